What follows belongs to an exercise in optimizing a design on an open flow for small area, a short achievable clock period and few clock cycles per item; a production flow would make more cautious choices.
Function was checked by simulation only, so behaviour that the tests miss may differ from the original.
Runs are listed by start time; runs that overlapped did not see each other's results, and the first one shown may already differ from the original design.
Some runs may be left out. An edit can pass the tests and still lose a function that they never use.

--- flow/constraint.sdc ---
create_clock -name core_clock -period 12.0 [get_ports {clk}]
set_input_delay 2.4000 -clock core_clock [delete_from_list [all_inputs] [get_ports {clk}]]
set_output_delay 2.4000 -clock core_clock [all_outputs]
set_load 0.01 [all_outputs]
--- flow/run.sh ---
#!/bin/bash
# synth_recipe.tcl (not shown) runs the flow's synth.tcl, then flattens the netlist and writes it again
# the make line also repeats each setting of config.mk as NAME=value (left out here)
make -C /OpenROAD-flow-scripts/flow DESIGN_CONFIG=/design/flow/config.mk WORK_HOME=/design/flow/orfs CLKGATE_MAP_FILE= SYNTH_SCRIPT=/design/flow/synth_recipe.tcl finish
--- flow/config.mk ---
export PLATFORM = sky130hd
export DESIGN_NAME = l3_gan
export DESIGN_NICKNAME = l3_gan
export VERILOG_FILES = /design/flow/design.v
export SDC_FILE = /design/flow/constraint.sdc
export NUM_CORES = 4
export LEC_CHECK = 0
export CAP_MARGIN = 50
export CORE_MARGIN = 2
export CORE_UTILIZATION = 35
export SLEW_MARGIN = 50
--- flow/design.v ---
module l3_neuron #(
    parameter N     = 4,
    parameter WIDTH = 16
) (
    input  signed [N*WIDTH-1:0] x,  
    input  signed [N*WIDTH-1:0] w,  
    input  signed [WIDTH-1:0]   b,  
    output signed [WIDTH-1:0]   y   
);
    localparam ACC_WIDTH   = 2*WIDTH + 1;                
    localparam MAX_16BIT_S = {1'b0, {(WIDTH-1){1'b1}}};  
    integer i;
    reg signed [ACC_WIDTH:0] sum;
    reg signed [WIDTH-1:0]   y_out;
    always @* begin
        sum = b;
        for (i = 0; i < N; i = i + 1) begin
            sum = sum + $signed(x[i*WIDTH +: WIDTH]) * $signed(w[i*WIDTH +: WIDTH]);
        end
        if (sum <= 0) begin
            y_out = 0;  
        end else if (sum > MAX_16BIT_S) begin
            y_out = MAX_16BIT_S;  
        end else begin
            y_out = sum[WIDTH-1:0];  
        end
    end
    assign y = y_out;
endmodule
module l3_gan (
    input               clk,
    input               rst,
    input               start,            
    input  signed [15:0] x1,
    input  signed [15:0] x2,
    input  signed [15:0] x3,
    input  signed [15:0] x4,
    input  signed [16*4*4-1:0] L1_w,      
    input  signed [16*4-1:0]   L1_b,
    input  signed [16*2*4-1:0] L2_w,      
    input  signed [16*2-1:0]   L2_b,
    input  signed [16*1*2-1:0] L3_w,      
    input  signed [16*1-1:0]   L3_b,
    input  signed [16*1*1-1:0] L4_w,      
    input  signed [16*1-1:0]   L4_b,
    input  signed [16*1*1-1:0] L5_w,      
    input  signed [16*1-1:0]   L5_b,
    input  signed [16*2*1-1:0] L6_w,      
    input  signed [16*2-1:0]   L6_b,
    input  signed [16*4*2-1:0] L7_w,      
    input  signed [16*4-1:0]   L7_b,
    input  signed [16*4*4-1:0] L8_w,      
    input  signed [16*4-1:0]   L8_b,
    output reg signed [15:0] out1,
    output reg signed [15:0] out2,
    output reg signed [15:0] out3,
    output reg signed [15:0] out4,
    output reg               done         
);
    reg signed [15:0] L1_1_out, L1_2_out, L1_3_out, L1_4_out;
    reg signed [15:0] L2_1_out, L2_2_out;
    reg signed [15:0] L3_1_out;
    reg signed [15:0] L4_1_out;
    reg signed [15:0] L5_1_out;
    reg signed [15:0] L6_1_out, L6_2_out;
    reg signed [15:0] L7_1_out, L7_2_out, L7_3_out, L7_4_out;
    reg signed [15:0] L8_1_out, L8_2_out, L8_3_out, L8_4_out;
    reg [5:0] state;
    localparam S_IDLE=0,
               S_L1_1=1, S_W1_1=2, S_L1_2=3, S_W1_2=4, S_L1_3=5, S_W1_3=6, S_L1_4=7, S_W1_4=8,
               S_L2_1=9, S_W2_1=10, S_L2_2=11, S_W2_2=12,
               S_L3_1=13, S_W3_1=14,
               S_L4_1=15, S_W4_1=16,
               S_L5_1=17, S_W5_1=18,
               S_L6_1=19, S_W6_1=20, S_L6_2=21, S_W6_2=22,
               S_L7_1=23, S_W7_1=24, S_L7_2=25, S_W7_2=26, S_L7_3=27, S_W7_3=28, S_L7_4=29, S_W7_4=30,
               S_L8_1=31, S_W8_1=32, S_L8_2=33, S_W8_2=34, S_L8_3=35, S_W8_3=36, S_L8_4=37, S_W8_4=38,
               S_OUT=39, S_DONE=40;
    reg  signed [63:0] neuron_x;  
    reg  signed [63:0] neuron_w;
    reg  signed [15:0] neuron_b;
    wire signed [15:0] neuron_y;
    l3_neuron #(.N(4), .WIDTH(16)) neuron_inst (
        .x(neuron_x),
        .w(neuron_w),
        .b(neuron_b),
        .y(neuron_y)
    );
    always @(posedge clk or posedge rst) begin
        if (rst) begin
            state    <= S_IDLE;
            done     <= 0;
            out1     <= 0;
            out2     <= 0;
            out3     <= 0;
            out4     <= 0;
            L1_1_out <= 0; L1_2_out <= 0; L1_3_out <= 0; L1_4_out <= 0;
            L2_1_out <= 0; L2_2_out <= 0;
            L3_1_out <= 0;
            L4_1_out <= 0;
            L5_1_out <= 0;
            L6_1_out <= 0; L6_2_out <= 0;
            L7_1_out <= 0; L7_2_out <= 0; L7_3_out <= 0; L7_4_out <= 0;
            L8_1_out <= 0; L8_2_out <= 0; L8_3_out <= 0; L8_4_out <= 0;
        end else begin
            case (state)
                S_IDLE: begin
                    done <= 0;
                    if (start) state <= S_L1_1;
                end
                S_L1_1: begin
                    neuron_x <= {x4, x3, x2, x1};
                    neuron_w <= L1_w[0*64 +: 64];
                    neuron_b <= L1_b[0*16 +: 16];
                    state    <= S_W1_1;
                end
                S_W1_1: begin
                    L1_1_out <= neuron_y;
                    state    <= S_L1_2;
                end
                S_L1_2: begin
                    neuron_x <= {x4, x3, x2, x1};
                    neuron_w <= L1_w[1*64 +: 64];
                    neuron_b <= L1_b[1*16 +: 16];
                    state    <= S_W1_2;
                end
                S_W1_2: begin
                    L1_2_out <= neuron_y;
                    state    <= S_L1_3;
                end
                S_L1_3: begin
                    neuron_x <= {x4, x3, x2, x1};
                    neuron_w <= L1_w[2*64 +: 64];
                    neuron_b <= L1_b[2*16 +: 16];
                    state    <= S_W1_3;
                end
                S_W1_3: begin
                    L1_3_out <= neuron_y;
                    state    <= S_L1_4;
                end
                S_L1_4: begin
                    neuron_x <= {x4, x3, x2, x1};
                    neuron_w <= L1_w[3*64 +: 64];
                    neuron_b <= L1_b[3*16 +: 16];
                    state    <= S_W1_4;
                end
                S_W1_4: begin
                    L1_4_out <= neuron_y;
                    state    <= S_L2_1;
                end
                S_L2_1: begin
                    neuron_x <= {L1_4_out, L1_3_out, L1_2_out, L1_1_out};
                    neuron_w <= L2_w[0*64 +: 64];
                    neuron_b <= L2_b[0*16 +: 16];
                    state    <= S_W2_1;
                end
                S_W2_1: begin
                    L2_1_out <= neuron_y;
                    state    <= S_L2_2;
                end
                S_L2_2: begin
                    neuron_x <= {L1_4_out, L1_3_out, L1_2_out, L1_1_out};
                    neuron_w <= L2_w[1*64 +: 64];
                    neuron_b <= L2_b[1*16 +: 16];
                    state    <= S_W2_2;
                end
                S_W2_2: begin
                    L2_2_out <= neuron_y;
                    state    <= S_L3_1;
                end
                S_L3_1: begin
                    neuron_x <= {32'b0, L2_2_out, L2_1_out};  
                    neuron_w <= L3_w;
                    neuron_b <= L3_b;
                    state    <= S_W3_1;
                end
                S_W3_1: begin
                    L3_1_out <= neuron_y;
                    state    <= S_L4_1;
                end
                S_L4_1: begin
                    neuron_x <= {48'b0, L3_1_out};  
                    neuron_w <= L4_w;
                    neuron_b <= L4_b;
                    state    <= S_W4_1;
                end
                S_W4_1: begin
                    L4_1_out <= neuron_y;
                    state    <= S_L5_1;
                end
                S_L5_1: begin
                    neuron_x <= {48'b0, L4_1_out};  
                    neuron_w <= L5_w;
                    neuron_b <= L5_b;
                    state    <= S_W5_1;
                end
                S_W5_1: begin
                    L5_1_out <= neuron_y;
                    state    <= S_L6_1;
                end
                S_L6_1: begin
                    neuron_x <= {48'b0, L5_1_out};  
                    neuron_w <= L6_w[0*16 +: 16];
                    neuron_b <= L6_b[0*16 +: 16];
                    state    <= S_W6_1;
                end
                S_W6_1: begin
                    L6_1_out <= neuron_y;
                    state    <= S_L6_2;
                end
                S_L6_2: begin
                    neuron_x <= {48'b0, L5_1_out};  
                    neuron_w <= L6_w[1*16 +: 16];
                    neuron_b <= L6_b[1*16 +: 16];
                    state    <= S_W6_2;
                end
                S_W6_2: begin
                    L6_2_out <= neuron_y;
                    state    <= S_L7_1;
                end
                S_L7_1: begin
                    neuron_x <= {32'b0, L6_2_out, L6_1_out};  
                    neuron_w <= L7_w[0*32 +: 32];
                    neuron_b <= L7_b[0*16 +: 16];
                    state    <= S_W7_1;
                end
                S_W7_1: begin
                    L7_1_out <= neuron_y;
                    state    <= S_L7_2;
                end
                S_L7_2: begin
                    neuron_x <= {32'b0, L6_2_out, L6_1_out};  
                    neuron_w <= L7_w[1*32 +: 32];
                    neuron_b <= L7_b[1*16 +: 16];
                    state    <= S_W7_2;
                end
                S_W7_2: begin
                    L7_2_out <= neuron_y;
                    state    <= S_L7_3;
                end
                S_L7_3: begin
                    neuron_x <= {32'b0, L6_2_out, L6_1_out};  
                    neuron_w <= L7_w[2*32 +: 32];
                    neuron_b <= L7_b[2*16 +: 16];
                    state    <= S_W7_3;
                end
                S_W7_3: begin
                    L7_3_out <= neuron_y;
                    state    <= S_L7_4;
                end
                S_L7_4: begin
                    neuron_x <= {32'b0, L6_2_out, L6_1_out};  
                    neuron_w <= L7_w[3*32 +: 32];
                    neuron_b <= L7_b[3*16 +: 16];
                    state    <= S_W7_4;
                end
                S_W7_4: begin
                    L7_4_out <= neuron_y;
                    state    <= S_L8_1;
                end
                S_L8_1: begin
                    neuron_x <= {L7_4_out, L7_3_out, L7_2_out, L7_1_out};
                    neuron_w <= L8_w[0*64 +: 64];
                    neuron_b <= L8_b[0*16 +: 16];
                    state    <= S_W8_1;
                end
                S_W8_1: begin
                    L8_1_out <= neuron_y;
                    state    <= S_L8_2;
                end
                S_L8_2: begin
                    neuron_x <= {L7_4_out, L7_3_out, L7_2_out, L7_1_out};
                    neuron_w <= L8_w[1*64 +: 64];
                    neuron_b <= L8_b[1*16 +: 16];
                    state    <= S_W8_2;
                end
                S_W8_2: begin
                    L8_2_out <= neuron_y;
                    state    <= S_L8_3;
                end
                S_L8_3: begin
                    neuron_x <= {L7_4_out, L7_3_out, L7_2_out, L7_1_out};
                    neuron_w <= L8_w[2*64 +: 64];
                    neuron_b <= L8_b[2*16 +: 16];
                    state    <= S_W8_3;
                end
                S_W8_3: begin
                    L8_3_out <= neuron_y;
                    state    <= S_L8_4;
                end
                S_L8_4: begin
                    neuron_x <= {L7_4_out, L7_3_out, L7_2_out, L7_1_out};
                    neuron_w <= L8_w[3*64 +: 64];
                    neuron_b <= L8_b[3*16 +: 16];
                    state    <= S_W8_4;
                end
                S_W8_4: begin
                    L8_4_out <= neuron_y;
                    state    <= S_OUT;
                end
                S_OUT: begin
                    out1 <= L8_1_out;
                    out2 <= L8_2_out;
                    out3 <= L8_3_out;
                    out4 <= L8_4_out;
                    done <= 1;
                    state <= S_DONE;
                end
                S_DONE: begin
                    done  <= 1;
                    if (!start)
                        state <= S_IDLE;
                end
            endcase
        end
    end
endmodule
==> results of run 1 <==
==> metrics by stage <==
step / utilization [%] / cells / area (µm²) / setup WS, ns
6_report: 44.9 / 11965 / 92700 / 0.769
5_1_grt: 44.8 / 11907 / 92500 / 0.279
4_1_cts: 44.6 / 11819 / 92000 / 0.725
3_5_place_dp: 43.5 / 11697 / 89700 / 0.793
3_3_place_gp: 42.9 / 11619 / 88600 / 0.637
2_1_floorplan: - / 7950 / 72500 / 2.64
==> critical path, delay by kind of cell, from the launching register on <==
family,cells,cell delay (ns)
adders and majority gates,10,4.99
xor gates and xnor gates,1,0.20
AOI/OAI and AO/OA,12,2.25
and+or+nand+nor,6,1.63
DFF,1,0.69
buffers and inverters,9,1.19
==> cell families (layout without fill, tap and decap cells) <==
kind of cell    after synthesis  after routing  share of synthesized area, %
simple gates               2518           2518                          16.6
buf+inv                    1771           2978                          9.39
fa+ha+maj                  1501           1501                          37.7
compound gates             1413           1413                          14.5
flops                       519            519                          18.9
xor+xnor                    164            164                          1.98
mux                          64             64                         0.984
other cells                   0            104                             0
==> worst max-delay path by stage <==
stage	from	endpoint	slack, ns	cells after the start
after CTS	neuron_x[9]$_DFFE_PP_	L6_2_out[8]$_DFFE_PP0P_	0.73	37
after floorplan	neuron_x[31]$_DFFE_PP_	L6_1_out[10]$_DFFE_PP0P_	2.64	40
after detailed placement	neuron_x[12]$_DFFE_PP_	L2_2_out[8]$_DFFE_PP0P_	0.79	36
after global placement	neuron_w[33]$_DFFE_PP_	L8_1_out[4]$_DFFE_PP0P_	0.64	32
final	neuron_x[31]$_DFFE_PP_	L7_4_out[4]$_DFFE_PP0P_	0.77	38
after global routing	neuron_x[31]$_DFFE_PP_	L1_4_out[5]$_DFFE_PP0P_	0.28	35
==> cell usage in the layout, fill, tap and decap left out, drive strengths merged, types with 100 or more instances in the layout <==
master and count:
nand3 116, nor2 539, a22oi 395, nand2 831, nor3 265, buf 266, xnor2 118, clkbuf 100
clkdlybuf4s50 1295, and2 493, ha 364, a21oi 183, diode 104, inv 1293, a211oi 298, dfrtp 375
edfxtp 144, a222oi 114, fa 1137
==> final cells by class <==
type / instances / area, µm²
diodes: 104 / 260
clock buffers: 93 / 1940
clock inverters: 29 / 319
fillers: 20183 / 114000
inverters: 1284 / 4820
multi-input cells: 5660 / 52700
flip-flops and latches: 519 / 13700
well taps: 2704 / 3380
repair buffers: 1572 / 15500
==> routing by layer <==
layer,up-vias,routed length (µm),GRT usage [%]
met5,-,477,0
met4,74,30400,24.0
met3,809,53100,14.6
met2,4230,183000,58.8
met1,36512,179000,55.0
li1,28816,-,-
==> impl_metrics.py, run 1 <==
metrics = {
    "run_status": {
        "status": "complete, no violations",
    },
    "critical_path": {
        "slowest_delay_ns": 0.71,
        "arrival_ns": 11.77,
        "crit_required_ns": 12.54,
        "cp-start-kind": "register",
        "crit_top_cell": "fa_1",
        "reg2reg_to": "L7_4_out[4]$_DFFE_PP0P_",
        "critPathSlowestCell": "fa_1",
        "crit_type": "register to register",
        "timing.rr.start": "neuron_x[31]$_DFFE_PP_",
        "critical_path.max_fanout": 42,
        "r2r_setup_slack_ns": 0.77,
        "reg2reg_depth": 38,
        "crit_path_end_kind": "register",
    },
    "yosys": {
        "synth_ff_type": "dfrtp_1",
        "synth_cell_types": 78,
        "synth_edf_count": 144,
        "synth_top_area_share_pct": 31.4,
        "synth_common_cells": "inv_1 (1,283), fa_1 (1,137), nand2_1 (831), nor2_1 (539), and2_1 (493)",
        "ys_async_sr_fraction_pct": 72.3,
        "yosysWarningCount": 2,
        "ys_ff_latch": 519,
        "syn_area_per_cell_um2": 9.12,
        "synth_area_leader_cell": "fa_1",
        "syn_inst": 7950,
        "netlist_area_um2": 72500,
        "synth.area.top_cells": "fa_1 (31%), dfrtp_1 (13%), inv_1 (6.6%), ha_1 (6.3%), edfxtp_1 (6.0%)",
        "post-synth-top-count-cell": "inv_1",
        "yosysSeqAreaShare_pct": 18.9,
    },
    "sta": {
        "fin_crit_ns": 11.23,
        "relSlewSlack_pct": 44.1,
        "timing.final.max_slew_violations": 0,
        "setup_tns_ns": 0,
        "rsz0062_at_grt": "no",
        "post-route-period-util_pct": 93.6,
        "tightestPinTransition_ns": 0.839,
        "holdWs_ns": 0.489,
        "setup_viol": 0,
        "final_hold_viol_count": 0,
        "fmax_mhz": 89.0,
        "finClkSkew_ns": 0.0569,
    },
    "global_routing": {
        "first_global_vias": 70124,
        "grt_max_degree": 161,
        "grt_first_pass_wirelength_mm": 598,
        "track_usage_pct": 41.7,
        "grt_remaining_overflow": 0,
        "antenna_found_initial": 174,
    },
    "drt": {
        "drcViolationCount": 0,
        "avgRoutedWirePerCell_um": 37.2,
        "vias_per_cell": 5.89,
        "vias": 70441,
        "route.antenna.remaining_nets": 0,
        "drt-initial-drc-count": 9405,
        "wirelength_mm": 445,
        "firstDrtPassIters": 7,
    },
    "clock_network": {
        "post_cts_buffers": 0,
        "cts_resized": 0,
        "ctsLongestPathBuffers": 3,
        "clk_latency_ns": 0.74,
        "numCtsBuffers": 68,
        "cts.sinks": 519,
        "cts_tree": "built",
        "clkTransAtPathRegs_ns": 0.06,
        "cts-hold-fix-buffers": 0,
        "clock-root-buffer": "clkbuf_16",
        "cts_max_level": 3,
    },
    "die": {
        "die_w_um": 459,
        "core_area_um2": 206000,
        "die_area_um2": 211000,
        "rows": 167,
        "die_h_um": 459,
        "ios": 1300,
        "initial_core_util_pct": 35.1,
    },
    "min_path": {
        "hold_class": "register to register",
        "hold_path_startpoint": "L1_3_out[15]$_DFFE_PP0P_",
        "min_path_cells": 1,
        "hold_end": "L1_3_out[15]$_DFFE_PP0P_",
    },
    "layout": {
        "drive_above_1_share_pct": 6.25,
        "nets": 11841,
        "area_delta_synth_final_pct": 27.8,
    },
    "place": {
        "port_buffers": 1299,
        "dp_hpwl_mm": 370,
        "gp_congestion": 1.05,
    },
    "job": {
        "maxCapViolations": 0,
    },
}
Testbench counts, summed over its fixed seeds: cycles 67,200, items 1,600.
Power of run 1 is not shown: default switching activity piles up to over one toggle a cycle in this logic, so the estimate is an artifact.
==> run 2, diff against run 1 <==
==> flow/design.v (replaced) <==
module l3_neuron (
    input  signed [63:0] x,   
    input  signed [63:0] w,   
    input  signed [15:0] b,   
    output        [14:0] y    
);
    wire signed [34:0] sum = b
        + $signed(x[15:0])  * $signed(w[15:0])
        + $signed(x[31:16]) * $signed(w[31:16])
        + $signed(x[47:32]) * $signed(w[47:32])
        + $signed(x[63:48]) * $signed(w[63:48]);
    assign y = sum[34] ? 15'd0 : (|sum[33:15]) ? 15'h7fff : sum[14:0];
endmodule
module l3_gan (
    input               clk,
    input               rst,
    input               start,
    input  signed [15:0] x1,
    input  signed [15:0] x2,
    input  signed [15:0] x3,
    input  signed [15:0] x4,
    input  signed [16*4*4-1:0] L1_w,
    input  signed [16*4-1:0]   L1_b,
    input  signed [16*2*4-1:0] L2_w,
    input  signed [16*2-1:0]   L2_b,
    input  signed [16*1*2-1:0] L3_w,
    input  signed [16*1-1:0]   L3_b,
    input  signed [16*1*1-1:0] L4_w,
    input  signed [16*1-1:0]   L4_b,
    input  signed [16*1*1-1:0] L5_w,
    input  signed [16*1-1:0]   L5_b,
    input  signed [16*2*1-1:0] L6_w,
    input  signed [16*2-1:0]   L6_b,
    input  signed [16*4*2-1:0] L7_w,
    input  signed [16*4-1:0]   L7_b,
    input  signed [16*4*4-1:0] L8_w,
    input  signed [16*4-1:0]   L8_b,
    output signed [15:0] out1,
    output signed [15:0] out2,
    output signed [15:0] out3,
    output signed [15:0] out4,
    output reg           done
);
    reg        busy;
    reg  [4:0] step;           
    reg  [63:0] wr;
    reg  [15:0] br;
    reg  [63:0] xr;
    reg  [14:0] o0, o1, o2, o3;
    wire [14:0] y;
    l3_neuron neuron_inst (.x(xr), .w(wr), .b(br), .y(y));
    function [79:0] wsel;
        input [4:0] s;
        begin
            case (s)
                5'd0:  wsel = {L1_b[0*16 +: 16], L1_w[0*64 +: 64]};
                5'd1:  wsel = {L1_b[1*16 +: 16], L1_w[1*64 +: 64]};
                5'd2:  wsel = {L1_b[2*16 +: 16], L1_w[2*64 +: 64]};
                5'd3:  wsel = {L1_b[3*16 +: 16], L1_w[3*64 +: 64]};
                5'd4:  wsel = {L2_b[0*16 +: 16], L2_w[0*64 +: 64]};
                5'd5:  wsel = {L2_b[1*16 +: 16], L2_w[1*64 +: 64]};
                5'd6:  wsel = {L3_b, L3_w, 32'd0};
                5'd7:  wsel = {L4_b, L4_w, 48'd0};
                5'd8:  wsel = {L5_b, L5_w, 48'd0};
                5'd9:  wsel = {L6_b[0*16 +: 16], L6_w[0*16 +: 16], 48'd0};
                5'd10: wsel = {L6_b[1*16 +: 16], L6_w[1*16 +: 16], 48'd0};
                5'd11: wsel = {L7_b[0*16 +: 16], L7_w[0*32 +: 32], 32'd0};
                5'd12: wsel = {L7_b[1*16 +: 16], L7_w[1*32 +: 32], 32'd0};
                5'd13: wsel = {L7_b[2*16 +: 16], L7_w[2*32 +: 32], 32'd0};
                5'd14: wsel = {L7_b[3*16 +: 16], L7_w[3*32 +: 32], 32'd0};
                5'd15: wsel = {L8_b[0*16 +: 16], L8_w[0*64 +: 64]};
                5'd16: wsel = {L8_b[1*16 +: 16], L8_w[1*64 +: 64]};
                5'd17: wsel = {L8_b[2*16 +: 16], L8_w[2*64 +: 64]};
                default: wsel = {L8_b[3*16 +: 16], L8_w[3*64 +: 64]};
            endcase
        end
    endfunction
    wire layer_end = (step == 5'd3) | (step == 5'd5) | (step == 5'd6) |
                     (step == 5'd7) | (step == 5'd8) | (step == 5'd10) |
                     (step == 5'd14);
    wire [4:0] step_nx = busy ? step + 5'd1 : 5'd0;
    always @(posedge clk or posedge rst) begin
        if (rst) begin
            busy <= 1'b0;
            done <= 1'b0;
            step <= 5'd0;
        end else if (busy) begin
            step <= step_nx;
            if (step == 5'd18) begin
                busy <= 1'b0;
                done <= 1'b1;
            end
        end else if (done) begin
            if (!start) done <= 1'b0;
        end else if (start) begin
            busy <= 1'b1;
            step <= 5'd0;
        end
    end
    always @(posedge clk) begin
        if (!busy) begin
            {br, wr} <= wsel(5'd0);
            xr <= {x4, x3, x2, x1};
        end else begin
            {br, wr} <= wsel(step_nx);
            {o3, o2, o1, o0} <= {y, o3, o2, o1};
            if (layer_end) xr <= {1'b0, y, 1'b0, o3, 1'b0, o2, 1'b0, o1};
        end
    end
    assign out1 = {1'b0, o0};
    assign out2 = {1'b0, o1};
    assign out3 = {1'b0, o2};
    assign out4 = {1'b0, o3};
endmodule
==> impl_metrics.py, run 2 <==
metrics = {
    "sta": {
        "final_hold_viol_count": 0,
        "finClkSkew_ns": 0.0351,
        "post-route-period-util_pct": 96.5,
        "timing.final.max_slew_violations": 0,
        "relSlewSlack_pct": 36.9,
        "fmax_mhz": 86.3,
        "setup_tns_ns": 0,
        "rsz0062_at_grt": "no",
        "worst_slack_ns": 0.416,
        "tightestPinTransition_ns": 0.946,
        "setup_viol": 0,
        "fin_crit_ns": 11.58,
    },
    "drt": {
        "route.antenna.remaining_nets": 0,
        "vias": 56044,
        "wirelength_mm": 412,
        "firstDrtPassIters": 13,
        "drcViolationCount": 0,
        "avgRoutedWirePerCell_um": 42.4,
        "vias_per_cell": 5.76,
        "drt-initial-drc-count": 6896,
    },
    "place": {
        "placed_area_um2": 73700,
        "port_buffers": 1295,
        "gp_congestion": 1.15,
        "pre_cts_ws_ns": 0.439,
        "dp_hpwl_mm": 361,
    },
    "run_status": {
        "status": "complete, no violations",
    },
    "critical_path": {
        "path_buf_inv": 9,
        "crit_type": "register to register",
        "crit_top_cell": "fa_1",
        "slowest_delay_ns": 0.67,
        "crit_path_end_kind": "register",
        "cp-start-kind": "register",
        "arrival_ns": 11.96,
        "critPathSlowestCell": "edfxtp_1",
        "r2r_setup_slack_ns": 0.42,
        "crit_required_ns": 12.37,
        "crit_family": "adder cells",
        "critical_path.max_fanout": 15,
    },
    "die": {
        "initial_core_util_pct": 35.3,
        "rows": 147,
        "die_area_um2": 166000,
        "core_area_um2": 161000,
        "die_h_um": 407,
        "die_w_um": 407,
        "ios": 1300,
    },
    "layout": {
        "drive_above_1_share_pct": 6.41,
        "fill_cells": 15695,
        "final_common_cell": "inv_1",
        "fin_area_um2": 75300,
        "multi_input_area_um2": 45700,
        "area_delta_synth_final_pct": 32.5,
        "nets": 10136,
        "seq_area_um2": 5530,
        "mostFrequentLayoutCells": "inv_1 (1,343), clkdlybuf4s50_1 (1,285), fa_1 (1,146)",
    },
    "yosys": {
        "synth_area_leader_cell": "fa_1",
        "yosysWarningCount": 1,
        "synth_top_area_share_pct": 40.4,
        "ys_async_sr_fraction_pct": 3.32,
        "synth.area.top_cells": "fa_1 (40%), inv_1 (8.9%), ha_1 (8.1%), and2_1 (6.9%), edfxtp_1 (6.6%)",
        "synth_edf_count": 124,
        "yosysSeqAreaShare_pct": 9.68,
        "netlist_area_um2": 56800,
        "synth_common_cells": "inv_1 (1,343), fa_1 (1,146), and2_1 (629), nand2_1 (491), ha_1 (367)",
        "syn_inst": 6101,
        "post-synth-top-count-cell": "inv_1",
        "synth_cell_types": 71,
        "syn_area_per_cell_um2": 9.32,
        "ys_ff_latch": 211,
        "synth_ff_type": "edfxtp_1",
    },
    "min_path": {
        "hold_class": "register to register",
    },
    "clock_network": {
        "cts-hold-fix-buffers": 0,
        "cts_max_level": 2,
        "ctsLongestPathBuffers": 3,
        "clkTransAtPathRegs_ns": 0.07,
        "cts.sinks": 211,
        "clock-root-buffer": "clkbuf_16",
        "cts_tree": "built",
        "numCtsBuffers": 35,
        "clk_latency_ns": 0.63,
    },
    "global_routing": {
        "grt_first_pass_wirelength_mm": 535,
        "antenna_found_initial": 223,
        "grt_max_degree": 70,
        "track_usage_pct": 49.9,
        "grt_remaining_overflow": 0,
        "first_global_vias": 56364,
    },
    "job": {
        "maxCapViolations": 0,
    },
}
==> run 2: cell type report <==
class                      count  share of cell area [%]
multi-input combinational   4264                    60.6
antenna                      157                   0.521
sequential                   211                    7.35
tap                         2160                    3.59
timing repair buffer        1532                    19.7
clock inverter                23                   0.357
clock buffer                  40                    1.19
inverter                    1344                    6.70
==> run 2: final timing paths <==
check	to	startpoint	cells past startpoint
max in group asynchronous	busy$_DFF_PP0_	rst	2
min in group asynchronous	done$_DFFE_PP0P_	rst	2
worst min-delay path	o1[1]$_DFFE_PP_	o2[1]$_DFFE_PP_	0
worst max register to register	xr[61]$_DFFE_PP_	xr[53]$_DFFE_PP_	41
worst max-delay path	xr[61]$_DFFE_PP_	xr[53]$_DFFE_PP_	41
worst min register to register	o1[1]$_DFFE_PP_	o2[1]$_DFFE_PP_	0
==> run 2: cells by family (layout without fill, tap and decap cells) <==
| kind of cell | count (synthesis) | after routing | share of synthesized area (%) |
|---|---|---|---|
| flip-flops | 211 | 211 | 9.68 |
| buffers and inverters | 1629 | 2939 | 10.8 |
| multiplexers | 97 | 97 | 1.91 |
| AO/OA/AOI/OAI | 926 | 926 | 12.4 |
| XOR/XNOR | 177 | 177 | 2.73 |
| adder cells (fa/ha/maj) | 1513 | 1513 | 48.4 |
| AND/OR/NAND/NOR | 1547 | 1547 | 14.1 |
| other | 1 | 161 | 0.00660 |
==> run 2: timing repair <==
action,4_1_cts,5_1_grt
gates resized for setup,0,1
setup endpoints to repair,0,1
buffers inserted,0,2
==> run 2: per-stage QoR <==
step | hold slack, ns | instances | utilization [%]
2_1_floorplan | 0.515 | 6104 | -
3_5_place_dp | 0.468 | 9504 | 45.8
5_1_grt | 0.496 | 9663 | 46.7
4_1_cts | 0.480 | 9567 | 46.5
3_3_place_gp | 0.451 | 9466 | 45.4
6_report | 0.482 | 9731 | 46.8
==> run 2: per-layer routing <==
layer / share of wire (%) / track usage (%) / vias to the layer above
met1: 33 / 51.7 / 28591
li1: - / - / 22266
met2: 42 / 71.3 / 3877
met4: 13 / 55.6 / 58
met5: 0.090 / 0.446 / -
met3: 11 / 21.9 / 1252
Testbench counts for the RTL of run 2, summed over its fixed seeds: cycles 33,600, items 1,600.
Power of run 2 is left out for the same reason.
==> run 3: too many edits to list; what changed since run 2 <==
flow/design.v: 114 -> 5412 lines; modules unchanged: 0
  l3_neuron: edited, 13 -> 5290 lines, shown in part
  l3_fa: new, 4 lines
  l3_ha: new, 4 lines
  l3_hn: new, 4 lines
  l3_gan: edited, 101 -> 110 lines
==> module l3_neuron, changes in run 3, first 92 of 5301 lines <==
@@ -1,13 +1,5290 @@
 module l3_neuron (
-    input  signed [63:0] x,   
-    input  signed [63:0] w,   
-    input  signed [15:0] b,   
-    output        [14:0] y    
+    input  [63:0] x,     
+    input  [63:0] w,     
+    input  [15:0] ba,    
+    input  [15:0] bb,    
+    input         dual,
+    output [14:0] y1,    
+    output [14:0] y2
 );
-    wire signed [34:0] sum = b
-        + $signed(x[15:0])  * $signed(w[15:0])
-        + $signed(x[31:16]) * $signed(w[31:16])
-        + $signed(x[47:32]) * $signed(w[47:32])
-        + $signed(x[63:48]) * $signed(w[63:48]);
-    assign y = sum[34] ? 15'd0 : (|sum[33:15]) ? 15'h7fff : sum[14:0];
+    wire pp1;
+    wire pp2;
+    wire pp3;
+    wire pp4;
+    wire pp5;
+    wire pp6;
+    wire pp7;
+    wire pp8;
+    wire pp9;
+    wire pp10;
+    wire pp11;
+    wire pp12;
+    wire pp13;
+    wire pp14;
+    wire pp15;
+    wire pp16;
+    wire pp17;
+    wire pp18;
+    wire pp19;
+    wire pp20;
+    wire pp21;
+    wire pp22;
+    wire pp23;
+    wire pp24;
+    wire pp25;
+    wire pp26;
+    wire pp27;
+    wire pp28;
+    wire pp29;
+    wire pp30;
+    wire pp31;
+    wire pp32;
+    wire pp33;
+    wire pp34;
+    wire pp35;
+    wire pp36;
+    wire pp37;
+    wire pp38;
+    wire pp39;
+    wire pp40;
+    wire pp41;
+    wire pp42;
+    wire pp43;
+    wire pp44;
+    wire pp45;
+    wire pp46;
+    wire pp47;
+    wire pp48;
+    wire pp49;
+    wire pp50;
+    wire pp51;
+    wire pp52;
+    wire pp53;
+    wire pp54;
+    wire pp55;
+    wire pp56;
+    wire pp57;
+    wire pp58;
+    wire pp59;
+    wire pp60;
+    wire pp61;
+    wire pp62;
+    wire pp63;
+    wire pp64;
+    wire pp65;
+    wire pp66;
+    wire pp67;
+    wire pp68;
+    wire pp69;
+    wire pp70;
+    wire pp71;
+    wire pp72;
==> module l3_fa as of run 3 <==
module l3_fa (input a, input b, input c, output s, output co);
    assign s  = a ^ b ^ c;
    assign co = (a & b) | (a & c) | (b & c);
endmodule
==> module l3_ha as of run 3 <==
module l3_ha (input a, input b, output s, output co);
    assign s  = a ^ b;
    assign co = a & b;
endmodule
==> module l3_hn as of run 3 <==
module l3_hn (input a, input b, output s, output co);
    assign s  = ~(a ^ b);
    assign co = a | b;
endmodule
==> module l3_gan as of run 3 <==
module l3_gan (
    input               clk,
    input               rst,
    input               start,
    input  signed [15:0] x1,
    input  signed [15:0] x2,
    input  signed [15:0] x3,
    input  signed [15:0] x4,
    input  signed [16*4*4-1:0] L1_w,
    input  signed [16*4-1:0]   L1_b,
    input  signed [16*2*4-1:0] L2_w,
    input  signed [16*2-1:0]   L2_b,
    input  signed [16*1*2-1:0] L3_w,
    input  signed [16*1-1:0]   L3_b,
    input  signed [16*1*1-1:0] L4_w,
    input  signed [16*1-1:0]   L4_b,
    input  signed [16*1*1-1:0] L5_w,
    input  signed [16*1-1:0]   L5_b,
    input  signed [16*2*1-1:0] L6_w,
    input  signed [16*2-1:0]   L6_b,
    input  signed [16*4*2-1:0] L7_w,
    input  signed [16*4-1:0]   L7_b,
    input  signed [16*4*4-1:0] L8_w,
    input  signed [16*4-1:0]   L8_b,
    output signed [15:0] out1,
    output signed [15:0] out2,
    output signed [15:0] out3,
    output signed [15:0] out4,
    output reg           done
);
    reg        busy;
    reg  [3:0] step;           
    reg        dual;           
    reg  [63:0] wr;
    reg  [15:0] bar, bbr;      
    reg  [63:0] xr;
    reg  [14:0] o0, o1, o2, o3;
    wire [14:0] y1, y2;
    l3_neuron neuron_inst (.x(xr), .w(wr), .ba(bar), .bb(bbr), .dual(dual),
                           .y1(y1), .y2(y2));
    function [95:0] wsel;
        input [3:0] s;
        begin
            case (s)
                4'd0:  wsel = {16'd0, L1_b[0*16 +: 16], L1_w[0*64 +: 64]};
                4'd1:  wsel = {16'd0, L1_b[1*16 +: 16], L1_w[1*64 +: 64]};
                4'd2:  wsel = {16'd0, L1_b[2*16 +: 16], L1_w[2*64 +: 64]};
                4'd3:  wsel = {16'd0, L1_b[3*16 +: 16], L1_w[3*64 +: 64]};
                4'd4:  wsel = {16'd0, L2_b[0*16 +: 16], L2_w[0*64 +: 64]};
                4'd5:  wsel = {16'd0, L2_b[1*16 +: 16], L2_w[1*64 +: 64]};
                4'd6:  wsel = {16'd0, L3_b, L3_w, 32'd0};
                4'd7:  wsel = {16'd0, L4_b, L4_w, 48'd0};
                4'd8:  wsel = {16'd0, L5_b, L5_w, 48'd0};
                4'd9:  wsel = {L6_b[1*16 +: 16], L6_b[0*16 +: 16],
                               L6_w[1*16 +: 16], 16'd0, L6_w[0*16 +: 16], 16'd0};
                4'd10: wsel = {L7_b[1*16 +: 16], L7_b[0*16 +: 16], L7_w[0*64 +: 64]};
                4'd11: wsel = {L7_b[3*16 +: 16], L7_b[2*16 +: 16], L7_w[1*64 +: 64]};
                4'd12: wsel = {16'd0, L8_b[0*16 +: 16], L8_w[0*64 +: 64]};
                4'd13: wsel = {16'd0, L8_b[1*16 +: 16], L8_w[1*64 +: 64]};
                4'd14: wsel = {16'd0, L8_b[2*16 +: 16], L8_w[2*64 +: 64]};
                default: wsel = {16'd0, L8_b[3*16 +: 16], L8_w[3*64 +: 64]};
            endcase
        end
    endfunction
    wire layer_end = (step == 4'd3) | (step == 4'd5) | (step == 4'd6) |
                     (step == 4'd7) | (step == 4'd8) | (step == 4'd9) |
                     (step == 4'd11);
    wire dup = (step == 4'd8) | (step == 4'd9);
    wire [3:0] step_nx = busy ? step + 4'd1 : 4'd0;
    wire [59:0] o_nx = dual ? {y2, y1, o3, o2} : {y1, o3, o2, o1};
    always @(posedge clk or posedge rst) begin
        if (rst) begin
            busy <= 1'b0;
            done <= 1'b0;
            step <= 4'd0;
            dual <= 1'b0;
        end else if (busy) begin
            step <= step_nx;
            dual <= (step_nx == 4'd9) | (step_nx == 4'd10) | (step_nx == 4'd11);
            if (step == 4'd15) begin
                busy <= 1'b0;
                done <= 1'b1;
            end
        end else if (done) begin
            if (!start) done <= 1'b0;
        end else if (start) begin
            busy <= 1'b1;
            step <= 4'd0;
            dual <= 1'b0;
        end
    end
    always @(posedge clk) begin
        if (!busy) begin
            {bbr, bar, wr} <= wsel(4'd0) ^ {16'h7fff, 16'h7fff, 64'd0};
            xr <= {x4, x3, x2, x1};
        end else begin
            {bbr, bar, wr} <= wsel(step_nx) ^ {16'h7fff, 16'h7fff, 64'd0};
            {o3, o2, o1, o0} <= o_nx;
            if (layer_end) begin
                xr[63:32] <= {1'b0, o_nx[59:45], 1'b0, o_nx[44:30]};
                xr[31:0]  <= dup ? {1'b0, o_nx[59:45], 1'b0, o_nx[44:30]}
                                 : {1'b0, o_nx[29:15], 1'b0, o_nx[14:0]};
            end
        end
    end
    assign out1 = {1'b0, o0};
    assign out2 = {1'b0, o1};
    assign out3 = {1'b0, o2};
    assign out4 = {1'b0, o3};
endmodule
--- a/flow/config.mk
+++ b/flow/config.mk
@@ -9,3 +9,5 @@
 export CORE_MARGIN = 2
 export CORE_UTILIZATION = 35
 export SLEW_MARGIN = 50
+export SYNTH_HIERARCHICAL = 1
+export SYNTH_MINIMUM_KEEP_SIZE = 0
==> impl_metrics.py, run 3 <==
metrics = {
    "run_status": {
        "status": "complete, no violations",
    },
    "critical_path": {
        "reg2reg_to": "xr[23]$_DFFE_PP_",
        "crit_top_cell": "fa_1",
        "cp-start-kind": "register",
        "reg2reg_depth": 27,
        "slowest_delay_ns": 0.84,
        "critPathSlowestCell": "edfxtp_1",
        "arrival_ns": 11.47,
        "crit_type": "register to register",
        "timing.rr.start": "xr[40]$_DFFE_PP_",
        "critical_path.max_fanout": 15,
        "r2r_setup_slack_ns": 0.91,
        "crit_required_ns": 12.38,
        "crit_path_end_kind": "register",
    },
    "clock_network": {
        "clk_latency_ns": 0.67,
        "cts-hold-fix-buffers": 0,
        "cts_max_level": 2,
        "cts_tree": "built",
        "clock-root-buffer": "clkbuf_16",
        "post_cts_buffers": 0,
        "clkTransAtPathRegs_ns": 0.06,
        "numCtsBuffers": 35,
        "ctsLongestPathBuffers": 3,
        "cts_resized": 0,
        "cts.sinks": 227,
    },
    "yosys": {
        "syn_area_per_cell_um2": 9.25,
        "netlist_area_um2": 48800,
        "yosysWarningCount": 7,
        "syn_inst": 5280,
    },
    "global_routing": {
        "grt_remaining_overflow": 0,
        "first_global_vias": 54628,
        "grt_util_met3_pct": 50.4,
        "grt_max_degree": 65,
        "grt.busiest_layer": "met2",
        "grt_use_met2_pct": 72.9,
        "grt_first_pass_wirelength_mm": 550,
        "track_usage_pct": 59.8,
        "antenna_found_initial": 289,
        "use_met1_pct": 66.3,
    },
    "sta": {
        "relSlewSlack_pct": 40.4,
        "finClkSkew_ns": 0.0631,
        "rsz0062_at_grt": "no",
        "post-route-period-util_pct": 92.4,
        "setup_viol": 0,
        "fmax_mhz": 90.2,
        "tightestPinTransition_ns": 0.894,
        "final_hold_viol_count": 0,
        "timing.final.max_slew_violations": 0,
        "setup_tns_ns": 0,
        "fin_crit_ns": 11.09,
    },
    "drt": {
        "drcViolationCount": 0,
        "vias": 58696,
        "vias_per_cell": 6.80,
        "avgRoutedWirePerCell_um": 50.6,
        "wirelength_mm": 437,
        "firstDrtPassIters": 10,
        "drt-initial-drc-count": 10880,
        "route.antenna.remaining_nets": 0,
    },
    "layout": {
        "final_common_cell": "clkdlybuf4s50_1",
        "fill_cells": 13287,
        "area_delta_synth_final_pct": 37.6,
        "nets": 8877,
        "mostFrequentLayoutCells": "clkdlybuf4s50_1 (1,291), nand2_1 (1,142), fa_1 (992)",
        "drive_above_1_share_pct": 10.3,
    },
    "place": {
        "gp_congestion": 1.18,
        "dp_hpwl_mm": 369,
        "port_buffers": 1295,
    },
    "die": {
        "die_w_um": 378,
        "rows": 137,
        "die_area_um2": 143000,
        "die_h_um": 378,
        "ios": 1300,
        "core_area_um2": 139000,
        "initial_core_util_pct": 35.1,
    },
    "min_path": {
        "hold_path_startpoint": "done$_DFFE_PP0P_",
        "min_path_cells": 2,
        "hold_end": "done$_DFFE_PP0P_",
        "hold_class": "register to register",
    },
    "job": {
        "maxCapViolations": 0,
    },
}
[run 3: worst max-delay path by stage]
stage,start,endpoint,slack [ns],cells past startpoint
finish,xr[40]$_DFFE_PP_,xr[23]$_DFFE_PP_,0.91,27
detailed placement,xr[34]$_DFFE_PP_,xr[23]$_DFFE_PP_,1.12,27
floorplan,xr[41]$_DFFE_PP_,xr[3]$_DFFE_PP_,2.43,29
global placement,xr[35]$_DFFE_PP_,xr[7]$_DFFE_PP_,1.04,27
CTS,xr[34]$_DFFE_PP_,xr[23]$_DFFE_PP_,1.04,27
global route,wr[46]$_DFF_P_,xr[10]$_DFFE_PP_,0.64,27
[run 3: per-stage QoR]
stage | hold slack (ns) | area [µm²] | util, % | instances | setup slack (ns)
after global placement | 0.552 | 64500 | 46.4 | 8313 | 1.04
after global routing | 0.641 | 67000 | 48.2 | 8546 | 0.635
after floorplan | 0.579 | 48900 | - | 5283 | 2.43
final | 0.592 | 67200 | 48.3 | 8628 | 0.910
after detailed placement | 0.584 | 65300 | 47.0 | 8364 | 1.12
after CTS | 0.598 | 66500 | 47.9 | 8428 | 1.04
[run 3: final cells by class]
cell class	instances	area (µm²)	share of cell area, %
Inverter	340	1280	1.90
Tap cell	1876	2350	3.49
Clock inverter	22	279	0.415
Sequential cell	227	5870	8.73
Antenna cell	186	465	0.693
Timing Repair Buffer	1584	15200	22.7
Multi-Input combinational cell	4351	40800	60.6
Clock buffer	42	975	1.45
[run 3: worst max-delay path, delay by kind of cell, from the launching register on]
family | cells | cell delay (ns)
adder cells (fa/ha/maj) | 11 | 5.72
multiplexers | 2 | 0.60
flip-flops | 1 | 0.84
buffers and inverters | 2 | 0.35
AO/OA/AOI/OAI | 7 | 1.97
AND/OR/NAND/NOR | 5 | 1.29
[run 3: metal layers]
layer	share of wire, %	up-vias
met5	0.45	-
met4	8.7	166
met3	21	1784
met2	36	6441
met1	34	29417
li1	-	20888
Testbench counts for the RTL of run 3, summed over its fixed seeds: cycles 28,800, items 1,600.
Power of run 3 is left out for the same reason.
## Run 4: large edit since run 3, in outline
flow/design.v: 5412 -> 6379 lines; modules unchanged: 3
  l3_neuron: edited, 5290 -> 5283 lines, shown in part
  l3_wmux: new, 981 lines, not shown
  l3_aoi222: new, 3 lines
  l3_gan: edited, 110 -> 100 lines
==> module l3_neuron, changes in run 4, first 96 of 3328 lines <==
@@ -1481,10 +1481,10 @@
     wire c1472;
     wire s1473;
     wire c1474;
-    wire s1475;
-    wire c1476;
-    wire s1477;
-    wire c1478;
+    wire pp1475;
+    wire pp1476;
+    wire pp1477;
+    wire pp1478;
     wire pp1479;
     wire pp1480;
     wire pp1481;
@@ -1993,10 +1993,10 @@
     wire pp1984;
     wire pp1985;
     wire pp1986;
-    wire pp1987;
-    wire pp1988;
-    wire pp1989;
-    wire pp1990;
+    wire s1987;
+    wire c1988;
+    wire s1989;
+    wire c1990;
     wire s1991;
     wire c1992;
     wire s1993;
@@ -2955,14 +2955,14 @@
     wire c2946;
     wire s2947;
     wire c2948;
-    wire s2949;
-    wire c2950;
-    wire s2951;
-    wire c2952;
-    wire s2953;
-    wire c2954;
-    wire s2955;
-    wire c2956;
+    wire g2949;
+    wire g2950;
+    wire g2951;
+    wire g2952;
+    wire g2953;
+    wire g2954;
+    wire g2955;
+    wire g2956;
     wire g2957;
     wire g2958;
     wire g2959;
@@ -3021,14 +3021,14 @@
     wire g3012;
     wire g3013;
     wire g3014;
-    wire g3015;
-    wire g3016;
-    wire g3017;
-    wire g3018;
-    wire g3019;
-    wire g3020;
-    wire g3021;
-    wire g3022;
+    wire s3015;
+    wire c3016;
+    wire s3017;
+    wire c3018;
+    wire s3019;
+    wire c3020;
+    wire s3021;
+    wire c3022;
     wire s3023;
     wire c3024;
     wire s3025;
@@ -3151,16 +3151,6 @@
     wire c3142;
     wire s3143;
     wire c3144;
-    wire s3145;
-    wire c3146;
-    wire s3147;
-    wire c3148;
-    wire s3149;
-    wire c3150;
-    wire s3151;
-    wire c3152;
-    wire s3153;
-    wire c3154;
     assign pp1 = ~(x[0] & w[0]);
     assign pp2 = ~(x[0] & w[1]);
     assign pp3 = ~(x[0] & w[2]);
@@ -3673,1618 +3663,1621 @@
     assign pp510 = x[31] & w[29];
     assign pp511 = x[31] & w[30];
==> module l3_aoi222 as of run 4 <==
module l3_aoi222 (input a1, input a2, input b1, input b2, input c1, input c2, output y);
    assign y = ~((a1 & a2) | (b1 & b2) | (c1 & c2));
endmodule
==> module l3_gan as of run 4 <==
module l3_gan (
    input               clk,
    input               rst,
    input               start,
    input  signed [15:0] x1,
    input  signed [15:0] x2,
    input  signed [15:0] x3,
    input  signed [15:0] x4,
    input  signed [16*4*4-1:0] L1_w,
    input  signed [16*4-1:0]   L1_b,
    input  signed [16*2*4-1:0] L2_w,
    input  signed [16*2-1:0]   L2_b,
    input  signed [16*1*2-1:0] L3_w,
    input  signed [16*1-1:0]   L3_b,
    input  signed [16*1*1-1:0] L4_w,
    input  signed [16*1-1:0]   L4_b,
    input  signed [16*1*1-1:0] L5_w,
    input  signed [16*1-1:0]   L5_b,
    input  signed [16*2*1-1:0] L6_w,
    input  signed [16*2-1:0]   L6_b,
    input  signed [16*4*2-1:0] L7_w,
    input  signed [16*4-1:0]   L7_b,
    input  signed [16*4*4-1:0] L8_w,
    input  signed [16*4-1:0]   L8_b,
    output signed [15:0] out1,
    output signed [15:0] out2,
    output signed [15:0] out3,
    output signed [15:0] out4,
    output reg           done
);
    reg        busy;
    reg  [3:0] step;           
    reg        dual;           
    reg  [63:0] wr;
    reg  [15:0] bar, bbr;      
    reg  [63:0] xr;
    reg  [14:0] o0, o1, o2, o3;
    wire [14:0] y1, y2;
    l3_neuron neuron_inst (.x(xr), .w(wr), .ba(bar), .bb(bbr), .dual(dual),
                           .y1(y1), .y2(y2));
    wire [15:0] sel;
    wire [95:0] wsel;
    l3_wmux wmux_inst (
        .L1_w(L1_w), .L1_b(L1_b), .L2_w(L2_w), .L2_b(L2_b),
        .L3_w(L3_w), .L3_b(L3_b), .L4_w(L4_w), .L4_b(L4_b),
        .L5_w(L5_w), .L5_b(L5_b), .L6_w(L6_w), .L6_b(L6_b),
        .L7_w(L7_w), .L7_b(L7_b), .L8_w(L8_w), .L8_b(L8_b),
        .e(sel), .y(wsel));
    wire layer_end = (step == 4'd3) | (step == 4'd5) | (step == 4'd6) |
                     (step == 4'd7) | (step == 4'd8) | (step == 4'd9) |
                     (step == 4'd11);
    wire dup = (step == 4'd8) | (step == 4'd9);
    wire [3:0] step_nx = busy ? step + 4'd1 : 4'd0;
    genvar k;
    generate
        for (k = 0; k < 16; k = k + 1) begin : g_sel
            assign sel[k] = (step_nx == k);
        end
    endgenerate
    wire [59:0] o_nx = dual ? {y1, y2, o3, o2} : {y1, o3, o2, o1};
    always @(posedge clk or posedge rst) begin
        if (rst) begin
            busy <= 1'b0;
            done <= 1'b0;
            step <= 4'd0;
            dual <= 1'b0;
        end else if (busy) begin
            step <= step_nx;
            dual <= (step_nx == 4'd9) | (step_nx == 4'd10) | (step_nx == 4'd11);
            if (step == 4'd15) begin
                busy <= 1'b0;
                done <= 1'b1;
            end
        end else if (done) begin
            if (!start) done <= 1'b0;
        end else if (start) begin
            busy <= 1'b1;
            step <= 4'd0;
            dual <= 1'b0;
        end
    end
    always @(posedge clk) begin
        if (!busy) begin
            {bbr, bar, wr} <= wsel;
            xr <= {x4, x3, x2, x1};
        end else begin
            {bbr, bar, wr} <= wsel;
            {o3, o2, o1, o0} <= o_nx;
            if (layer_end) begin
                xr[63:32] <= {1'b0, o_nx[59:45], 1'b0, o_nx[44:30]};
                xr[31:0]  <= dup ? {1'b0, o_nx[59:45], 1'b0, o_nx[44:30]}
                                 : {1'b0, o_nx[29:15], 1'b0, o_nx[14:0]};
            end
        end
    end
    assign out1 = {1'b0, o0};
    assign out2 = {1'b0, o1};
    assign out3 = {1'b0, o2};
    assign out4 = {1'b0, o3};
endmodule
removed: flow/run.sh
==> flow/flow/run.sh (new file) <==
#!/bin/bash
set -e
cp standard.sh standard.sh.txt
cp config.mk config.mk.txt
export BUFFER_PORTS_ARGS="-buffer_cell sky130_fd_sc_hd__buf_1"
bash standard.sh > standard.log 2>&1
==> flow/standard.sh (new file) <==
#!/bin/bash
# synth_recipe.tcl (not shown) runs the flow's synth.tcl, then flattens the netlist and writes it again
# the make line also repeats each setting of config.mk as NAME=value (left out here)
make -C /OpenROAD-flow-scripts/flow DESIGN_CONFIG=/design/flow/config.mk WORK_HOME=/design/flow/orfs CLKGATE_MAP_FILE= SYNTH_SCRIPT=/design/flow/synth_recipe.tcl "${@:-finish}"
--- a/flow/config.mk
+++ b/flow/config.mk
@@ -8,6 +8,7 @@
 export CAP_MARGIN = 50
 export CORE_MARGIN = 2
 export CORE_UTILIZATION = 35
+export SETUP_SLACK_MARGIN = 4.5
 export SLEW_MARGIN = 50
 export SYNTH_HIERARCHICAL = 1
 export SYNTH_MINIMUM_KEEP_SIZE = 0
==> impl_metrics.py, run 4 <==
metrics = {
    "yosys": {
        "yosysWarningCount": 7,
        "netlist_area_um2": 43100,
        "synth_cell_types": 72,
        "synth_common_cells": "nand2_1 (996), fa_1 (992), a222oi_1 (368), inv_1 (263), clkbuf_1 (143)",
        "post-synth-top-count-cell": "nand2_1",
        "synth_top_area_share_pct": 46.1,
        "synth_compound_area_share_pct": 13.4,
        "synth_xor_area_share_pct": 1.20,
        "ys_async_sr_fraction_pct": 3.08,
        "synth_top_family_by_area": "adder cells",
        "synth_edf_count": 124,
        "synth_area_leader_cell": "fa_1",
        "synth_ff_type": "edfxtp_1",
        "ys_ff_latch": 227,
        "synth.mux.area_fraction_pct": 1.98,
        "synth.area.top_cells": "fa_1 (46%), nand2_1 (8.7%), edfxtp_1 (8.6%), a222oi_1 (8.6%), dfxtp_1 (4.5%)",
        "syn_inst": 4046,
        "yosysSeqAreaShare_pct": 13.5,
        "syn_area_per_cell_um2": 10.6,
        "yosys.area_share.adder_pct": 50.2,
        "yosys.area_share.simple_pct": 15.0,
    },
    "run_status": {
        "status": "stopped before the end",
        "stop_error": "[ERROR PPL-0024] Number of IO pins (1300) exceeds maximum number of available positions (1282). Increase the die perimeter from 1419.04um to 1768.00um.",
        "stop_stage": "I/O pin placement (3_2_place_iop)",
    },
    "die": {
        "initial_core_util_pct": 35.3,
        "die_w_um": 355,
        "rows": 128,
        "die_h_um": 355,
    },
}
==> run 4: cell families after synthesis <==
logic type,Yosys count
AO/OA/AOI/OAI,633
other,1
flip-flops,227
XOR/XNOR,59
adder cells (fa/ha/maj),1133
buffers and inverters,467
multiplexers,62
AND/OR/NAND/NOR,1464
==> run 4: modules after synthesis, one instance, submodules excluded <==
module	cell area, µm²	flops+latches	copies in the design	cells inside
l3_aoi222	10.0	0	368	1
l3_neuron	8830	0	1	1760
l3_hn	27.5	0	31	5
l3_gan	8480	227	1	568
l3_ha	12.5	0	6	1
l3_fa	20.0	0	990	1
l3_wmux	1320	0	1	199
Testbench counts for the RTL of run 4, summed over its fixed seeds: cycles 28,800, items 1,600.
==> run 5, diff against run 4 <==
--- a/flow/design.v
+++ b/flow/design.v
@@ -6313,7 +6313,7 @@
     reg  [63:0] wr;
     reg  [15:0] bar, bbr;      
     reg  [63:0] xr;
-    reg  [14:0] o0, o1, o2, o3;
+    reg  [14:0] o1, o2, o3;
     wire [14:0] y1, y2;
     l3_neuron neuron_inst (.x(xr), .w(wr), .ba(bar), .bb(bbr), .dual(dual),
                            .y1(y1), .y2(y2));
@@ -6327,7 +6327,7 @@
         .e(sel), .y(wsel));
     wire layer_end = (step == 4'd3) | (step == 4'd5) | (step == 4'd6) |
                      (step == 4'd7) | (step == 4'd8) | (step == 4'd9) |
-                     (step == 4'd11);
+                     (step == 4'd11) | (step == 4'd15);
     wire dup = (step == 4'd8) | (step == 4'd9);
     wire [3:0] step_nx = busy ? step + 4'd1 : 4'd0;
     genvar k;
@@ -6359,12 +6359,11 @@
         end
     end
     always @(posedge clk) begin
+        {bbr, bar, wr} <= wsel;
         if (!busy) begin
-            {bbr, bar, wr} <= wsel;
-            xr <= {x4, x3, x2, x1};
+            if (!done) xr <= {x4, x3, x2, x1};
         end else begin
-            {bbr, bar, wr} <= wsel;
-            {o3, o2, o1, o0} <= o_nx;
+            {o3, o2, o1} <= o_nx[59:15];
             if (layer_end) begin
                 xr[63:32] <= {1'b0, o_nx[59:45], 1'b0, o_nx[44:30]};
                 xr[31:0]  <= dup ? {1'b0, o_nx[59:45], 1'b0, o_nx[44:30]}
@@ -6372,8 +6371,8 @@
             end
         end
     end
-    assign out1 = {1'b0, o0};
-    assign out2 = {1'b0, o1};
-    assign out3 = {1'b0, o2};
-    assign out4 = {1'b0, o3};
+    assign out1 = xr[15:0];
+    assign out2 = xr[31:16];
+    assign out3 = xr[47:32];
+    assign out4 = xr[63:48];
 endmodule
==> impl_metrics.py, run 5 <==
metrics = {
    "run_status": {
        "status": "stopped before the end",
        "stop_stage": "I/O pin placement (3_2_place_iop)",
        "stop_error": "[ERROR PPL-0024] Number of IO pins (1300) exceeds maximum number of available positions (1266). Increase the die perimeter from 1403.26um to 1768.00um.",
    },
    "yosys": {
        "synth_top_area_share_pct": 47.2,
        "synth_common_cells": "nand2_1 (994), fa_1 (992), a222oi_1 (368), inv_1 (264), clkbuf_1 (150)",
        "yosys.area_share.adder_pct": 51.4,
        "syn_inst": 4028,
        "synth_area_leader_cell": "fa_1",
        "netlist_area_um2": 42100,
        "yosys.area_share.simple_pct": 15.5,
        "ys_ff_latch": 212,
        "synth_xor_area_share_pct": 1.23,
        "yosysSeqAreaShare_pct": 12.8,
        "ys_async_sr_fraction_pct": 3.30,
        "synth.area.top_cells": "fa_1 (47%), nand2_1 (8.9%), a222oi_1 (8.7%), edfxtp_1 (7.8%), dfxtp_1 (4.6%)",
        "synth_edf_count": 109,
        "syn_area_per_cell_um2": 10.5,
        "synth_ff_type": "edfxtp_1",
        "yosysWarningCount": 7,
        "synth.mux.area_fraction_pct": 1.31,
        "synth_top_family_by_area": "adder cells",
        "synth_cell_types": 68,
        "post-synth-top-count-cell": "nand2_1",
        "synth_compound_area_share_pct": 13.3,
    },
    "die": {
        "initial_core_util_pct": 35.2,
        "rows": 127,
        "die_h_um": 351,
        "die_w_um": 351,
    },
}
run 5: cell types whose count changed after synthesis, sizes merged, moves of 7 or more:
cell / before / now
a21oi: 66 / 47
clkbuf: 143 / 150
a221oi: 1 / 17
buf: 60 / 53
edfxtp: 124 / 109
nor2b: 13 / 28
mux2: 61 / 47
run 5: logic make-up after synthesis:
group,after synthesis
flip-flops,212
AND/OR/NAND/NOR,1479
multiplexers,49
adder cells (fa/ha/maj),1133
AO/OA/AOI/OAI,629
buffers and inverters,467
XOR/XNOR,59
run 5: modules after synthesis (local to each module, per instance), excerpt:
module | area [µm²] | copies in the design | flops+latches | cells inside
l3_gan | 7520 | 1 | 212 | 550
l3_neuron | 8830 | 1 | 0 | 1760
l3_hn | 27.5 | 31 | 0 | 5
l3_ha | 12.5 | 6 | 0 | 1
l3_fa | 20.0 | 990 | 0 | 1
l3_aoi222 | 10.0 | 368 | 0 | 1
Testbench counts for the RTL of run 5, summed over its fixed seeds: cycles 28,800, items 1,600.
==> run 6, diff against run 5 <==
==> flow/run.sh (new file) <==
#!/bin/bash
# synth_recipe.tcl (not shown) runs the flow's synth.tcl, then flattens the netlist and writes it again
# the make line also repeats each setting of config.mk as NAME=value (left out here)
make -C /OpenROAD-flow-scripts/flow DESIGN_CONFIG=/design/flow/config.mk WORK_HOME=/design/flow/orfs CLKGATE_MAP_FILE= SYNTH_SCRIPT=/design/flow/synth_recipe.tcl finish
--- a/flow/config.mk
+++ b/flow/config.mk
@@ -8,7 +8,7 @@
 export CAP_MARGIN = 50
 export CORE_MARGIN = 2
 export CORE_UTILIZATION = 35
-export SETUP_SLACK_MARGIN = 4.5
+export SETUP_SLACK_MARGIN = 3.5
 export SLEW_MARGIN = 50
 export SYNTH_HIERARCHICAL = 1
 export SYNTH_MINIMUM_KEEP_SIZE = 0
removed: flow/flow/run.sh
removed: flow/standard.sh
==> impl_metrics.py, run 6 <==
metrics = {
    "run_status": {
        "status": "stopped before the end",
        "stop_stage": "I/O pin placement (3_2_place_iop)",
        "stop_error": "[ERROR PPL-0024] Number of IO pins (1300) exceeds maximum number of available positions (1266). Increase the die perimeter from 1403.26um to 1768.00um.",
    },
    "yosys": {
        "ys_async_sr_fraction_pct": 3.30,
        "synth_top_area_share_pct": 47.2,
        "synth_area_leader_cell": "fa_1",
        "synth_edf_count": 109,
        "syn_inst": 4028,
        "ys_ff_latch": 212,
        "syn_area_per_cell_um2": 10.5,
        "synth_ff_type": "edfxtp_1",
        "synth_common_cells": "nand2_1 (994), fa_1 (992), a222oi_1 (368), inv_1 (264), clkbuf_1 (150)",
        "synth.area.top_cells": "fa_1 (47%), nand2_1 (8.9%), a222oi_1 (8.7%), edfxtp_1 (7.8%), dfxtp_1 (4.6%)",
        "netlist_area_um2": 42100,
        "yosysSeqAreaShare_pct": 12.8,
        "post-synth-top-count-cell": "nand2_1",
        "synth_cell_types": 68,
        "yosysWarningCount": 7,
    },
    "die": {
        "die_h_um": 351,
        "die_w_um": 351,
        "rows": 127,
        "initial_core_util_pct": 35.2,
    },
}
run 6: cell counts after synthesis:
No cell type changed its count.
run 6: logic make-up after synthesis:
family | synth area share [%]
DFF | 12.8
and+or+nand+nor | 15.5
AOI/OAI and AO/OA | 13.3
adders and majority gates | 51.4
muxes | 1.31
xor gates and xnor gates | 1.23
buffers and inverters | 4.56
run 6: Yosys stat by module (local to each module, per instance):
| module | cells inside | copies in the design | flops+latches | area [µm²] |
|---|---|---|---|---|
| l3_wmux | 199 | 1 | 0 | 1320 |
| l3_aoi222 | 1 | 368 | 0 | 10.0 |
| l3_ha | 1 | 6 | 0 | 12.5 |
| l3_gan | 550 | 1 | 212 | 7520 |
| l3_neuron | 1760 | 1 | 0 | 8830 |
| l3_fa | 1 | 990 | 0 | 20.0 |
| l3_hn | 5 | 31 | 0 | 27.5 |
==> run 7, diff against run 6 <==
==> flow/flow/run.sh (new file) <==
#!/bin/bash
set -e
cp standard.sh standard.sh.txt
cp config.mk config.mk.txt
export BUFFER_PORTS_ARGS="-buffer_cell sky130_fd_sc_hd__buf_1"
bash standard.sh > standard.log 2>&1
==> flow/standard.sh (new file) <==
#!/bin/bash
# synth_recipe.tcl (not shown) runs the flow's synth.tcl, then flattens the netlist and writes it again
# the make line also repeats each setting of config.mk as NAME=value (left out here)
make -C /OpenROAD-flow-scripts/flow DESIGN_CONFIG=/design/flow/config.mk WORK_HOME=/design/flow/orfs CLKGATE_MAP_FILE= SYNTH_SCRIPT=/design/flow/synth_recipe.tcl "${@:-finish}"
--- a/flow/config.mk
+++ b/flow/config.mk
@@ -6,9 +6,9 @@
 export NUM_CORES = 4
 export LEC_CHECK = 0
 export CAP_MARGIN = 50
-export CORE_MARGIN = 2
-export CORE_UTILIZATION = 35
-export SETUP_SLACK_MARGIN = 3.5
+export CORE_AREA = 5 5 465 465
+export DIE_AREA = 0 0 470 470
+export SETUP_SLACK_MARGIN = 4.5
 export SLEW_MARGIN = 50
 export SYNTH_HIERARCHICAL = 1
 export SYNTH_MINIMUM_KEEP_SIZE = 0
removed: flow/run.sh
==> impl_metrics.py, run 7 <==
metrics = {
    "clock_network": {
        "clk_latency_ns": 0.62,
        "ctsLongestPathBuffers": 3,
        "cts_max_level": 1,
        "numCtsBuffers": 27,
        "cts.sinks": 212,
        "cts_tree": "built",
        "clock-root-buffer": "clkbuf_16",
        "clkTransAtPathRegs_ns": 0.07,
    },
    "layout": {
        "final_common_cell": "buf_1",
        "fin_area_um2": 55600,
        "fin_cells": 8406,
        "mostFrequentLayoutCells": "buf_1 (1,308), nand2_1 (988), fa_1 (847)",
        "drive_above_1_share_pct": 15.8,
        "nets": 7916,
        "fill_cells": 22457,
        "area_delta_synth_final_pct": 32.1,
    },
    "yosys": {
        "yosysSeqAreaShare_pct": 12.8,
        "synth_cell_types": 68,
        "ys_ff_latch": 212,
        "synth_edf_count": 109,
        "ys_async_sr_fraction_pct": 3.30,
        "synth.area.top_cells": "fa_1 (47%), nand2_1 (8.9%), a222oi_1 (8.7%), edfxtp_1 (7.8%), dfxtp_1 (4.6%)",
        "synth_common_cells": "nand2_1 (994), fa_1 (992), a222oi_1 (368), inv_1 (264), clkbuf_1 (150)",
        "synth_ff_type": "edfxtp_1",
        "yosysWarningCount": 7,
        "synth_area_leader_cell": "fa_1",
        "syn_area_per_cell_um2": 10.5,
        "netlist_area_um2": 42100,
        "post-synth-top-count-cell": "nand2_1",
        "syn_inst": 4028,
        "synth_top_area_share_pct": 47.2,
    },
    "critical_path": {
        "cp-start-kind": "register",
        "reg2reg_to": "xr[25]$_DFFE_PP_",
        "crit_top_cell": "fa_1",
        "crit_type": "register to register",
        "arrival_ns": 8.53,
        "timing.rr.start": "xr[5]$_DFFE_PP_",
        "crit_end": "xr[25]$_DFFE_PP_",
        "critPathSlowestCell": "fa_1",
        "r2r_setup_slack_ns": 3.78,
        "startpoint": "xr[5]$_DFFE_PP_",
        "reg2reg_depth": 29,
        "crit_required_ns": 12.31,
        "crit_path_end_kind": "register",
        "critical_path.max_fanout": 8,
        "slowest_delay_ns": 0.56,
    },
    "run_status": {
        "status": "complete, no violations",
    },
    "place": {
        "pre_cts_ws_ns": 3.04,
        "gp_congestion": 1.05,
        "dp_hpwl_mm": 240,
        "placed_area_um2": 52000,
        "port_buffers": 1299,
        "place_inst": 8197,
    },
    "die": {
        "initial_core_util_pct": 20.0,
        "die_h_um": 470,
        "rows": 168,
        "ios": 1300,
        "die_w_um": 470,
        "core_area_um2": 210000,
        "die_area_um2": 221000,
    },
    "sta": {
        "tightestPinTransition_ns": 0.867,
        "fmax_mhz": 122,
        "fin_crit_ns": 8.22,
        "post-route-period-util_pct": 68.5,
        "setup_tns_ns": 0,
        "finClkSkew_ns": 0.0403,
        "rsz0062_at_grt": "yes",
        "setup_viol": 0,
        "relSlewSlack_pct": 42.2,
        "timing.final.max_slew_violations": 0,
        "final_hold_viol_count": 0,
        "worst_slack_ns": 3.78,
    },
    "global_routing": {
        "track_usage_pct": 25.2,
        "antenna_found_initial": 70,
        "grt_max_degree": 80,
        "grt_first_pass_wirelength_mm": 390,
        "first_global_vias": 45544,
        "grt_remaining_overflow": 0,
    },
    "min_path": {
        "hold_class": "register to register",
    },
    "drt": {
        "vias": 44169,
        "drt-initial-drc-count": 6916,
        "avgRoutedWirePerCell_um": 34.9,
        "wirelength_mm": 293,
        "drcViolationCount": 0,
        "firstDrtPassIters": 11,
        "vias_per_cell": 5.25,
        "route.antenna.remaining_nets": 0,
    },
    "job": {
        "maxCapViolations": 0,
    },
}
run 7: area by class of cell:
class | count | area [µm²] | area share, %
multi-input cells | 3350 | 36200 | 65.2
inverters | 264 | 991 | 1.78
well taps | 2805 | 3510 | 6.31
repair buffers | 1693 | 8380 | 15.1
diodes | 35 | 87.6 | 0.157
clock inverters | 13 | 91.3 | 0.164
flip-flops and latches | 212 | 5560 | 10.0
clock buffers | 34 | 743 | 1.34
run 7: critical path, delay by kind of cell, from the launching register on:
family | cells | cell delay [ns]
AO/OA/AOI/OAI | 5 | 0.90
adder cells (fa/ha/maj) | 11 | 4.90
buffers and inverters | 9 | 1.18
flip-flops | 1 | 0.44
AND/OR/NAND/NOR | 4 | 0.49
run 7: cells by family after synthesis:
kind of cell,Yosys count,synth area share (%)
simple gates,1479,15.5
fa+ha+maj,1133,51.4
compound gates,629,13.3
buf+inv,467,4.56
flops,212,12.8
xor+xnor,59,1.23
mux,49,1.31
run 7: timing repair:
| item | in CTS | in global routing |
|---|---|---|
| hold buffers | 0 | 0 |
| pin swaps | 82 | 20 |
| setup buffers | 80 | 32 |
| gates cloned | 3 | 2 |
| endpoints found under the setup margin | 90 | 69 |
| gates resized for setup | 306 | 98 |
run 7: per-layer routing:
metal / vias to the layer above / track usage, % / share of wire [%]
met5: - / 0 / 0.083
met4: 38 / 6.64 / 3.5
met3: 566 / 10.3 / 13
met2: 3470 / 38.7 / 44
met1: 22931 / 32.9 / 40
li1: 17164 / - / -
run 7: worst min path at each step:
stage / startpoint / to / slack, ns / cells after the start
finish: o2[14]$_DFFE_PP_ / o1[14]$_DFFE_PP_ / 0.61 / 1
global route: o2[14]$_DFFE_PP_ / o1[14]$_DFFE_PP_ / 0.62 / 1
CTS: o2[14]$_DFFE_PP_ / o1[14]$_DFFE_PP_ / 0.60 / 1
global placement: o2[0]$_DFFE_PP_ / o1[0]$_DFFE_PP_ / 0.59 / 1
floorplan: o3[0]$_DFFE_PP_ / o1[0]$_DFFE_PP_ / 0.56 / 1
detailed placement: o2[10]$_DFFE_PP_ / o1[10]$_DFFE_PP_ / 0.59 / 1
run 7: modules after synthesis (local to each module, per instance):
module	cells inside	times used
l3_aoi222	1	368
l3_fa	1	990
l3_gan	550	1
l3_ha	1	6
l3_hn	5	31
l3_neuron	1760	1
l3_wmux	199	1
run 7: through the flow:
step,utilization [%],hold slack [ns]
floorplan,-,0.564
global route,26.5,0.622
finish,26.5,0.605
detailed placement,24.8,0.590
CTS,26.0,0.598
global placement,24.2,0.591
Power of run 7 is left out for the same reason.
==> run 8, diff against run 7 <==
==> flow/run.sh (new file) <==
#!/bin/bash
# synth_recipe.tcl (not shown) runs the flow's synth.tcl, then flattens the netlist and writes it again
# the make line also repeats each setting of config.mk as NAME=value (left out here)
make -C /OpenROAD-flow-scripts/flow DESIGN_CONFIG=/design/flow/config.mk WORK_HOME=/design/flow/orfs CLKGATE_MAP_FILE= SYNTH_SCRIPT=/design/flow/synth_recipe.tcl finish
--- a/flow/config.mk
+++ b/flow/config.mk
@@ -8,7 +8,7 @@
 export CAP_MARGIN = 50
 export CORE_AREA = 5 5 465 465
 export DIE_AREA = 0 0 470 470
-export SETUP_SLACK_MARGIN = 4.5
+export SETUP_SLACK_MARGIN = 3.5
 export SLEW_MARGIN = 50
 export SYNTH_HIERARCHICAL = 1
 export SYNTH_MINIMUM_KEEP_SIZE = 0
removed: flow/flow/run.sh
removed: flow/standard.sh
==> impl_metrics.py, run 8 <==
metrics = {
    "drt": {
        "wirelength_mm": 295,
        "drcViolationCount": 0,
        "vias_per_cell": 5.22,
        "route.antenna.remaining_nets": 0,
        "drt-initial-drc-count": 6602,
        "avgRoutedWirePerCell_um": 35.3,
        "vias": 43696,
        "firstDrtPassIters": 13,
    },
    "yosys": {
        "post-synth-top-count-cell": "nand2_1",
        "synth_common_cells": "nand2_1 (994), fa_1 (992), a222oi_1 (368), inv_1 (264), clkbuf_1 (150)",
        "ys_ff_latch": 212,
        "yosysWarningCount": 7,
        "yosysSeqAreaShare_pct": 12.8,
        "synth_cell_types": 68,
        "syn_inst": 4028,
        "synth_ff_type": "edfxtp_1",
        "syn_area_per_cell_um2": 10.5,
        "synth_edf_count": 109,
        "netlist_area_um2": 42100,
        "synth_top_area_share_pct": 47.2,
        "synth.area.top_cells": "fa_1 (47%), nand2_1 (8.9%), a222oi_1 (8.7%), edfxtp_1 (7.8%), dfxtp_1 (4.6%)",
        "ys_async_sr_fraction_pct": 3.30,
        "synth_area_leader_cell": "fa_1",
    },
    "critical_path": {
        "critPathSlowestCell": "fa_1",
        "critical_path.max_fanout": 7,
        "r2r_setup_slack_ns": 3.54,
        "cp-start-kind": "register",
        "crit_required_ns": 12.38,
        "slowest_delay_ns": 0.62,
        "crit_path_end_kind": "register",
        "crit_top_cell": "fa_1",
        "path_buf_inv": 6,
        "crit_family": "adder cells",
        "timing.rr.start": "xr[1]$_DFFE_PP_",
        "crit_type": "register to register",
        "reg2reg_to": "xr[23]$_DFFE_PP_",
        "reg2reg_depth": 28,
        "arrival_ns": 8.84,
    },
    "sta": {
        "setup_tns_ns": 0,
        "relSlewSlack_pct": 43.5,
        "post-route-period-util_pct": 70.5,
        "fmax_mhz": 118,
        "finClkSkew_ns": 0.0506,
        "rsz0062_at_grt": "no",
        "timing.final.max_slew_violations": 0,
        "fin_crit_ns": 8.46,
        "setup_viol": 0,
        "tightestPinTransition_ns": 0.848,
        "final_hold_viol_count": 0,
    },
    "clock_network": {
        "clock-root-buffer": "clkbuf_16",
        "clkTransAtPathRegs_ns": 0.08,
        "clk_latency_ns": 0.62,
        "ctsLongestPathBuffers": 3,
        "cts.sinks": 212,
        "cts_tree": "built",
        "cts_max_level": 1,
        "numCtsBuffers": 26,
    },
    "layout": {
        "mostFrequentLayoutCells": "clkdlybuf4s50_1 (1,299), nand2_1 (992), fa_1 (925)",
        "nets": 7861,
        "final_common_cell": "clkdlybuf4s50_1",
        "fin_area_um2": 62400,
        "area_delta_synth_final_pct": 48.3,
        "fill_cells": 21811,
        "drive_above_1_share_pct": 12.7,
    },
    "die": {
        "die_h_um": 470,
        "rows": 168,
        "core_area_um2": 210000,
        "die_w_um": 470,
        "die_area_um2": 221000,
        "ios": 1300,
        "initial_core_util_pct": 20.0,
    },
    "global_routing": {
        "grt_max_degree": 81,
        "grt_remaining_overflow": 0,
        "grt_first_pass_wirelength_mm": 394,
        "antenna_found_initial": 87,
        "first_global_vias": 45927,
        "track_usage_pct": 25.5,
    },
    "job": {
        "maxCapViolations": 0,
    },
    "place": {
        "port_buffers": 1299,
        "gp_congestion": 1.01,
        "placed_area_um2": 59900,
        "dp_hpwl_mm": 246,
    },
    "min_path": {
        "min_path_cells": 1,
        "hold_end": "o1[5]$_DFFE_PP_",
        "hold_class": "register to register",
        "hold_path_startpoint": "o3[5]$_DFFE_PP_",
    },
    "run_status": {
        "status": "complete, no violations",
    },
}
==> run 8: cell counts after synthesis <==
No cell type changed its count.
==> run 8: per-layer routing <==
| layer | vias up | track usage [%] | wire length (µm) |
|---|---|---|---|
| met5 | - | 0 | 401 |
| met4 | 55 | 6.45 | 9250 |
| met3 | 580 | 8.64 | 37300 |
| met2 | 3459 | 39.8 | 131000 |
| met1 | 22530 | 34.0 | 117000 |
| li1 | 17072 | - | - |
==> run 8: worst max path at each step <==
stage,from,to,slack [ns],cells after the start
global route,xr[15]$_SDFFCE_PP0P_,xr[20]$_DFFE_PP_,3.44,26
global placement,xr[54]$_DFFE_PP_,xr[23]$_DFFE_PP_,2.56,24
finish,xr[1]$_DFFE_PP_,xr[23]$_DFFE_PP_,3.54,28
floorplan,xr[43]$_DFFE_PP_,xr[29]$_DFFE_PP_,4.03,26
CTS,xr[44]$_DFFE_PP_,xr[26]$_DFFE_PP_,3.50,25
detailed placement,xr[50]$_DFFE_PP_,xr[30]$_DFFE_PP_,2.76,25
==> run 8: kinds of logic (layout without fill, tap and decap cells) <==
logic type               count (synthesis)  after routing  synth area share, %
other                                    0             55                    0
AND/OR/NAND/NOR                       1479           1479                 15.5
multiplexers                            49             49                 1.31
flip-flops                             212            212                 12.8
adder cells (fa/ha/maj)               1133           1133                 51.4
XOR/XNOR                                59             59                 1.23
AO/OA/AOI/OAI                          629            630                 13.3
buffers and inverters                  467           1951                 4.56
==> run 8: per-module statistics from Yosys (local to each module, per instance) <==
| module | cell area [µm²] | flops+latches | cells inside | copies in the design |
|---|---|---|---|---|
| l3_fa | 20.0 | 0 | 1 | 990 |
| l3_ha | 12.5 | 0 | 1 | 6 |
| l3_hn | 27.5 | 0 | 5 | 31 |
| l3_aoi222 | 10.0 | 0 | 1 | 368 |
| l3_wmux | 1320 | 0 | 199 | 1 |
| l3_gan | 7520 | 212 | 550 | 1 |
| l3_neuron | 8830 | 0 | 1760 | 1 |
==> run 8: area by class of cell <==
class	instances	area [µm²]	area share (%)
Antenna cell	55	138	0.220
Clock buffer	37	756	1.21
Multi-Input combinational cell	3350	35400	56.8
Timing Repair Buffer	1639	15900	25.5
Sequential cell	212	5570	8.92
Tap cell	2805	3510	5.62
Inverter	264	991	1.59
Clock inverter	11	100	0.160
==> run 8: timing repair <==
item | 4_1_cts | 5_1_grt
hold buffers | 0 | 0
buffers inserted | 40 | 42
gates cloned | 1 | 0
pin swaps | 6 | 43
gates resized for setup | 40 | 180
setup endpoints to repair | 48 | 50
==> run 8: through the flow <==
stage / setup slack (ns) / cells / hold slack, ns / util (%)
finish: 3.54 / 8373 / 0.602 / 29.7
global route: 3.44 / 8329 / 0.628 / 29.7
CTS: 3.50 / 8272 / 0.598 / 29.2
detailed placement: 2.76 / 8183 / 0.591 / 28.5
global placement: 2.56 / 8044 / 0.581 / 28.0
floorplan: 4.03 / 4028 / 0.564 / -
Power of run 8 is left out for the same reason.
==> run 9, diff against run 8 <==
==> flow/flow/run.sh (new file) <==
#!/bin/bash
set -e
cp standard.sh standard.sh.txt
cp config.mk config.mk.txt
export BUFFER_PORTS_ARGS="-buffer_cell sky130_fd_sc_hd__buf_1"
bash standard.sh > standard.log 2>&1
==> flow/standard.sh (new file) <==
#!/bin/bash
# synth_recipe.tcl (not shown) runs the flow's synth.tcl, then flattens the netlist and writes it again
# the make line also repeats each setting of config.mk as NAME=value (left out here)
make -C /OpenROAD-flow-scripts/flow DESIGN_CONFIG=/design/flow/config.mk WORK_HOME=/design/flow/orfs CLKGATE_MAP_FILE= SYNTH_SCRIPT=/design/flow/synth_recipe.tcl "${@:-finish}"
--- a/flow/config.mk
+++ b/flow/config.mk
@@ -8,7 +8,7 @@
 export CAP_MARGIN = 50
 export CORE_AREA = 5 5 465 465
 export DIE_AREA = 0 0 470 470
-export SETUP_SLACK_MARGIN = 3.5
+export SETUP_SLACK_MARGIN = 5
 export SLEW_MARGIN = 50
 export SYNTH_HIERARCHICAL = 1
 export SYNTH_MINIMUM_KEEP_SIZE = 0
removed: flow/run.sh
==> impl_metrics.py, run 9 <==
metrics = {
    "clock_network": {
        "cts.sinks": 212,
        "clock-root-buffer": "clkbuf_16",
        "clkTransAtPathRegs_ns": 0.07,
        "ctsLongestPathBuffers": 3,
        "cts-hold-fix-buffers": 0,
        "cts_max_level": 1,
        "clk_latency_ns": 0.63,
        "numCtsBuffers": 26,
        "cts_tree": "built",
    },
    "global_routing": {
        "track_usage_pct": 24.6,
        "first_global_vias": 46253,
        "grt_first_pass_wirelength_mm": 382,
        "grt_max_degree": 97,
        "grt_remaining_overflow": 0,
        "antenna_found_initial": 70,
    },
    "sta": {
        "tightestPinTransition_ns": 0.872,
        "fin_crit_ns": 8.16,
        "post-route-period-util_pct": 68.0,
        "setup_viol": 0,
        "holdWs_ns": 0.610,
        "final_hold_viol_count": 0,
        "setup_tns_ns": 0,
        "relSlewSlack_pct": 41.9,
        "rsz0062_at_grt": "yes",
        "finClkSkew_ns": 0.0382,
        "fmax_mhz": 123,
        "timing.final.max_slew_violations": 0,
    },
    "min_path": {
        "hold_class": "register to register",
    },
    "yosys": {
        "syn_area_per_cell_um2": 10.5,
        "netlist_area_um2": 42100,
        "synth_ff_type": "edfxtp_1",
        "synth_common_cells": "nand2_1 (994), fa_1 (992), a222oi_1 (368), inv_1 (264), clkbuf_1 (150)",
        "synth.area.top_cells": "fa_1 (47%), nand2_1 (8.9%), a222oi_1 (8.7%), edfxtp_1 (7.8%), dfxtp_1 (4.6%)",
        "syn_inst": 4028,
        "ys_async_sr_fraction_pct": 3.30,
        "synth_top_area_share_pct": 47.2,
        "synth_cell_types": 68,
        "yosysSeqAreaShare_pct": 12.8,
        "post-synth-top-count-cell": "nand2_1",
        "yosysWarningCount": 7,
        "ys_ff_latch": 212,
        "synth_area_leader_cell": "fa_1",
        "synth_edf_count": 109,
    },
    "critical_path": {
        "slowest_delay_ns": 0.58,
        "crit_family": "adder cells",
        "critPathSlowestCell": "fa_1",
        "crit_path_end_kind": "register",
        "crit_top_cell": "fa_1",
        "crit_type": "register to register",
        "cp-start-kind": "register",
        "path_buf_inv": 5,
        "crit_required_ns": 12.33,
        "arrival_ns": 8.48,
        "critical_path.max_fanout": 8,
    },
    "layout": {
        "nets": 7954,
        "drive_above_1_share_pct": 16.9,
        "final_common_cell": "buf_1",
        "mostFrequentLayoutCells": "buf_1 (1,301), nand2_1 (986), fa_1 (833)",
        "fin_cells": 8440,
        "area_delta_synth_final_pct": 33.8,
        "fin_area_um2": 56300,
    },
    "drt": {
        "vias": 43922,
        "avgRoutedWirePerCell_um": 33.8,
        "drt-initial-drc-count": 7011,
        "wirelength_mm": 285,
        "drcViolationCount": 0,
        "firstDrtPassIters": 14,
        "vias_per_cell": 5.20,
        "route.antenna.remaining_nets": 0,
    },
    "die": {
        "core_area_um2": 210000,
        "die_w_um": 470,
        "rows": 168,
        "die_h_um": 470,
        "ios": 1300,
        "die_area_um2": 221000,
        "initial_core_util_pct": 20.0,
    },
    "run_status": {
        "status": "complete, no violations",
    },
    "place": {
        "placed_area_um2": 52400,
        "port_buffers": 1299,
        "place_inst": 8204,
        "gp_congestion": 1.00,
        "dp_hpwl_mm": 235,
    },
    "job": {
        "maxCapViolations": 0,
    },
}
## run 9: changes by cell type in the layout (fill, tap and decap cells not counted), moves of 25 or more
cell / previous run / this run
mux2_2: 46 / 17
fa_2: 67 / 159
buf_4: 171 / 210
buf_1: 4 / 1301
clkdlybuf4s50_1: 1299 / 0
mux2_4: 1 / 30
diode_2: 55 / 30
buf_6: 46 / 79
fa_1: 925 / 833
## run 9: per-layer routing
metal	track usage, %	part of all wire [%]
met1	32.9	40
met2	38.1	44
met3	8.06	12
met4	6.70	3.6
met5	0	0.048
## run 9: timing repair
item	CTS	global route
pin swaps	64	37
gates resized for setup	292	85
cloned	5	1
setup buffers	118	30
setup endpoints to repair	90	90
## run 9: logic make-up (layout without fill, tap and decap cells)
kind of cell	Yosys count	count (layout)	synth area share, %
AOI/OAI and AO/OA	629	629	13.3
xor gates and xnor gates	59	59	1.23
adders and majority gates	1133	1133	51.4
buffers and inverters	467	2042	4.56
DFF	212	212	12.8
muxes	49	49	1.31
other	0	30	0
and+or+nand+nor	1479	1481	15.5
## run 9: area by class of cell
cell class	instances	area [µm²]
timing repair buffer	1731	8890
fill	22271	154000
inverter	264	991
clock inverter	14	146
sequential	212	5540
clock buffer	33	761
antenna	30	75.1
tap	2805	3510
multi-input combinational	3351	36400
## run 9: path summary, 6_finish.rpt
check	start	endpoint	slack [ns]	cells after the start
setup / recovery	xr[2]$_DFFE_PP_	xr[29]$_DFFE_PP_	3.84	27
hold / removal	o3[13]$_DFFE_PP_	o1[13]$_DFFE_PP_	0.61	1
setup reg to reg	xr[2]$_DFFE_PP_	xr[29]$_DFFE_PP_	3.84	27
hold reg to reg	o3[13]$_DFFE_PP_	o1[13]$_DFFE_PP_	0.61	1
max in group asynchronous	rst	busy$_DFF_PP0_	9.80	2
min in group asynchronous	rst	step[0]$_DFFE_PP0P_	1.96	2
## run 9: metrics by stage
step	worst slack (ns)	utilization (%)
after floorplan	4.61	-
after global placement	2.94	24.3
after detailed placement	3.14	25.0
after CTS	3.98	26.5
after global routing	3.64	26.8
final	3.84	26.8
## run 9: Yosys stat by module, one instance, submodules excluded
module / cell area (µm²) / cells
l3_ha: 12.5 / 1
l3_hn: 27.5 / 5
l3_aoi222: 10.0 / 1
l3_wmux: 1320 / 199
l3_fa: 20.0 / 1
l3_neuron: 8830 / 1760
l3_gan: 7520 / 550
Power of run 9 is left out for the same reason.
==> run 10, diff against run 9 <==
==> flow/config.mk (replaced) <==
export PLATFORM = sky130hd
export DESIGN_NAME = l3_gan
export DESIGN_NICKNAME = l3_gan
export VERILOG_FILES = /design/flow/design.v
export SDC_FILE = /design/flow/constraint.sdc
export NUM_CORES = 4
export LEC_CHECK = 0
export CAP_MARGIN = 20
export CORE_AREA = 5 5 465 465
export DIE_AREA = 0 0 470 470
export PLACE_DENSITY = 0.7
export SETUP_SLACK_MARGIN = 4.5
export SLEW_MARGIN = 20
export SYNTH_HIERARCHICAL = 1
export SYNTH_MINIMUM_KEEP_SIZE = 0
==> impl_metrics.py, run 10 <==
metrics = {
    "run_status": {
        "status": "complete, no violations",
    },
    "clock_network": {
        "clk_latency_ns": 0.61,
        "ctsLongestPathBuffers": 3,
        "cts_max_level": 1,
        "numCtsBuffers": 27,
        "cts.sinks": 212,
        "cts_tree": "built",
        "clock-root-buffer": "clkbuf_16",
        "clkTransAtPathRegs_ns": 0.07,
        "cts-hold-fix-buffers": 0,
    },
    "min_path": {
        "hold_class": "register to register",
        "hold_path_startpoint": "o3[2]$_DFFE_PP_",
    },
    "yosys": {
        "synth_top_area_share_pct": 47.2,
        "post-synth-top-count-cell": "nand2_1",
        "synth_ff_type": "edfxtp_1",
        "yosysWarningCount": 7,
        "synth_common_cells": "nand2_1 (994), fa_1 (992), a222oi_1 (368), inv_1 (264), clkbuf_1 (150)",
        "synth_cell_types": 68,
        "netlist_area_um2": 42100,
        "ys_async_sr_fraction_pct": 3.30,
        "synth_edf_count": 109,
        "synth_area_leader_cell": "fa_1",
        "syn_area_per_cell_um2": 10.5,
        "synth.area.top_cells": "fa_1 (47%), nand2_1 (8.9%), a222oi_1 (8.7%), edfxtp_1 (7.8%), dfxtp_1 (4.6%)",
        "ys_ff_latch": 212,
        "yosysSeqAreaShare_pct": 12.8,
        "syn_inst": 4028,
    },
    "critical_path": {
        "reg2reg_to": "xr[29]$_DFFE_PP_",
        "reg2reg_depth": 25,
        "crit_path_end_kind": "register",
        "cp.depth": 25,
        "crit_type": "register to register",
        "crit_required_ns": 12.31,
        "critPathSlowestCell": "dfxtp_2",
        "crit_family": "adder cells",
        "r2r_setup_slack_ns": 3.79,
        "arrival_ns": 8.52,
        "crit_end": "xr[29]$_DFFE_PP_",
        "path_buf_inv": 3,
        "cp-start-kind": "register",
        "slowest_delay_ns": 0.66,
        "crit_top_cell": "fa_1",
        "timing.rr.start": "wr[27]$_DFF_P_",
        "critical_path.max_fanout": 16,
        "startpoint": "wr[27]$_DFF_P_",
    },
    "job": {
        "maxCapViolations": 0,
    },
    "drt": {
        "firstDrtPassIters": 11,
        "drt-initial-drc-count": 7367,
        "wirelength_mm": 303,
        "route.antenna.remaining_nets": 0,
        "vias": 44180,
        "avgRoutedWirePerCell_um": 36.3,
        "vias_per_cell": 5.29,
        "drcViolationCount": 0,
    },
    "die": {
        "die_area_um2": 221000,
        "die_h_um": 470,
        "core_area_um2": 210000,
        "rows": 168,
        "die_w_um": 470,
        "ios": 1300,
        "initial_core_util_pct": 20.0,
    },
    "sta": {
        "finClkSkew_ns": 0.0214,
        "tightestPinTransition_ns": 1.24,
        "relSlewSlack_pct": 17.5,
        "fin_crit_ns": 8.21,
        "final_hold_viol_count": 0,
        "timing.final.max_slew_violations": 0,
        "setup_viol": 0,
        "post-route-period-util_pct": 68.4,
        "setup_tns_ns": 0,
        "fmax_mhz": 122,
        "rsz0062_at_grt": "yes",
    },
    "place": {
        "dp_hpwl_mm": 249,
        "gp_congestion": 1.06,
        "port_buffers": 1299,
    },
    "global_routing": {
        "grt_max_degree": 89,
        "grt_remaining_overflow": 0,
        "track_usage_pct": 26.2,
        "antenna_found_initial": 104,
        "grt_first_pass_wirelength_mm": 401,
        "first_global_vias": 45924,
    },
    "layout": {
        "final_common_cell": "buf_1",
        "nets": 7831,
        "drive_above_1_share_pct": 13.1,
        "mostFrequentLayoutCells": "buf_1 (1,299), nand2_1 (992), fa_1 (882)",
        "area_delta_synth_final_pct": 30.3,
    },
}
run 10: repair_timing:
item	in CTS	in global routing
setup buffers	139	21
resized for setup	256	78
setup endpoints to repair	90	73
gates cloned	0	2
pin swaps	43	26
hold endpoints to repair	0	0
run 10: kinds of logic after synthesis:
kind of cell | Yosys count | synth area share, %
compound gates | 629 | 13.3
buf+inv | 467 | 4.56
fa+ha+maj | 1133 | 51.4
xor+xnor | 59 | 1.23
mux | 49 | 1.31
flops | 212 | 12.8
simple gates | 1479 | 15.5
run 10: cell type report:
cell class	instances	area, µm²
fillers	22339	155000
flip-flops and latches	212	5560
inverters	264	991
well taps	2805	3510
clock buffers	33	719
multi-input cells	3349	35700
repair buffers	1609	8050
diodes	63	158
clock inverters	15	148
run 10: how the worst min path moves through the flow:
stage	cells past startpoint	slack [ns]	endpoint
after global routing	1	0.62	o1[7]$_DFFE_PP_
final	1	0.60	o1[2]$_DFFE_PP_
after global placement	1	0.58	o1[12]$_DFFE_PP_
after floorplan	1	0.56	o1[0]$_DFFE_PP_
after CTS	1	0.61	o1[7]$_DFFE_PP_
after detailed placement	1	0.59	o1[2]$_DFFE_PP_
run 10: Yosys stat by module, one instance, submodules excluded:
module     times used  flip-flops and latches
l3_hn              31                       0
l3_gan              1                     212
l3_ha               6                       0
l3_aoi222         368                       0
l3_fa             990                       0
l3_wmux             1                       0
l3_neuron           1                       0
run 10: stage by stage:
stage / cell area (µm²) / utilization [%] / cells / worst slack, ns / hold WS (ns)
floorplan: 42500 / - / 4028 / 4.51 / 0.564
global placement: 51000 / 24.3 / 8067 / 2.91 / 0.583
detailed placement: 51000 / 24.3 / 8074 / 2.90 / 0.587
CTS: 54200 / 25.8 / 8261 / 3.89 / 0.605
global route: 54700 / 26.1 / 8301 / 3.67 / 0.618
finish: 54900 / 26.1 / 8350 / 3.79 / 0.605
run 10: worst reg2reg max path, cell delays in order, from the launching register on:
cell,delay [ns]
dfxtp_2,0.66
nand2_1,0.16
fa_1,0.43
fa_1,0.47
fa_1,0.47
fa_1,0.52
fa_1,0.45
fa_1,0.43
fa_1,0.43
fa_2,0.63
fa_1,0.45
fa_1,0.54
inv_2,0.06
ha_4,0.23
xnor2_2,0.15
nor4_1,0.19
nand3_1,0.17
nor4_4,0.31
nand2_1,0.09
mux2_4,0.33
o21ai_4,0.08
buf_12,0.15
buf_12,0.15
o21ai_4,0.08
nor3_2,0.19
o31ai_1,0.11
run 10: metal layers:
| layer | GRT usage (%) | up-vias | routed length, µm | share of wire, % |
|---|---|---|---|---|
| met5 | 0.173 | - | 376 | 0.12 |
| met1 | 35.8 | 22771 | 124000 | 41 |
| li1 | - | 17031 | - | - |
| met4 | 7.36 | 55 | 11600 | 3.8 |
| met3 | 9.99 | 597 | 40200 | 13 |
| met2 | 38.6 | 3726 | 126000 | 42 |
Power of run 10 is left out for the same reason.
==> run 11, diff against run 10 <==
--- a/flow/design.v
+++ b/flow/design.v
@@ -3663,19 +3663,19 @@
     assign pp510 = x[31] & w[29];
     assign pp511 = x[31] & w[30];
     assign pp512 = ~(x[31] & w[31]);
-    l3_hn u_s513 (.a(ba[0]), .b(pp1), .s(s513), .co(c514));
+    l3_fa u_s513 (.a(ba[0]), .b(pp1), .c(1'b1), .s(s513), .co(c514));
     l3_fa u_s515 (.a(ba[1]), .b(pp2), .c(pp17), .s(s515), .co(c516));
     l3_fa u_s517 (.a(pp258), .b(pp273), .c(c514), .s(s517), .co(c518));
     l3_fa u_s519 (.a(ba[2]), .b(pp3), .c(pp18), .s(s519), .co(c520));
     l3_fa u_s521 (.a(pp33), .b(pp259), .c(pp274), .s(s521), .co(c522));
     l3_fa u_s523 (.a(pp289), .b(c516), .c(s519), .s(s523), .co(c524));
-    l3_hn u_s525 (.a(s521), .b(c518), .s(s525), .co(c526));
+    l3_fa u_s525 (.a(s521), .b(c518), .c(1'b1), .s(s525), .co(c526));
     l3_fa u_s527 (.a(ba[3]), .b(pp4), .c(pp19), .s(s527), .co(c528));
     l3_fa u_s529 (.a(pp34), .b(pp49), .c(pp260), .s(s529), .co(c530));
     l3_fa u_s531 (.a(pp275), .b(pp290), .c(pp305), .s(s531), .co(c532));
     l3_fa u_s533 (.a(c520), .b(c522), .c(s527), .s(s533), .co(c534));
     l3_fa u_s535 (.a(s529), .b(s531), .c(c524), .s(s535), .co(c536));
-    l3_hn u_s537 (.a(s533), .b(c526), .s(s537), .co(c538));
+    l3_fa u_s537 (.a(s533), .b(c526), .c(1'b1), .s(s537), .co(c538));
     l3_fa u_s539 (.a(ba[4]), .b(pp5), .c(pp20), .s(s539), .co(c540));
     l3_fa u_s541 (.a(pp35), .b(pp50), .c(pp65), .s(s541), .co(c542));
     l3_fa u_s543 (.a(pp261), .b(pp276), .c(pp291), .s(s543), .co(c544));
@@ -3683,7 +3683,7 @@
     l3_fa u_s547 (.a(c530), .b(c532), .c(s539), .s(s547), .co(c548));
     l3_fa u_s549 (.a(s541), .b(s543), .c(s545), .s(s549), .co(c550));
     l3_fa u_s551 (.a(c534), .b(s547), .c(c536), .s(s551), .co(c552));
-    l3_hn u_s553 (.a(s549), .b(c538), .s(s553), .co(c554));
+    l3_fa u_s553 (.a(s549), .b(c538), .c(1'b1), .s(s553), .co(c554));
     l3_fa u_s555 (.a(ba[5]), .b(pp6), .c(pp21), .s(s555), .co(c556));
     l3_fa u_s557 (.a(pp36), .b(pp51), .c(pp66), .s(s557), .co(c558));
     l3_fa u_s559 (.a(pp81), .b(pp262), .c(pp277), .s(s559), .co(c560));
@@ -3693,7 +3693,7 @@
     l3_fa u_s567 (.a(s559), .b(s561), .c(c546), .s(s567), .co(c568));
     l3_fa u_s569 (.a(c548), .b(s563), .c(s565), .s(s569), .co(c570));
     l3_fa u_s571 (.a(c550), .b(s567), .c(s569), .s(s571), .co(c572));
-    l3_hn u_s573 (.a(c552), .b(c554), .s(s573), .co(c574));
+    l3_fa u_s573 (.a(c552), .b(c554), .c(1'b1), .s(s573), .co(c574));
     l3_fa u_s575 (.a(ba[6]), .b(pp7), .c(pp22), .s(s575), .co(c576));
     l3_fa u_s577 (.a(pp37), .b(pp52), .c(pp67), .s(s577), .co(c578));
     l3_fa u_s579 (.a(pp82), .b(pp97), .c(pp263), .s(s579), .co(c580));
@@ -3705,7 +3705,7 @@
     l3_fa u_s591 (.a(c564), .b(c566), .c(s585), .s(s591), .co(c592));
     l3_fa u_s593 (.a(s587), .b(s589), .c(c568), .s(s593), .co(c594));
     l3_fa u_s595 (.a(c570), .b(s591), .c(s593), .s(s595), .co(c596));
-    l3_hn u_s597 (.a(c572), .b(s595), .s(s597), .co(c598));
+    l3_fa u_s597 (.a(c572), .b(s595), .c(1'b1), .s(s597), .co(c598));
     l3_fa u_s599 (.a(ba[7]), .b(pp8), .c(pp23), .s(s599), .co(c600));
     l3_fa u_s601 (.a(pp38), .b(pp53), .c(pp68), .s(s601), .co(c602));
     l3_fa u_s603 (.a(pp83), .b(pp98), .c(pp113), .s(s603), .co(c604));
@@ -3719,7 +3719,7 @@
     l3_fa u_s619 (.a(c590), .b(s611), .c(s613), .s(s619), .co(c620));
     l3_fa u_s621 (.a(s615), .b(c592), .c(s617), .s(s621), .co(c622));
     l3_fa u_s623 (.a(s619), .b(c594), .c(s621), .s(s623), .co(c624));
-    l3_hn u_s625 (.a(c596), .b(s623), .s(s625), .co(c626));
+    l3_fa u_s625 (.a(c596), .b(s623), .c(1'b1), .s(s625), .co(c626));
     l3_fa u_s627 (.a(ba[8]), .b(pp9), .c(pp24), .s(s627), .co(c628));
     l3_fa u_s629 (.a(pp39), .b(pp54), .c(pp69), .s(s629), .co(c630));
     l3_fa u_s631 (.a(pp84), .b(pp99), .c(pp114), .s(s631), .co(c632));
@@ -3735,7 +3735,7 @@
     l3_fa u_s651 (.a(s643), .b(s645), .c(c618), .s(s651), .co(c652));
     l3_fa u_s653 (.a(s647), .b(c620), .c(s649), .s(s653), .co(c654));
     l3_fa u_s655 (.a(s651), .b(c622), .c(s653), .s(s655), .co(c656));
-    l3_hn u_s657 (.a(c624), .b(s655), .s(s657), .co(c658));
+    l3_fa u_s657 (.a(c624), .b(s655), .c(1'b1), .s(s657), .co(c658));
     l3_fa u_s659 (.a(ba[9]), .b(pp10), .c(pp25), .s(s659), .co(c660));
     l3_fa u_s661 (.a(pp40), .b(pp55), .c(pp70), .s(s661), .co(c662));
     l3_fa u_s663 (.a(pp85), .b(pp100), .c(pp115), .s(s663), .co(c664));
@@ -3753,7 +3753,7 @@
     l3_fa u_s687 (.a(c648), .b(c650), .c(s681), .s(s687), .co(c688));
     l3_fa u_s689 (.a(s683), .b(s685), .c(c652), .s(s689), .co(c690));
     l3_fa u_s691 (.a(c654), .b(s687), .c(s689), .s(s691), .co(c692));
-    l3_hn u_s693 (.a(c656), .b(s691), .s(s693), .co(c694));
+    l3_fa u_s693 (.a(c656), .b(s691), .c(1'b1), .s(s693), .co(c694));
     l3_fa u_s695 (.a(ba[10]), .b(pp11), .c(pp26), .s(s695), .co(c696));
     l3_fa u_s697 (.a(pp41), .b(pp56), .c(pp71), .s(s697), .co(c698));
     l3_fa u_s699 (.a(pp86), .b(pp101), .c(pp116), .s(s699), .co(c700));
@@ -3773,7 +3773,7 @@
     l3_fa u_s727 (.a(c684), .b(c686), .c(s721), .s(s727), .co(c728));
     l3_fa u_s729 (.a(s723), .b(c688), .c(s725), .s(s729), .co(c730));
     l3_fa u_s731 (.a(s727), .b(c690), .c(s729), .s(s731), .co(c732));
-    l3_hn u_s733 (.a(c692), .b(s731), .s(s733), .co(c734));
+    l3_fa u_s733 (.a(c692), .b(s731), .c(1'b1), .s(s733), .co(c734));
     l3_fa u_s735 (.a(ba[11]), .b(pp12), .c(pp27), .s(s735), .co(c736));
     l3_fa u_s737 (.a(pp42), .b(pp57), .c(pp72), .s(s737), .co(c738));
     l3_fa u_s739 (.a(pp87), .b(pp102), .c(pp117), .s(s739), .co(c740));
@@ -3795,7 +3795,7 @@
     l3_fa u_s771 (.a(s763), .b(s765), .c(s767), .s(s771), .co(c772));
     l3_fa u_s773 (.a(c726), .b(c728), .c(s769), .s(s773), .co(c774));
     l3_fa u_s775 (.a(s771), .b(c730), .c(s773), .s(s775), .co(c776));
-    l3_hn u_s777 (.a(c732), .b(s775), .s(s777), .co(c778));
+    l3_fa u_s777 (.a(c732), .b(s775), .c(1'b1), .s(s777), .co(c778));
     l3_fa u_s779 (.a(ba[12]), .b(pp13), .c(pp28), .s(s779), .co(c780));
     l3_fa u_s781 (.a(pp43), .b(pp58), .c(pp73), .s(s781), .co(c782));
     l3_fa u_s783 (.a(pp88), .b(pp103), .c(pp118), .s(s783), .co(c784));
@@ -3819,7 +3819,7 @@
     l3_fa u_s819 (.a(s813), .b(c768), .c(s815), .s(s819), .co(c820));
     l3_fa u_s821 (.a(c770), .b(s817), .c(c772), .s(s821), .co(c822));
     l3_fa u_s823 (.a(s819), .b(c774), .c(s821), .s(s823), .co(c824));
-    l3_hn u_s825 (.a(c776), .b(s823), .s(s825), .co(c826));
+    l3_fa u_s825 (.a(c776), .b(s823), .c(1'b1), .s(s825), .co(c826));
     l3_fa u_s827 (.a(ba[13]), .b(pp14), .c(pp29), .s(s827), .co(c828));
     l3_fa u_s829 (.a(pp44), .b(pp59), .c(pp74), .s(s829), .co(c830));
     l3_fa u_s831 (.a(pp89), .b(pp104), .c(pp119), .s(s831), .co(c832));
@@ -3845,7 +3845,7 @@
     l3_fa u_s871 (.a(c816), .b(s865), .c(c818), .s(s871), .co(c872));
     l3_fa u_s873 (.a(s867), .b(s869), .c(c820), .s(s873), .co(c874));
     l3_fa u_s875 (.a(s871), .b(c822), .c(s873), .s(s875), .co(c876));
-    l3_hn u_s877 (.a(c824), .b(s875), .s(s877), .co(c878));
+    l3_fa u_s877 (.a(c824), .b(s875), .c(1'b1), .s(s877), .co(c878));
     l3_fa u_s879 (.a(ba[14]), .b(pp15), .c(pp30), .s(s879), .co(c880));
     l3_fa u_s881 (.a(pp45), .b(pp60), .c(pp75), .s(s881), .co(c882));
     l3_fa u_s883 (.a(pp90), .b(pp105), .c(pp120), .s(s883), .co(c884));
@@ -3873,7 +3873,7 @@
     l3_fa u_s927 (.a(c868), .b(s921), .c(c870), .s(s927), .co(c928));
     l3_fa u_s929 (.a(s923), .b(s925), .c(c872), .s(s929), .co(c930));
     l3_fa u_s931 (.a(s927), .b(c874), .c(s929), .s(s931), .co(c932));
-    l3_hn u_s933 (.a(c876), .b(s931), .s(s933), .co(c934));
+    l3_fa u_s933 (.a(c876), .b(s931), .c(1'b1), .s(s933), .co(c934));
     l3_ha u_s935 (.a(ba[15]), .b(pp16), .s(s935), .co(c936));
     l3_fa u_s937 (.a(pp31), .b(pp46), .c(pp61), .s(s937), .co(c938));
     l3_fa u_s939 (.a(pp76), .b(pp91), .c(pp106), .s(s939), .co(c940));
@@ -3933,7 +3933,7 @@
     l3_fa u_s1047 (.a(c984), .b(s1041), .c(s1043), .s(s1047), .co(c1048));
     l3_fa u_s1049 (.a(c986), .b(c988), .c(s1045), .s(s1049), .co(c1050));
     l3_fa u_s1051 (.a(s1047), .b(c990), .c(s1049), .s(s1051), .co(c1052));
-    l3_hn u_s1053 (.a(c992), .b(s1051), .s(s1053), .co(c1054));
+    l3_fa u_s1053 (.a(c992), .b(s1051), .c(1'b1), .s(s1053), .co(c1054));
     l3_fa u_s1055 (.a(pp48), .b(pp63), .c(pp78), .s(s1055), .co(c1056));
     l3_fa u_s1057 (.a(pp93), .b(pp108), .c(pp123), .s(s1057), .co(c1058));
     l3_fa u_s1059 (.a(pp138), .b(pp153), .c(pp168), .s(s1059), .co(c1060));
@@ -4656,19 +4656,19 @@
     assign pp1984 = x[63] & w[61];
     assign pp1985 = x[63] & w[62];
     assign pp1986 = ~(x[63] & w[63]);
-    l3_hn u_s1987 (.a(bb[0]), .b(pp1475), .s(s1987), .co(c1988));
+    l3_fa u_s1987 (.a(bb[0]), .b(pp1475), .c(1'b1), .s(s1987), .co(c1988));
     l3_fa u_s1989 (.a(bb[1]), .b(pp1476), .c(pp1491), .s(s1989), .co(c1990));
     l3_fa u_s1991 (.a(pp1732), .b(pp1747), .c(c1988), .s(s1991), .co(c1992));
     l3_fa u_s1993 (.a(bb[2]), .b(pp1477), .c(pp1492), .s(s1993), .co(c1994));
     l3_fa u_s1995 (.a(pp1507), .b(pp1733), .c(pp1748), .s(s1995), .co(c1996));
     l3_fa u_s1997 (.a(pp1763), .b(c1990), .c(s1993), .s(s1997), .co(c1998));
-    l3_hn u_s1999 (.a(s1995), .b(c1992), .s(s1999), .co(c2000));
+    l3_fa u_s1999 (.a(s1995), .b(c1992), .c(1'b1), .s(s1999), .co(c2000));
     l3_fa u_s2001 (.a(bb[3]), .b(pp1478), .c(pp1493), .s(s2001), .co(c2002));
     l3_fa u_s2003 (.a(pp1508), .b(pp1523), .c(pp1734), .s(s2003), .co(c2004));
     l3_fa u_s2005 (.a(pp1749), .b(pp1764), .c(pp1779), .s(s2005), .co(c2006));
     l3_fa u_s2007 (.a(c1994), .b(c1996), .c(s2001), .s(s2007), .co(c2008));
     l3_fa u_s2009 (.a(s2003), .b(s2005), .c(c1998), .s(s2009), .co(c2010));
-    l3_hn u_s2011 (.a(s2007), .b(c2000), .s(s2011), .co(c2012));
+    l3_fa u_s2011 (.a(s2007), .b(c2000), .c(1'b1), .s(s2011), .co(c2012));
     l3_fa u_s2013 (.a(bb[4]), .b(pp1479), .c(pp1494), .s(s2013), .co(c2014));
     l3_fa u_s2015 (.a(pp1509), .b(pp1524), .c(pp1539), .s(s2015), .co(c2016));
     l3_fa u_s2017 (.a(pp1735), .b(pp1750), .c(pp1765), .s(s2017), .co(c2018));
@@ -4676,7 +4676,7 @@
     l3_fa u_s2021 (.a(c2004), .b(c2006), .c(s2013), .s(s2021), .co(c2022));
     l3_fa u_s2023 (.a(s2015), .b(s2017), .c(s2019), .s(s2023), .co(c2024));
     l3_fa u_s2025 (.a(c2008), .b(s2021), .c(c2010), .s(s2025), .co(c2026));
-    l3_hn u_s2027 (.a(s2023), .b(c2012), .s(s2027), .co(c2028));
+    l3_fa u_s2027 (.a(s2023), .b(c2012), .c(1'b1), .s(s2027), .co(c2028));
     l3_fa u_s2029 (.a(bb[5]), .b(pp1480), .c(pp1495), .s(s2029), .co(c2030));
     l3_fa u_s2031 (.a(pp1510), .b(pp1525), .c(pp1540), .s(s2031), .co(c2032));
     l3_fa u_s2033 (.a(pp1555), .b(pp1736), .c(pp1751), .s(s2033), .co(c2034));
@@ -4686,7 +4686,7 @@
     l3_fa u_s2041 (.a(s2033), .b(s2035), .c(c2020), .s(s2041), .co(c2042));
     l3_fa u_s2043 (.a(c2022), .b(s2037), .c(s2039), .s(s2043), .co(c2044));
     l3_fa u_s2045 (.a(c2024), .b(s2041), .c(s2043), .s(s2045), .co(c2046));
-    l3_hn u_s2047 (.a(c2026), .b(c2028), .s(s2047), .co(c2048));
+    l3_fa u_s2047 (.a(c2026), .b(c2028), .c(1'b1), .s(s2047), .co(c2048));
     l3_fa u_s2049 (.a(bb[6]), .b(pp1481), .c(pp1496), .s(s2049), .co(c2050));
     l3_fa u_s2051 (.a(pp1511), .b(pp1526), .c(pp1541), .s(s2051), .co(c2052));
     l3_fa u_s2053 (.a(pp1556), .b(pp1571), .c(pp1737), .s(s2053), .co(c2054));
@@ -4698,7 +4698,7 @@
     l3_fa u_s2065 (.a(c2038), .b(c2040), .c(s2059), .s(s2065), .co(c2066));
     l3_fa u_s2067 (.a(s2061), .b(s2063), .c(c2042), .s(s2067), .co(c2068));
     l3_fa u_s2069 (.a(c2044), .b(s2065), .c(s2067), .s(s2069), .co(c2070));
-    l3_hn u_s2071 (.a(c2046), .b(s2069), .s(s2071), .co(c2072));
+    l3_fa u_s2071 (.a(c2046), .b(s2069), .c(1'b1), .s(s2071), .co(c2072));
     l3_fa u_s2073 (.a(bb[7]), .b(pp1482), .c(pp1497), .s(s2073), .co(c2074));
     l3_fa u_s2075 (.a(pp1512), .b(pp1527), .c(pp1542), .s(s2075), .co(c2076));
     l3_fa u_s2077 (.a(pp1557), .b(pp1572), .c(pp1587), .s(s2077), .co(c2078));
@@ -4712,7 +4712,7 @@
     l3_fa u_s2093 (.a(c2064), .b(s2085), .c(s2087), .s(s2093), .co(c2094));
     l3_fa u_s2095 (.a(s2089), .b(c2066), .c(s2091), .s(s2095), .co(c2096));
     l3_fa u_s2097 (.a(s2093), .b(c2068), .c(s2095), .s(s2097), .co(c2098));
-    l3_hn u_s2099 (.a(c2070), .b(s2097), .s(s2099), .co(c2100));
+    l3_fa u_s2099 (.a(c2070), .b(s2097), .c(1'b1), .s(s2099), .co(c2100));
     l3_fa u_s2101 (.a(bb[8]), .b(pp1483), .c(pp1498), .s(s2101), .co(c2102));
     l3_fa u_s2103 (.a(pp1513), .b(pp1528), .c(pp1543), .s(s2103), .co(c2104));
     l3_fa u_s2105 (.a(pp1558), .b(pp1573), .c(pp1588), .s(s2105), .co(c2106));
@@ -4728,7 +4728,7 @@
     l3_fa u_s2125 (.a(s2117), .b(s2119), .c(c2092), .s(s2125), .co(c2126));
     l3_fa u_s2127 (.a(s2121), .b(c2094), .c(s2123), .s(s2127), .co(c2128));
     l3_fa u_s2129 (.a(s2125), .b(c2096), .c(s2127), .s(s2129), .co(c2130));
-    l3_hn u_s2131 (.a(c2098), .b(s2129), .s(s2131), .co(c2132));
+    l3_fa u_s2131 (.a(c2098), .b(s2129), .c(1'b1), .s(s2131), .co(c2132));
     l3_fa u_s2133 (.a(bb[9]), .b(pp1484), .c(pp1499), .s(s2133), .co(c2134));
     l3_fa u_s2135 (.a(pp1514), .b(pp1529), .c(pp1544), .s(s2135), .co(c2136));
     l3_fa u_s2137 (.a(pp1559), .b(pp1574), .c(pp1589), .s(s2137), .co(c2138));
@@ -4746,7 +4746,7 @@
     l3_fa u_s2161 (.a(c2122), .b(c2124), .c(s2155), .s(s2161), .co(c2162));
     l3_fa u_s2163 (.a(s2157), .b(s2159), .c(c2126), .s(s2163), .co(c2164));
     l3_fa u_s2165 (.a(c2128), .b(s2161), .c(s2163), .s(s2165), .co(c2166));
-    l3_hn u_s2167 (.a(c2130), .b(s2165), .s(s2167), .co(c2168));
+    l3_fa u_s2167 (.a(c2130), .b(s2165), .c(1'b1), .s(s2167), .co(c2168));
     l3_fa u_s2169 (.a(bb[10]), .b(pp1485), .c(pp1500), .s(s2169), .co(c2170));
     l3_fa u_s2171 (.a(pp1515), .b(pp1530), .c(pp1545), .s(s2171), .co(c2172));
     l3_fa u_s2173 (.a(pp1560), .b(pp1575), .c(pp1590), .s(s2173), .co(c2174));
@@ -4766,7 +4766,7 @@
     l3_fa u_s2201 (.a(c2158), .b(c2160), .c(s2195), .s(s2201), .co(c2202));
     l3_fa u_s2203 (.a(s2197), .b(c2162), .c(s2199), .s(s2203), .co(c2204));
     l3_fa u_s2205 (.a(s2201), .b(c2164), .c(s2203), .s(s2205), .co(c2206));
-    l3_hn u_s2207 (.a(c2166), .b(s2205), .s(s2207), .co(c2208));
+    l3_fa u_s2207 (.a(c2166), .b(s2205), .c(1'b1), .s(s2207), .co(c2208));
     l3_fa u_s2209 (.a(bb[11]), .b(pp1486), .c(pp1501), .s(s2209), .co(c2210));
     l3_fa u_s2211 (.a(pp1516), .b(pp1531), .c(pp1546), .s(s2211), .co(c2212));
     l3_fa u_s2213 (.a(pp1561), .b(pp1576), .c(pp1591), .s(s2213), .co(c2214));
@@ -4788,7 +4788,7 @@
     l3_fa u_s2245 (.a(s2237), .b(s2239), .c(s2241), .s(s2245), .co(c2246));
     l3_fa u_s2247 (.a(c2200), .b(c2202), .c(s2243), .s(s2247), .co(c2248));
     l3_fa u_s2249 (.a(s2245), .b(c2204), .c(s2247), .s(s2249), .co(c2250));
-    l3_hn u_s2251 (.a(c2206), .b(s2249), .s(s2251), .co(c2252));
+    l3_fa u_s2251 (.a(c2206), .b(s2249), .c(1'b1), .s(s2251), .co(c2252));
     l3_fa u_s2253 (.a(bb[12]), .b(pp1487), .c(pp1502), .s(s2253), .co(c2254));
     l3_fa u_s2255 (.a(pp1517), .b(pp1532), .c(pp1547), .s(s2255), .co(c2256));
     l3_fa u_s2257 (.a(pp1562), .b(pp1577), .c(pp1592), .s(s2257), .co(c2258));
@@ -4812,7 +4812,7 @@
     l3_fa u_s2293 (.a(s2287), .b(c2242), .c(s2289), .s(s2293), .co(c2294));
     l3_fa u_s2295 (.a(c2244), .b(s2291), .c(c2246), .s(s2295), .co(c2296));
     l3_fa u_s2297 (.a(s2293), .b(c2248), .c(s2295), .s(s2297), .co(c2298));
-    l3_hn u_s2299 (.a(c2250), .b(s2297), .s(s2299), .co(c2300));
+    l3_fa u_s2299 (.a(c2250), .b(s2297), .c(1'b1), .s(s2299), .co(c2300));
     l3_fa u_s2301 (.a(bb[13]), .b(pp1488), .c(pp1503), .s(s2301), .co(c2302));
     l3_fa u_s2303 (.a(pp1518), .b(pp1533), .c(pp1548), .s(s2303), .co(c2304));
     l3_fa u_s2305 (.a(pp1563), .b(pp1578), .c(pp1593), .s(s2305), .co(c2306));
@@ -4838,7 +4838,7 @@
     l3_fa u_s2345 (.a(c2290), .b(s2339), .c(c2292), .s(s2345), .co(c2346));
     l3_fa u_s2347 (.a(s2341), .b(s2343), .c(c2294), .s(s2347), .co(c2348));
     l3_fa u_s2349 (.a(s2345), .b(c2296), .c(s2347), .s(s2349), .co(c2350));
-    l3_hn u_s2351 (.a(c2298), .b(s2349), .s(s2351), .co(c2352));
+    l3_fa u_s2351 (.a(c2298), .b(s2349), .c(1'b1), .s(s2351), .co(c2352));
     l3_fa u_s2353 (.a(bb[14]), .b(pp1489), .c(pp1504), .s(s2353), .co(c2354));
     l3_fa u_s2355 (.a(pp1519), .b(pp1534), .c(pp1549), .s(s2355), .co(c2356));
     l3_fa u_s2357 (.a(pp1564), .b(pp1579), .c(pp1594), .s(s2357), .co(c2358));
@@ -4866,7 +4866,7 @@
     l3_fa u_s2401 (.a(c2342), .b(s2395), .c(c2344), .s(s2401), .co(c2402));
     l3_fa u_s2403 (.a(s2397), .b(s2399), .c(c2346), .s(s2403), .co(c2404));
     l3_fa u_s2405 (.a(s2401), .b(c2348), .c(s2403), .s(s2405), .co(c2406));
-    l3_hn u_s2407 (.a(c2350), .b(s2405), .s(s2407), .co(c2408));
+    l3_fa u_s2407 (.a(c2350), .b(s2405), .c(1'b1), .s(s2407), .co(c2408));
     l3_ha u_s2409 (.a(bb[15]), .b(pp1490), .s(s2409), .co(c2410));
     l3_fa u_s2411 (.a(pp1505), .b(pp1520), .c(pp1535), .s(s2411), .co(c2412));
     l3_fa u_s2413 (.a(pp1550), .b(pp1565), .c(pp1580), .s(s2413), .co(c2414));
@@ -4926,7 +4926,7 @@
     l3_fa u_s2521 (.a(c2458), .b(s2515), .c(s2517), .s(s2521), .co(c2522));
     l3_fa u_s2523 (.a(c2460), .b(c2462), .c(s2519), .s(s2523), .co(c2524));
     l3_fa u_s2525 (.a(s2521), .b(c2464), .c(s2523), .s(s2525), .co(c2526));
-    l3_hn u_s2527 (.a(c2466), .b(s2525), .s(s2527), .co(c2528));
+    l3_fa u_s2527 (.a(c2466), .b(s2525), .c(1'b1), .s(s2527), .co(c2528));
     l3_fa u_s2529 (.a(pp1522), .b(pp1537), .c(pp1552), .s(s2529), .co(c2530));
     l3_fa u_s2531 (.a(pp1567), .b(pp1582), .c(pp1597), .s(s2531), .co(c2532));
     l3_fa u_s2533 (.a(pp1612), .b(pp1627), .c(pp1642), .s(s2533), .co(c2534));
@@ -5211,7 +5211,7 @@
     assign g3014 = 1'b0 | dual;
     l3_fa u_s3015 (.a(pp257), .b(g2949), .c(s513), .s(s3015), .co(c3016));
     l3_fa u_s3017 (.a(s515), .b(g2951), .c(s517), .s(s3017), .co(c3018));
-    l3_hn u_s3019 (.a(c3016), .b(g2952), .s(s3019), .co(c3020));
+    l3_fa u_s3019 (.a(c3016), .b(g2952), .c(1'b1), .s(s3019), .co(c3020));
     l3_fa u_s3021 (.a(s523), .b(g2953), .c(c3018), .s(s3021), .co(c3022));
     l3_fa u_s3023 (.a(s525), .b(c3020), .c(g2954), .s(s3023), .co(c3024));
     l3_fa u_s3025 (.a(s535), .b(g2955), .c(s537), .s(s3025), .co(c3026));
@@ -5289,10 +5289,6 @@
     assign s  = a ^ b;
     assign co = a & b;
 endmodule
-module l3_hn (input a, input b, output s, output co);
-    assign s  = ~(a ^ b);
-    assign co = a | b;
-endmodule
 module l3_wmux (
     input  [255:0] L1_w,
     input  [63:0] L1_b,
==> impl_metrics.py, run 11 <==
metrics = {
    "run_status": {
        "status": "complete, no violations",
    },
    "sta": {
        "relSlewSlack_pct": 5.84,
        "final_hold_viol_count": 0,
        "fmax_mhz": 121,
        "tightestPinTransition_ns": 1.41,
        "holdWs_ns": 0.613,
        "finClkSkew_ns": 0.0195,
        "fin_crit_ns": 8.23,
        "setup_viol": 0,
        "setup_tns_ns": 0,
        "rsz0062_at_grt": "yes",
        "worst_slack_ns": 3.77,
        "timing.final.max_slew_violations": 0,
        "post-route-period-util_pct": 68.6,
    },
    "global_routing": {
        "antenna_found_initial": 89,
        "first_global_vias": 45880,
        "track_usage_pct": 25.8,
        "grt_remaining_overflow": 0,
        "grt_max_degree": 97,
        "grt_first_pass_wirelength_mm": 394,
    },
    "critical_path": {
        "arrival_ns": 8.55,
        "critical_path.max_fanout": 8,
        "crit_path_end_kind": "register",
        "critPathSlowestCell": "fa_1",
        "crit_required_ns": 12.32,
        "crit_type": "register to register",
        "slowest_delay_ns": 0.58,
        "cp-start-kind": "register",
        "crit_top_cell": "fa_2",
    },
    "layout": {
        "mostFrequentLayoutCells": "buf_1 (1,299), nand2_1 (988), fa_1 (908)",
        "final_common_cell": "buf_1",
        "fill_cells": 22310,
        "area_delta_synth_final_pct": 32.5,
        "nets": 7792,
        "drive_above_1_share_pct": 15.1,
    },
    "place": {
        "port_buffers": 1299,
        "gp_congestion": 1.02,
        "dp_hpwl_mm": 244,
        "pre_cts_ws_ns": 2.74,
    },
    "yosys": {
        "synth_common_cells": "fa_1 (1,023), nand2_1 (994), a222oi_1 (368), clkbuf_1 (150), inv_1 (140)",
        "ys_async_sr_fraction_pct": 3.30,
        "syn_inst": 3905,
        "synth_cell_types": 69,
        "yosysWarningCount": 7,
        "netlist_area_um2": 41900,
        "synth_ff_type": "edfxtp_1",
        "synth.area.top_cells": "fa_1 (49%), nand2_1 (8.9%), a222oi_1 (8.8%), edfxtp_1 (7.8%), dfxtp_1 (4.6%)",
        "ys_ff_latch": 212,
        "post-synth-top-count-cell": "fa_1",
        "yosysSeqAreaShare_pct": 12.8,
        "synth_edf_count": 109,
        "syn_area_per_cell_um2": 10.7,
        "synth_area_leader_cell": "fa_1",
        "synth_top_area_share_pct": 48.9,
    },
    "min_path": {
        "hold_class": "register to register",
    },
    "drt": {
        "firstDrtPassIters": 13,
        "drt-initial-drc-count": 7453,
        "avgRoutedWirePerCell_um": 36.0,
        "wirelength_mm": 299,
        "drcViolationCount": 0,
        "route.antenna.remaining_nets": 0,
        "vias_per_cell": 5.32,
        "vias": 44192,
    },
    "die": {
        "die_area_um2": 221000,
        "die_w_um": 470,
        "rows": 168,
        "core_area_um2": 210000,
        "initial_core_util_pct": 19.9,
        "ios": 1300,
        "die_h_um": 470,
    },
    "clock_network": {
        "cts_max_level": 1,
        "cts.sinks": 212,
        "ctsLongestPathBuffers": 3,
        "clk_latency_ns": 0.62,
        "cts_tree": "built",
        "clkTransAtPathRegs_ns": 0.07,
        "numCtsBuffers": 26,
        "clock-root-buffer": "clkbuf_16",
    },
    "job": {
        "maxCapViolations": 0,
    },
}
==> run 11: cell types whose count changed in the layout (fill, tap and decap cells not counted), sizes merged <==
cell and change:
clkinv +2, fa +31, clkbuf -3, diode -4, nand2 +2, bufinv -2
ha -31, clkinvlp +1, bufbuf +1, inv -121, conb +31, buf +51
==> run 11: cell families (layout without fill, tap and decap cells) <==
family	Yosys count	in the layout	share of synthesized area, %
fa+ha+maj	1133	1133	52.2
xor+xnor	59	59	1.23
buf+inv	343	1850	3.48
compound gates	629	629	13.3
flops	212	212	12.8
other cells	1	90	0.00896
simple gates	1479	1481	15.6
mux	49	49	1.32
==> run 11: what timing repair did <==
item                                    CTS  global route
pin swaps                                65            53
buffers inserted                        190            29
gates cloned                              3             1
hold buffers                              0             0
endpoints found under the setup margin   90            83
gates resized for setup                 217           126
==> run 11: critical path, delay by kind of cell (launching register included) <==
family | cells | cell delay, ns
simple gates | 6 | 0.98
buf+inv | 5 | 0.69
compound gates | 6 | 0.87
fa+ha+maj | 11 | 4.89
flops | 1 | 0.50
==> run 11: through the flow <==
step	utilization [%]	cells	area (µm²)
after floorplan	-	3935	42600
after global placement	24.2	7963	50900
after detailed placement	24.2	7972	50900
after CTS	25.9	8213	54500
after global routing	26.4	8263	55400
final	26.4	8308	55500
==> run 11: layout make-up <==
| cell class | instances | area [µm²] | share of cell area [%] |
|---|---|---|---|
| antenna | 59 | 148 | 0.266 |
| clock buffer | 29 | 662 | 1.19 |
| sequential | 212 | 5540 | 9.98 |
| tap | 2805 | 3510 | 6.32 |
| clock inverter | 19 | 150 | 0.271 |
| inverter | 140 | 526 | 0.947 |
| multi-input combinational | 3382 | 36500 | 65.8 |
| timing repair buffer | 1662 | 8430 | 15.2 |
==> run 11: final timing paths <==
path                                        from                  end  slack, ns  cells after the start
worst max register to register  xr[37]$_DFFE_PP_     xr[23]$_DFFE_PP_       3.77                     28
worst min register to register  o3[11]$_DFFE_PP_     o1[11]$_DFFE_PP_       0.61                      1
max in group asynchronous                    rst       busy$_DFF_PP0_       9.77                      2
worst max-delay path            xr[37]$_DFFE_PP_     xr[23]$_DFFE_PP_       3.77                     28
min in group asynchronous                    rst  step[2]$_DFFE_PP0P_       1.99                      2
worst min-delay path            o3[11]$_DFFE_PP_     o1[11]$_DFFE_PP_       0.61                      1
==> run 11: per-layer routing <==
metal  track usage, %  vias to the layer above  wire (µm)
met5                0                        -        258
met4             8.29                       40      12900
met3             9.71                      699      38400
met2             38.5                     3793     127000
met1             34.5                    22769     120000
li1                 -                    16891          -
==> run 11: per-module statistics from Yosys, one instance, submodules excluded <==
module,times used,cells inside
l3_wmux,1,199
l3_gan,1,550
l3_neuron,1,1761
l3_aoi222,368,1
l3_fa,1021,1
l3_ha,6,1
Testbench counts for the RTL of run 11, summed over its fixed seeds: cycles 28,800, items 1,600.
Power of run 11 is left out for the same reason.
==> run 12, diff against run 11 <==
--- a/flow/config.mk
+++ b/flow/config.mk
@@ -8,7 +8,7 @@
 export CAP_MARGIN = 20
 export CORE_AREA = 5 5 465 465
 export DIE_AREA = 0 0 470 470
-export PLACE_DENSITY = 0.7
+export PLACE_DENSITY = 0.8
 export SETUP_SLACK_MARGIN = 4.5
 export SLEW_MARGIN = 20
 export SYNTH_HIERARCHICAL = 1
==> impl_metrics.py, run 12 <==
metrics = {
    "run_status": {
        "status": "complete, no violations",
    },
    "clock_network": {
        "cts-hold-fix-buffers": 0,
        "clkTransAtPathRegs_ns": 0.06,
        "clk_latency_ns": 0.64,
        "ctsLongestPathBuffers": 3,
        "cts_max_level": 1,
        "clock-root-buffer": "clkbuf_16",
        "cts_tree": "built",
        "cts.sinks": 212,
        "numCtsBuffers": 29,
    },
    "sta": {
        "relSlewSlack_pct": 9.27,
        "setup_tns_ns": 0,
        "post-route-period-util_pct": 70.0,
        "rsz0062_at_grt": "yes",
        "tightestPinTransition_ns": 1.36,
        "fmax_mhz": 119,
        "timing.final.max_slew_violations": 0,
        "finClkSkew_ns": 0.0275,
        "setup_viol": 0,
        "final_hold_viol_count": 0,
        "fin_crit_ns": 8.40,
    },
    "global_routing": {
        "grt_remaining_overflow": 0,
        "track_usage_pct": 25.3,
        "first_global_vias": 45153,
        "grt_max_degree": 82,
        "antenna_found_initial": 122,
        "grt_first_pass_wirelength_mm": 387,
    },
    "critical_path": {
        "reg2reg_to": "xr[24]$_DFFE_PP_",
        "reg2reg_depth": 22,
        "cp-start-kind": "register",
        "timing.rr.start": "wr[31]$_DFF_P_",
        "crit_path_end_kind": "register",
        "startpoint": "wr[31]$_DFF_P_",
        "crit_type": "register to register",
        "arrival_ns": 8.83,
        "r2r_setup_slack_ns": 3.60,
        "crit_required_ns": 12.43,
        "critical_path.max_fanout": 16,
    },
    "drt": {
        "vias_per_cell": 5.41,
        "firstDrtPassIters": 12,
        "drcViolationCount": 0,
        "vias": 44640,
        "route.antenna.remaining_nets": 0,
        "wirelength_mm": 294,
        "drt-initial-drc-count": 7720,
        "avgRoutedWirePerCell_um": 35.6,
    },
    "layout": {
        "multi_input_area_um2": 36400,
        "drive_above_1_share_pct": 14.3,
        "final_common_cell": "buf_1",
        "seq_area_um2": 5550,
        "area_delta_synth_final_pct": 31.7,
        "fill_cells": 22055,
        "mostFrequentLayoutCells": "buf_1 (1,299), nand2_1 (990), fa_1 (929)",
        "nets": 7756,
    },
    "min_path": {
        "min_path_cells": 1,
        "hold_class": "register to register",
        "hold_path_startpoint": "o3[2]$_DFFE_PP_",
        "hold_end": "o1[2]$_DFFE_PP_",
    },
    "yosys": {
        "syn_inst": 3905,
        "ys_async_sr_fraction_pct": 3.30,
        "synth.area.top_cells": "fa_1 (49%), nand2_1 (8.9%), a222oi_1 (8.8%), edfxtp_1 (7.8%), dfxtp_1 (4.6%)",
        "netlist_area_um2": 41900,
        "yosysSeqAreaShare_pct": 12.8,
        "ys_ff_latch": 212,
        "yosysWarningCount": 7,
        "post-synth-top-count-cell": "fa_1",
        "synth_area_leader_cell": "fa_1",
        "synth_ff_type": "edfxtp_1",
        "synth_top_area_share_pct": 48.9,
        "synth_edf_count": 109,
        "synth_common_cells": "fa_1 (1,023), nand2_1 (994), a222oi_1 (368), clkbuf_1 (150), inv_1 (140)",
        "syn_area_per_cell_um2": 10.7,
        "synth_cell_types": 69,
    },
    "die": {
        "die_area_um2": 221000,
        "die_w_um": 470,
        "core_area_um2": 210000,
        "initial_core_util_pct": 19.9,
        "ios": 1300,
        "rows": 168,
        "die_h_um": 470,
    },
    "place": {
        "gp_congestion": 1.02,
        "port_buffers": 1299,
        "dp_hpwl_mm": 240,
    },
    "job": {
        "maxCapViolations": 0,
    },
}
==> run 12: cell count changes in the layout (fill, tap and decap cells not counted), sizes merged, moves of 2 or more <==
| cell | previous run | this run |
|---|---|---|
| buf | 1655 | 1619 |
| bufinv | 0 | 2 |
| clkbuf | 35 | 43 |
| clkinv | 11 | 9 |
| clkinvlp | 3 | 0 |
| diode | 59 | 42 |
==> run 12: logic make-up after synthesis <==
group                    after synthesis  share of synthesized area [%]
AO/OA/AOI/OAI                        629                           13.3
XOR/XNOR                              59                           1.23
flip-flops                           212                           12.8
adder cells (fa/ha/maj)             1133                           52.2
AND/OR/NAND/NOR                     1479                           15.6
other                                  1                        0.00896
buffers and inverters                343                           3.48
multiplexers                          49                           1.32
==> run 12: worst max path at each step <==
stage,end,slack [ns]
after detailed placement,xr[13]$_DFFE_PP_,2.97
after floorplan,xr[29]$_DFFE_PP_,4.50
final,xr[24]$_DFFE_PP_,3.60
after global placement,xr[13]$_DFFE_PP_,2.93
after global routing,xr[17]$_DFFE_PP_,3.50
after CTS,xr[61]$_DFFE_PP_,3.89
==> run 12: routing by layer <==
metal | track usage (%) | vias to the layer above | wire (µm)
met5 | 0 | - | 563
met4 | 8.22 | 88 | 14400
met3 | 11.9 | 968 | 45400
met2 | 37.7 | 4367 | 124000
met1 | 32.1 | 22412 | 110000
li1 | - | 16805 | -
==> run 12: area by class of cell <==
cell class                      instances  area share (%)
Antenna cell                           42           0.191
Clock buffer                           38            1.41
Clock inverter                         16           0.300
Inverter                              140           0.953
Multi-Input combinational cell       3381            66.1
Sequential cell                       212            10.1
Tap cell                             2805            6.37
Timing Repair Buffer                 1624            14.6
==> run 12: Yosys stat by module, one instance, submodules excluded <==
| module | flip-flops and latches | cell area [µm²] | cells inside |
|---|---|---|---|
| l3_aoi222 | 0 | 10.0 | 1 |
| l3_fa | 0 | 20.0 | 1 |
| l3_gan | 212 | 7520 | 550 |
| l3_ha | 0 | 12.5 | 1 |
| l3_neuron | 0 | 8840 | 1761 |
| l3_wmux | 0 | 1320 | 199 |
==> run 12: repair_timing <==
action                     in CTS  in global routing
pin swaps                      57                 56
gates cloned                    1                  0
setup buffers                 179                 25
gates resized for setup       148                155
setup endpoints to repair      90                 89
==> run 12: through the flow <==
stage	std cells	setup slack (ns)	hold WS, ns	instance area (µm²)	utilization, %
floorplan	3935	4.50	0.564	42600	-
global placement	7946	2.93	0.582	50700	24.1
detailed placement	7952	2.97	0.585	50700	24.2
CTS	8186	3.89	0.600	54200	25.8
global route	8225	3.50	0.635	55100	26.2
finish	8258	3.60	0.615	55100	26.3
==> run 12: critical path, stage by stage, from the launching register on <==
cell     delay (ns)
dfxtp_1        0.86
and2_1         0.29
fa_1           0.45
fa_1           0.45
fa_1           0.52
fa_1           0.45
fa_1           0.56
fa_1           0.48
fa_1           0.53
fa_1           0.52
fa_1           0.57
inv_1          0.09
ha_4           0.31
xnor2_1        0.07
nor4_1         0.32
nand3_1        0.19
nor4_4         0.21
nand2_1        0.08
mux2_4         0.33
buf_12         0.18
o21ai_4        0.25
nor3_2         0.09
o31ai_1        0.36
Power of run 12 is left out for the same reason.
==> run 13, diff against run 12 <==
==> flow/design.v: back to that of run 5 <==
--- a/flow/config.mk
+++ b/flow/config.mk
@@ -8,8 +8,8 @@
 export CAP_MARGIN = 20
 export CORE_AREA = 5 5 465 465
 export DIE_AREA = 0 0 470 470
-export PLACE_DENSITY = 0.8
-export SETUP_SLACK_MARGIN = 4.5
+export PLACE_DENSITY = 0.7
+export SETUP_SLACK_MARGIN = 4.0
 export SLEW_MARGIN = 20
 export SYNTH_HIERARCHICAL = 1
 export SYNTH_MINIMUM_KEEP_SIZE = 0
==> impl_metrics.py, run 13 <==
metrics = {
    "sta": {
        "post-route-period-util_pct": 68.4,
        "tightestPinTransition_ns": 1.41,
        "timing.final.max_slew_violations": 0,
        "finClkSkew_ns": 0.0294,
        "relSlewSlack_pct": 6.03,
        "setup_tns_ns": 0,
        "setup_viol": 0,
        "rsz0062_at_grt": "yes",
        "final_hold_viol_count": 0,
        "fmax_mhz": 122,
        "fin_crit_ns": 8.20,
    },
    "yosys": {
        "synth_common_cells": "nand2_1 (994), fa_1 (992), a222oi_1 (368), inv_1 (264), clkbuf_1 (150)",
        "ys_async_sr_fraction_pct": 3.30,
        "yosysSeqAreaShare_pct": 12.8,
        "synth_area_leader_cell": "fa_1",
        "synth_top_family_by_area": "adder cells",
        "synth_edf_count": 109,
        "synth_top_area_share_pct": 47.2,
        "ys_ff_latch": 212,
        "synth_compound_area_share_pct": 13.3,
        "synth_cell_types": 68,
        "syn_inst": 4028,
        "yosys.area_share.adder_pct": 51.4,
        "yosysWarningCount": 7,
        "synth_ff_type": "edfxtp_1",
        "syn_area_per_cell_um2": 10.5,
        "synth_xor_area_share_pct": 1.23,
        "synth.mux.area_fraction_pct": 1.31,
        "netlist_area_um2": 42100,
        "post-synth-top-count-cell": "nand2_1",
        "yosys.area_share.simple_pct": 15.5,
        "synth.area.top_cells": "fa_1 (47%), nand2_1 (8.9%), a222oi_1 (8.7%), edfxtp_1 (7.8%), dfxtp_1 (4.6%)",
    },
    "critical_path": {
        "arrival_ns": 8.57,
        "crit_required_ns": 12.37,
        "timing.rr.start": "xr[20]$_DFFE_PP_",
        "crit_path_end_kind": "register",
        "slowest_delay_ns": 0.59,
        "critical_path.max_fanout": 5,
        "r2r_setup_slack_ns": 3.80,
        "critPathSlowestCell": "fa_2",
        "crit_type": "register to register",
        "reg2reg_depth": 27,
        "reg2reg_to": "xr[53]$_DFFE_PP_",
        "cp-start-kind": "register",
        "crit_top_cell": "fa_2",
    },
    "global_routing": {
        "track_usage_pct": 26.5,
        "grt_first_pass_wirelength_mm": 403,
        "antenna_found_initial": 109,
        "grt_remaining_overflow": 0,
        "grt_max_degree": 107,
        "first_global_vias": 46114,
    },
    "layout": {
        "area_delta_synth_final_pct": 32.5,
        "mostFrequentLayoutCells": "buf_1 (1,298), nand2_1 (988), fa_1 (844)",
        "drive_above_1_share_pct": 15.5,
        "fill_cells": 22365,
        "nets": 7901,
        "fin_util_pct": 26.6,
        "fin_cells": 8406,
        "final_common_cell": "buf_1",
    },
    "die": {
        "core_area_um2": 210000,
        "initial_core_util_pct": 20.0,
        "die_w_um": 470,
        "ios": 1300,
        "die_area_um2": 221000,
        "rows": 168,
        "die_h_um": 470,
    },
    "drt": {
        "vias": 44927,
        "firstDrtPassIters": 14,
        "drt-initial-drc-count": 7886,
        "avgRoutedWirePerCell_um": 36.6,
        "vias_per_cell": 5.34,
        "drcViolationCount": 0,
        "route.antenna.remaining_nets": 0,
        "wirelength_mm": 308,
    },
    "place": {
        "dp_hpwl_mm": 252,
        "gp_congestion": 1.06,
        "place_inst": 8095,
        "port_buffers": 1299,
    },
    "clock_network": {
        "clkTransAtPathRegs_ns": 0.07,
        "cts.sinks": 212,
        "clk_latency_ns": 0.63,
        "cts_tree": "built",
        "ctsLongestPathBuffers": 3,
        "cts_max_level": 1,
        "numCtsBuffers": 26,
        "clock-root-buffer": "clkbuf_16",
    },
    "min_path": {
        "hold_class": "register to register",
        "hold_end": "o1[13]$_DFFE_PP_",
        "hold_path_startpoint": "o3[13]$_DFFE_PP_",
        "min_path_cells": 1,
    },
    "run_status": {
        "status": "complete, no violations",
    },
    "job": {
        "maxCapViolations": 0,
    },
}
run 13: area by class of cell:
cell class	instances	area [µm²]	area share (%)
antenna	48	120	0.215
clock buffer	31	712	1.28
clock inverter	17	196	0.352
inverter	264	991	1.78
multi-input combinational	3350	36000	64.5
sequential	212	5550	9.96
tap	2805	3510	6.29
timing repair buffer	1679	8700	15.6
run 13: cells by family (layout without fill, tap and decap cells):
kind of cell / count (synthesis) / after routing
AND/OR/NAND/NOR: 1479 / 1479
adder cells (fa/ha/maj): 1133 / 1133
AO/OA/AOI/OAI: 629 / 630
buffers and inverters: 467 / 1991
flip-flops: 212 / 212
XOR/XNOR: 59 / 59
multiplexers: 49 / 49
other: 0 / 48
run 13: worst max-delay path, delay by kind of cell, from the launching register on:
kind | cells | cell delay (ns)
simple gates | 1 | 0.10
mux | 1 | 0.26
buf+inv | 6 | 0.83
flops | 1 | 0.54
fa+ha+maj | 11 | 4.84
compound gates | 8 | 1.39
run 13: per-layer routing:
layer,GRT usage [%],wire length (µm)
met1,35.2,122000
met2,38.8,128000
met3,10.9,43200
met4,9.02,14100
met5,0,369
run 13: per-stage QoR:
step | setup slack [ns] | cell area, µm² | hold WS [ns]
2_1_floorplan | 4.03 | 42100 | 0.564
3_3_place_gp | 2.50 | 50900 | 0.584
3_5_place_dp | 2.53 | 51000 | 0.584
4_1_cts | 3.86 | 54500 | 0.602
5_1_grt | 3.63 | 55700 | 0.625
6_report | 3.80 | 55800 | 0.608
run 13: worst max-delay path by stage:
stage / from / endpoint / cells after the start
final: xr[20]$_DFFE_PP_ / xr[53]$_DFFE_PP_ / 27
after global routing: xr[38]$_DFFE_PP_ / xr[53]$_DFFE_PP_ / 26
after CTS: xr[33]$_DFFE_PP_ / xr[60]$_DFFE_PP_ / 27
after detailed placement: xr[32]$_DFFE_PP_ / xr[19]$_DFFE_PP_ / 24
after global placement: wr[53]$_DFF_P_ / xr[18]$_DFFE_PP_ / 24
after floorplan: xr[43]$_DFFE_PP_ / xr[29]$_DFFE_PP_ / 26
run 13: Yosys stat by module (local to each module, per instance):
module / flip-flops and latches / cells inside / times used / cell area [µm²]
l3_hn: 0 / 5 / 31 / 27.5
l3_wmux: 0 / 199 / 1 / 1320
l3_aoi222: 0 / 1 / 368 / 10.0
l3_ha: 0 / 1 / 6 / 12.5
l3_gan: 212 / 550 / 1 / 7520
l3_fa: 0 / 1 / 990 / 20.0
l3_neuron: 0 / 1760 / 1 / 8830
run 13: repair_timing:
action                     in CTS  in global routing
pin swaps                      70                109
buffers inserted              159                 51
hold buffers                    0                  0
gates cloned                    4                  0
setup endpoints to repair      90                 72
gates resized for setup       260                206
Testbench counts for the RTL of run 13, summed over its fixed seeds: cycles 28,800, items 1,600.
Power of run 13 is left out for the same reason.
==> run 14, diff against run 13 <==
--- a/flow/config.mk
+++ b/flow/config.mk
@@ -8,8 +8,8 @@
 export CAP_MARGIN = 20
 export CORE_AREA = 5 5 465 465
 export DIE_AREA = 0 0 470 470
-export PLACE_DENSITY = 0.7
-export SETUP_SLACK_MARGIN = 4.0
+export PLACE_DENSITY = 0.65
+export SETUP_SLACK_MARGIN = 4.5
 export SLEW_MARGIN = 20
 export SYNTH_HIERARCHICAL = 1
 export SYNTH_MINIMUM_KEEP_SIZE = 0
==> impl_metrics.py, run 14 <==
metrics = {
    "yosys": {
        "synth_common_cells": "nand2_1 (994), fa_1 (992), a222oi_1 (368), inv_1 (264), clkbuf_1 (150)",
        "ys_async_sr_fraction_pct": 3.30,
        "yosysSeqAreaShare_pct": 12.8,
        "yosysWarningCount": 7,
        "ys_ff_latch": 212,
        "synth_area_leader_cell": "fa_1",
        "synth_ff_type": "edfxtp_1",
        "synth_top_area_share_pct": 47.2,
        "synth_cell_types": 68,
        "syn_area_per_cell_um2": 10.5,
        "synth.area.top_cells": "fa_1 (47%), nand2_1 (8.9%), a222oi_1 (8.7%), edfxtp_1 (7.8%), dfxtp_1 (4.6%)",
        "syn_inst": 4028,
        "synth_edf_count": 109,
        "post-synth-top-count-cell": "nand2_1",
        "netlist_area_um2": 42100,
    },
    "layout": {
        "final_common_cell": "buf_1",
        "mostFrequentLayoutCells": "buf_1 (1,299), nand2_1 (992), fa_1 (865)",
        "seq_area_um2": 5590,
        "multi_input_area_um2": 35800,
        "fin_area_um2": 55100,
        "drive_above_1_share_pct": 14.0,
        "fill_cells": 22393,
        "nets": 7839,
        "area_delta_synth_final_pct": 30.9,
    },
    "global_routing": {
        "antenna_found_initial": 94,
        "grt_max_degree": 82,
        "first_global_vias": 45762,
        "grt_remaining_overflow": 0,
        "track_usage_pct": 25.7,
        "grt_first_pass_wirelength_mm": 393,
    },
    "die": {
        "core_area_um2": 210000,
        "die_w_um": 470,
        "rows": 168,
        "die_area_um2": 221000,
        "die_h_um": 470,
        "initial_core_util_pct": 20.0,
        "ios": 1300,
    },
    "sta": {
        "fin_crit_ns": 8.08,
        "timing.final.max_slew_violations": 0,
        "rsz0062_at_grt": "yes",
        "setup_tns_ns": 0,
        "setup_viol": 0,
        "tightestPinTransition_ns": 1.28,
        "relSlewSlack_pct": 14.5,
        "finClkSkew_ns": 0.0434,
        "post-route-period-util_pct": 67.3,
        "fmax_mhz": 124,
        "final_hold_viol_count": 0,
    },
    "place": {
        "placed_area_um2": 50900,
        "gp_congestion": 1.02,
        "dp_hpwl_mm": 243,
        "port_buffers": 1299,
    },
    "drt": {
        "drt-initial-drc-count": 6682,
        "wirelength_mm": 299,
        "firstDrtPassIters": 12,
        "vias_per_cell": 5.30,
        "vias": 44210,
        "route.antenna.remaining_nets": 0,
        "drcViolationCount": 0,
        "avgRoutedWirePerCell_um": 35.9,
    },
    "clock_network": {
        "clk_latency_ns": 0.63,
        "clock-root-buffer": "clkbuf_16",
        "cts.sinks": 212,
        "ctsLongestPathBuffers": 3,
        "clkTransAtPathRegs_ns": 0.06,
        "cts_max_level": 1,
        "numCtsBuffers": 25,
        "cts_tree": "built",
    },
    "critical_path": {
        "arrival_ns": 8.42,
        "crit_required_ns": 12.34,
        "crit_path_end_kind": "register",
        "cp-start-kind": "register",
        "critical_path.max_fanout": 16,
        "crit_type": "register to register",
    },
    "job": {
        "maxCapViolations": 0,
    },
    "min_path": {
        "hold_class": "register to register",
    },
    "run_status": {
        "status": "complete, no violations",
    },
}
## run 14: area by class of cell
| class | instances | area share, % |
|---|---|---|
| multi-input cells | 3349 | 65.0 |
| repair buffers | 1619 | 15.0 |
| flip-flops and latches | 212 | 10.1 |
| well taps | 2805 | 6.37 |
| inverters | 264 | 1.80 |
| clock buffers | 30 | 1.17 |
| clock inverters | 16 | 0.347 |
| diodes | 44 | 0.200 |
## run 14: routing by layer
layer	vias up	GRT usage, %	routed length, µm
met5	-	0	342
met4	58	8.16	12600
met3	682	10.0	39600
met2	3569	38.8	128000
met1	22871	33.7	119000
li1	17030	-	-
## run 14: worst max-delay path, cell delays in order, from the launching register on
cell and delay [ns]:
dfxtp_2 0.68, nand2_1 0.16, fa_1 0.48, fa_1 0.51, fa_1 0.42, fa_1 0.48, fa_1 0.40, fa_1 0.38
fa_1 0.47, fa_2 0.63, fa_2 0.47, fa_1 0.51, inv_1 0.06, ha_1 0.33, nand2_1 0.07, o21ai_0 0.18
nand3_1 0.12, a311oi_2 0.32, a2111oi_4 0.08, and3_4 0.22, o21ai_4 0.16, buf_6 0.15, buf_16 0.12, o21ai_4 0.06
nor3_1 0.23, o31ai_1 0.11
## run 14: metrics by stage
stage | util (%) | hold WS (ns) | instances | worst slack (ns)
2_1_floorplan | - | 0.564 | 4028 | 4.51
3_3_place_gp | 24.2 | 0.589 | 8049 | 2.79
3_5_place_dp | 24.2 | 0.590 | 8057 | 2.77
4_1_cts | 25.8 | 0.605 | 8259 | 4.01
5_1_grt | 26.2 | 0.616 | 8315 | 3.69
6_report | 26.2 | 0.607 | 8339 | 3.92
## run 14: final timing paths
path	cells after the start	start	to	slack, ns
worst max-delay path	25	wr[19]$_DFF_P_	xr[17]$_DFFE_PP_	3.92
worst min-delay path	1	o2[8]$_DFFE_PP_	o1[8]$_DFFE_PP_	0.61
worst max register to register	25	wr[19]$_DFF_P_	xr[17]$_DFFE_PP_	3.92
worst min register to register	1	o2[8]$_DFFE_PP_	o1[8]$_DFFE_PP_	0.61
max in group asynchronous	2	rst	busy$_DFF_PP0_	9.80
min in group asynchronous	2	rst	busy$_DFF_PP0_	1.96
## run 14: timing repair
item                                    CTS  global route
endpoints found under the setup margin   90            80
pin swaps                                74            45
setup buffers                           154            28
gates cloned                              2             4
resized for setup                       283            96
hold buffers                              0             0
## run 14: cells by family after synthesis
| family | count (synthesis) | share of synthesized area (%) |
|---|---|---|
| AND/OR/NAND/NOR | 1479 | 15.5 |
| adder cells (fa/ha/maj) | 1133 | 51.4 |
| AO/OA/AOI/OAI | 629 | 13.3 |
| buffers and inverters | 467 | 4.56 |
| flip-flops | 212 | 12.8 |
| XOR/XNOR | 59 | 1.23 |
| multiplexers | 49 | 1.31 |
## run 14: per-module statistics from Yosys (local to each module, per instance)
module / flip-flops and latches / cells inside / copies in the design / cell area (µm²)
l3_gan: 212 / 550 / 1 / 7520
l3_hn: 0 / 5 / 31 / 27.5
l3_neuron: 0 / 1760 / 1 / 8830
l3_aoi222: 0 / 1 / 368 / 10.0
l3_fa: 0 / 1 / 990 / 20.0
l3_ha: 0 / 1 / 6 / 12.5
l3_wmux: 0 / 199 / 1 / 1320
Power of run 14 is left out for the same reason.

-- separate check: timing with driven ports --
The results above use ideal ports. As a check the final layouts listed here were re-extracted and re-timed, cells and wires unchanged. Step 1 sets driving cells, clkbuf_16 on the clock port and buf_2 on the other inputs (assumed; they add their load-dependent delay and slew). Step 2 adds t to the input delays and takes it off the output delays; t is the mean of the earliest and latest rising clock arrival at the registers after step 1. Input paths then give back, and output paths get back, about the clock's delay inside the block. a / b / c = ideal / step 1 / step 2; a / b = the first two.
run	t, ns	setup slack, ns	worst setup path at the end	worst slew at a driven data input, ns	cell pins on the clock port's net
run 1	0.817	0.769 / 0.769 / 0.769	register to register	0.48	1
run 2	0.699	0.416 / 0.416 / 0.416	register to register	0.59	1
run 3	0.721	0.910 / 0.910 / 0.910	register to register	0.60	1
run 7	0.665	3.783 / 3.783 / 3.783	register to register	0.42	1
run 8	0.661	3.538 / 3.538 / 3.538	register to register	0.53	1
run 9	0.667	3.844 / 3.844 / 3.844	register to register	0.45	1
run 10	0.672	3.789 / 3.789 / 3.789	register to register	0.46	1
run 11	0.664	3.769 / 3.769 / 3.769	register to register	0.49	1
run 12	0.698	3.600 / 3.600 / 3.600	register to register	0.41	1
run 13	0.683	3.798 / 3.798 / 3.798	register to register	0.43	1
run 14	0.677	3.920 / 3.920 / 3.920	register to register	0.43	1
After both steps setup and hold are still met in every run listed.
